Background: an optimization exercise with open tools, aiming at small area, a short achievable clock period and few clock cycles per item. Do not read the settings as production practice.
RTL that was checked went through simulation tests only; none was proved equivalent to the original.
The runs stand in the order in which they began. Some may have run side by side, so a run need not build on the results above it, and the first need not be the original design.
Some runs may be left out. An edit can pass the tests and still lose a function that they never use.
For runs 3 to 6, only the layout was checked, not whether the RTL still works.

==> design/flow/design.v <==
module radix_4_mul (
  input logic clk,
  input logic rst,
  input logic mul_in_valid,
  input logic [1:0] mul_type,
  input logic [31:0] multiplier,
  input logic [31:0] multiplicand,
  input logic cpu_busy,
  output logic [31:0] mul_out,
  output logic mul_out_valid,
  output logic mul_busy
);
  enum bit [1:0] {MUL_WAIT_VALID, MUL_PRE_COMPUTE, MUL_COMPUTE, MUL_DONE} mul_state;
  logic [34:0] neg_1_multiplicand_w;
  logic [5:0]  cnt;
  logic [34:0] op_vector;
  logic [33:0] real_multiplier;
  logic [33:0] real_multiplicand;
  logic [67:0] neg_1_multiplicand;
  logic [67:0] pos_1_multiplicand;
  logic [67:0] product;
  logic [1:0] mul_type_r;
  assign mul_busy = (mul_state != MUL_WAIT_VALID);
  assign mul_out_valid = (mul_state == MUL_DONE);
  assign mul_out = !mul_type_r ? product[31:0] : product[63:32];
  always_ff @(posedge clk or posedge rst) begin
    if (rst) begin
      mul_type_r <= 2'd0;
    end
    else if (mul_state == MUL_WAIT_VALID && mul_in_valid) begin
      mul_type_r <= mul_type;
    end
  end
  always_ff @(posedge clk or posedge rst) begin
    if (rst) begin
      mul_state <= MUL_WAIT_VALID;
    end
    else begin
      case (mul_state)
        MUL_WAIT_VALID:  mul_state <= mul_in_valid ? MUL_PRE_COMPUTE : MUL_WAIT_VALID;
        MUL_PRE_COMPUTE: mul_state <= MUL_COMPUTE;
        MUL_COMPUTE:     mul_state <= (cnt == 5'd16) ? MUL_DONE : MUL_COMPUTE;
        MUL_DONE:        mul_state <= cpu_busy ? MUL_DONE : MUL_WAIT_VALID;
      endcase
    end
  end
  assign neg_1_multiplicand_w = ~{real_multiplicand[33], real_multiplicand} + 35'd1;
  always_ff @(posedge clk or posedge rst) begin
    if (rst) begin
      neg_1_multiplicand <= 68'd0;
      pos_1_multiplicand <= 68'd0;
      op_vector <= 35'd0;
      product <= 68'd0;
      cnt <= 6'd0;
    end
    else if (mul_state == MUL_PRE_COMPUTE) begin
      neg_1_multiplicand <= {{33{neg_1_multiplicand_w[34]}}, neg_1_multiplicand_w};
      pos_1_multiplicand <= {{34{real_multiplicand[33]}}, real_multiplicand};
      op_vector <= {real_multiplier, 1'b0};
      product <= 68'd0;
      cnt <= 6'd0;
    end
    else if (mul_state == MUL_COMPUTE) begin
      cnt <= cnt + 6'd1;
      op_vector <= op_vector >> 2;
      case (op_vector[2:0])
        3'b010, 3'b001: product <= product + ((pos_1_multiplicand) << (cnt << 1));
        3'b110, 3'b101: product <= product + ((neg_1_multiplicand) << (cnt << 1));
        3'b111, 3'b000: product <= product;
        3'b011:         product <= product + ((pos_1_multiplicand << 1) << (cnt << 1));
        3'b100:         product <= product + ((neg_1_multiplicand << 1) << (cnt << 1));
      endcase
    end
  end
  always_ff @(posedge clk or posedge rst) begin
    if (rst) begin
      real_multiplier <= 34'd0;
    end
    else if(mul_state == MUL_WAIT_VALID && mul_in_valid) begin
      if (mul_type[1]) begin
        real_multiplier <= {2'd0, multiplier};
      end
      else begin
        real_multiplier <= {{2{multiplier[31]}}, multiplier};
      end
    end
  end
  always_ff @(posedge clk or posedge rst) begin
    if (rst) begin
      real_multiplicand <= 34'd0;
    end
    else if (mul_state == MUL_WAIT_VALID && mul_in_valid) begin
      if (mul_type == 2'b11) begin
        real_multiplicand <= {2'd0, multiplicand};
      end
      else begin
        real_multiplicand <= {{2{multiplicand[31]}}, multiplicand};
      end
    end
  end
endmodule
module divider (
  input logic clk,
  input logic rst,
  input logic [31:0] divisor,
  input logic [31:0] dividend,
  input logic div_in_valid,
  input logic [1:0] div_type,
  input logic cpu_busy,
  output logic [31:0] div_out,
  output logic div_out_valid,
  output logic div_busy,
  output logic exception
);
  enum bit [2:0] {DIV_WAIT_VALID, DIV_DETECT_EXCEPTION, DIV_CONVERT_SIGN, DIV_COMPUTE, DIV_ADJUST, DIV_DONE} div_state;
  logic [31:0] divisor_r;
  logic [63:0] div_result;
  logic [4:0] cnt;
  logic divisor_sign;
  logic dividend_sign;
  logic [1:0] div_type_r;
  logic exception_w;
  logic exception_cond_1; 
  logic exception_cond_2;
  logic [31:0] alu_in_1;
  logic [31:0] alu_in_2;
  logic [31:0] alu_out;
  logic        rem_hi;
  logic [32:0] alu_out_33;
  logic [63:0] div_result_1;
  logic [63:0] div_result_2;
  assign div_out_valid = (div_state == DIV_DONE);
  assign div_busy = (div_state != DIV_WAIT_VALID);
  assign div_out = !div_type_r[1] ? div_result[31:0] : div_result[63:32];
  assign exception_cond_1 = (divisor_r == 32'd0);
  assign exception_cond_2 = (!div_type_r[0] && div_result[31:0] == 32'h80000000 && divisor_r == 32'hffffffff);
  assign exception_w = (exception_cond_1 || exception_cond_2);
  assign div_result_1 = div_result << 1;
  assign div_result_2 = {alu_out[30:0], div_result[31:0], 1'b1};
  always_ff @(posedge clk or posedge rst) begin
    if (rst) begin
      rem_hi <= 1'b0;
    end
    else if (div_state == DIV_CONVERT_SIGN) begin
      rem_hi <= 1'b0;
    end
    else if (div_state == DIV_COMPUTE) begin
      rem_hi <= alu_out_33[32] ? div_result[63] : alu_out[31];
    end
  end
  always_ff @(posedge clk or posedge rst) begin
    if (rst) begin
      div_type_r <= 2'd0;
    end
    else if (div_state == DIV_WAIT_VALID && div_in_valid) begin
      div_type_r <= div_type;
    end
  end
  always_ff @(posedge clk or posedge rst) begin 
    if (rst) begin
      div_state <= DIV_WAIT_VALID;
    end
    else begin
      case (div_state)
        DIV_WAIT_VALID:       div_state <= div_in_valid ? DIV_DETECT_EXCEPTION : DIV_WAIT_VALID;
        DIV_DETECT_EXCEPTION: div_state <= exception_w ? DIV_DONE : DIV_CONVERT_SIGN;
        DIV_CONVERT_SIGN:     div_state <= DIV_COMPUTE;
        DIV_COMPUTE:          div_state <= (cnt == 5'd31) ? DIV_ADJUST : DIV_COMPUTE;
        DIV_ADJUST:           div_state <= DIV_DONE;
        DIV_DONE:             div_state <= cpu_busy ? DIV_DONE : DIV_WAIT_VALID;
      endcase
    end
  end
  always_ff @(posedge clk or posedge rst) begin
    if (rst) begin
      divisor_r <= 32'd0;
      divisor_sign <= 1'b0;
    end
    else if (div_state == DIV_WAIT_VALID && div_in_valid) begin
      divisor_r <= divisor;
      divisor_sign <= 1'b0;
    end
    else if (div_state == DIV_CONVERT_SIGN && !div_type_r[0] && divisor_r[31]) begin
      divisor_r <= ~divisor_r + 32'd1;
      divisor_sign <= 1'b1;
    end
  end
  always_ff @(posedge clk or posedge rst) begin
    if (rst) begin
      dividend_sign <= 1'b0;
    end
    else if (div_state == DIV_WAIT_VALID && div_in_valid) begin
      dividend_sign <= 1'b0;
    end
    else if (div_state == DIV_CONVERT_SIGN && !div_type_r[0] && div_result[31]) begin
      dividend_sign <= 1'b1;
    end
  end
  always_ff @(posedge clk or posedge rst) begin
    if (rst) begin
      div_result <= 64'd0;
    end
    else if (div_state == DIV_WAIT_VALID && div_in_valid) begin
      div_result <= {32'd0, dividend};
    end
    else if (div_state == DIV_DETECT_EXCEPTION) begin
      if (exception_cond_1) begin
        div_result <= {div_result[31:0], 32'hffffffff};
      end
      else if (exception_cond_2) begin
        div_result <= {32'd0, div_result[31:0]};
      end
    end
    else if (div_state == DIV_CONVERT_SIGN) begin
      if (!div_type_r[0] && div_result[31]) begin
        div_result <= {31'd0, ~div_result[31:0] + 32'd1, 1'b0};
      end
      else begin
        div_result <= div_result << 1;
      end
    end
    else if (div_state == DIV_COMPUTE) begin
      if (alu_out_33[32]) begin
        div_result <= (cnt == 5'd31) ? {div_result[63:32], div_result_1[31:0]} : div_result_1;
      end
      else begin
        div_result <= (cnt == 5'd31) ? {alu_out, div_result_2[31:0]} : div_result_2;
      end
    end
    else if (div_state == DIV_ADJUST && !div_type_r[0]) begin
        case ({dividend_sign, divisor_sign})
          2'b01: div_result <= {div_result[63:32], ~div_result[31:0] + 32'd1};
          2'b10: div_result <= {~div_result[63:32] + 32'd1, ~div_result[31:0] + 32'd1};
          2'b11: div_result <= {~div_result[63:32] + 32'd1, div_result[31:0]};
        endcase
    end
  end
  always_ff @(posedge clk or posedge rst) begin
    if (rst) begin
      exception <= 1'b0;
    end
    else if (div_state == DIV_DETECT_EXCEPTION) begin
      exception <= exception_w;
    end
    else if (div_state == DIV_DONE && !cpu_busy) begin
      exception <= 1'b0;
    end
  end
  always_ff @(posedge clk or posedge rst) begin
    if (rst) begin
      cnt <= 5'd0;
    end
    else if (div_state == DIV_COMPUTE) begin
      cnt <= cnt + 5'd1;
    end
    else if (div_state == DIV_DONE && !cpu_busy) begin
      cnt <= 5'd0;
    end
  end
  assign alu_in_1 = div_result[63:32];
  assign alu_in_2 = divisor_r;
  assign alu_out_33 = {rem_hi, alu_in_1} - {1'b0, alu_in_2};
  assign alu_out = alu_out_33[31:0];
endmodule
module mdu_top(
  input logic clk,
  input logic rst,
  input logic mdu_in_valid,
  input logic [2:0] funct3,
  input logic [31:0] mdu_in_1,  
  input logic [31:0] mdu_in_2,  
  input logic cpu_busy,
  output logic [31:0] mdu_out,
  output logic mdu_out_valid,
  output logic mdu_busy,
  output logic exception
);
  logic funct3_2_r;
  logic mul_in_valid;
  logic [31:0] mul_out;
  logic mul_out_valid;
  logic mul_busy;
  logic div_in_valid;
  logic [31:0] div_out;
  logic div_out_valid;
  logic div_busy;
  assign mdu_busy = mul_busy || div_busy;
  assign mdu_out_valid = mul_out_valid || div_out_valid;
  assign mdu_out = funct3_2_r ? div_out : mul_out;
  assign mul_in_valid = mdu_in_valid && ~funct3[2];
  assign div_in_valid = mdu_in_valid && funct3[2];
  always_ff @(posedge clk or posedge rst) begin
    if (rst) begin
      funct3_2_r <= 1'b0;
    end
    else if (mdu_in_valid) begin
      funct3_2_r <= funct3[2];
    end
  end
  radix_4_mul radix_4_mul_0 (
    .clk(clk),
    .rst(rst),
    .multiplier(mdu_in_2),
    .multiplicand(mdu_in_1),
    .mul_in_valid(mul_in_valid),
    .mul_type(funct3[1:0]),
    .cpu_busy(cpu_busy),
    .mul_out(mul_out),
    .mul_out_valid(mul_out_valid),
    .mul_busy(mul_busy)
  );
  divider divider_0 (
    .clk(clk),
    .rst(rst),
    .divisor(mdu_in_2),
    .dividend(mdu_in_1),
    .div_in_valid(div_in_valid),
    .div_type(funct3[1:0]),
    .cpu_busy(cpu_busy),
    .div_out(div_out),
    .div_out_valid(div_out_valid),
    .div_busy(div_busy),
    .exception(exception)
  );
endmodule
==> design/flow/run.sh <==
#!/bin/bash
# synth_recipe.tcl (not shown) runs the flow's synth.tcl, then flattens the netlist and writes it again
# the make line also repeats each setting of config.mk as NAME=value (left out here)
make -C /OpenROAD-flow-scripts/flow DESIGN_CONFIG=/design/flow/config.mk WORK_HOME=/design/flow/orfs CLKGATE_MAP_FILE= SYNTH_SCRIPT=/design/flow/synth_recipe.tcl finish
==> design/flow/config.mk <==
export PLATFORM = sky130hd
export DESIGN_NAME = mdu_top
export DESIGN_NICKNAME = mdu_top
export VERILOG_FILES = /design/flow/design.v
export SDC_FILE = /design/flow/constraint.sdc
export NUM_CORES = 4
export LEC_CHECK = 0
export CAP_MARGIN = 20
export CORE_MARGIN = 2
export CORE_UTILIZATION = 40
export SLEW_MARGIN = 20
==> design/flow/constraint.sdc <==
create_clock -name core_clock -period 10.0 [get_ports {clk}]
set_input_delay 2.0000 -clock core_clock [delete_from_list [all_inputs] [get_ports {clk}]]
set_output_delay 2.0000 -clock core_clock [all_outputs]
set_load 0.01 [all_outputs]
==> impl_results.md, run 1 <==
* Outcome: finished clean
* Ys Warns at 3
* Vias in the first global route at 25547
* Critical R2R Capture: radix_4_mul_0.product[63]
* Post-route cell area at 32200 um2
* RSZ-0062 raised after global routing: no
* Initial core utilization at 0.405
* Worst setup endpoint: radix_4_mul_0.product[63]
* Share of flip-flops with an asynchronous set or reset at 1.00
* WL/cell at 23.4 um
* Final GP Congestion at 0.969
* Syn nets at 3712
* I/O Pins at 106
* Final Routed Wirelength at 104000 um
* Crit Path Max Fanout at 56
* Area share of the largest cell type after synthesis at 0.304
* Top cells by area, synth: dfrtp_1 30%, mux2_2 5.6%, mux2i_1 5.4%
* TritonCTS Sinks at 352
* Max Fclk at 155 MHz
* FF-to-FF setup slack at 3550 ps
* Startpoint Class: flop
* Max cap viols at 0
* Kind of critical path: reg -> reg
* DR pass1 iterations at 6
* GRT Util Overall at 0.272
* Slew @ Worst Pin at 1120 ps
* Setup TNS at 0 ps
* Final setup fails at 0
* NumNets Final at 3643
* DPL Wire Length at 76400 um
* Worst slew margin at 0.252
* Fillers at 7170
* Post-Synthesis Cells at 3525
* Core area at 71600 um2
* Slew Viols, Final at 0
* Clock-pin slew on the worst setup and hold paths at 60 ps
* Vias at 27261
* R2r startpoint: radix_4_mul_0.op_vector[1]
* Vias per cell at 6.14
* # hold bufs at CTS at 0
* Required time worst endpoint at 10530 ps
* Die W at 273 um
* Largest net degree at the start of global routing at 158
* H-tree depth at 2
* Hold Path Stages at 2
* EDFF count, synth at 0
* CTS resizes at 0
* CTS tree: done
* Post-DRT Antenna Nets at 0
* IO Port Bufs at 105
* Layout Area Growth over Synthesis at 10.9%
* Fin crit period at 6450 ps
* Maximum buffer depth of the clock tree at 3
* Register area share after synthesis at 0.304
* Post-CTS Setup Inserts at 0
* Setup crit end kind: flop
* Global-route wire length before repair at 159000 um
* Die Span Y at 273 um
* # DRC at 0
* Iter 0 DRT Violations at 2981
* Placed instance area at 30700 um2
* Critical Path AT at 6980 ps
* Worst reg2reg path depth at 18
* Cell taking the most area after synthesis: dfrtp_1
* Clock Skews at 43.0 ps
* Final period utilization at 0.645
* Share of layout cells above drive strength 1 at 0.0963
* CTS buffer count at 44
* Synth Register Bits at 352
* Netlist cell types at 88
* Main synth FF type: dfrtp_1
* Gr ovfl total at 0
* Die area at 74600 um2
* Final Hold Viols at 0
* Initial antenna violation count at 2
* CTS root buffer: clkbuf_16
* Row cnt at 98
* Avg Cell Area, Syn at 8.22 um2
* HP Class: reg -> reg
* Critical path origin: radix_4_mul_0.op_vector[1]
* Clock latency (worst-skew pair) at 620 ps
* Mapped Area at 29000 um2
## cell families after synthesis
kind of cell | count (synthesis) | share of synthesized area
multiplexers | 311 | 0.118
XOR/XNOR | 175 | 0.0535
adder cells (fa/ha/maj) | 116 | 0.0506
flip-flops | 352 | 0.304
AND/OR/NAND/NOR | 1065 | 0.175
AO/OA/AOI/OAI | 1134 | 0.249
buffers and inverters | 372 | 0.0499
## routing by layer
| metal | vias to the layer above | global-route usage | wire length (um) | part of all wire |
|---|---|---|---|---|
| li1 | 12887 | - | - | - |
| met2 | 948 | 0.445 | 48100 | 0.46 |
| met3 | 186 | 0.0378 | 6390 | 0.062 |
| met4 | 2 | 0.106 | 4100 | 0.040 |
| met5 | - | 0 | 12 | 0.00012 |
| met1 | 13238 | 0.364 | 45100 | 0.43 |
## layout by cell type (no fill, tap or decap), types with 14 or more instances in the layout
master,synthesis,final
xnor2_1,95,95
a31oi_1,35,35
o21a_1,14,14
nor2b_1,58,56
and3_1,49,49
a221oi_1,43,43
o22ai_1,35,35
inv_1,99,97
a22o_1,17,17
a21oi_1,298,298
nor2_1,276,273
a22oi_1,34,34
o21ai_0,294,294
nor4_1,26,26
and2_1,14,14
ha_1,114,111
nand3b_1,14,14
xor2_1,79,79
clkbuf_16,0,44
a211oi_1,77,77
o211ai_1,27,27
clkdlybuf4s50_1,0,105
mux2_2,144,144
buf_4,0,48
or2_2,16,16
nand2b_1,29,28
nand3_1,75,75
nand2_1,307,306
o31ai_1,29,29
o21ai_1,19,18
o41ai_1,14,14
nor3_1,99,98
or3_1,24,24
dfrtp_1,352,349
mux2i_1,157,157
nand4_1,39,39
o21bai_1,15,15
a21o_1,51,51
a221o_1,19,19
## critical path: stages (launching register included)
cell,delay (ps)
dfrtp_2,1000
xor2_4,400
a2111oi_0,880
nor2_1,160
mux4_2,560
mux2i_1,310
mux2i_1,160
and2_1,180
ha_1,440
nand4_1,260
nor4_1,490
nand2_1,120
a211oi_1,280
o21ai_0,240
a21oi_1,270
o211a_1,190
a211oi_2,40
or3_1,320
o21ai_2,60
## state kept, by name, summed over array words and instances, names as in the netlist
register	count
divider_0.divisor_r	32
radix_4_mul_0.mul_state	2
radix_4_mul_0.mul_type_r	2
divider_0.exception	1
radix_4_mul_0.product	64
radix_4_mul_0.pos_1_multiplicand	32
funct3_2_r	1
divider_0.divisor_sign	1
divider_0.div_type_r	2
divider_0.dividend_sign	1
radix_4_mul_0.real_multiplicand	33
divider_0.rem_hi	1
divider_0.cnt	5
radix_4_mul_0.real_multiplier	33
divider_0.div_state	3
divider_0.div_result	64
radix_4_mul_0.cnt	6
radix_4_mul_0.neg_1_multiplicand	35
radix_4_mul_0.op_vector	34
## metrics by stage
step / setup slack, ps / instances / hold slack [ps] / util
5_1_grt: 3000 / 4438 / 515 / 0.449
4_1_cts: 3800 / 4438 / 499 / 0.449
6_report: 3550 / 4439 / 493 / 0.449
3_3_place_gp: 3860 / 4360 / 476 / 0.428
3_5_place_dp: 3810 / 4360 / 484 / 0.428
2_1_floorplan: 3290 / 3525 / 451 / -
## synthesized netlist by cell type, types with 79 or more instances
master and count:
mux2i_1 157, xnor2_1 95, mux2_2 144, nor3_1 99, ha_1 114, clkbuf_1 208, inv_1 99, xor2_1 79
nand2_1 307, nor2_1 276, dfrtp_1 352, a21oi_1 298, o21ai_0 294
## worst min-delay path by stage
stage / from / to / slack, ps
CTS: radix_4_mul_0.real_multiplier[32] / radix_4_mul_0.real_multiplier[32] / 500
floorplan: radix_4_mul_0.real_multiplier[32] / radix_4_mul_0.real_multiplier[32] / 450
global route: radix_4_mul_0.real_multiplier[4] / radix_4_mul_0.real_multiplier[4] / 510
detailed placement: radix_4_mul_0.real_multiplier[32] / radix_4_mul_0.real_multiplier[32] / 480
finish: radix_4_mul_0.real_multiplier[32] / radix_4_mul_0.real_multiplier[32] / 490
global placement: radix_4_mul_0.real_multiplier[32] / radix_4_mul_0.real_multiplier[32] / 480
## area by class of cell
cell class	instances	area (um2)	area share
sequential	352	8810	0.274
inverter	102	387	0.0120
tap	950	1190	0.0370
clock buffer	59	1250	0.0388
clock inverter	19	239	0.00743
antenna	1	2.50	0.0000778
multi-input combinational	2801	18800	0.585
timing repair buffer	155	1450	0.0451
Testbench counts, summed over its fixed seeds: cycles 67,312, ops 2,400.
Power of run 1 is not shown: the default activity estimate is doubtful for this run.
==> run 2, diff against run 1 <==
==> design/flow/design.v (replaced) <==
module mdu_top(
  input  logic        clk,
  input  logic        rst,
  input  logic        mdu_in_valid,
  input  logic [2:0]  funct3,
  input  logic [31:0] mdu_in_1,
  input  logic [31:0] mdu_in_2,
  input  logic        cpu_busy,
  output logic [31:0] mdu_out,
  output logic        mdu_out_valid,
  output logic        mdu_busy,
  output logic        exception
);
  logic s_pend, s_mul, s_mcor, s_dneg, s_div, s_dfix;
  logic vld;
  logic busy;
  logic [32:0] a;       
  logic [32:0] h;       
  logic [31:0] l;       
  logic        bp;      
  logic        hz;      
  logic [5:0]  cnt;     
  logic [2:0]  op;
  logic        nneg;    
  logic        dneg;    
  logic        dzr;     
  logic        exc;
  logic        c_h, c_hs, c_l31, c_l, c_inv, c_b1, c_b2, c_binv, c_ci;
  assign mdu_out       = h[31:0];
  assign mdu_out_valid = vld;
  assign mdu_busy      = busy;
  assign exception     = exc;
  wire accept = mdu_in_valid & ~busy;
  wire div_signed = ~op[0];
  wire [32:0] he = h & {33{~hz}};
  logic [31:0] sm;                              
  always_comb begin
    sm = a[31:0];
    sm = sm | (sm >> 1);
    sm = sm | (sm >> 2);
    sm = sm | (sm >> 4);
    sm = sm | (sm >> 8);
    sm = sm | (sm >> 16);
  end
  wire [31:0] hi_mask = ~(sm >> 1);             
  wire ovf = dneg & (a[31:0] == 32'd0) & (l == 32'h80000000);
  wire [47:0] r16 = {he[31:0], l[31:16]};
  wire [35:0] r4  = {he[31:0], l[31:28]};
  wire skip16 = (cnt[5] | cnt[4]) & ~|(r16[47:32]) & ~|(r16[31:0] & hi_mask);
  wire skip4  = (|cnt[5:2]) & ~|(r4[35:32]) & ~|(r4[31:0] & hi_mask);
  wire [34:0] a35 = {{2{a[32]}}, a};
  logic [34:0] add_a, add_b, sum;
  logic        sum_lsb;
  always_comb begin
    add_a = ({35{c_h}}  & {{2{h[32]}}, h}) |
            ({35{c_hs}} & {1'b0, h[32:0], 1'b0}) |
            {34'd0, c_l31 & l[31]} |
            ({35{c_l}}  & {3'd0, l});
    add_a = add_a ^ {35{c_inv}};
    add_b = (({35{c_b1}} & a35) | ({35{c_b2}} & {a35[33:0], 1'b0})) ^ {35{c_binv}};
    {sum, sum_lsb} = {add_a, 1'b1} + {add_b, c_ci};
  end
  wire q = ~sum[34];
  wire last_mul = (cnt[4:0] == 5'd1);
  wire op_mulhu = (op[1:0] == 2'd3);
  wire div_first_special = hz & (dzr | nneg);
  wire div_last = skip16 ? (cnt == 6'd16) : skip4 ? (cnt == 6'd4) : (cnt == 6'd1);
  wire fix_inv = div_signed & (op[1] ? nneg : (nneg ^ dneg));
  function automatic logic [2:0] booth(input logic b2, input logic b1, input logic b0);
    booth[0] = b1 ^ b0;
    booth[1] = (b2 & ~b1 & ~b0) | (~b2 & b1 & b0);
    booth[2] = b2 & ~(b1 & b0);
  endfunction
  wire go = accept & ~(vld & cpu_busy);           
  wire resume = s_pend & ~cpu_busy;
  logic n_mul, n_mcor, n_dneg, n_div, n_dfix, n_pend;
  always_comb begin
    n_pend = (accept & vld & cpu_busy) | (s_pend & cpu_busy);
    n_mul  = (go & ~funct3[2]) | (resume & ~op[2]) | (s_mul & ~last_mul);
    n_mcor = s_mul & last_mul & op_mulhu & l[1];
    n_dneg = s_div & hz & ~dzr & nneg;
    n_div  = (go & funct3[2]) | (resume & op[2]) | s_dneg |
             (s_div & ~div_first_special & ~div_last);
    n_dfix = (s_div & hz & dzr) | (s_div & ~div_first_special & div_last);
  end
  logic [2:0] bn;
  always_comb begin
    if (!busy)       bn = booth(mdu_in_1[1], mdu_in_1[0], 1'b0);
    else if (s_pend) bn = booth(l[1], l[0], 1'b0);
    else             bn = booth(l[3], l[2], l[1]);
  end
  wire dneg_n = busy ? dneg : (mdu_in_2[31] & ~funct3[0]);
  always_ff @(posedge clk or posedge rst) begin
    if (rst) begin
      s_pend <= 1'b0; s_mul <= 1'b0; s_mcor <= 1'b0;
      s_dneg <= 1'b0; s_div <= 1'b0; s_dfix <= 1'b0;
      vld  <= 1'b0;
      busy <= 1'b0;
    end else begin
      s_pend <= n_pend; s_mul <= n_mul; s_mcor <= n_mcor;
      s_dneg <= n_dneg; s_div <= n_div; s_dfix <= n_dfix;
      busy <= n_pend | n_mul | n_mcor | n_dneg | n_div | n_dfix;
      if ((s_mul & ~n_mul & ~n_mcor) | s_mcor | s_dfix) vld <= 1'b1;
      else if (~cpu_busy & (~busy | s_pend))             vld <= 1'b0;
    end
  end
  always_ff @(posedge clk) begin
    c_h    <= (s_mul & n_mul) | n_mcor | (n_dfix & ~dzr & op[1]);
    c_hs   <= n_div & (s_div | s_dneg);
    c_l31  <= n_div;
    c_l    <= n_dneg | (n_dfix & (dzr ? op[1] : ~op[1]));
    c_inv  <= n_dneg | (n_dfix & (dzr ? ~op[1] : fix_inv));
    c_b1   <= (n_mul & bn[0]) | n_mcor | n_div;
    c_b2   <= n_mul & bn[1];
    c_binv <= (n_mul & bn[2]) | n_div;
    c_ci   <= (n_mul & bn[2]) | (n_div & ~dneg_n) | n_dneg | (n_dfix & ~dzr & fix_inv);
  end
  always_ff @(posedge clk) begin
    if (!busy) begin
      l    <= mdu_in_1;
      if (funct3[2])
        a  <= {1'b0, mdu_in_2 ^ {32{mdu_in_2[31] & ~funct3[0]}}};
      else
        a  <= {mdu_in_2[31] & ~funct3[1], mdu_in_2};
      op   <= funct3;
      nneg <= mdu_in_1[31] & ~funct3[0];
      dneg <= mdu_in_2[31] & ~funct3[0];
      dzr  <= (mdu_in_2 == 32'd0);
      bp   <= 1'b0;
      hz   <= 1'b1;
      cnt  <= funct3[2] ? 6'd32 : 6'd16;
    end
    if (s_mul) begin
      hz  <= 1'b0;
      exc <= 1'b0;
      bp  <= l[1];
      l   <= {sum[1:0], l[31:2]};
      cnt <= cnt - 6'd1;
      if (last_mul && op[1:0] == 2'b00) h <= {1'b0, sum[1:0], l[31:2]};
      else                              h <= sum[34:2];
    end
    if (s_mcor) h <= sum[32:0];
    if (s_dneg) begin
      l  <= sum[31:0];
      h  <= 33'd0;
      hz <= 1'b0;
    end
    if (s_div) begin
      if (hz) exc <= dzr | ovf;
      if (!div_first_special) begin
        hz <= 1'b0;
        if (skip16) begin
          h <= {1'b0, r16[31:0]};
          l <= {l[15:0], 16'd0};
          cnt <= cnt - 6'd16;
        end else if (skip4) begin
          h <= {1'b0, r4[31:0]};
          l <= {l[27:0], 4'd0};
          cnt <= cnt - 6'd4;
        end else begin
          h <= q ? {1'b0, sum[31:0]} : {he[31:0], l[31]};
          l <= {l[30:0], q};
          cnt <= cnt - 6'd1;
        end
      end
    end
    if (s_dfix) h <= sum[32:0];
  end
endmodule
==> run 2 against run 1 <==
  * Design area is 56% lower
  * Non-clock buffer count down 17
  * Sequential share of layout area shrank 5.8 points
  * Highest routed layer unchanged
  * Synthesized cell count down 53%
  * Still clean on timing, DRC and antenna
  * Critical endpoint is now h[27]
  * Die area fell by 56%
  * Final cell count shrank 54%
  * Area after synthesis decreased by 56%
  * Fmax is 35% higher
  * Core utilization up 0.32 points
  * Global-route usage rose by 4.7 points
  * Critical path depth down 5
  * Clock skew down 25 ps
==> impl_results.md, run 2 <==
* Outcome: finished clean
* Synth Area in XOR/XNOR at 0.0971 (+0.0435)
* Vias in the first global route at 12660 (-50%)
* # DRC at 0 (unchanged)
* NumNets Final at 1746 (-52%)
* Top post-synthesis cells by count: 176 x a21oi_1, 154 x nand2_1, 141 x nor2_1
* Most frequent cells in the layout: 176 x a21oi_1, 154 x nand2_1, 140 x nor2_1
* Top cells by area, synth: dfxtp_1 13%, edfxtp_1 10%, xnor2_1 8.8%
* Maximum buffer depth of the clock tree at 2 (-1)
* EDFF count, synth at 42 (+42)
* Critical Path AT at 5140 ps (-1840 ps)
* Max cap viols at 0 (unchanged)
* Die Span Y at 182 um (-34%)
* Required time worst endpoint at 10350 ps (-180 ps)
* Initial antenna violation count at 2 (unchanged)
* Largest family of logic cells by synthesized area: compound AO/OA/AOI/OAI gates
* Setup TNS at 0 ps (unchanged)
* Slew @ Worst Pin at 1100 ps (-20.9 ps)
* Netlist cell types at 82 (-6.8%)
* Most common cell after layout, fill and taps aside: a21oi_1
* Count leader, synth: a21oi_1
* Final Hold Viols at 0 (unchanged)
* Slew Viols, Final at 0 (unchanged)
* Clock Skews at 18.2 ps (-24.8 ps)
* Gr ovfl total at 0 (unchanged)
* DR pass1 iterations at 11 (+5)
* H-tree depth at 4 (+2)
* Setup crit end kind: flop
* Mapped Area at 12600 um2 (-56%)
* Final Routed Wirelength at 53100 um (-49%)
* # hold bufs at CTS at 0 (unchanged)
* Syn nets at 1782 (-52%)
* Synth Register Bits at 129 (-63%)
* Area share of the largest cell type after synthesis at 0.125 (-0.179)
* Compound-Gate Fraction of Synth Area at 0.296 (+0.0470)
* CTS tree: done
* Iter 0 DRT Violations at 2121 (-29%)
* CTS root buffer: clkbuf_16
* I/O Pins at 106 (unchanged)
* Post-DRT Antenna Nets at 0 (unchanged)
* Final GP Congestion at 0.994 (+2.5%)
* IO Port Bufs at 105 (unchanged)
* Vias at 13563 (-50%)
* Largest net degree at the start of global routing at 86 (-46%)
* Ys Warns at 1 (-2)
* GRT Util Overall at 0.319 (+0.0467)
* Initial core utilization at 0.403 (-0.00177)
* Register area share after synthesis at 0.241 (-0.0627)
* Post-synthesis mux area share at 0.0520 (-0.0657)
* Vias per cell at 6.62 (+7.8%)
* Startpoint Class: flop
* Clock latency (worst-skew pair) at 450 ps (-170 ps)
* Row cnt at 65 (-34%)
* Cell taking the most area after synthesis: dfxtp_1
* Layout Area Growth over Synthesis at 12.2%
* Share of flip-flops with an asynchronous set or reset at 0.0620 (-0.938)
* Top flop regs: a (33), h (33), l (32)
* Share of layout cells above drive strength 1 at 0.0578 (-0.0386)
* Post-CTS Setup Inserts at 0 (unchanged)
* HP Class: reg -> reg
* Adder-Cell Fraction of Synth Area at 0.0432 (-0.00736)
* Synth Area in Simple Gates at 0.188 (+0.0124)
* DPL Wire Length at 38200 um (-50%)
* Final period utilization at 0.480 (-0.166)
* Post-Synthesis Cells at 1668 (-53%)
* CTS buffer count at 17 (-61%)
* Avg Cell Area, Syn at 7.57 um2 (-8.0%)
* Die W at 182 um (-34%)
* Max Fclk at 209 MHz (+35%)
* Crit Path Max Fanout at 34 (-39%)
* Final setup fails at 0 (unchanged)
* WL/cell at 25.9 um (+11%)
* CTS resizes at 0 (unchanged)
* Core area at 31300 um2 (-56%)
* Die area at 33000 um2 (-56%)
* TritonCTS Sinks at 129 (-63%)
* Clock-pin slew on the worst setup and hold paths at 70 ps (about the same)
* Fin crit period at 4800 ps (-1660 ps)
* Global-route wire length before repair at 80200 um (-50%)
* Kind of critical path: reg -> reg
* Worst slew margin at 0.268 (+0.0157)
* Main synth FF type: dfxtp_1
* RSZ-0062 raised after global routing: no
-- run 2: cell types whose count changed after synthesis, moves of 71 or more --
cell,delta
o21ai_0,-217
clkbuf_1,-91
mux2i_1,-96
dfrtp_1,-344
nor3_1,-71
ha_1,-72
mux2_2,-140
nor2_1,-135
dfxtp_1,+79
nand2_1,-153
a21oi_1,-122
-- run 2: cell families after synthesis --
group / count (synthesis)
and+or+nand+nor: 499
DFF: 129
AOI/OAI and AO/OA: 559
buffers and inverters: 234
xor gates and xnor gates: 139
adders and majority gates: 43
muxes: 65
-- run 2: through the flow --
step	cells	utilization	hold WS, ps	setup slack, ps	area (um2)
finish	2048	0.452	523	5200	14200
detailed placement	2015	0.433	506	5020	13600
CTS	2047	0.452	527	4990	14200
global route	2047	0.452	557	4910	14200
floorplan	1668	-	492	6140	12600
global placement	2015	0.433	520	5180	13600
-- run 2: cell type report --
type / count / area (um2)
timing repair buffer: 138 / 1300
clock buffer: 19 / 433
multi-input combinational: 1305 / 8550
inverter: 41 / 154
tap: 402 / 503
clock inverter: 13 / 161
sequential: 129 / 3060
fill: 3170 / 17200
antenna: 1 / 2.50
-- run 2: per-layer routing --
metal | vias to the layer above | wire [um] | track usage
met3 | 175 | 5680 | 0.0718
met5 | - | 13 | 0
li1 | 6102 | - | -
met4 | 2 | 3070 | 0.174
met2 | 871 | 23100 | 0.489
met1 | 6413 | 21300 | 0.417
-- run 2: critical path, stage by stage (launching register included) --
cell	delay [ps]
dfxtp_2	1010
xnor2_1	210
ha_1	430
a21oi_1	500
nand2_1	110
a221oi_1	220
nand3_1	280
a41oi_2	320
xor2_2	150
buf_4	290
and2_1	540
a221o_1	230
o21ai_0	90
o311ai_1	270
-- run 2: worst paths after layout --
check,cells after the start,to,startpoint,slack (ps)
setup / recovery,13,h[27],c_binv,5200
hold / removal,2,exc,exc,520
setup reg to reg,13,h[27],c_binv,5200
hold reg to reg,2,exc,exc,520
max in group asynchronous,2,s_mul,rst,7930
min in group asynchronous,2,vld,rst,1810
Testbench counts for the RTL of run 2, summed over its fixed seeds: cycles 32,869, ops 2,400.
Power of run 2 is left out: the tool's default activity adds up to more than one toggle a clock period on the data nets, which glitch-free logic cannot reach.
==> run 3, diff against run 2 <==
--- a/design/flow/design.v
+++ b/design/flow/design.v
@@ -26,6 +26,7 @@
   logic        dzr;     
   logic        exc;
   logic        c_h, c_hs, c_l31, c_l, c_inv, c_b1, c_b2, c_binv, c_ci;
+  logic        c_d1, c_d2, c_dinv;    
   assign mdu_out       = h[31:0];
   assign mdu_out_valid = vld;
   assign mdu_busy      = busy;
@@ -48,20 +49,23 @@
   wire [35:0] r4  = {he[31:0], l[31:28]};
   wire skip16 = (cnt[5] | cnt[4]) & ~|(r16[47:32]) & ~|(r16[31:0] & hi_mask);
   wire skip4  = (|cnt[5:2]) & ~|(r4[35:32]) & ~|(r4[31:0] & hi_mask);
-  wire [34:0] a35 = {{2{a[32]}}, a};
-  logic [34:0] add_a, add_b, sum;
+  wire [36:0] a37 = {{4{a[32]}}, a};
+  logic [36:0] add_a, add_b, add_c, cs_s, cs_c, sum;
   logic        sum_lsb;
   always_comb begin
-    add_a = ({35{c_h}}  & {{2{h[32]}}, h}) |
-            ({35{c_hs}} & {1'b0, h[32:0], 1'b0}) |
-            {34'd0, c_l31 & l[31]} |
-            ({35{c_l}}  & {3'd0, l});
-    add_a = add_a ^ {35{c_inv}};
-    add_b = (({35{c_b1}} & a35) | ({35{c_b2}} & {a35[33:0], 1'b0})) ^ {35{c_binv}};
-    {sum, sum_lsb} = {add_a, 1'b1} + {add_b, c_ci};
+    add_a = ({37{c_h}}  & {{4{h[32]}}, h}) |
+            ({37{c_hs}} & {3'b0, h[32:0], 1'b0}) |
+            {36'd0, c_l31 & l[31]} |
+            ({37{c_l}}  & {5'd0, l});
+    add_a = add_a ^ {37{c_inv}};
+    add_b = (({37{c_b1}} & a37) | ({37{c_b2}} & {a37[35:0], 1'b0})) ^ {37{c_binv}};
+    add_c = (({37{c_d1}} & {a37[34:0], 2'b0}) | ({37{c_d2}} & {a37[33:0], 3'b0})) ^ {37{c_dinv}};
+    cs_s = add_a ^ add_b ^ add_c;
+    cs_c = {(add_a[35:0] & add_b[35:0]) | (add_a[35:0] & add_c[35:0]) | (add_b[35:0] & add_c[35:0]), c_ci};
+    {sum, sum_lsb} = {cs_s, 1'b1} + {cs_c, c_dinv};
   end
-  wire q = ~sum[34];
-  wire last_mul = (cnt[4:0] == 5'd1);
+  wire q = ~sum[36];
+  wire last_mul = (cnt[3:0] == 4'd1);
   wire op_mulhu = (op[1:0] == 2'd3);
   wire div_first_special = hz & (dzr | nneg);
   wire div_last = skip16 ? (cnt == 6'd16) : skip4 ? (cnt == 6'd4) : (cnt == 6'd1);
@@ -77,17 +81,24 @@
   always_comb begin
     n_pend = (accept & vld & cpu_busy) | (s_pend & cpu_busy);
     n_mul  = (go & ~funct3[2]) | (resume & ~op[2]) | (s_mul & ~last_mul);
-    n_mcor = s_mul & last_mul & op_mulhu & l[1];
+    n_mcor = s_mul & last_mul & op_mulhu & nneg;
     n_dneg = s_div & hz & ~dzr & nneg;
     n_div  = (go & funct3[2]) | (resume & op[2]) | s_dneg |
              (s_div & ~div_first_special & ~div_last);
     n_dfix = (s_div & hz & dzr) | (s_div & ~div_first_special & div_last);
   end
-  logic [2:0] bn;
+  logic [2:0] bn, bn2;
   always_comb begin
-    if (!busy)       bn = booth(mdu_in_1[1], mdu_in_1[0], 1'b0);
-    else if (s_pend) bn = booth(l[1], l[0], 1'b0);
-    else             bn = booth(l[3], l[2], l[1]);
+    if (!busy) begin
+      bn  = booth(mdu_in_1[1], mdu_in_1[0], 1'b0);
+      bn2 = booth(mdu_in_1[3], mdu_in_1[2], mdu_in_1[1]);
+    end else if (s_pend) begin
+      bn  = booth(l[1], l[0], 1'b0);
+      bn2 = booth(l[3], l[2], l[1]);
+    end else begin
+      bn  = booth(l[5], l[4], l[3]);
+      bn2 = booth(l[7], l[6], l[5]);
+    end
   end
   wire dneg_n = busy ? dneg : (mdu_in_2[31] & ~funct3[0]);
   always_ff @(posedge clk or posedge rst) begin
@@ -113,6 +124,9 @@
     c_b1   <= (n_mul & bn[0]) | n_mcor | n_div;
     c_b2   <= n_mul & bn[1];
     c_binv <= (n_mul & bn[2]) | n_div;
+    c_d1   <= n_mul & bn2[0];
+    c_d2   <= n_mul & bn2[1];
+    c_dinv <= n_mul & bn2[2];
     c_ci   <= (n_mul & bn[2]) | (n_div & ~dneg_n) | n_dneg | (n_dfix & ~dzr & fix_inv);
   end
   always_ff @(posedge clk) begin
@@ -123,21 +137,21 @@
       else
         a  <= {mdu_in_2[31] & ~funct3[1], mdu_in_2};
       op   <= funct3;
-      nneg <= mdu_in_1[31] & ~funct3[0];
+      nneg <= mdu_in_1[31] & (~funct3[0] | ~funct3[2]);
       dneg <= mdu_in_2[31] & ~funct3[0];
       dzr  <= (mdu_in_2 == 32'd0);
       bp   <= 1'b0;
       hz   <= 1'b1;
-      cnt  <= funct3[2] ? 6'd32 : 6'd16;
+      cnt  <= funct3[2] ? 6'd32 : 6'd8;
     end
     if (s_mul) begin
       hz  <= 1'b0;
       exc <= 1'b0;
-      bp  <= l[1];
-      l   <= {sum[1:0], l[31:2]};
+      bp  <= l[3];
+      l   <= {sum[3:0], l[31:4]};
       cnt <= cnt - 6'd1;
-      if (last_mul && op[1:0] == 2'b00) h <= {1'b0, sum[1:0], l[31:2]};
-      else                              h <= sum[34:2];
+      if (last_mul && op[1:0] == 2'b00) h <= {1'b0, sum[3:0], l[31:4]};
+      else                              h <= sum[36:4];
     end
     if (s_mcor) h <= sum[32:0];
     if (s_dneg) begin
==> run 3 against run 2 <==
  * Highest routed layer is now met4
  * Core utilization fell by 0.31 points
  * Non-clock buffer count rose by 10
  * Largest cell class unchanged
  * Design area rose by 16%
==> impl_results.md, run 3 <==
* # DRC at 0 (unchanged)
* Gr ovfl total at 0 (unchanged)
* Final GP Congestion at 1.04 (+4.3%)
* WL/cell at 27.9 um (+7.5%)
* Maximum buffer depth of the clock tree at 2 (unchanged)
* Largest net degree at the start of global routing at 69 (-20%)
* TritonCTS Sinks at 132 (+2.3%)
* Hold Worst Slack at 604 ps (+81.4 ps)
* Netlist cell types at 92 (+12%)
* Outcome: finished clean
* Critical Path AT at 6030 ps (+890 ps)
* Final setup fails at 0 (unchanged)
* Worst slew margin at 0.166 (-0.101)
* Clock latency (worst-skew pair) at 470 ps (+20 ps)
* Top cells by area, synth: dfxtp_1 11%, edfxtp_1 8.6%, xor2_1 6.1%
* Crit-path cells: xor2_1 -> fa_1 -> inv_1 -> ha_1 -> a21oi_1 -> o211ai_1 -> a41oi_1 -> o21ai_0 -> or4_1 -> nand3_2 -> or2_1 -> o21ai_2 -> a32o_1 -> or3_1
* Post-Synthesis Cells at 1892 (+13%)
* Share of flip-flops with an asynchronous set or reset at 0.0606 (-0.00141)
* H-tree depth at 4 (unchanged)
* Startpoint Class: flop
* Kind of critical path: reg -> reg
* CTS buffer count at 17 (unchanged)
* EDFF count, synth at 42 (unchanged)
* Cell taking the most area after synthesis: dfxtp_1
* Most common cell after layout, fill and taps aside: a21oi_1
* Slowest-stage cell, CP: dfxtp_2
* Die W at 196 um (+7.9%)
* Placed instance area at 15800 um2 (+16%)
* Final period utilization at 0.568 (+0.0880)
* Row cnt at 70 (+7.7%)
* Mapped Area at 14700 um2 (+17%)
* WL met1 at 26100 um (+23%)
* Ys Warns at 1 (unchanged)
* Syn nets at 2047 (+15%)
* Required time worst endpoint at 10350 ps (about the same)
* Die area at 38400 um2 (+16%)
* I/O Pins at 106 (unchanged)
* NumNets Final at 2011 (+15%)
* Fin crit period at 5680 ps (+880 ps)
* CP max stage delay at 1070 ps (+60 ps)
* Met2 wire length at 27800 um (+21%)
* Area share of the largest cell type after synthesis at 0.111 (-0.0139)
* Count leader, synth: a21oi_1
* Max cap viols at 0 (unchanged)
* Setup TNS at 0 ps (unchanged)
* Fillers at 3696 (+17%)
* Most frequent cells in the layout: 170 x a21oi_1, 158 x nor2_1, 139 x nand2_1
* Global-route wire length before repair at 96900 um (+21%)
* CTS tree: done
* Met3 WL at 6820 um (+20%)
* Slew @ Worst Pin at 1250 ps (+148 ps)
* RSZ-0062 raised after global routing: no
* HP Class: reg -> reg
* Slew Viols, Final at 0 (unchanged)
* Layout Area Growth over Synthesis at 11.1%
* Post-route cell area at 16400 um2 (+16%)
* CTS root buffer: clkbuf_16
* CTS resizes at 0 (unchanged)
* IO Port Bufs at 105 (unchanged)
* Initial antenna violation count at 1 (-1)
* Post-CTS Setup Inserts at 0 (unchanged)
* Share of layout cells above drive strength 1 at 0.0610 (+0.00324)
* Core area at 36400 um2 (+16%)
* Main synth FF type: dfxtp_1
* Post-DRT Antenna Nets at 0 (unchanged)
* DR pass1 iterations at 10 (-1)
* Clock-pin slew on the worst setup and hold paths at 70 ps (about the same)
* Setup crit end kind: flop
* Register area share after synthesis at 0.211 (-0.0305)
* Max Fclk at 176 MHz (-16%)
* Vias at 15591 (+15%)
* Synth Register Bits at 132 (+2.3%)
* Iter 0 DRT Violations at 2361 (+11%)
* # hold bufs at CTS at 0 (unchanged)
* Vias per cell at 6.66 (+0.61%)
* Final Routed Wirelength at 65300 um (+23%)
* GRT Util Overall at 0.338 (+0.0185)
* Crit Path Max Fanout at 34 (unchanged)
* DPL Wire Length at 47300 um (+24%)
* Initial core utilization at 0.404 (+0.00126)
* Final WS setup at 4320 ps (-880 ps)
* Top post-synthesis cells by count: 170 x a21oi_1, 159 x nor2_1, 139 x nand2_1
* Avg Cell Area, Syn at 7.79 um2 (+2.9%)
* Top flop regs: a (33), h (33), l (32)
* Die Span Y at 196 um (+7.9%)
* Place WS at 4060 ps (-955 ps)
* Top routing layer used: met4
* Clock Skews at 15.5 ps (-2.66 ps)
* Final Hold Viols at 0 (unchanged)
* Vias in the first global route at 14809 (+17%)
## run 3: metrics by stage
stage	cells	util
after global routing	2338	0.449
after CTS	2337	0.449
final	2340	0.449
after floorplan	1892	-
after global placement	2305	0.433
after detailed placement	2305	0.433
## run 3: per-layer routing
layer,vias up,global-route usage
met5,-,0
met2,973,0.509
met4,0,0.215
met1,7552,0.436
met3,262,0.0763
li1,6804,-
## run 3: kinds of logic after synthesis
logic type | count (synthesis) | share of synthesized area
AO/OA/AOI/OAI | 611 | 0.283
AND/OR/NAND/NOR | 506 | 0.169
buffers and inverters | 310 | 0.0925
XOR/XNOR | 173 | 0.103
flip-flops | 132 | 0.211
adder cells (fa/ha/maj) | 84 | 0.0897
multiplexers | 76 | 0.0520
## run 3: worst paths after layout
kind / startpoint / endpoint / slack (ps) / cells past startpoint
worst min-delay path: vld / vld / 600 / 2
worst min register to register: vld / vld / 600 / 2
min in group asynchronous: rst / vld / 1790 / 2
worst max-delay path: c_binv / h[22] / 4320 / 14
max in group asynchronous: rst / s_mul / 7920 / 2
worst max register to register: c_binv / h[22] / 4320 / 14
## run 3: final cells by class
| cell class | instances | area [um2] | area share |
|---|---|---|---|
| antenna | 3 | 7.51 | 0.000459 |
| clock buffer | 21 | 482 | 0.0294 |
| clock inverter | 11 | 111 | 0.00681 |
| inverter | 107 | 402 | 0.0245 |
| multi-input combinational | 1450 | 10300 | 0.629 |
| sequential | 132 | 3120 | 0.190 |
| tap | 468 | 586 | 0.0358 |
| timing repair buffer | 148 | 1370 | 0.0840 |
## run 3: critical path, delay by kind of cell, from the launching register on
kind / cells / cell delay, ps
buf+inv: 1 / 40
flops: 1 / 1070
fa+ha+maj: 2 / 930
xor+xnor: 1 / 200
simple gates: 4 / 1850
compound gates: 6 / 1410
Power of run 3 is left out for the same reason.
==> run 4, diff against run 3 <==
==> design/flow/flow/run.sh (new file) <==
#!/bin/bash
# Standard ORFS layout, with the resizer asked for extra setup margin so that
# it repairs timing below the 10 ns constraint. The SDC is left unchanged.
set -euo pipefail
MARGIN=$(cat flow/margin.txt)
bash standard.sh synth > synth.log 2>&1
bash standard.sh SETUP_SLACK_MARGIN=$MARGIN finish > layout.log 2>&1
==> design/flow/flow/margin.txt (new file) <==
6
==> design/flow/standard.sh (new file) <==
#!/bin/bash
# synth_recipe.tcl (not shown) runs the flow's synth.tcl, then flattens the netlist and writes it again
# the make line also repeats each setting of config.mk as NAME=value (left out here)
make -C /OpenROAD-flow-scripts/flow DESIGN_CONFIG=/design/flow/config.mk WORK_HOME=/design/flow/orfs CLKGATE_MAP_FILE= SYNTH_SCRIPT=/design/flow/synth_recipe.tcl "${@:-finish}"
removed: design/flow/run.sh
==> run 4 against run 3 <==
  * First-iteration DRC count is 2.3% lower
  * Clock skew is 2.2 ps higher
  * Final cell count is 3.4% higher
  * Critical path type unchanged
==> impl_results.md, run 4 <==
* Initial core utilization at 0.404 (unchanged)
* CTS buffer count at 17 (unchanged)
* Setup crit end kind: flop
* CTS root buffer: clkbuf_16
* Required time worst endpoint at 10350 ps (about the same)
* Clock Skews at 17.7 ps (+2.16 ps)
* Ys Warns at 1 (unchanged)
* Worst slew margin at 0.246 (+0.0801)
* H-tree depth at 4 (unchanged)
* CTS tree: done
* Max Fclk at 214 MHz (+22%)
* I/O Pins at 106 (unchanged)
* Synth Area in XOR/XNOR at 0.103 (unchanged)
* # hold bufs at CTS at 0 (unchanged)
* Row cnt at 70 (unchanged)
* Area share of the largest cell type after synthesis at 0.111 (unchanged)
* RSZ-0062 raised after global routing: yes
* Largest net degree at the start of global routing at 77 (+12%)
* Core area at 36400 um2 (unchanged)
* Placed instance area at 15800 um2 (+0.31%)
* DPL Wire Length at 46900 um (-0.93%)
* Initial antenna violation count at 1 (unchanged)
* Final GP Congestion at 0.993 (-4.2%)
* Max cap viols at 0 (unchanged)
* Vias in the first global route at 15455 (+4.4%)
* Iter 0 DRT Violations at 2306 (-2.3%)
* R2r startpoint: c_h
* Cell taking the most area after synthesis: dfxtp_1
* Final Routed Wirelength at 68400 um (+4.7%)
* Main synth FF type: dfxtp_1
* DR pass1 iterations at 11 (+1)
* NumNets Final at 2093 (+4.1%)
* Vias at 16003 (+2.6%)
* WL/cell at 28.2 um (+1.2%)
* Layout Area Growth over Synthesis at 26.1%
* Slew @ Worst Pin at 1130 ps (-120 ps)
* TritonCTS Sinks at 132 (unchanged)
* Die area at 38400 um2 (unchanged)
* Final Hold Viols at 0 (unchanged)
* Post-DRT Antenna Nets at 0 (unchanged)
* # DRC at 0 (unchanged)
* Adder-Cell Fraction of Synth Area at 0.0897 (unchanged)
* Die Span Y at 196 um (unchanged)
* Most common cell after layout, fill and taps aside: nor2_1
* Avg Cell Area, Syn at 7.79 um2 (unchanged)
* Vias per cell at 6.61 (-0.75%)
* Top flop regs: a (33), h (33), l (32)
* Mapped Area at 14700 um2 (unchanged)
* Setup TNS at 0 ps (unchanged)
* Outcome: finished clean
* Hold Path Stages at 2 (unchanged)
* Worst Min Path Start: vld
* GRT Util Overall at 0.351 (+0.0132)
* Post-synthesis mux area share at 0.0520 (unchanged)
* Critical path origin: c_h
* Post-route cell area at 18600 um2 (+13%)
* Synth Register Bits at 132 (unchanged)
* Syn nets at 2047 (unchanged)
* EDFF count, synth at 42 (unchanged)
* Top post-synthesis cells by count: 170 x a21oi_1, 159 x nor2_1, 139 x nand2_1
* Netlist cell types at 92 (unchanged)
* Count leader, synth: a21oi_1
* Slew Viols, Final at 0 (unchanged)
* Gr ovfl total at 0 (unchanged)
* Crit Path Max Fanout at 18 (-47%)
* Critical Path AT at 5020 ps (-1010 ps)
* Worst reg2reg path depth at 17 (+3)
* Synth Area in Simple Gates at 0.169 (unchanged)
* Most frequent cells in the layout: 154 x nor2_1, 137 x a21oi_1, 128 x nand2_1
* HP Class: reg -> reg
* Final period utilization at 0.467 (-0.101)
* Fin crit period at 4670 ps (-1010 ps)
* Startpoint Class: flop
* IO Port Bufs at 105 (unchanged)
* Clock-pin slew on the worst setup and hold paths at 70 ps (about the same)
* Die W at 196 um (unchanged)
* Final setup fails at 0 (unchanged)
* Compound-Gate Fraction of Synth Area at 0.283 (unchanged)
* Share of flip-flops with an asynchronous set or reset at 0.0606 (unchanged)
* Share of layout cells above drive strength 1 at 0.191 (+0.130)
* Maximum buffer depth of the clock tree at 2 (unchanged)
* Global-route wire length before repair at 101000 um (+4.1%)
* Register area share after synthesis at 0.211 (unchanged)
* Top cells by area, synth: dfxtp_1 11%, edfxtp_1 8.6%, xor2_1 6.1%
* Kind of critical path: reg -> reg
* Clock latency (worst-skew pair) at 460 ps (about the same)
* Post-Synthesis Cells at 1892 (unchanged)
* Largest family of logic cells by synthesized area: compound AO/OA/AOI/OAI gates
[run 4: cell families after synthesis]
| logic type | after synthesis |
|---|---|
| AO/OA/AOI/OAI | 611 |
| XOR/XNOR | 173 |
| adder cells (fa/ha/maj) | 84 |
| buffers and inverters | 310 |
| flip-flops | 132 |
| multiplexers | 76 |
| AND/OR/NAND/NOR | 506 |
[run 4: critical path, stage by stage (launching register included)]
cell and delay (ps):
dfxtp_4 370, buf_12 150, a222oi_1 660, xor2_1 160, fa_1 530, inv_2 50, ha_4 260, a21oi_4 170
o211ai_1 140, a21oi_2 170, buf_4 160, a21oi_4 70, or4_4 570, nand3_4 160, or2_4 190, o21ai_4 90
a32o_1 280, or3_1 350
[run 4: final timing paths]
check / end / slack (ps)
worst max-delay path: h[22] / 5330
max in group asynchronous: s_mul / 7930
min in group asynchronous: vld / 1790
worst min register to register: vld / 600
worst max register to register: h[22] / 5330
worst min-delay path: vld / 600
[run 4: area by class of cell]
type	instances	area, um2
clock inverters	10	95.1
fillers	3448	17900
flip-flops and latches	132	3130
multi-input cells	1451	11600
clock buffers	22	477
inverters	107	402
repair buffers	229	2230
well taps	468	586
diodes	1	2.50
[run 4: what timing repair did]
| item | CTS | global route |
|---|---|---|
| gates resized for setup | 197 | 93 |
| endpoints found under the hold margin | 0 | 0 |
| pin swaps | 66 | 77 |
| buffers inserted | 50 | 26 |
| gates cloned | 5 | 0 |
| setup endpoints to repair | 59 | 56 |
[run 4: stage by stage]
step	setup slack (ps)	utilization	cells	hold WS [ps]
after floorplan	5810	-	1892	468
after global placement	4400	0.434	2306	587
after detailed placement	4420	0.434	2306	585
after CTS	5520	0.491	2393	607
after global routing	5250	0.510	2419	673
final	5330	0.510	2420	603
[run 4: layer usage]
layer	GRT usage	up-vias	routed length, um
li1	-	6955	-
met1	0.454	7697	27000
met2	0.526	1060	29100
met3	0.0799	289	7290
met4	0.224	2	4960
met5	0.0115	-	55
Power of run 4 is left out for the same reason.
==> run 5, diff against run 4 <==
==> design/flow/design.v (replaced) <==
module mdu_top(
  input  logic        clk,
  input  logic        rst,
  input  logic        mdu_in_valid,
  input  logic [2:0]  funct3,
  input  logic [31:0] mdu_in_1,
  input  logic [31:0] mdu_in_2,
  input  logic        cpu_busy,
  output logic [31:0] mdu_out,
  output logic        mdu_out_valid,
  output logic        mdu_busy,
  output logic        exception
);
  logic s_pend, s_mul, s_mcor, s_norm, s_div, s_dfix;
  logic vld;
  logic busy;
  logic [33:0] a;       
  logic [32:0] h;       
  logic [31:0] l;       
  logic        bp;      
  logic [5:0]  cnt;     
  logic [2:0]  op;
  logic        nneg;    
  logic        dneg;    
  logic        dzr;     
  logic        exc;
  logic        c_h, c_l, c_inv, c_b1, c_b2, c_binv, c_ci;
  logic        c_d1, c_d2, c_dinv;    
  assign mdu_out       = h[31:0];
  assign mdu_out_valid = vld;
  assign mdu_busy      = busy;
  assign exception     = exc;
  wire accept = mdu_in_valid & ~busy;
  wire div_signed = ~op[0];
  wire [36:0] a37 = {{3{a[33]}}, a};
  logic [36:0] add_a, add_b, add_c, cs_s, cs_c, sum;
  logic        sum_lsb;
  always_comb begin
    add_a = ({37{c_h}} & {{4{h[32]}}, h}) |
            ({37{c_l}} & {5'd0, l});
    add_a = add_a ^ {37{c_inv}};
    add_b = (({37{c_b1}} & a37) | ({37{c_b2}} & {a37[35:0], 1'b0})) ^ {37{c_binv}};
    add_c = (({37{c_d1}} & {a37[34:0], 2'b0}) | ({37{c_d2}} & {a37[33:0], 3'b0})) ^ {37{c_dinv}};
    cs_s = add_a ^ add_b ^ add_c;
    cs_c = {(add_a[35:0] & add_b[35:0]) | (add_a[35:0] & add_c[35:0]) | (add_b[35:0] & add_c[35:0]), c_ci};
    {sum, sum_lsb} = {cs_s, 1'b1} + {cs_c, c_dinv};
  end
  function automatic logic [5:0] clz32(input logic [31:0] x);
    logic [15:0] z1; logic [15:0] c1;
    logic [7:0]  z2; logic [1:0] c2 [8];
    logic [3:0]  z3; logic [2:0] c3 [4];
    logic [1:0]  z4; logic [3:0] c4 [2];
    logic        z5; logic [4:0] c5;
    for (int i = 0; i < 16; i++) begin
      z1[i] = ~(x[2*i+1] | x[2*i]);
      c1[i] = ~x[2*i+1];
    end
    for (int i = 0; i < 8; i++) begin
      z2[i] = z1[2*i+1] & z1[2*i];
      c2[i] = z1[2*i+1] ? {1'b1, c1[2*i]} : {1'b0, c1[2*i+1]};
    end
    for (int i = 0; i < 4; i++) begin
      z3[i] = z2[2*i+1] & z2[2*i];
      c3[i] = z2[2*i+1] ? {1'b1, c2[2*i]} : {1'b0, c2[2*i+1]};
    end
    for (int i = 0; i < 2; i++) begin
      z4[i] = z3[2*i+1] & z3[2*i];
      c4[i] = z3[2*i+1] ? {1'b1, c3[2*i]} : {1'b0, c3[2*i+1]};
    end
    z5 = z4[1] & z4[0];
    c5 = z4[1] ? {1'b1, c4[0]} : {1'b0, c4[1]};
    clz32 = z5 ? 6'd32 : {1'b0, c5};
  endfunction
  wire [5:0] nclz = clz32(l ^ {32{nneg}});
  wire [5:0] dclz0 = clz32(a[31:0] ^ {32{dneg}});
  wire [5:0] dclz = dclz0[5] ? 6'd31 : dclz0;
  wire [6:0] kdiff = {1'b0, dclz} - {1'b0, nclz} + {6'd0, nneg};    
  wire [4:0] k = kdiff[4:0];
  wire [33:0] a_sh = a << k;
  wire ovf = dneg & (&a) & (l == 32'h80000000);
  wire q = ~sum[36];
  wire last_mul = (cnt[3:0] == 4'd1);
  wire last_div = (cnt == 6'd1);
  wire op_mulhu = (op[1:0] == 2'd3);
  wire fix_inv = div_signed & (op[1] ? nneg : (nneg ^ dneg));
  function automatic logic [2:0] booth(input logic b2, input logic b1, input logic b0);
    booth[0] = b1 ^ b0;
    booth[1] = (b2 & ~b1 & ~b0) | (~b2 & b1 & b0);
    booth[2] = b2 & ~(b1 & b0);
  endfunction
  wire go = accept & ~(vld & cpu_busy);           
  wire resume = s_pend & ~cpu_busy;
  wire norm_fix = dzr | kdiff[6];                 
  wire need_fix = dzr | fix_inv;                  
  logic n_mul, n_mcor, n_norm, n_div, n_dfix, n_pend;
  always_comb begin
    n_pend = (accept & vld & cpu_busy) | (s_pend & cpu_busy);
    n_mul  = (go & ~funct3[2]) | (resume & ~op[2]) | (s_mul & ~last_mul);
    n_mcor = s_mul & last_mul & op_mulhu & nneg;
    n_norm = (go & funct3[2]) | (resume & op[2]);
    n_div  = (s_norm & ~norm_fix) | (s_div & ~last_div);
    n_dfix = ((s_norm & norm_fix) | (s_div & last_div)) & need_fix;
  end
  logic [2:0] bn, bn2;
  always_comb begin
    if (!busy) begin
      bn  = booth(mdu_in_1[1], mdu_in_1[0], 1'b0);
      bn2 = booth(mdu_in_1[3], mdu_in_1[2], mdu_in_1[1]);
    end else if (s_pend) begin
      bn  = booth(l[1], l[0], 1'b0);
      bn2 = booth(l[3], l[2], l[1]);
    end else begin
      bn  = booth(l[5], l[4], l[3]);
      bn2 = booth(l[7], l[6], l[5]);
    end
  end
  wire nneg_n = busy ? nneg : (mdu_in_1[31] & ~funct3[0]);
  always_ff @(posedge clk or posedge rst) begin
    if (rst) begin
      s_pend <= 1'b0; s_mul <= 1'b0; s_mcor <= 1'b0;
      s_norm <= 1'b0; s_div <= 1'b0; s_dfix <= 1'b0;
      vld  <= 1'b0;
      busy <= 1'b0;
    end else begin
      s_pend <= n_pend; s_mul <= n_mul; s_mcor <= n_mcor;
      s_norm <= n_norm; s_div <= n_div; s_dfix <= n_dfix;
      busy <= n_pend | n_mul | n_mcor | n_norm | n_div | n_dfix;
      if ((s_mul & ~n_mul & ~n_mcor) | s_mcor | s_dfix |
          (((s_norm & norm_fix) | (s_div & last_div)) & ~need_fix)) vld <= 1'b1;
      else if (~cpu_busy & (~busy | s_pend))             vld <= 1'b0;
    end
  end
  always_ff @(posedge clk) begin
    c_h    <= (s_mul & n_mul) | n_mcor | n_div | (n_dfix & ~dzr & op[1]);
    c_l    <= n_norm | (n_dfix & (dzr ? op[1] : ~op[1]));
    c_inv  <= (n_norm & nneg_n) | (n_dfix & (dzr ? ~op[1] : fix_inv));
    c_b1   <= (n_mul & bn[0]) | n_mcor | n_div;
    c_b2   <= n_mul & bn[1];
    c_binv <= (n_mul & bn[2]) | (n_div & ~dneg);
    c_d1   <= n_mul & bn2[0];
    c_d2   <= n_mul & bn2[1];
    c_dinv <= n_mul & bn2[2];
    c_ci   <= (n_mul & bn[2]) | (n_div & ~dneg) | (n_norm & nneg_n) |
              (n_dfix & ~dzr & fix_inv);
  end
  always_ff @(posedge clk) begin
    if (!busy) begin
      l    <= mdu_in_1;
      a    <= {{2{mdu_in_2[31] & (funct3[2] ? ~funct3[0] : ~funct3[1])}}, mdu_in_2};
      op   <= funct3;
      nneg <= mdu_in_1[31] & (~funct3[0] | ~funct3[2]);
      dneg <= mdu_in_2[31] & ~funct3[0];
      dzr  <= (mdu_in_2 == 32'd0);
      bp   <= 1'b0;
      cnt  <= 6'd8;
    end
    if (s_mul) begin
      exc <= 1'b0;
      bp  <= l[3];
      l   <= {sum[3:0], l[31:4]};
      cnt <= cnt - 6'd1;
      if (last_mul && op[1:0] == 2'b00) h <= {1'b0, sum[3:0], l[31:4]};
      else                              h <= sum[36:4];
    end
    if (s_mcor) h <= sum[32:0];
    if (s_norm) begin
      exc <= dzr | ovf;
      h   <= {1'b0, sum[31:0]} & {33{~(kdiff[6] & ~op[1] & ~need_fix)}};
      if (!dzr) l <= 32'd0;
      a   <= a_sh;
      cnt <= {1'b0, k} + 6'd1;
    end
    if (s_div) begin
      if (last_div && !op[1] && !need_fix) h <= {1'b0, l[30:0], q};
      else if (q) h <= sum[32:0];
      l   <= {l[30:0], q};
      a   <= {a[33], a[33:1]};
      cnt <= cnt - 6'd1;
    end
    if (s_dfix) h <= sum[32:0];
  end
endmodule
==> design/flow/run.sh (new file) <==
#!/bin/bash
# synth_recipe.tcl (not shown) runs the flow's synth.tcl, then flattens the netlist and writes it again
# the make line also repeats each setting of config.mk as NAME=value (left out here)
make -C /OpenROAD-flow-scripts/flow DESIGN_CONFIG=/design/flow/config.mk WORK_HOME=/design/flow/orfs CLKGATE_MAP_FILE= SYNTH_SCRIPT=/design/flow/synth_recipe.tcl finish
removed: design/flow/flow/run.sh
removed: design/flow/flow/margin.txt
removed: design/flow/standard.sh
==> run 5 against run 4 <==
  * Setup slack worse by 1300 ps
  * Sequential cell count down 2
  * Hold slack worse by 88 ps
  * Final cell count up 5.7%
  * Area after synthesis up 7.8%
  * Fmax down 22%
  * Wire length down 10%
  * Count of clock-buffer cells in the layout down 5
  * Largest cell class unchanged
  * Design area down 6.3%
  * First-iteration DRC count down 14%
==> impl_results.md, run 5 <==
* Outcome: finished clean
* Post-Synthesis Cells at 2109 (+11%)
* WL/cell at 24.0 um (-15%)
* Most common cell after layout, fill and taps aside: nand2_1
* Cell taking the most area after synthesis: dfxtp_1
* Gr ovfl total at 0 (unchanged)
* Area share of the largest cell type after synthesis at 0.0945 (-0.0169)
* GRT Util Overall at 0.295 (-0.0560)
* Netlist cell types at 95 (+3.3%)
* # hold bufs at CTS at 0 (unchanged)
* Slew @ Worst Pin at 1210 ps (+79.9 ps)
* Vias per cell at 6.35 (-4.0%)
* Clock latency (worst-skew pair) at 460 ps (about the same)
* DPL Wire Length at 46000 um (-1.9%)
* Global-route wire length before repair at 94000 um (-6.8%)
* Ys Warns at 7 (+6)
* Max cap viols at 0 (unchanged)
* Final period utilization at 0.600 (+0.133)
* Die W at 203 um (+3.8%)
* CTS tree: done
* Placed instance area at 16800 um2 (+6.2%)
* Crit Path Max Fanout at 43 (+25)
* EDFF count, synth at 47 (+12%)
* NumNets Final at 2192 (+4.7%)
* Kind of critical path: reg -> reg
* Vias in the first global route at 15274 (-1.2%)
* HP Class: reg -> reg
* IO Port Bufs at 105 (unchanged)
* Largest net degree at the start of global routing at 98 (+27%)
* Top flop regs: a (34), h (33), l (32)
* TritonCTS Sinks at 130 (-1.5%)
* Initial core utilization at 0.408 (+0.00382)
* Count leader, synth: nand2_1
* Syn nets at 2273 (+11%)
* R2r startpoint: l[13]
* Biggest register: a
* Iter 0 DRT Violations at 1983 (-14%)
* Setup TNS at 0 ps (unchanged)
* Setup crit end kind: flop
* Worst reg2reg path depth at 19 (+2)
* Slew Viols, Final at 0 (unchanged)
* ANT cells at 0 (-1)
* Register area share after synthesis at 0.196 (-0.0147)
* Post-route cell area at 17400 um2 (-6.3%)
* Critical Path AT at 6160 ps (+1140 ps)
* Maximum buffer depth of the clock tree at 2 (unchanged)
* Top post-synthesis cells by count: 239 x nand2_1, 190 x nor2_1, 163 x clkbuf_1
* I/O Pins at 106 (unchanged)
* CTS resizes at 0 (-100%)
* Critical R2R Capture: a[31]
* RSZ-0062 raised after global routing: no
* Clock Skews at 14.1 ps (-3.59 ps)
* Final Hold Viols at 0 (unchanged)
* Most frequent cells in the layout: 238 x nand2_1, 190 x nor2_1, 151 x a21oi_1
* H-tree depth at 4 (unchanged)
* Post-DRT Antenna Nets at 0 (unchanged)
* Main synth FF type: dfxtp_1
* Clock-pin slew on the worst setup and hold paths at 70 ps (about the same)
* Die Span Y at 203 um (+3.8%)
* CTS root buffer: clkbuf_16
* Row cnt at 72 (+2.9%)
* Layout Area Growth over Synthesis at 9.52%
* Max Fclk at 167 MHz (-22%)
* Required time worst endpoint at 10160 ps (-190 ps)
* Vias at 16246 (+1.5%)
* DR pass1 iterations at 6 (-5)
* Startpoint Class: flop
* Post-CTS Setup Inserts at 0 (-100%)
* # DRC at 0 (unchanged)
* Final setup fails at 0 (unchanged)
* Die area at 41300 um2 (+7.7%)
* Share of flip-flops with an asynchronous set or reset at 0.0615 (+0.000932)
* Top cells by area, synth: dfxtp_1 9.5%, edfxtp_1 8.9%, xor2_1 6.3%
* Synth Register Bits at 130 (-1.5%)
* CTS buffer count at 17 (unchanged)
* Final GP Congestion at 0.967 (-2.7%)
* Fin crit period at 6000 ps (+1330 ps)
* Critical path origin: l[13]
* Mapped Area at 15900 um2 (+7.8%)
* Final Routed Wirelength at 61300 um (-10%)
* Initial antenna violation count at 0 (-1)
* Worst setup endpoint: a[31]
* Core area at 38900 um2 (+6.8%)
* Max reg flops at 34
* Avg Cell Area, Syn at 7.53 um2 (-3.3%)
* FF-to-FF setup slack at 4000 ps (-1330 ps)
* Worst slew margin at 0.190 (-0.0565)
* Share of layout cells above drive strength 1 at 0.0715 (-0.119)
[run 5: cell count changes after synthesis, moves of 29 or more]
cell      change
nand2_1     +100
a22oi_1      +53
a222oi_1     -34
clkbuf_1     +29
xnor2_1      -34
o21ai_0      +39
nor2_1       +31
[run 5: cell type report]
type,instances,area [um2]
fillers,3957,21500
multi-input cells,1628,11300
flip-flops and latches,130,3130
repair buffers,132,1250
well taps,518,648
inverters,119,447
clock buffers,17,425
clock inverters,15,165
[run 5: worst min-delay path by stage]
stage	start	endpoint	slack (ps)	depth (start not counted)
floorplan	h[14]	h[14]	500	2
finish	dneg	c_binv	520	1
global route	dneg	c_binv	540	1
CTS	dneg	c_binv	520	1
global placement	dneg	c_binv	500	1
detailed placement	dneg	c_binv	510	1
[run 5: critical path: stages (launching register included)]
cell	delay (ps)
dfxtp_1	500
or4_1	740
o22ai_1	390
nand2_1	160
nor2_1	190
nor2_1	60
inv_1	170
o31ai_1	160
ha_1	310
inv_1	60
ha_4	160
fa_2	1290
mux2i_1	340
a21oi_1	120
mux2_2	340
mux2_2	310
nand2_1	80
o31ai_1	60
a21oi_1	150
o21ai_0	100
[run 5: through the flow]
| stage | instances | utilization | hold WS [ps] | setup slack, ps |
|---|---|---|---|---|
| after floorplan | 2109 | - | 502 | 5140 |
| after global placement | 2526 | 0.431 | 504 | 4040 |
| after detailed placement | 2526 | 0.431 | 510 | 4070 |
| after CTS | 2558 | 0.446 | 520 | 4040 |
| after global routing | 2559 | 0.447 | 539 | 3690 |
| final | 2559 | 0.447 | 515 | 4000 |
[run 5: routing by layer]
| metal | vias to the layer above | global-route usage | wire length, um | part of all wire |
|---|---|---|---|---|
| met5 | - | 0 | 0 | 0 |
| met4 | 0 | 0.126 | 2600 | 0.042 |
| li1 | 7383 | - | - | - |
| met1 | 7744 | 0.414 | 26500 | 0.43 |
| met3 | 162 | 0.0551 | 5820 | 0.095 |
| met2 | 957 | 0.442 | 26400 | 0.43 |
[run 5: kinds of logic (layout without fill, tap and decap cells)]
kind of cell    count (synthesis)  in the layout  share of synthesized area
flops                         130            130                      0.196
simple gates                  634            634                      0.179
xor+xnor                      153            153                     0.0853
fa+ha+maj                      93             93                     0.0908
mux                            90             90                     0.0714
compound gates                658            658                      0.283
buf+inv                       351            283                     0.0941
Power of run 5 is left out for the same reason.
==> run 6, diff against run 5 <==
==> design/flow/flow/run.sh (new file) <==
#!/bin/bash
# Standard ORFS layout, with the resizer asked for extra setup margin so that
# it repairs timing below the 10 ns constraint. The SDC is left unchanged.
set -euo pipefail
MARGIN=$(cat flow/margin.txt)
bash standard.sh synth > synth.log 2>&1
bash standard.sh SETUP_SLACK_MARGIN=$MARGIN finish > layout.log 2>&1
==> design/flow/flow/margin.txt (new file) <==
6
==> design/flow/standard.sh (new file) <==
#!/bin/bash
# synth_recipe.tcl (not shown) runs the flow's synth.tcl, then flattens the netlist and writes it again
# the make line also repeats each setting of config.mk as NAME=value (left out here)
make -C /OpenROAD-flow-scripts/flow DESIGN_CONFIG=/design/flow/config.mk WORK_HOME=/design/flow/orfs CLKGATE_MAP_FILE= SYNTH_SCRIPT=/design/flow/synth_recipe.tcl "${@:-finish}"
removed: design/flow/run.sh
==> run 6 against run 5 <==
  * Sequential share of layout area fell by 2.1 points
  * Synthesized cell count did not move
  * Wire length rose by 13%
  * Design area rose by 15%
  * Largest cell class unchanged
==> impl_results.md, run 6 <==
* Outcome: finished clean
* WL/cell at 25.6 um (+6.9%)
* Vias at 17392 (+7.1%)
* DR pass1 iterations at 8 (+2)
* Max reg flops at 34 (unchanged)
* TritonCTS Sinks at 130 (unchanged)
* Setup TNS at 0 ps (unchanged)
* Placed instance area at 16900 um2 (+0.82%)
* Required time worst endpoint at 10190 ps (+30 ps)
* Count leader, synth: nand2_1
* Kind of critical path: reg -> reg
* H-tree depth at 4 (unchanged)
* CTS tree: done
* Area share of the largest cell type after synthesis at 0.0945 (unchanged)
* Register area share after synthesis at 0.196 (unchanged)
* Post-Synthesis Cells at 2109 (unchanged)
* Ys Warns at 7 (unchanged)
* Maximum buffer depth of the clock tree at 2 (unchanged)
* Cell taking the most area after synthesis: dfxtp_1
* Final Hold Viols at 0 (unchanged)
* Slew Viols, Final at 0 (unchanged)
* Avg Cell Area, Syn at 7.53 um2 (unchanged)
* Clock Skews at 13.2 ps (-0.850 ps)
* Largest net degree at the start of global routing at 75 (-23%)
* CTS buffer count at 17 (unchanged)
* Final period utilization at 0.510 (-0.0898)
* DPL Wire Length at 47400 um (+3.0%)
* Layout Area Growth over Synthesis at 25.6%
* Post-route cell area at 20000 um2 (+15%)
* Final setup fails at 0 (unchanged)
* GRT Util Overall at 0.326 (+0.0307)
* Gr ovfl total at 0 (unchanged)
* Initial antenna violation count at 0 (unchanged)
* Fin crit period at 5100 ps (-898 ps)
* CTS root buffer: clkbuf_16
* EDFF count, synth at 47 (unchanged)
* Most frequent cells in the layout: 223 x nand2_1, 178 x nor2_1, 128 x a21oi_1
* Netlist cell types at 95 (unchanged)
* Slew @ Worst Pin at 1020 ps (-183 ps)
* Top post-synthesis cells by count: 239 x nand2_1, 190 x nor2_1, 163 x clkbuf_1
* Synth Register Bits at 130 (unchanged)
* RSZ-0062 raised after global routing: yes
* # hold bufs at CTS at 0 (unchanged)
* Post-DRT Antenna Nets at 0 (unchanged)
* Startpoint Class: flop
* Setup crit end kind: flop
* Final GP Congestion at 0.957 (-1.1%)
* Cell mode on critical path: buf_4
* Global-route wire length before repair at 103000 um (+9.3%)
* Mapped Area at 15900 um2 (unchanged)
* Top cells by area, synth: dfxtp_1 9.5%, edfxtp_1 8.9%, xor2_1 6.3%
* Buf+Inv Stages, Crit Path at 7 (+5)
* Vias in the first global route at 16296 (+6.7%)
* ANT cells at 0 (unchanged)
* Worst slew margin at 0.313 (+0.123)
* Row cnt at 72 (unchanged)
* Most common cell after layout, fill and taps aside: nand2_1
* HP Class: reg -> reg
* NumNets Final at 2326 (+6.1%)
* Die W at 203 um (unchanged)
* Crit-path cells: or4_4 -> o22ai_2 -> nand2b_1 -> buf_4 -> buf_4 -> buf_6 -> o211ai_1 -> o21ai_1 -> ha_1 -> inv_2 -> ha_4 -> fa_4 -> buf_12 -> buf_12 -> buf_4 -> mux4_2 -> nand2_1 -> nand2_1 -> nor2_1 -> nor3_1 -> a21oi_1 -> o21ai_0
* Clock-pin slew on the worst setup and hold paths at 70 ps (about the same)
* Slowest-stage cell, CP: fa_4
* Share of layout cells above drive strength 1 at 0.219 (+0.148)
* Critical Path AT at 5290 ps (-870 ps)
* Max cap viols at 0 (unchanged)
* Initial core utilization at 0.408 (unchanged)
* Biggest register: a
* Share of flip-flops with an asynchronous set or reset at 0.0615 (unchanged)
* Main synth FF type: dfxtp_1
* Max Fclk at 196 MHz (+18%)
* Final Routed Wirelength at 69000 um (+13%)
* Iter 0 DRT Violations at 2322 (+17%)
* IO Port Bufs at 105 (unchanged)
* # DRC at 0 (unchanged)
* Crit Path Max Fanout at 7 (-84%)
* Top flop regs: a (34), h (33), l (32)
* Clock latency (worst-skew pair) at 470 ps (about the same)
* CP max stage delay at 870 ps (-420 ps)
* I/O Pins at 106 (unchanged)
* Core area at 38900 um2 (unchanged)
* Vias per cell at 6.46 (+1.7%)
* Die area at 41300 um2 (unchanged)
* Syn nets at 2273 (unchanged)
* Cell family with most CP delay: adder cells
* Die Span Y at 203 um (unchanged)
[run 6: final timing paths]
path / slack (ps) / startpoint / cells after the start / to
min in group asynchronous: 1810 / rst / 2 / busy
max reg2reg: 4900 / a[11] / 22 / a[23]
max in group asynchronous: 7910 / rst / 2 / s_mul
min reg2reg: 560 / l[8] / 2 / l[9]
min: 560 / l[8] / 2 / l[9]
max: 4900 / a[11] / 22 / a[23]
[run 6: cell type report]
cell class / instances / area [um2]
well taps: 518 / 648
flip-flops and latches: 130 / 3170
clock inverters: 15 / 184
clock buffers: 17 / 425
fillers: 3737 / 19000
multi-input cells: 1631 / 12400
inverters: 119 / 449
repair buffers: 263 / 2640
[run 6: worst register-to-register path, cell delays in order, from the launching register on]
cell      delay, ps
edfxtp_1        500
or4_4           550
o22ai_2         120
nand2b_1        120
buf_4           140
buf_4           120
buf_6           110
o211ai_1        150
o21ai_1         100
ha_1            310
inv_2            40
ha_4            150
fa_4            870
buf_12          140
buf_12          120
buf_4           110
mux4_2          310
nand2_1         100
nand2_1          70
nor2_1          160
nor3_1          100
a21oi_1         280
o21ai_0         140
[run 6: per-layer routing]
metal  vias up  part of all wire  global-route usage
met4         0             0.054               0.154
met1      8426              0.42               0.451
met3       209              0.10              0.0606
li1       7674                 -                   -
met5         -                 0                   0
met2      1083              0.43               0.488
[run 6: through the flow]
step	hold WS, ps	cells	util	worst slack [ps]
2_1_floorplan	502	2109	-	5730
4_1_cts	557	2632	0.481	5030
6_report	564	2693	0.513	4900
5_1_grt	593	2693	0.513	4730
3_5_place_dp	575	2526	0.435	4010
3_3_place_gp	568	2526	0.435	3990
[run 6: cell families after synthesis]
group                      after synthesis  synth area share
AOI/OAI and AO/OA                      658             0.283
buffers and inverters                  351            0.0941
xor gates and xnor gates               153            0.0853
DFF                                    130             0.196
and+or+nand+nor                        634             0.179
muxes                                   90            0.0714
adders and majority gates               93            0.0908
[run 6: repair_timing]
item                       4_1_cts  5_1_grt
resized for setup              135      156
setup endpoints to repair       86       85
cloned                           8        0
pin swaps                       53       65
buffers inserted                66       60
Power of run 6 is left out for the same reason.
==> run 7, diff against run 6 <==
--- a/design/flow/design.v
+++ b/design/flow/design.v
@@ -24,6 +24,8 @@
   logic        dneg;    
   logic        dzr;     
   logic        exc;
+  logic [5:0]  nclz;    
+  logic [5:0]  dclz;    
   logic        c_h, c_l, c_inv, c_b1, c_b2, c_binv, c_ci;
   logic        c_d1, c_d2, c_dinv;    
   assign mdu_out       = h[31:0];
@@ -71,9 +73,7 @@
     c5 = z4[1] ? {1'b1, c4[0]} : {1'b0, c4[1]};
     clz32 = z5 ? 6'd32 : {1'b0, c5};
   endfunction
-  wire [5:0] nclz = clz32(l ^ {32{nneg}});
-  wire [5:0] dclz0 = clz32(a[31:0] ^ {32{dneg}});
-  wire [5:0] dclz = dclz0[5] ? 6'd31 : dclz0;
+  wire [5:0] dclz_in = clz32(mdu_in_2 ^ {32{mdu_in_2[31] & ~funct3[0]}});
   wire [6:0] kdiff = {1'b0, dclz} - {1'b0, nclz} + {6'd0, nneg};    
   wire [4:0] k = kdiff[4:0];
   wire [33:0] a_sh = a << k;
@@ -151,6 +151,8 @@
       nneg <= mdu_in_1[31] & (~funct3[0] | ~funct3[2]);
       dneg <= mdu_in_2[31] & ~funct3[0];
       dzr  <= (mdu_in_2 == 32'd0);
+      nclz <= clz32(mdu_in_1 ^ {32{mdu_in_1[31] & ~funct3[0]}});
+      dclz <= dclz_in[5] ? 6'd31 : dclz_in;
       bp   <= 1'b0;
       cnt  <= 6'd8;
     end
==> design/flow/run.sh (new file) <==
#!/bin/bash
# synth_recipe.tcl (not shown) runs the flow's synth.tcl, then flattens the netlist and writes it again
# the make line also repeats each setting of config.mk as NAME=value (left out here)
make -C /OpenROAD-flow-scripts/flow DESIGN_CONFIG=/design/flow/config.mk WORK_HOME=/design/flow/orfs CLKGATE_MAP_FILE= SYNTH_SCRIPT=/design/flow/synth_recipe.tcl finish
--- a/design/flow/config.mk
+++ b/design/flow/config.mk
@@ -5,7 +5,7 @@
 export SDC_FILE = /design/flow/constraint.sdc
 export NUM_CORES = 4
 export LEC_CHECK = 0
-export CAP_MARGIN = 20
+export CAP_MARGIN = 50
 export CORE_MARGIN = 2
 export CORE_UTILIZATION = 40
-export SLEW_MARGIN = 20
+export SLEW_MARGIN = 80
removed: design/flow/flow/run.sh
removed: design/flow/flow/margin.txt
removed: design/flow/standard.sh
==> run 7 against run 6 <==
  * Core utilization decreased by 0.20 points
  * Sequential share of layout area grew 1.3 points
  * Register-to-register slack worse by 1200 ps
  * Clock skew about the same
  * Setup slack lost 1200 ps
  * Fmax is 19% lower
  * Synthesized cell count shrank 0.85%
  * Non-clock buffer count increased by 35
  * Wire length fell by 6.4%
  * Critical path depth is 2 higher
==> impl_results.md, run 7 <==
* Layout Area Growth over Synthesis at 25.8%
* CTS buffer count at 17 (unchanged)
* Register area share after synthesis at 0.213 (+0.0169)
* Max Fclk at 160 MHz (-19%)
* FF-to-FF setup slack at 3730 ps (-1160 ps)
* Cell taking the most area after synthesis: edfxtp_1
* Max reg flops at 34 (unchanged)
* Biggest register: a
* H-tree depth at 4 (unchanged)
* IO Port Bufs at 105 (unchanged)
* I/O Pins at 106 (unchanged)
* Gr ovfl total at 0 (unchanged)
* NumNets Final at 2361 (+1.5%)
* Core area at 39800 um2 (+2.3%)
* Initial antenna violation count at 1 (+1)
* Setup crit end kind: flop
* Startpoint Class: flop
* Required time worst endpoint at 10410 ps (+220 ps)
* Top flop regs: a (34), h (33), l (32)
* Top post-synthesis cells by count: 225 x nand2_1, 152 x a21oi_1, 139 x nor2_1, 139 x o21ai_0, 130 x a22oi_1
* Worst slew margin at 0.774 (+0.461)
* Most common cell after layout, fill and taps aside: nand2_1
* HP Class: reg -> reg
* Most frequent cells in the layout: 221 x nand2_1, 130 x nor2_1, 130 x a21oi_1
* ANT cells at 0 (unchanged)
* CTS resizes at 0 (-100%)
* R2r startpoint: a[11]
* DR pass1 iterations at 7 (-1)
* EDFF count, synth at 58 (+23%)
* Final Hold Viols at 0 (unchanged)
* Setup TNS at 0 ps (unchanged)
* CTS tree: done
* # hold bufs at CTS at 0 (unchanged)
* Fin crit period at 6270 ps (+1160 ps)
* Slew @ Worst Pin at 339 ps (-685 ps)
* WL/cell at 23.6 um (-7.8%)
* DPL Wire Length at 49900 um (+5.3%)
* Post-DRT Antenna Nets at 0 (unchanged)
* Crit Path Max Fanout at 7 (unchanged)
* Area share of the largest cell type after synthesis at 0.108 (+0.0132)
* Netlist cell types at 88 (-7.4%)
* Die Span Y at 205 um (+0.88%)
* Initial core utilization at 0.406 (-0.00206)
* Largest net degree at the start of global routing at 39 (-48%)
* Final setup fails at 0 (unchanged)
* GRT Util Overall at 0.304 (-0.0218)
* Kind of critical path: reg -> reg
* TritonCTS Sinks at 141 (+8.5%)
* Row cnt at 73 (+1.4%)
* Final period utilization at 0.627 (+0.116)
* Post-CTS Setup Inserts at 0 (-100%)
* Vias at 17277 (-0.66%)
* Synth Register Bits at 141 (+8.5%)
* Slew Viols, Final at 0 (unchanged)
* Worst setup endpoint: h[16]
* Final GP Congestion at 0.952 (-0.51%)
* RSZ-0062 raised after global routing: no
* Final Routed Wirelength at 64600 um (-6.4%)
* Clock Skews at 13.4 ps (+0.175 ps)
* Clock-pin slew on the worst setup and hold paths at 70 ps (about the same)
* Outcome: finished clean
* Syn nets at 2255 (-0.79%)
* Top cells by area, synth: edfxtp_1 11%, dfxtp_1 9.3%, xor2_1 6.2%
* Critical R2R Capture: h[16]
* Max cap viols at 0 (unchanged)
* Die W at 205 um (+0.88%)
* # DRC at 0 (unchanged)
* Count leader, synth: nand2_1
* Ys Warns at 7 (unchanged)
* Global-route wire length before repair at 97500 um (-5.1%)
* Post-Synthesis Cells at 2091 (-0.85%)
* Worst reg2reg path depth at 24 (+9.1%)
* Die area at 42000 um2 (+1.8%)
* Vias in the first global route at 15989 (-1.9%)
* Share of flip-flops with an asynchronous set or reset at 0.0567 (-0.00480)
* Iter 0 DRT Violations at 1991 (-14%)
* Critical Path AT at 6680 ps (+1390 ps)
* Maximum buffer depth of the clock tree at 2 (unchanged)
* Mapped Area at 16200 um2 (+1.8%)
* Share of layout cells above drive strength 1 at 0.216 (-0.00347)
* Clock latency (worst-skew pair) at 460 ps (about the same)
* CTS root buffer: clkbuf_16
* Main synth FF type: dfxtp_1
* Avg Cell Area, Syn at 7.73 um2 (+2.7%)
* Vias per cell at 6.32 (-2.2%)
* Critical path origin: a[11]
-- run 7: worst min path at each step --
stage	from	end	slack [ps]	cells after the start
after floorplan	l[19]	h[20]	500	2
after global placement	vld	vld	580	2
after detailed placement	l[22]	l[23]	530	2
after CTS	l[22]	l[23]	540	2
after global routing	l[14]	l[15]	580	2
final	l[22]	l[23]	550	2
-- run 7: cell families (layout without fill, tap and decap cells) --
kind of cell               after synthesis  count (layout)  share of synthesized area
and+or+nand+nor                        611             611                      0.178
DFF                                    141             141                      0.213
buffers and inverters                  338             457                     0.0927
adders and majority gates               93              93                     0.0891
muxes                                  107             107                     0.0798
AOI/OAI and AO/OA                      651             651                      0.266
xor gates and xnor gates               150             150                     0.0812
-- run 7: area by class of cell --
type / instances / area (um2)
Inverter: 127 / 479
Clock inverter: 14 / 121
Sequential cell: 141 / 3500
Fill cell: 3848 / 19500
Clock buffer: 18 / 450
Tap cell: 525 / 657
Timing Repair Buffer: 298 / 2620
Multi-Input combinational cell: 1612 / 12500
-- run 7: worst max-delay path, cell delays in order, from the launching register on --
cell and delay (ps):
edfxtp_1 450, clkdlybuf4s18_2 310, clkdlybuf4s18_2 290, a22oi_1 230, xor2_1 140, fa_1 560
inv_1 50, ha_2 440, a21oi_2 110, o211ai_1 170, clkdlybuf4s25_1 330, a22oi_1 90
clkdlybuf4s25_1 320, clkdlybuf4s25_1 290, a211o_1 330, a2111oi_4 380, buf_1 190, clkdlybuf4s50_1 540
o31ai_4 70, clkbuf_2 160, buf_1 160, buf_1 140, buf_2 170, a211oi_1 170
a221o_1 130
-- run 7: metal layers --
metal  part of all wire  up-vias  track usage
li1                   -     7781            -
met1               0.40     8291        0.406
met2               0.46     1033        0.494
met3              0.092      170       0.0466
met4              0.042        2        0.116
met5            0.00014        -            0
-- run 7: stage by stage --
| step | utilization | hold slack [ps] | setup WS [ps] | std cells | area (um2) |
|---|---|---|---|---|---|
| after floorplan | - | 501 | 5570 | 2091 | 16200 |
| after global placement | 0.430 | 579 | 4620 | 2538 | 17100 |
| after detailed placement | 0.488 | 532 | 4070 | 2693 | 19400 |
| after CTS | 0.502 | 542 | 4030 | 2725 | 20000 |
| after global routing | 0.511 | 577 | 3470 | 2735 | 20300 |
| final | 0.511 | 550 | 3730 | 2735 | 20300 |
Testbench counts for the RTL of run 7, summed over its fixed seeds: cycles 18,533, ops 2,400.
Power of run 7 is left out for the same reason.
==> run 8, diff against run 7 <==
--- a/design/flow/config.mk
+++ b/design/flow/config.mk
@@ -5,7 +5,7 @@
 export SDC_FILE = /design/flow/constraint.sdc
 export NUM_CORES = 4
 export LEC_CHECK = 0
-export CAP_MARGIN = 50
+export CAP_MARGIN = 20
 export CORE_MARGIN = 2
 export CORE_UTILIZATION = 40
-export SLEW_MARGIN = 80
+export SLEW_MARGIN = 20
==> run 8 against run 7 <==
  * Non-clock buffer count fell by 165
  * Synthesized cell count did not move
  * Setup slack improved by 710 ps
  * Critical endpoint is now h[12]
==> impl_results.md, run 8 <==
* Outcome: finished clean
* # DRC at 0 (unchanged)
* CTS resizes at 0 (unchanged)
* GRT Util Overall at 0.298 (-0.00575)
* Max Fclk at 180 MHz (+13%)
* Fin crit period at 5560 ps (-708 ps)
* Worst slew margin at 0.256 (-0.518)
* Top cells by area, synth: edfxtp_1 11%, dfxtp_1 9.3%, xor2_1 6.2%
* Startpoint Class: flop
* HP Class: reg -> reg
* Die Span Y at 205 um (unchanged)
* Initial antenna violation count at 0 (-1)
* Vias per cell at 6.40 (+1.4%)
* TritonCTS Sinks at 141 (unchanged)
* Largest net degree at the start of global routing at 66 (+69%)
* Cell taking the most area after synthesis: edfxtp_1
* Max reg flops at 34 (unchanged)
* Post-Synthesis Cells at 2091 (unchanged)
* EDFF count, synth at 58 (unchanged)
* Vias in the first global route at 15367 (-3.9%)
* Setup crit end kind: flop
* Fillers at 4143 (+7.7%)
* WL/cell at 24.4 um (+3.5%)
* Avg Cell Area, Syn at 7.73 um2 (unchanged)
* CTS buffer count at 17 (unchanged)
* Global-route wire length before repair at 95200 um (-2.4%)
* Gr ovfl total at 0 (unchanged)
* DPL Wire Length at 46500 um (-6.9%)
* Max cap viols at 0 (unchanged)
* Final Routed Wirelength at 62800 um (-2.7%)
* Most common cell after layout, fill and taps aside: nand2_1
* Final setup fails at 0 (unchanged)
* Core area at 39800 um2 (unchanged)
* Die W at 205 um (unchanged)
* Layout Area Growth over Synthesis at 9.19%
* Final period utilization at 0.556 (-0.0708)
* Setup TNS at 0 ps (unchanged)
* Post-DRT Antenna Nets at 0 (unchanged)
* Slew Viols, Final at 0 (unchanged)
* Die area at 42000 um2 (unchanged)
* H-tree depth at 4 (unchanged)
* Syn nets at 2255 (unchanged)
* NumNets Final at 2196 (-7.0%)
* Row cnt at 73 (unchanged)
* Maximum buffer depth of the clock tree at 2 (unchanged)
* Kind of critical path: reg -> reg
* Most frequent cells in the layout: 224 x nand2_1, 152 x a21oi_1, 139 x nor2_1
* Iter 0 DRT Violations at 2002 (+0.55%)
* Final GP Congestion at 0.952 (unchanged)
* Ys Warns at 7 (unchanged)
* Post-CTS Setup Inserts at 0 (unchanged)
* Biggest register: a
* Mapped Area at 16200 um2 (unchanged)
* Register area share after synthesis at 0.213 (unchanged)
* Share of layout cells above drive strength 1 at 0.0606 (-0.155)
* Main synth FF type: dfxtp_1
* IO Port Bufs at 105 (unchanged)
* Clock latency (worst-skew pair) at 460 ps (about the same)
* Required time worst endpoint at 10380 ps (-30 ps)
* Synth Register Bits at 141 (unchanged)
* RSZ-0062 raised after global routing: no
* Clock-pin slew on the worst setup and hold paths at 70 ps (about the same)
* Initial core utilization at 0.406 (unchanged)
* Share of flip-flops with an asynchronous set or reset at 0.0567 (unchanged)
* CTS root buffer: clkbuf_16
* Crit Path Max Fanout at 33 (+26)
* Vias at 16462 (-4.7%)
* Top post-synthesis cells by count: 225 x nand2_1, 152 x a21oi_1, 139 x nor2_1, 139 x o21ai_0, 130 x a22oi_1
* CTS tree: done
* Final Hold Viols at 0 (unchanged)
* Critical Path AT at 5950 ps (-730 ps)
* I/O Pins at 106 (unchanged)
* # hold bufs at CTS at 0 (unchanged)
* Area share of the largest cell type after synthesis at 0.108 (unchanged)
* Top flop regs: a (34), h (33), l (32)
* Count leader, synth: nand2_1
* Netlist cell types at 88 (unchanged)
* Clock Skews at 13.7 ps (+0.317 ps)
* DR pass1 iterations at 6 (-1)
* Slew @ Worst Pin at 1120 ps (+777 ps)
## run 8: path summary, 6_finish.rpt
path	startpoint	endpoint	slack (ps)	depth (start not counted)
setup / recovery	c_h	h[12]	4440	15
hold / removal	l[22]	l[23]	610	2
setup reg to reg	c_h	h[12]	4440	15
hold reg to reg	l[22]	l[23]	610	2
max in group asynchronous	rst	s_mul	7950	2
min in group asynchronous	rst	busy	1780	2
## run 8: layer usage
| metal | wire length [um] | share of wire | track usage |
|---|---|---|---|
| met5 | 0 | 0 | 0 |
| met4 | 3000 | 0.048 | 0.146 |
| met3 | 5360 | 0.085 | 0.0437 |
| met2 | 28400 | 0.45 | 0.467 |
| met1 | 26100 | 0.41 | 0.401 |
## run 8: kinds of logic after synthesis
| family | count (synthesis) | share of synthesized area |
|---|---|---|
| flip-flops | 141 | 0.213 |
| XOR/XNOR | 150 | 0.0812 |
| adder cells (fa/ha/maj) | 93 | 0.0891 |
| AND/OR/NAND/NOR | 611 | 0.178 |
| buffers and inverters | 338 | 0.0927 |
| multiplexers | 107 | 0.0798 |
| AO/OA/AOI/OAI | 651 | 0.266 |
## run 8: critical path, stage by stage (launching register included)
cell and delay [ps]:
dfxtp_1 300, buf_4 250, a22oi_1 520, xor2_1 150, fa_1 500, inv_1 40, ha_1 410, nand2_1 180
nor4_1 390, a22oi_1 190, a211o_1 370, a2111oi_4 470, o31a_1 920, nand2_2 330, a211o_1 320, o211ai_1 90
## run 8: layout make-up
class / instances / area, um2 / area share
Multi-Input combinational cell: 1612 / 11300 / 0.638
Clock inverter: 14 / 110 / 0.00624
Sequential cell: 141 / 3450 / 0.196
Tap cell: 525 / 657 / 0.0372
Timing Repair Buffer: 133 / 1260 / 0.0714
Clock buffer: 18 / 429 / 0.0243
Inverter: 127 / 477 / 0.0270
Antenna cell: 1 / 2.50 / 0.000142
## run 8: stage by stage
stage	setup slack, ps	cells	utilization	cell area (um2)	hold WS [ps]
floorplan	5570	2091	-	16200	501
global route	4250	2570	0.443	17700	642
CTS	4550	2570	0.443	17700	597
detailed placement	4580	2538	0.430	17100	591
global placement	4620	2538	0.430	17100	579
finish	4440	2571	0.443	17700	608
Power of run 8 is left out for the same reason.
==> run 9, diff against run 8 <==
--- a/design/flow/config.mk
+++ b/design/flow/config.mk
@@ -5,6 +5,7 @@
 export SDC_FILE = /design/flow/constraint.sdc
 export NUM_CORES = 4
 export LEC_CHECK = 0
+export ABC_AREA = 1
 export CAP_MARGIN = 20
 export CORE_MARGIN = 2
 export CORE_UTILIZATION = 40
==> run 9 against run 8 <==
  * Core utilization increased by 0.44 points
  * Count of clock-buffer cells in the layout is 6 higher
  * Critical path depth increased by 5
  * Die area increased by 5.4%
  * Area after synthesis grew 5.5%
  * Fmax grew 6.5%
  * Register-to-register slack improved by 340 ps
  * Sequential share of layout area down 1.3 points
==> impl_results.md, run 9 <==
* Worst Min Path Start: l[14]
* Final period utilization at 0.522 (-0.0341)
* ANT cells at 0 (-1)
* Vias per cell at 5.81 (-9.3%)
* Share of layout cells above drive strength 1 at 0.0472 (-0.0135)
* DR pass1 iterations at 6 (unchanged)
* H-tree depth at 4 (unchanged)
* Final setup fails at 0 (unchanged)
* Row cnt at 75 (+2.7%)
* Hold Worst Slack at 549 ps (-58.9 ps)
* DPL Wire Length at 53300 um (+15%)
* Slew @ Worst Pin at 1070 ps (-42.1 ps)
* Die area at 44300 um2 (+5.4%)
* Critical R2R Capture: h[7]
* FF-to-FF setup slack at 4780 ps (+340 ps)
* CTS resizes at 0 (unchanged)
* Iter 0 DRT Violations at 2103 (+5.0%)
* IO Port Bufs at 105 (unchanged)
* Crit Path Max Fanout at 32 (-3.0%)
* Gr ovfl total at 0 (unchanged)
* # hold bufs at CTS at 0 (unchanged)
* Slew Viols, Final at 0 (unchanged)
* Most common cell after layout, fill and taps aside: nand2_1
* Share of flip-flops with an asynchronous set or reset at 0.0567 (unchanged)
* Place WS at 4910 ps (+326 ps)
* Kind of critical path: reg -> reg
* CTS root buffer: clkbuf_16
* Vias in the first global route at 17607 (+15%)
* Netlist cell types at 65 (-26%)
* Clock latency (worst-skew pair) at 470 ps (about the same)
* Initial core utilization at 0.406 (about the same)
* NumNets Final at 2864 (+30%)
* Max Fclk at 192 MHz (+6.5%)
* Initial antenna violation count at 1 (+1)
* Required time worst endpoint at 10410 ps (+30 ps)
* Final GP Congestion at 0.994 (+4.4%)
* EDFF count, synth at 58 (unchanged)
* Cell taking the most area after synthesis: nand2_1
* Critical Path AT at 5630 ps (-320 ps)
* Layout Area Growth over Synthesis at 10.3%
* Mapped Area at 17100 um2 (+5.5%)
* Vias at 18891 (+15%)
* Worst slew margin at 0.283 (+0.0273)
* Top cells by area, synth: nand2_1 14%, edfxtp_1 10%, dfxtp_1 8.8%
* Max cap viols at 0 (unchanged)
* HP Class: reg -> reg
* Maximum buffer depth of the clock tree at 2 (unchanged)
* Fin crit period at 5220 ps (-341 ps)
* Post-DRT Antenna Nets at 0 (unchanged)
* Outcome: finished clean
* CTS tree: done
* Register area share after synthesis at 0.202 (-0.0112)
* Setup TNS at 0 ps (unchanged)
* Ys Warns at 7 (unchanged)
* Top post-synthesis cells by count: 652 x nand2_1, 372 x inv_1, 233 x o21ai_0
* Largest net degree at the start of global routing at 69 (+4.5%)
* TritonCTS Sinks at 141 (unchanged)
* RSZ-0062 raised after global routing: no
* FF/Latch Area at 3440 um2 (-0.25%)
* Synth Register Bits at 141 (unchanged)
* Area share of the largest cell type after synthesis at 0.143 (+0.0357)
* Post-Synthesis Cells at 2712 (+30%)
* Count leader, synth: nand2_1
* Startpoint Class: flop
* R2r startpoint: c_l
* Die W at 211 um (+2.7%)
* Final Hold Viols at 0 (unchanged)
* Avg Cell Area, Syn at 6.29 um2 (-19%)
* Footprint of the multi-input gates at 11300 um2 (+0.62%)
* Setup crit end kind: flop
* Hold Path Sink: l[10]
* Clock-pin slew on the worst setup and hold paths at 70 ps (about the same)
* Final Routed Wirelength at 68200 um (+8.6%)
* Max reg flops at 34 (unchanged)
* WL/cell at 21.0 um (-14%)
* Worst reg2reg path depth at 20 (+5)
* Most frequent cells in the layout: 652 x nand2_1, 370 x inv_1, 232 x o21ai_0
* CTS buffer count at 17 (unchanged)
* Global-route wire length before repair at 103000 um (+8.0%)
* Clock Skews at 17.5 ps (+3.76 ps)
* GRT Util Overall at 0.302 (+0.00423)
* Fillers at 4431 (+7.0%)
* I/O Pins at 106 (unchanged)
* Hold Path Stages at 2 (unchanged)
* Main synth FF type: dfxtp_1
* Top flop regs: a (34), h (33), l (32)
* Final WS setup at 4780 ps (+341 ps)
* Syn nets at 2876 (+28%)
* Die Span Y at 211 um (+2.7%)
* Core area at 42000 um2 (+5.6%)
* # DRC at 0 (unchanged)
* Biggest register: a
* Post-CTS Setup Inserts at 0 (unchanged)
-- run 9: changes by cell type after synthesis, moves of 30 or more --
cell     delta
o21ai_0    +94
nand2_1   +427
nor2_1     +47
inv_1     +247
a22oi_1    -91
o22ai_1    +97
nand3_1    +92
xnor2_1    -30
mux2i_1    -65
-- run 9: cells by family (layout without fill, tap and decap cells) --
logic type / Yosys count / count (layout) / share of synthesized area
adders and majority gates: 93 / 93 / 0.0845
DFF: 141 / 141 / 0.202
muxes: 20 / 20 / 0.0117
buffers and inverters: 564 / 565 / 0.135
AOI/OAI and AO/OA: 662 / 662 / 0.226
xor gates and xnor gates: 130 / 130 / 0.0676
and+or+nand+nor: 1102 / 1102 / 0.274
-- run 9: worst max-delay path by stage --
stage	start	depth (start not counted)	end	slack, ps
after floorplan	mdu_in_2[31]	12	dclz[0]	6410
after global placement	funct3[0]	9	nclz[3]	4940
after detailed placement	funct3[0]	9	nclz[3]	4910
after CTS	c_l	20	h[7]	4930
after global routing	c_b1	22	h[10]	4350
final	c_l	20	h[7]	4780
-- run 9: cell type report --
class,instances,share of cell area
clock buffer,24,0.0279
clock inverter,8,0.00525
inverter,406,0.0811
multi-input combinational,2007,0.602
sequential,141,0.183
tap,539,0.0358
timing repair buffer,127,0.0646
-- run 9: metal layers --
metal  track usage  share of wire  vias to the layer above  wire length, um
met4         0.124          0.039                        2             2630
li1              -              -                     8946                -
met5             0        0.00019                        -               13
met1         0.410           0.43                     8816            29200
met2         0.464           0.44                      978            29700
met3        0.0672          0.097                      149             6610
-- run 9: per-stage QoR --
step | util | std cells | area [um2]
6_report | 0.448 | 3252 | 18800
5_1_grt | 0.448 | 3252 | 18800
4_1_cts | 0.448 | 3252 | 18800
3_5_place_dp | 0.433 | 3220 | 18200
3_3_place_gp | 0.433 | 3220 | 18200
2_1_floorplan | - | 2712 | 17100
-- run 9: worst max-delay path: stages, from the launching register on --
cell and delay [ps]:
dfxtp_1 300, inv_1 760, o21ai_0 460, xor2_1 260, fa_1 530, inv_1 40
ha_1 440, nand2_1 140, nor2_1 240, nand2_1 110, a21oi_1 140, nor2_1 80
nand2_1 70, nand2_1 70, nand3_2 300, nand3_2 430, inv_2 480, nand2_1 90
nand2_1 80, nor2_1 40, nor2_1 90
Power of run 9 is left out for the same reason.
==> run 10, diff against run 9 <==
==> design/flow/flow/run.sh (new file) <==
#!/bin/bash
# Standard ORFS layout with two changes to how it is made (the SDC is unchanged):
# - the port buffers that ORFS inserts at placement are plain buffers (buf_2)
#   instead of the delay cells buffer_ports picks by default;
# - the resizer is asked for extra setup margin (flow/margin.txt, in ns) so it
#   also repairs timing below the 10 ns constraint.
set -euo pipefail
MARGIN=$(cat flow/margin.txt)
bash standard.sh synth > synth.log 2>&1
bash standard.sh "BUFFER_PORTS_ARGS=-buffer_cell sky130_fd_sc_hd__buf_2" \
  "SETUP_SLACK_MARGIN=$MARGIN" finish > layout.log 2>&1
==> design/flow/flow/margin.txt (new file) <==
5.5
==> design/flow/standard.sh (new file) <==
#!/bin/bash
# synth_recipe.tcl (not shown) runs the flow's synth.tcl, then flattens the netlist and writes it again
# the make line also repeats each setting of config.mk as NAME=value (left out here)
make -C /OpenROAD-flow-scripts/flow DESIGN_CONFIG=/design/flow/config.mk WORK_HOME=/design/flow/orfs CLKGATE_MAP_FILE= SYNTH_SCRIPT=/design/flow/synth_recipe.tcl "${@:-finish}"
--- a/design/flow/config.mk
+++ b/design/flow/config.mk
@@ -5,8 +5,7 @@
 export SDC_FILE = /design/flow/constraint.sdc
 export NUM_CORES = 4
 export LEC_CHECK = 0
-export ABC_AREA = 1
-export CAP_MARGIN = 20
+export CAP_MARGIN = 40
 export CORE_MARGIN = 2
 export CORE_UTILIZATION = 40
 export SLEW_MARGIN = 20
removed: design/flow/run.sh
==> run 10 against run 9 <==
  * Wire length decreased by 8.6%
  * Register-to-register slack improved by 760 ps
  * Synthesized cell count decreased by 23%
  * Final cell count decreased by 19%
  * Critical path type unchanged
  * Critical endpoint is now h[25]
  * Highest routed layer is now met4
==> impl_results.md, run 10 <==
* CP max stage delay at 660 ps (-100 ps)
* Row cnt at 73 (-2.7%)
* Most common cell after layout, fill and taps aside: nand2_1
* I/O Pins at 106 (unchanged)
* Fillers at 4045 (-8.7%)
* DR pass1 iterations at 7 (+1)
* Largest family of logic cells by synthesized area: compound AO/OA/AOI/OAI gates
* Cell family with most CP delay: compound AO/OA/AOI/OAI gates
* Slew Viols, Final at 0 (unchanged)
* Count leader, synth: nand2_1
* WL/cell at 23.7 um (+13%)
* Synth Area in Simple Gates at 0.178 (-0.0963)
* Most frequent cells in the layout: 223 x nand2_1, 146 x a21oi_1, 138 x nor2_1
* Vias per cell at 6.33 (+8.9%)
* Cell mode on critical path: o21ai_0
* Largest net degree at the start of global routing at 66 (-4.3%)
* Final Hold Viols at 0 (unchanged)
* Register area share after synthesis at 0.213 (+0.0112)
* Critical Path AT at 4790 ps (-840 ps)
* Share of flip-flops with an asynchronous set or reset at 0.0567 (unchanged)
* Initial antenna violation count at 0 (-1)
* Buf+Inv Stages, Crit Path at 2 (-1)
* Startpoint Class: flop
* Setup crit end kind: flop
* RSZ-0062 raised after global routing: yes
* Ys Warns at 7 (unchanged)
* Syn nets at 2255 (-22%)
* NumNets Final at 2254 (-21%)
* H-tree depth at 4 (unchanged)
* Initial core utilization at 0.406 (about the same)
* Final GP Congestion at 0.987 (-0.73%)
* Mapped Area at 16200 um2 (-5.2%)
* Die area at 42000 um2 (-5.1%)
* Avg Cell Area, Syn at 7.73 um2 (+23%)
* Outcome: finished clean
* Synth Area in XOR/XNOR at 0.0812 (+0.0136)
* GRT Util Overall at 0.292 (-0.0100)
* Adder-Cell Fraction of Synth Area at 0.0891 (+0.00467)
* Final Routed Wirelength at 62300 um (-8.6%)
* Top flop regs: a (34), h (33), l (32)
* Post-DRT Antenna Nets at 0 (unchanged)
* Synth Register Bits at 141 (unchanged)
* # DRC at 0 (unchanged)
* Fin crit period at 4460 ps (-758 ps)
* Clock-pin slew on the worst setup and hold paths at 60 ps (about the same)
* CTS root buffer: clkbuf_16
* Worst slew margin at 0.383 (+0.0999)
* Maximum buffer depth of the clock tree at 2 (unchanged)
* DPL Wire Length at 45500 um (-15%)
* Cell taking the most area after synthesis: edfxtp_1
* Slowest-stage cell, CP: dfxtp_1
* Max reg flops at 34 (unchanged)
* Top cells by area, synth: edfxtp_1 11%, dfxtp_1 9.3%, xor2_1 6.2%
* Gr ovfl total at 0 (unchanged)
* Global-route wire length before repair at 93500 um (-9.0%)
* EDFF count, synth at 58 (unchanged)
* Iter 0 DRT Violations at 2141 (+1.8%)
* Required time worst endpoint at 10330 ps (-80 ps)
* Share of layout cells above drive strength 1 at 0.168 (+0.121)
* Netlist cell types at 88 (+35%)
* Core area at 39800 um2 (-5.3%)
* Layout Area Growth over Synthesis at 12.2%
* ANT cells at 0 (unchanged)
* Area share of the largest cell type after synthesis at 0.108 (-0.0357)
* Max Fclk at 224 MHz (+17%)
* Biggest register: a
* Kind of critical path: reg -> reg
* Compound-Gate Fraction of Synth Area at 0.266 (+0.0406)
* CTS tree: done
* Top post-synthesis cells by count: 225 x nand2_1, 152 x a21oi_1, 139 x nor2_1, 139 x o21ai_0, 130 x a22oi_1
* IO Port Bufs at 105 (unchanged)
* Crit Path Max Fanout at 7 (-78%)
* Die W at 205 um (-2.6%)
* Final period utilization at 0.446 (-0.0758)
* # hold bufs at CTS at 0 (unchanged)
* Post-Synthesis Cells at 2091 (-23%)
* Vias in the first global route at 15416 (-12%)
* Slew @ Worst Pin at 911 ps (-163 ps)
* TritonCTS Sinks at 141 (unchanged)
* Clock Skews at 18.0 ps (+0.474 ps)
* Setup TNS at 0 ps (unchanged)
* HP Class: reg -> reg
* CTS buffer count at 17 (unchanged)
* Main synth FF type: dfxtp_1
* Crit-path cells: a22oi_1 -> xor2_1 -> fa_1 -> inv_1 -> ha_1 -> a21oi_1 -> o21ai_0 -> a221oi_1 -> o31ai_4 -> a311oi_2 -> buf_4 -> o21ai_0 -> xnor2_2 -> o221a_2 -> o221ai_1
* Final setup fails at 0 (unchanged)
* Clock latency (worst-skew pair) at 460 ps (about the same)
* FF/Latch Area at 3460 um2 (+0.58%)
* Footprint of the multi-input gates at 11600 um2 (+2.5%)
* Max cap viols at 0 (unchanged)
* Vias at 16625 (-12%)
* Post-synthesis mux area share at 0.0798 (+0.0680)
* Die Span Y at 205 um (-2.6%)
-- run 10: worst paths after layout --
| check | cells past startpoint | startpoint | slack [ps] | end |
|---|---|---|---|---|
| max reg2reg | 15 | l[10] | 5540 | h[25] |
| max | 15 | l[10] | 5540 | h[25] |
| min reg2reg | 2 | l[26] | 600 | l[27] |
| min in group asynchronous | 2 | rst | 1480 | s_mul |
| min | 2 | l[26] | 600 | l[27] |
| max in group asynchronous | 2 | rst | 8250 | s_mul |
-- run 10: area by class of cell --
type,count,share of cell area
clock buffers,20,0.0252
repair buffers,191,0.0731
multi-input cells,1612,0.641
well taps,525,0.0362
inverters,127,0.0263
flip-flops and latches,141,0.191
clock inverters,12,0.00745
-- run 10: routing by layer --
layer,up-vias,share of wire,global-route usage
met2,973,0.45,0.458
met4,0,0.048,0.136
met3,167,0.10,0.0606
li1,7569,-,-
met1,7916,0.40,0.385
met5,-,0,0
-- run 10: what timing repair did --
action	CTS	global route
setup buffers	23	27
resized for setup	32	73
setup endpoints to repair	33	33
pin swaps	3	10
hold endpoints to repair	0	0
cloned	0	1
-- run 10: stage by stage --
step	hold slack [ps]	cells	utilization	area [um2]	worst slack, ps
floorplan	501	2091	-	16200	5570
global placement	581	2539	0.417	16600	4930
detailed placement	590	2543	0.418	16700	4820
CTS	603	2598	0.441	17600	5480
global route	626	2628	0.456	18100	5410
finish	596	2628	0.456	18100	5540
-- run 10: tightest hold or removal path: stages (launching register included) --
cell and delay [ps]:
dfxtp_2 400, nand2_1 90, o21ai_0 70
-- run 10: kinds of logic after synthesis --
family,Yosys count
buffers and inverters,338
adder cells (fa/ha/maj),93
AND/OR/NAND/NOR,611
multiplexers,107
XOR/XNOR,150
AO/OA/AOI/OAI,651
flip-flops,141
Power of run 10 is left out for the same reason.
==> run 11, diff against run 10 <==
--- a/design/flow/config.mk
+++ b/design/flow/config.mk
@@ -5,6 +5,7 @@
 export SDC_FILE = /design/flow/constraint.sdc
 export NUM_CORES = 4
 export LEC_CHECK = 0
+export ABC_AREA = 1
 export CAP_MARGIN = 40
 export CORE_MARGIN = 2
 export CORE_UTILIZATION = 40
==> run 11 against run 10 <==
  * Register-to-register slack improved by 160 ps
  * Synthesized cell count grew 30%
  * First-iteration DRC count increased by 16%
  * Highest routed layer is now met5
==> impl_results.md, run 11 <==
* Largest family of logic cells by synthesized area: simple AND/OR/NAND/NOR gates
* Startpoint Class: flop
* IO Port Bufs at 105 (unchanged)
* Avg Cell Area, Syn at 6.29 um2 (-19%)
* FF/Latch Area at 3450 um2 (-0.47%)
* Slowest-stage cell, CP: fa_1
* DR pass1 iterations at 6 (-1)
* Critical path origin: c_l
* Count leader, synth: nand2_1
* Area share of the largest cell type after synthesis at 0.143 (+0.0357)
* RSZ-0062 raised after global routing: no
* H-tree depth at 4 (unchanged)
* Post-synthesis mux area share at 0.0117 (-0.0680)
* DPL Wire Length at 54500 um (+20%)
* Outcome: finished clean
* Max Fclk at 232 MHz (+3.7%)
* Initial core utilization at 0.406 (about the same)
* Met2 wire length at 31000 um (+11%)
* # DRC at 0 (unchanged)
* CTS tree: done
* Register area share after synthesis at 0.202 (-0.0112)
* Syn nets at 2876 (+28%)
* Slew @ Worst Pin at 921 ps (+10.3 ps)
* I/O Pins at 106 (unchanged)
* Die Span Y at 211 um (+2.7%)
* Cell family with most CP delay: simple AND/OR/NAND/NOR gates
* Share of layout cells above drive strength 1 at 0.0931 (-0.0748)
* Netlist cell types at 65 (-26%)
* ANT cells at 0 (unchanged)
* Cell taking the most area after synthesis: nand2_1
* Synth Register Bits at 141 (unchanged)
* Top post-synthesis cells by count: 652 x nand2_1, 372 x inv_1, 233 x o21ai_0
* CP max stage delay at 500 ps (-160 ps)
* Setup TNS at 0 ps (unchanged)
* CP Depth at 20 (+5)
* Clock Skews at 18.1 ps (+0.150 ps)
* Gr ovfl total at 0 (unchanged)
* Top routing layer used: met5
* Top cells by area, synth: nand2_1 14%, edfxtp_1 10%, dfxtp_1 8.8%
* CTS buffer count at 17 (unchanged)
* NumNets Final at 2880 (+28%)
* Core area at 42000 um2 (+5.6%)
* WL met1 at 29600 um (+18%)
* Max cap viols at 0 (unchanged)
* Final GP Congestion at 1.01 (+2.7%)
* Critical R2R Capture: h[12]
* Buf+Inv Stages, Crit Path at 3 (+1)
* Initial antenna violation count at 1 (+1)
* Main synth FF type: dfxtp_1
* Worst reg2reg path depth at 20 (+5)
* Crit-path cells: clkinvlp_4 -> buf_6 -> o21ai_0 -> xor2_1 -> fa_1 -> inv_1 -> ha_1 -> a21oi_1 -> o21ai_1 -> nand2_1 -> a21oi_1 -> nor2_1 -> nand2_1 -> nand2_1 -> nand2_1 -> nor2_4 -> nand2_2 -> nand2_4 -> nand2_1 -> a21oi_1
* Required time worst endpoint at 10420 ps (+90 ps)
* Max reg flops at 34 (unchanged)
* Worst setup endpoint: h[12]
* Vias at 18722 (+13%)
* Adder-Cell Fraction of Synth Area at 0.0845 (-0.00467)
* Hold Worst Slack at 548 ps (-47.8 ps)
* Synth Area in XOR/XNOR at 0.0676 (-0.0136)
* Hold Path Stages at 2 (unchanged)
* Most common cell after layout, fill and taps aside: nand2_1
* Cell mode on critical path: nand2_1
* FF-to-FF setup slack at 5700 ps (+160 ps)
* Most frequent cells in the layout: 652 x nand2_1, 369 x inv_1, 224 x o21ai_0
* Share of flip-flops with an asynchronous set or reset at 0.0567 (unchanged)
* Vias in the first global route at 17486 (+13%)
* Fin crit period at 4300 ps (-160 ps)
* EDFF count, synth at 58 (unchanged)
* Clock-pin slew on the worst setup and hold paths at 70 ps (about the same)
* CTS root buffer: clkbuf_16
* Top flop regs: a (34), h (33), l (32)
* Mapped Area at 17100 um2 (+5.5%)
* R2r startpoint: c_l
* Die area at 44300 um2 (+5.4%)
* Ys Warns at 7 (unchanged)
* Compound-Gate Fraction of Synth Area at 0.226 (-0.0406)
* Post-DRT Antenna Nets at 0 (unchanged)
* Biggest register: a
* Maximum buffer depth of the clock tree at 2 (unchanged)
* Post-Synthesis Cells at 2712 (+30%)
* Crit Path Max Fanout at 15 (+8)
* Synth Area in Simple Gates at 0.274 (+0.0963)
* Critical Path AT at 4720 ps (-70 ps)
* Layout Area Growth over Synthesis at 8.77%
* Row cnt at 75 (+2.7%)
* Iter 0 DRT Violations at 2479 (+16%)
* Slew Viols, Final at 0 (unchanged)
* Final Hold Viols at 0 (unchanged)
* Clock latency (worst-skew pair) at 490 ps (+30 ps)
* # hold bufs at CTS at 0 (unchanged)
* Kind of critical path: reg -> reg
* Fillers at 4538 (+12%)
* Setup crit end kind: flop
* Footprint of the multi-input gates at 11400 um2 (-2.1%)
* Vias per cell at 5.73 (-9.4%)
* Final Routed Wirelength at 69000 um (+11%)
* Largest net degree at the start of global routing at 69 (+4.5%)
* Final setup fails at 0 (unchanged)
* Final period utilization at 0.430 (-0.0160)
* TritonCTS Sinks at 141 (unchanged)
* HP Class: reg -> reg
* Die W at 211 um (+2.7%)
* Worst slew margin at 0.380 (-0.00295)
* Final core utilization at 0.442 (-0.0141)
* Met3 WL at 6070 um (-2.8%)
* Global-route wire length before repair at 105000 um (+12%)
* GRT Util Overall at 0.311 (+0.0187)
* WL/cell at 21.1 um (-11%)
[run 11: worst reg2reg max path, stage by stage (launching register included)]
cell        delay (ps)
dfxtp_2            410
clkinvlp_4         180
buf_6              190
o21ai_0            470
xor2_1             160
fa_1               500
inv_1               40
ha_1               370
a21oi_1            210
o21ai_1            100
nand2_1             90
a21oi_1             60
nor2_1             180
nand2_1             80
nand2_1            120
nand2_1            150
nor2_4             280
nand2_2            150
nand2_4            250
nand2_1             80
a21oi_1            150
[run 11: timing repair]
item	4_1_cts	5_1_grt
setup buffers	5	0
gates cloned	1	0
setup endpoints to repair	24	32
pin swaps	1	0
resized for setup	10	12
[run 11: per-layer routing]
| layer | up-vias | global-route usage |
|---|---|---|
| met5 | - | 0 |
| met4 | 2 | 0.117 |
| met3 | 119 | 0.0517 |
| met2 | 961 | 0.493 |
| met1 | 8659 | 0.424 |
| li1 | 8981 | - |
[run 11: worst min path at each step]
stage | slack [ps] | end | from
after global placement | 530 | l[7] | l[11]
final | 550 | l[19] | l[23]
after CTS | 550 | l[19] | l[23]
after global routing | 570 | l[20] | l[24]
after detailed placement | 530 | l[16] | l[20]
after floorplan | 500 | l[16] | l[20]
[run 11: cell families after synthesis]
family | Yosys count
buffers and inverters | 564
muxes | 20
AOI/OAI and AO/OA | 662
DFF | 141
xor gates and xnor gates | 130
adders and majority gates | 93
and+or+nand+nor | 1102
[run 11: area by class of cell]
cell class / instances / share of cell area
inverters: 406 / 0.0827
flip-flops and latches: 141 / 0.186
multi-input cells: 2007 / 0.613
repair buffers: 142 / 0.0478
clock buffers: 21 / 0.0254
clock inverters: 11 / 0.00876
well taps: 539 / 0.0363
repair inverters: 1 / 0.000404
[run 11: per-stage QoR]
stage	cell area [um2]	setup slack (ps)	cells
6_report	18600	5700	3268
5_1_grt	18600	5520	3268
4_1_cts	18500	5680	3266
3_5_place_dp	17800	5250	3228
3_3_place_gp	17700	5060	3219
2_1_floorplan	17100	6410	2712
Power of run 11 is left out for the same reason.
==> run 12, diff against run 11 <==
==> design/flow/flow/margin.txt (replaced) <==
6
==> run 12 against run 11 <==
  * Die area unchanged
  * Largest cell class unchanged
  * Critical path type is now in -> reg
  * Design area increased by 3.6%
  * Global-route usage increased by 0.11 points
  * Synthesized cell count unchanged
  * Area after synthesis unchanged
  * Still clean
==> impl_results.md, run 12 <==
* WL/cell at 21.3 um (+0.63%)
* Vias per cell at 5.77 (+0.79%)
* Area share of the largest cell type after synthesis at 0.143 (unchanged)
* Vias at 19037 (+1.7%)
* Cell taking the most area after synthesis: nand2_1
* Netlist cell types at 65 (unchanged)
* FF-to-FF setup slack at 6170 ps (+470 ps)
* Die Span Y at 211 um (unchanged)
* Vias in the first global route at 17516 (+0.17%)
* Largest net degree at the start of global routing at 69 (unchanged)
* Hold Path Stages at 2 (unchanged)
* Slew @ Worst Pin at 939 ps (+17.7 ps)
* Global-route wire length before repair at 105000 um (+0.30%)
* Outcome: finished clean
* Max Fclk at 258 MHz (+11%)
* Die area at 44300 um2 (unchanged)
* Hold Path Sink: l[20]
* Setup crit end kind: flop
* CTS root buffer: clkbuf_16
* Maximum buffer depth of the clock tree at 2 (unchanged)
* Max cap viols at 0 (unchanged)
* Fillers at 4514 (-0.53%)
* Die W at 211 um (unchanged)
* Top post-synthesis cells by count: 652 x nand2_1, 372 x inv_1, 233 x o21ai_0
* Startpoint Class: primary input
* Share of flip-flops with an asynchronous set or reset at 0.0567 (unchanged)
* Gr ovfl total at 0 (unchanged)
* Critical R2R Capture: h[27]
* DR pass1 iterations at 6 (unchanged)
* Crit Path Max Fanout at 27 (+12)
* Compound-Gate Fraction of Synth Area at 0.226 (unchanged)
* Max reg flops at 34 (unchanged)
* R2r startpoint: a[30]
* Worst Min Path Start: l[24]
* Worst slew margin at 0.368 (-0.0119)
* # DRC at 0 (unchanged)
* ANT cells at 0 (unchanged)
* Final period utilization at 0.387 (-0.0432)
* CTS tree: done
* Main synth FF type: dfxtp_1
* Clock latency (worst-skew pair) at 480 ps (about the same)
* Post-DRT Antenna Nets at 0 (unchanged)
* GRT Util Overall at 0.312 (+0.00106)
* Core area at 42000 um2 (unchanged)
* EDFF count, synth at 58 (unchanged)
* Top flop regs: a (34), h (33), l (32)
* Largest family of logic cells by synthesized area: simple AND/OR/NAND/NOR gates
* Final Hold Viols at 0 (unchanged)
* Post-synthesis mux area share at 0.0117 (unchanged)
* Clock Skews at 17.8 ps (-0.304 ps)
* NumNets Final at 2909 (+1.0%)
* Register area share after synthesis at 0.202 (unchanged)
* Post-Synthesis Cells at 2712 (unchanged)
* Synth Register Bits at 141 (unchanged)
* Critical Path AT at 4070 ps (-650 ps)
* Initial core utilization at 0.406 (unchanged)
* Initial antenna violation count at 0 (-1)
* Final GP Congestion at 1.01 (unchanged)
* Biggest register: a
* CTS buffer count at 17 (unchanged)
* Fin crit period at 3870 ps (-432 ps)
* Kind of critical path: in -> reg
* Synth Area in XOR/XNOR at 0.0676 (unchanged)
* Layout Area Growth over Synthesis at 12.6%
* Final setup fails at 0 (unchanged)
* IO Port Bufs at 105 (unchanged)
* Slew Viols, Final at 0 (unchanged)
* Most frequent cells in the layout: 644 x nand2_1, 346 x inv_1, 205 x o21ai_0
* RSZ-0062 raised after global routing: yes
* Ys Warns at 7 (unchanged)
* Row cnt at 75 (unchanged)
* HP Class: reg -> reg
* Mapped Area at 17100 um2 (unchanged)
* Adder-Cell Fraction of Synth Area at 0.0845 (unchanged)
* H-tree depth at 4 (unchanged)
* Setup TNS at 0 ps (unchanged)
* Top cells by area, synth: nand2_1 14%, edfxtp_1 10%, dfxtp_1 8.8%
* Worst reg2reg path depth at 19 (-5.0%)
* Clock-pin slew on the worst setup and hold paths at 70 ps (about the same)
* Syn nets at 2876 (unchanged)
* Share of layout cells above drive strength 1 at 0.134 (+0.0407)
* Iter 0 DRT Violations at 2696 (+8.8%)
* I/O Pins at 106 (unchanged)
* Hold Worst Slack at 549 ps (+1.33 ps)
* TritonCTS Sinks at 141 (unchanged)
* Synth Area in Simple Gates at 0.274 (unchanged)
* Avg Cell Area, Syn at 6.29 um2 (unchanged)
* Final Routed Wirelength at 70100 um (+1.5%)
* DPL Wire Length at 54500 um (unchanged)
* Most common cell after layout, fill and taps aside: nand2_1
* Count leader, synth: nand2_1
* Required time worst endpoint at 10200 ps (-220 ps)
## run 12: cell counts after synthesis
No cell type changed its count.
## run 12: how the worst max path moves through the flow
stage	endpoint	start	depth (start not counted)
2_1_floorplan	dclz[0]	mdu_in_2[31]	12
3_5_place_dp	h[9]	c_l	20
4_1_cts	h[24]	c_l	22
6_report	nclz[0]	funct3[0]	10
3_3_place_gp	h[9]	c_l	20
5_1_grt	h[30]	c_l	22
## run 12: critical path: stages
cell and delay, ps:
buf_2 280, nor2_4 110, inv_4 240, nand3_1 120
o21ai_1 170, nand2_1 180, nor3_2 260, nand2_2 180
nor4_4 390, a31oi_1 130
## run 12: routing by layer
metal | routed length [um] | global-route usage
met1 | 29600 | 0.429
met2 | 31500 | 0.495
met3 | 6370 | 0.0484
met4 | 2580 | 0.113
met5 | 0 | 0
## run 12: cell families after synthesis
group | Yosys count
AO/OA/AOI/OAI | 662
AND/OR/NAND/NOR | 1102
XOR/XNOR | 130
buffers and inverters | 564
flip-flops | 141
multiplexers | 20
adder cells (fa/ha/maj) | 93
## run 12: repair_timing
item | 4_1_cts | 5_1_grt
resized for setup | 37 | 125
cloned | 2 | 2
pin swaps | 4 | 8
hold buffers | 0 | 0
setup buffers | 9 | 23
endpoints found under the setup margin | 40 | 55
## run 12: through the flow
stage | cell area, um2 | setup slack, ps | cells | utilization
after floorplan | 17100 | 6410 | 2712 | -
after global placement | 17700 | 5060 | 3219 | 0.420
after detailed placement | 17800 | 5250 | 3228 | 0.423
after CTS | 18600 | 6010 | 3271 | 0.443
after global routing | 19200 | 5920 | 3297 | 0.457
final | 19200 | 6130 | 3297 | 0.457
## run 12: area by class of cell
type	instances	area, um2	share of cell area
clock buffer	21	472	0.0245
clock inverter	11	163	0.00846
inverter	406	1570	0.0817
multi-input combinational	2009	11800	0.611
sequential	141	3460	0.180
tap	539	674	0.0351
timing repair buffer	168	1120	0.0583
timing repair inverter	2	15.0	0.000781
Power of run 12 is left out for the same reason.
==> run 13, diff against run 12 <==
==> design/flow/flow/margin.txt (replaced) <==
6.5
==> run 13 against run 12 <==
  * Hold slack gained 1.9 ps
  * First-iteration DRC count shrank 9.0%
  * Design area grew 9.5%
==> impl_results.md, run 13 <==
* CTS root buffer: clkbuf_16
* Share of flip-flops with an asynchronous set or reset at 0.0567 (unchanged)
* Post-Synthesis Cells at 2712 (unchanged)
* Top cells by area, synth: nand2_1 14%, edfxtp_1 10%, dfxtp_1 8.8%
* Outcome: finished clean
* Netlist cell types at 65 (unchanged)
* Critical Path AT at 4020 ps (-50 ps)
* Die Span Y at 211 um (unchanged)
* Worst Min Path Start: l[24]
* Avg Cell Area, Syn at 6.29 um2 (unchanged)
* Gr ovfl total at 0 (unchanged)
* Synth Area in XOR/XNOR at 0.0676 (unchanged)
* Max Fclk at 276 MHz (+6.7%)
* Final setup fails at 0 (unchanged)
* Startpoint Class: flop
* HP Class: reg -> reg
* Compound-Gate Fraction of Synth Area at 0.226 (unchanged)
* H-tree depth at 4 (unchanged)
* # hold bufs at CTS at 0 (unchanged)
* WL/cell at 22.0 um (+3.4%)
* Most common cell after layout, fill and taps aside: nand2_1
* Maximum buffer depth of the clock tree at 2 (unchanged)
* Largest net degree at the start of global routing at 69 (unchanged)
* Die area at 44300 um2 (unchanged)
* TritonCTS Sinks at 141 (unchanged)
* Global-route wire length before repair at 111000 um (+6.2%)
* Vias at 19676 (+3.4%)
* Share of layout cells above drive strength 1 at 0.219 (+0.0855)
* Count leader, synth: nand2_1
* Initial antenna violation count at 2 (+2)
* IO Port Bufs at 105 (unchanged)
* Vias in the first global route at 18712 (+6.8%)
* Largest family of logic cells by synthesized area: simple AND/OR/NAND/NOR gates
* Core area at 42000 um2 (unchanged)
* Setup TNS at 0 ps (unchanged)
* Layout Area Growth over Synthesis at 23.3%
* CTS buffer count at 17 (unchanged)
* Area share of the largest cell type after synthesis at 0.143 (unchanged)
* Fillers at 4325 (-4.2%)
* Most frequent cells in the layout: 597 x nand2_1, 324 x inv_1, 178 x o21ai_0
* Top flop regs: a (34), h (33), l (32)
* Synth Register Bits at 141 (unchanged)
* Cell taking the most area after synthesis: nand2_1
* Max cap viols at 0 (unchanged)
* RSZ-0062 raised after global routing: yes
* Vias per cell at 5.84 (+1.2%)
* Clock-pin slew on the worst setup and hold paths at 60 ps (about the same)
* DPL Wire Length at 55600 um (+2.0%)
* Synth Area in Simple Gates at 0.274 (unchanged)
* # DRC at 0 (unchanged)
* Biggest register: a
* Ys Warns at 7 (unchanged)
* GRT Util Overall at 0.331 (+0.0187)
* Register area share after synthesis at 0.202 (unchanged)
* Initial core utilization at 0.406 (unchanged)
* Final Routed Wirelength at 74000 um (+5.6%)
* Max reg flops at 34 (unchanged)
* Clock latency (worst-skew pair) at 470 ps (about the same)
* Mapped Area at 17100 um2 (unchanged)
* Final Hold Viols at 0 (unchanged)
* Slew Viols, Final at 0 (unchanged)
* Critical path origin: c_l
* Clock Skews at 9.32 ps (-8.48 ps)
* Setup crit end kind: flop
* EDFF count, synth at 58 (unchanged)
* Final period utilization at 0.363 (-0.0242)
* CTS tree: done
* R2r startpoint: c_l
* Crit Path Max Fanout at 9 (-67%)
* Row cnt at 75 (unchanged)
* Slew @ Worst Pin at 939 ps (+0.391 ps)
* Kind of critical path: reg -> reg
* Die W at 211 um (unchanged)
* NumNets Final at 2978 (+2.4%)
* Final GP Congestion at 1.01 (-0.35%)
* I/O Pins at 106 (unchanged)
* Post-DRT Antenna Nets at 0 (unchanged)
* Post-synthesis mux area share at 0.0117 (unchanged)
* Adder-Cell Fraction of Synth Area at 0.0845 (unchanged)
* Main synth FF type: dfxtp_1
* DR pass1 iterations at 8 (+2)
* Fin crit period at 3630 ps (-242 ps)
* Iter 0 DRT Violations at 2454 (-9.0%)
* Syn nets at 2876 (unchanged)
* Required time worst endpoint at 10390 ps (+190 ps)
* Top post-synthesis cells by count: 652 x nand2_1, 372 x inv_1, 233 x o21ai_0
* Worst slew margin at 0.373 (+0.00482)
[run 13: stage by stage]
| stage | setup slack, ps | instances | hold slack (ps) | cell area, um2 | utilization |
|---|---|---|---|---|---|
| final | 6370 | 3367 | 551 | 21000 | 0.501 |
| after floorplan | 6440 | 2712 | 503 | 17100 | - |
| after detailed placement | 5410 | 3226 | 528 | 17900 | 0.425 |
| after global routing | 6180 | 3366 | 577 | 21000 | 0.500 |
| after global placement | 5050 | 3218 | 523 | 17700 | 0.421 |
| after CTS | 6410 | 3335 | 543 | 20400 | 0.484 |
[run 13: critical path: stages, from the launching register on]
cell and delay [ps]:
dfxtp_2 340, clkinvlp_4 90, buf_12 160, buf_12 160, buf_8 130, o22ai_4 190
xor2_1 120, fa_1 500, inv_2 50, ha_4 300, nand2_4 70, nor2_4 130
nand2_2 90, a21oi_2 150, nor2_4 70, nand2_1 70, nand2_2 80, nand3_4 140
nand3_4 190, buf_6 230, nor2_2 90, nor2_2 50, a21oi_2 140
[run 13: path summary, 6_finish.rpt]
path | endpoint | slack [ps] | depth (start not counted)
worst max-delay path | h[14] | 6370 | 22
worst min-delay path | l[20] | 550 | 2
worst max register to register | h[14] | 6370 | 22
worst min register to register | l[20] | 550 | 2
max in group asynchronous | s_mul | 8250 | 2
min in group asynchronous | s_norm | 1480 | 2
[run 13: final cells by class]
| class | count | area, um2 | share of cell area |
|---|---|---|---|
| multi-input combinational | 2010 | 12800 | 0.608 |
| tap | 539 | 674 | 0.0320 |
| timing repair inverter | 2 | 17.5 | 0.000832 |
| antenna | 1 | 2.50 | 0.000119 |
| clock buffer | 26 | 514 | 0.0244 |
| inverter | 406 | 1600 | 0.0760 |
| clock inverter | 6 | 35.0 | 0.00166 |
| timing repair buffer | 236 | 1940 | 0.0920 |
| sequential | 141 | 3460 | 0.164 |
[run 13: cell families after synthesis]
| logic type | after synthesis |
|---|---|
| compound gates | 662 |
| xor+xnor | 130 |
| fa+ha+maj | 93 |
| buf+inv | 564 |
| flops | 141 |
| mux | 20 |
| simple gates | 1102 |
[run 13: timing repair]
item,CTS,global route
setup endpoints to repair,74,66
gates cloned,7,3
gates resized for setup,338,116
hold endpoints to repair,0,0
pin swaps,44,35
setup buffers,70,28
[run 13: metal layers]
metal / global-route usage / routed length (um) / vias to the layer above
met5: 0 / 0 / -
met4: 0.198 / 4480 / 0
met3: 0.0626 / 7170 / 190
met2: 0.500 / 32000 / 1109
met1: 0.438 / 30400 / 9196
li1: - / - / 9181
Power of run 13 is left out for the same reason.
==> run 14, diff against run 13 <==
==> design/flow/flow/margin.txt (replaced) <==
6
--- a/design/flow/config.mk
+++ b/design/flow/config.mk
@@ -9,4 +9,5 @@
 export CAP_MARGIN = 40
 export CORE_MARGIN = 2
 export CORE_UTILIZATION = 40
+export CTS_BUF_LIST = sky130_fd_sc_hd__clkbuf_4 sky130_fd_sc_hd__clkbuf_8
 export SLEW_MARGIN = 20
==> run 14 against run 13 <==
  * Sequential cell count unchanged
  * Final cell count decreased by 2.1%
  * Synthesized cell count unchanged
  * Core utilization decreased by 4.9 points
  * Non-clock buffer count decreased by 68
  * Area after synthesis unchanged
  * Setup slack got worse by 260 ps
  * Critical path type unchanged
  * Clock skew increased by 8.9 ps
  * Fmax decreased by 6.6%
==> impl_results.md, run 14 <==
* Outcome: finished clean
* Clock Skews at 18.2 ps (+8.86 ps)
* Register area share after synthesis at 0.202 (unchanged)
* DPL Wire Length at 54500 um (-2.0%)
* Synth Area in Simple Gates at 0.274 (unchanged)
* Initial antenna violation count at 0 (-2)
* Final setup fails at 0 (unchanged)
* Final period utilization at 0.388 (+0.0257)
* WL/cell at 21.2 um (-3.6%)
* HP Class: reg -> reg
* Top flop regs: a (34), h (33), l (32)
* Ys Warns at 7 (unchanged)
* Max cap viols at 0 (unchanged)
* CTS tree: done
* Gr ovfl total at 0 (unchanged)
* Post-Synthesis Cells at 2712 (unchanged)
* Avg Cell Area, Syn at 6.29 um2 (unchanged)
* Final Hold Viols at 0 (unchanged)
* Adder-Cell Fraction of Synth Area at 0.0845 (unchanged)
* Largest net degree at the start of global routing at 69 (unchanged)
* EDFF count, synth at 58 (unchanged)
* Slew @ Worst Pin at 843 ps (-95.9 ps)
* Setup TNS at 0 ps (unchanged)
* Critical Path AT at 4330 ps (+310 ps)
* Netlist cell types at 65 (unchanged)
* Synth Register Bits at 141 (unchanged)
* CP max stage delay at 500 ps (about the same)
* Post-Place Cells at 3228 (+0.062%)
* H-tree depth at 4 (unchanged)
* ANT cells at 0 (-1)
* Fillers at 4533 (+4.8%)
* Die Span Y at 211 um (unchanged)
* Slew Viols, Final at 0 (unchanged)
* Post-synthesis mux area share at 0.0117 (unchanged)
* Cell mode on critical path: inv_1
* Area share of the largest cell type after synthesis at 0.143 (unchanged)
* Syn nets at 2876 (unchanged)
* Vias in the first global route at 17500 (-6.5%)
* Final Routed Wirelength at 69900 um (-5.6%)
* Maximum buffer depth of the clock tree at 2 (unchanged)
* Global-route wire length before repair at 105000 um (-6.0%)
* Most common cell after layout, fill and taps aside: nand2_1
* Setup crit end kind: flop
* CTS root buffer: clkbuf_8
* Die area at 44300 um2 (unchanged)
* Clock latency (worst-skew pair) at 540 ps (+70 ps)
* IO Port Bufs at 105 (unchanged)
* Largest family of logic cells by synthesized area: simple AND/OR/NAND/NOR gates
* Mapped Area at 17100 um2 (unchanged)
* Final GP Congestion at 1.01 (+0.35%)
* Row cnt at 75 (unchanged)
* TritonCTS Sinks at 141 (unchanged)
* Vias at 19063 (-3.1%)
* Share of layout cells above drive strength 1 at 0.128 (-0.0913)
* GRT Util Overall at 0.310 (-0.0203)
* Max Fclk at 257 MHz (-6.6%)
* Core area at 42000 um2 (unchanged)
* RSZ-0062 raised after global routing: yes
* Share of flip-flops with an asynchronous set or reset at 0.0567 (unchanged)
* Crit-path cells: clkinvlp_4 -> buf_8 -> o21ai_1 -> xor2_1 -> fa_1 -> inv_1 -> ha_1 -> nand2_1 -> nor2_1 -> inv_1 -> nor3_1 -> nand2_2 -> nand3_1 -> nand2_2 -> inv_1 -> nor2_1 -> a21oi_1 -> nand3_1 -> nand2_1 -> inv_1
* Main synth FF type: dfxtp_1
* Finished Layout Cells at 3297 (-2.1%)
* Die W at 211 um (unchanged)
* Kind of critical path: reg -> reg
* I/O Pins at 106 (unchanged)
* Fin crit period at 3880 ps (+257 ps)
* Slowest-stage cell, CP: fa_1
* Count leader, synth: nand2_1
* DR pass1 iterations at 6 (-2)
* Max reg flops at 34 (unchanged)
* Top post-synthesis cells by count: 652 x nand2_1, 372 x inv_1, 233 x o21ai_0
* Iter 0 DRT Violations at 2630 (+7.2%)
* Initial core utilization at 0.406 (unchanged)
* Vias per cell at 5.78 (-1.1%)
* Crit Path Max Fanout at 13 (+4)
* Most frequent cells in the layout: 647 x nand2_1, 355 x inv_1, 208 x o21ai_0
* Compound-Gate Fraction of Synth Area at 0.226 (unchanged)
* Worst slew margin at 0.433 (+0.0594)
* Startpoint Class: flop
* Top cells by area, synth: nand2_1 14%, edfxtp_1 10%, dfxtp_1 8.8%
* Post-DRT Antenna Nets at 0 (unchanged)
* Synth Area in XOR/XNOR at 0.0676 (unchanged)
* CTS buffer count at 17 (unchanged)
* Clock-pin slew on the worst setup and hold paths at 90 ps (+30 ps)
* Required time worst endpoint at 10450 ps (+60 ps)
* Layout Area Growth over Synthesis at 11.2%
* Biggest register: a
* Cell taking the most area after synthesis: nand2_1
* NumNets Final at 2909 (-2.3%)
* # DRC at 0 (unchanged)
run 14: path summary, 6_finish.rpt:
kind	slack, ps	to	from	depth (start not counted)
worst max register to register	6120	h[30]	c_l	20
min in group asynchronous	1410	busy	rst	2
worst max-delay path	6120	h[30]	c_l	20
worst min-delay path	550	l[16]	l[20]	2
max in group asynchronous	8320	s_mul	rst	2
worst min register to register	550	l[16]	l[20]	2
run 14: logic make-up (layout without fill, tap and decap cells):
family	after synthesis	count (layout)
flip-flops	141	141
AO/OA/AOI/OAI	662	662
multiplexers	20	20
buffers and inverters	564	607
AND/OR/NAND/NOR	1102	1105
XOR/XNOR	130	130
adder cells (fa/ha/maj)	93	93
run 14: what timing repair did:
item,CTS,global route
gates cloned,2,2
pin swaps,4,10
buffers inserted,6,26
hold buffers,0,0
gates resized for setup,37,97
endpoints found under the setup margin,38,56
run 14: routing by layer:
layer | routed length (um) | vias up | GRT usage
met5 | 0 | - | 0
met4 | 2870 | 0 | 0.120
met3 | 6230 | 148 | 0.0445
met2 | 31200 | 1028 | 0.492
met1 | 29600 | 8859 | 0.426
li1 | - | 9028 | -
run 14: critical path: cells and delay by family, from the launching register on:
kind	cells	cell delay, ps
compound gates	2	490
xor+xnor	1	130
fa+ha+maj	2	840
buf+inv	6	680
flops	1	400
simple gates	9	1260
run 14: per-stage QoR:
stage               setup slack, ps  cell area, um2  hold WS, ps   util
finish                         6120           19000          553  0.451
global placement               5060           17700          529  0.420
CTS                            6010           18400          550  0.438
detailed placement             5250           17800          529  0.423
global route                   5850           19000          574  0.451
floorplan                      6410           17100          503      -
run 14: layout make-up:
cell class	instances	area, um2	share of cell area
clock buffers	20	263	0.0138
clock inverters	12	193	0.0102
inverters	406	1560	0.0824
flip-flops and latches	141	3460	0.182
multi-input cells	2010	11700	0.617
repair inverters	1	7.51	0.000396
well taps	539	674	0.0355
repair buffers	168	1100	0.0581
Power of run 14 is left out for the same reason.
==> run 15, diff against run 14 <==
--- a/design/flow/config.mk
+++ b/design/flow/config.mk
@@ -10,4 +10,5 @@
 export CORE_MARGIN = 2
 export CORE_UTILIZATION = 40
 export CTS_BUF_LIST = sky130_fd_sc_hd__clkbuf_4 sky130_fd_sc_hd__clkbuf_8
+export PLACE_DENSITY = 0.7
 export SLEW_MARGIN = 20
==> run 15 against run 14 <==
  * Critical path depth down 7
  * Highest routed layer is now met5
  * Largest cell class unchanged
  * Count of clock-buffer cells in the layout shrank 2
  * Clock skew is 4.9 ps higher
  * Sequential share of layout area up 0.24 points
  * Critical path type unchanged
==> impl_results.md, run 15 <==
* Footprint of the multi-input gates at 11600 um2 (-1.2%)
* Gr ovfl total at 0 (unchanged)
* Die area at 44300 um2 (unchanged)
* Most common cell after layout, fill and taps aside: nand2_1
* Slew Viols, Final at 0 (unchanged)
* Synth Area in XOR/XNOR at 0.0676 (unchanged)
* Top cells by area, synth: nand2_1 14%, edfxtp_1 10%, dfxtp_1 8.8%
* Post-DRT Antenna Nets at 0 (unchanged)
* Count leader, synth: nand2_1
* Fin crit period at 3870 ps (-12.0 ps)
* CTS tree: done
* Crit Path Max Fanout at 30 (+17)
* Row cnt at 75 (unchanged)
* Biggest register: a
* R2r startpoint: nclz[0]
* Register area share after synthesis at 0.202 (unchanged)
* RSZ-0062 raised after global routing: yes
* Setup crit end kind: flop
* Cell taking the most area after synthesis: nand2_1
* Compound-Gate Fraction of Synth Area at 0.226 (unchanged)
* GRT Util Overall at 0.307 (-0.00292)
* H-tree depth at 4 (unchanged)
* Iter 0 DRT Violations at 2468 (-6.2%)
* TritonCTS Sinks at 141 (unchanged)
* Outcome: finished clean
* Clock Skews at 23.1 ps (+4.94 ps)
* Top flop regs: a (34), h (33), l (32)
* Syn nets at 2876 (unchanged)
* Synth Register Bits at 141 (unchanged)
* Clock-pin slew on the worst setup and hold paths at 80 ps (about the same)
* Max Fclk at 258 MHz (+0.31%)
* Vias per cell at 5.93 (+2.6%)
* CTS buffer count at 17 (unchanged)
* Ys Warns at 7 (unchanged)
* Share of flip-flops with an asynchronous set or reset at 0.0567 (unchanged)
* Most frequent cells in the layout: 647 x nand2_1, 332 x inv_1, 220 x o21ai_0
* Final Hold Viols at 0 (unchanged)
* Largest net degree at the start of global routing at 69 (unchanged)
* DPL Wire Length at 54600 um (+0.14%)
* Main synth FF type: dfxtp_1
* Layout Area Growth over Synthesis at 10.3%
* Synth Area in Simple Gates at 0.274 (unchanged)
* Worst slew margin at 0.415 (-0.0171)
* Clock latency (worst-skew pair) at 520 ps (-20 ps)
* # hold bufs at CTS at 0 (unchanged)
* Startpoint Class: flop
* Final Routed Wirelength at 71100 um (+1.7%)
* Die Span Y at 211 um (unchanged)
* Initial antenna violation count at 1 (+1)
* Max cap viols at 0 (unchanged)
* Hold Path Stages at 2 (unchanged)
* Top post-synthesis cells by count: 652 x nand2_1, 372 x inv_1, 233 x o21ai_0
* Initial core utilization at 0.406 (unchanged)
* Worst Min Path Start: l[24]
* Max reg flops at 34 (unchanged)
* Mapped Area at 17100 um2 (unchanged)
* FF-to-FF setup slack at 6130 ps (about the same)
* Avg Cell Area, Syn at 6.29 um2 (unchanged)
* Slew @ Worst Pin at 876 ps (+32.5 ps)
* NumNets Final at 2905 (-0.14%)
* HP Class: reg -> reg
* EDFF count, synth at 58 (unchanged)
* WL/cell at 21.6 um (+1.7%)
* Post-synthesis mux area share at 0.0117 (unchanged)
* Largest family of logic cells by synthesized area: simple AND/OR/NAND/NOR gates
* Share of layout cells above drive strength 1 at 0.132 (+0.00418)
* Setup TNS at 0 ps (unchanged)
* Die W at 211 um (unchanged)
* Fillers at 4479 (-1.2%)
* # DRC at 0 (unchanged)
* FF/Latch Area at 3470 um2 (+0.51%)
* Post-Synthesis Cells at 2712 (unchanged)
* Critical R2R Capture: a[28]
* DR pass1 iterations at 7 (+1)
* Critical Path AT at 4090 ps (-240 ps)
* Worst reg2reg path depth at 13 (-35%)
* Area share of the largest cell type after synthesis at 0.143 (unchanged)
* Vias in the first global route at 17795 (+1.7%)
* Kind of critical path: reg -> reg
* CTS root buffer: clkbuf_8
* Netlist cell types at 65 (unchanged)
* Core area at 42000 um2 (unchanged)
* Adder-Cell Fraction of Synth Area at 0.0845 (unchanged)
* Final period utilization at 0.387 (-0.00120)
* I/O Pins at 106 (unchanged)
* Global-route wire length before repair at 104000 um (-0.58%)
* Required time worst endpoint at 10220 ps (-230 ps)
* Maximum buffer depth of the clock tree at 2 (unchanged)
* Vias at 19538 (+2.5%)
* IO Port Bufs at 105 (unchanged)
* Hold Path Sink: l[20]
* Final setup fails at 0 (unchanged)
* Final GP Congestion at 1.02 (+0.95%)
run 15: changes by cell type in the layout (fill, tap and decap cells not counted), moves of 5 or more:
cell     delta
o21ai_2     -8
ha_2        -7
dfxtp_2     +5
o21ai_0    +12
dfxtp_1     -8
buf_8       -6
inv_1      -23
inv_2      +17
buf_4       -7
ha_1        +8
run 15: what timing repair did:
item,CTS,global route
pin swaps,1,8
setup endpoints to repair,36,48
gates cloned,1,9
setup buffers,0,26
resized for setup,22,114
run 15: worst max-delay path by stage:
stage                            start  endpoint  slack (ps)
after global placement            c_b2      h[9]        5170
after global routing               c_l     h[23]        5910
after floorplan           mdu_in_2[31]   dclz[0]        6410
final                          nclz[0]     a[28]        6130
after detailed placement          c_b1     h[10]        5020
after CTS                          c_h     h[10]        6000
run 15: kinds of logic after synthesis:
group                    count (synthesis)
AO/OA/AOI/OAI                          662
XOR/XNOR                               130
adder cells (fa/ha/maj)                 93
buffers and inverters                  564
flip-flops                             141
multiplexers                            20
AND/OR/NAND/NOR                       1102
run 15: metrics by stage:
step,hold slack [ps],utilization,instances,cell area (um2),worst slack [ps]
after floorplan,503,-,2712,17100,6410
after global placement,515,0.420,3219,17700,5170
after detailed placement,524,0.423,3224,17800,5020
after CTS,543,0.434,3257,18200,6000
after global routing,569,0.448,3293,18800,5910
final,548,0.448,3294,18800,6130
run 15: routing by layer:
metal / GRT usage / wire (um) / share of wire
met1: 0.407 / 28900 / 0.41
met2: 0.478 / 31000 / 0.44
met3: 0.0670 / 7840 / 0.11
met4: 0.142 / 3280 / 0.046
met5: 0 / 27 / 0.00038
run 15: cell type report:
type                    instances  area share
flip-flops and latches        141       0.185
clock buffers                  18      0.0128
diodes                          1    0.000133
well taps                     539      0.0358
multi-input cells            2011       0.615
repair inverters                4     0.00146
repair buffers                160      0.0580
inverters                     406      0.0848
clock inverters                14     0.00764
run 15: critical path: stages (launching register included):
cell and delay [ps]:
edfxtp_1 430, ha_1 300, inv_1 40, ha_1 210
fa_1 560, buf_6 250, clkinvlp_4 210, buf_16 190
or2_2 290, o21ai_0 100, o21ai_0 170, or2_2 300
o21ai_0 310, o221ai_1 200
Power of run 15 is left out for the same reason.
==> run 16, diff against run 15 <==
--- a/design/flow/config.mk
+++ b/design/flow/config.mk
@@ -10,5 +10,5 @@
 export CORE_MARGIN = 2
 export CORE_UTILIZATION = 40
 export CTS_BUF_LIST = sky130_fd_sc_hd__clkbuf_4 sky130_fd_sc_hd__clkbuf_8
-export PLACE_DENSITY = 0.7
+export PLACE_DENSITY = 0.8
 export SLEW_MARGIN = 20
==> run 16 against run 15 <==
  * Wire length shrank 8.9%
  * Sequential cell count unchanged
  * Fmax decreased by 1.0%
  * Synthesized cell count unchanged
  * Sequential share of layout area shrank 0.13 points
  * Highest routed layer is now met4
==> impl_results.md, run 16 <==
* Outcome: finished clean
* Buf+Inv Stages, Crit Path at 5 (+1)
* TritonCTS Sinks at 141 (unchanged)
* CTS buffer count at 17 (unchanged)
* Critical R2R Capture: h[16]
* Share of layout cells above drive strength 1 at 0.121 (-0.0115)
* Max reg flops at 34 (unchanged)
* I/O Pins at 106 (unchanged)
* CP Depth at 21 (+8)
* Biggest register: a
* Kind of critical path: reg -> reg
* Vias in the first global route at 17037 (-4.3%)
* # hold bufs at CTS at 0 (unchanged)
* Footprint of the multi-input gates at 11600 um2 (+0.44%)
* CTS root buffer: clkbuf_8
* Post-DRT Antenna Nets at 0 (unchanged)
* Worst slew margin at 0.336 (-0.0794)
* Cell taking the most area after synthesis: nand2_1
* Ys Warns at 7 (unchanged)
* WL/cell at 19.7 um (-8.6%)
* Maximum buffer depth of the clock tree at 2 (unchanged)
* Final Hold Viols at 0 (unchanged)
* Post-Place Cells at 3223 (-0.031%)
* DPL Wire Length at 48900 um (-10%)
* Count leader, synth: nand2_1
* Final Routed Wirelength at 64700 um (-8.9%)
* Die area at 44300 um2 (unchanged)
* GRT Util Overall at 0.281 (-0.0267)
* Slew @ Worst Pin at 993 ps (+117 ps)
* Hold Path Sink: l[18]
* Netlist cell types at 65 (unchanged)
* Register area share after synthesis at 0.202 (unchanged)
* RSZ-0062 raised after global routing: yes
* Required time worst endpoint at 10370 ps (+150 ps)
* Die W at 211 um (unchanged)
* Final period utilization at 0.391 (+0.00404)
* Global-route wire length before repair at 97000 um (-6.7%)
* Layout Area Growth over Synthesis at 10.5%
* Slew Viols, Final at 0 (unchanged)
* Largest net degree at the start of global routing at 70 (+1.4%)
* Main synth FF type: dfxtp_1
* Post-Synthesis Cells at 2712 (unchanged)
* Max Fclk at 256 MHz (-1.0%)
* Finished Layout Cells at 3284 (-0.30%)
* Mapped Area at 17100 um2 (unchanged)
* Final core utilization at 0.448 (+0.000685)
* Clock latency (worst-skew pair) at 500 ps (-20 ps)
* Clock-pin slew on the worst setup and hold paths at 90 ps (about the same)
* FF-to-FF setup slack at 6090 ps (-40 ps)
* Top cells by area, synth: nand2_1 14%, edfxtp_1 10%, dfxtp_1 8.8%
* Most frequent cells in the layout: 641 x nand2_1, 361 x inv_1, 207 x o21ai_0
* CTS tree: done
* Clock Skews at 15.4 ps (-7.76 ps)
* R2r startpoint: c_l
* Vias at 19404 (-0.69%)
* Row cnt at 75 (unchanged)
* Share of flip-flops with an asynchronous set or reset at 0.0567 (unchanged)
* EDFF count, synth at 58 (unchanged)
* Crit-path cells: clkinvlp_4 -> buf_12 -> buf_6 -> o22ai_4 -> xor2_2 -> fa_1 -> inv_1 -> ha_1 -> a21oi_1 -> o21ai_1 -> nand2_1 -> nand3_1 -> nor2_2 -> nand2_1 -> nand2_1 -> nand3_4 -> nand3_4 -> nand2_8 -> clkbuf_4 -> nand2_1 -> nand3_1
* Crit Path Max Fanout at 8 (-73%)
* Max cap viols at 0 (unchanged)
* Cell mode on critical path: nand2_1
* NumNets Final at 2895 (-0.34%)
* # DRC at 0 (unchanged)
* Critical Path AT at 4290 ps (+200 ps)
* Avg Cell Area, Syn at 6.29 um2 (unchanged)
* Area share of the largest cell type after synthesis at 0.143 (unchanged)
* Gr ovfl total at 0 (unchanged)
* CP max stage delay at 490 ps (-70 ps)
* HP Class: reg -> reg
* H-tree depth at 4 (unchanged)
* Setup TNS at 0 ps (unchanged)
* IO Port Bufs at 105 (unchanged)
* Hold Path Stages at 2 (unchanged)
* Worst reg2reg path depth at 21 (+8)
* Top post-synthesis cells by count: 652 x nand2_1, 372 x inv_1, 233 x o21ai_0
* Initial core utilization at 0.406 (unchanged)
* Fillers at 4201 (-6.2%)
* Syn nets at 2876 (unchanged)
* Core area at 42000 um2 (unchanged)
* Startpoint Class: flop
* Iter 0 DRT Violations at 3117 (+26%)
* Final setup fails at 0 (unchanged)
* Worst Min Path Start: l[22]
* Setup crit end kind: flop
* Initial antenna violation count at 2 (+1)
* Die Span Y at 211 um (unchanged)
* FF/Latch Area at 3450 um2 (-0.58%)
* Vias per cell at 5.91 (-0.38%)
* Slowest-stage cell, CP: fa_1
* Top flop regs: a (34), h (33), l (32)
* Synth Register Bits at 141 (unchanged)
* Most common cell after layout, fill and taps aside: nand2_1
* Cell family with most CP delay: simple AND/OR/NAND/NOR gates
* Final GP Congestion at 1.06 (+3.7%)
* Fin crit period at 3910 ps (+40.4 ps)
* DR pass1 iterations at 9 (+2)
## run 16: cell count changes in the layout (fill, tap and decap cells not counted), sizes merged
| cell | delta |
|---|---|
| nand2 | -1 |
| buf | -4 |
| clkdlybuf4s15 | -1 |
| nand3 | -1 |
| nor2 | -1 |
| inv | +2 |
| clkbuf | +2 |
| clkinv | -2 |
| clkinvlp | -4 |
## run 16: cell families (layout without fill, tap and decap cells)
group           count (synthesis)  after routing  share of synthesized area
simple gates                 1102           1103                      0.274
other cells                     0              1                          0
fa+ha+maj                      93             93                     0.0845
xor+xnor                      130            130                     0.0676
compound gates                662            662                      0.226
flops                         141            141                      0.202
buf+inv                       564            595                      0.135
mux                            20             20                     0.0117
## run 16: how the worst max path moves through the flow
stage / slack [ps] / end / start
2_1_floorplan: 6410 / dclz[0] / mdu_in_2[31]
3_3_place_gp: 5310 / h[7] / c_l
3_5_place_dp: 5250 / h[25] / c_d2
4_1_cts: 6020 / h[12] / c_b2
5_1_grt: 5960 / h[16] / c_l
6_report: 6090 / h[16] / c_l
## run 16: repair_timing
action	CTS	global route
setup endpoints to repair	36	44
buffers inserted	4	19
gates resized for setup	22	100
cloned	1	4
pin swaps	2	8
endpoints found under the hold margin	0	0
## run 16: through the flow
stage | area [um2] | worst slack (ps) | hold WS [ps]
detailed placement | 17800 | 5250 | 531
global route | 18900 | 5960 | 564
global placement | 17600 | 5310 | 519
finish | 18900 | 6090 | 569
CTS | 18300 | 6020 | 552
floorplan | 17100 | 6410 | 503
## run 16: layer usage
layer,track usage,vias up,routed length [um]
met3,0.0553,239,8080
met2,0.425,1360,27800
met5,0,-,0
met4,0.141,0,3610
met1,0.381,8813,25200
li1,-,8992,-
## run 16: worst min-delay path, stage by stage (launching register included)
cell	delay [ps]
dfxtp_1	350
a22oi_1	90
o22ai_1	90
## run 16: area by class of cell
class / instances / area share
flip-flops and latches: 141 / 0.183
diodes: 1 / 0.000133
repair inverters: 1 / 0.000265
repair buffers: 156 / 0.0599
inverters: 406 / 0.0832
clock inverters: 13 / 0.00743
well taps: 539 / 0.0358
clock buffers: 19 / 0.0135
multi-input cells: 2008 / 0.617
Power of run 16 is left out for the same reason.
==> run 17, diff against run 16 <==
==> design/flow/flow/margin.txt (replaced) <==
6.25
--- a/design/flow/config.mk
+++ b/design/flow/config.mk
@@ -10,5 +10,5 @@
 export CORE_MARGIN = 2
 export CORE_UTILIZATION = 40
 export CTS_BUF_LIST = sky130_fd_sc_hd__clkbuf_4 sky130_fd_sc_hd__clkbuf_8
-export PLACE_DENSITY = 0.8
+export PLACE_DENSITY = 0.7
 export SLEW_MARGIN = 20
==> run 17 against run 16 <==
  * Critical path depth is 2 lower
  * Sequential cell count stayed put
  * Wire length is 14% higher
  * Via count is 3.0% higher
  * Critical endpoint is now h[27]
==> impl_results.md, run 17 <==
* Outcome: finished clean
* DR pass1 iterations at 6 (-3)
* Setup crit end kind: flop
* # DRC at 0 (unchanged)
* Vias in the first global route at 18072 (+6.1%)
* Buf+Inv Stages, Crit Path at 4 (-1)
* Clock-pin slew on the worst setup and hold paths at 90 ps (about the same)
* Setup TNS at 0 ps (unchanged)
* Area share of the largest cell type after synthesis at 0.143 (unchanged)
* Cell family with most CP delay: simple AND/OR/NAND/NOR gates
* Most common cell after layout, fill and taps aside: nand2_1
* Clock Skews at 21.1 ps (+5.75 ps)
* WL/cell at 21.9 um (+11%)
* Netlist cell types at 65 (unchanged)
* Critical Path AT at 4150 ps (-140 ps)
* GRT Util Overall at 0.315 (+0.0344)
* Most frequent cells in the layout: 599 x nand2_1, 314 x inv_1, 196 x o21ai_0
* Slew Viols, Final at 0 (unchanged)
* Avg Cell Area, Syn at 6.29 um2 (unchanged)
* Post-Synthesis Cells at 2712 (unchanged)
* Startpoint Class: flop
* HP Class: reg -> reg
* Top flop regs: a (34), h (33), l (32)
* CTS tree: done
* Final period utilization at 0.370 (-0.0215)
* Share of layout cells above drive strength 1 at 0.215 (+0.0946)
* Ys Warns at 7 (unchanged)
* Cell mode on critical path: nand3_4
* H-tree depth at 4 (unchanged)
* Top post-synthesis cells by count: 652 x nand2_1, 372 x inv_1, 233 x o21ai_0
* Syn nets at 2876 (unchanged)
* Fin crit period at 3700 ps (-215 ps)
* Row cnt at 75 (unchanged)
* Synth Register Bits at 141 (unchanged)
* Final setup fails at 0 (unchanged)
* Gr ovfl total at 0 (unchanged)
* Initial core utilization at 0.406 (unchanged)
* Largest net degree at the start of global routing at 69 (-1.4%)
* Slowest-stage cell, CP: fa_1
* Core area at 42000 um2 (unchanged)
* Global-route wire length before repair at 106000 um (+9.6%)
* IO Port Bufs at 105 (unchanged)
* Required time worst endpoint at 10450 ps (+80 ps)
* Share of flip-flops with an asynchronous set or reset at 0.0567 (unchanged)
* Clock latency (worst-skew pair) at 520 ps (+20 ps)
* Max Fclk at 270 MHz (+5.8%)
* Worst slew margin at 0.393 (+0.0573)
* Count leader, synth: nand2_1
* Max reg flops at 34 (unchanged)
* Cell taking the most area after synthesis: nand2_1
* Final Routed Wirelength at 73500 um (+14%)
* Vias per cell at 5.94 (+0.59%)
* Layout Area Growth over Synthesis at 20.6%
* Register area share after synthesis at 0.202 (unchanged)
* Max cap viols at 0 (unchanged)
* CTS root buffer: clkbuf_8
* Mapped Area at 17100 um2 (unchanged)
* Initial antenna violation count at 2 (unchanged)
* Vias at 19983 (+3.0%)
* Main synth FF type: dfxtp_1
* TritonCTS Sinks at 141 (unchanged)
* Die Span Y at 211 um (unchanged)
* RSZ-0062 raised after global routing: yes
* Biggest register: a
* Final GP Congestion at 1.02 (-3.6%)
* Top cells by area, synth: nand2_1 14%, edfxtp_1 10%, dfxtp_1 8.8%
* Final Hold Viols at 0 (unchanged)
* Kind of critical path: reg -> reg
* Die W at 211 um (unchanged)
* Crit-path cells: buf_12 -> clkinvlp_4 -> o22ai_4 -> xor2_2 -> fa_1 -> inv_2 -> ha_4 -> a21oi_4 -> o21ai_2 -> nand2_1 -> nand3_2 -> nor2_4 -> nand3_4 -> nand3_4 -> nand3_4 -> buf_6 -> nor2_2 -> nand2_1 -> a21oi_1
* Maximum buffer depth of the clock tree at 2 (unchanged)
* I/O Pins at 106 (unchanged)
* DPL Wire Length at 54600 um (+12%)
* Slew @ Worst Pin at 909 ps (-84.2 ps)
* Crit Path Max Fanout at 8 (unchanged)
* CP max stage delay at 530 ps (+40 ps)
* EDFF count, synth at 58 (unchanged)
* CTS buffer count at 17 (unchanged)
* Post-DRT Antenna Nets at 0 (unchanged)
* NumNets Final at 2971 (+2.6%)
* Die area at 44300 um2 (unchanged)
* Iter 0 DRT Violations at 2359 (-24%)
## run 17: layer usage
metal  vias up  track usage  share of wire
met2      1202        0.487           0.44
met5         -            0              0
li1       9166            -              -
met4         0        0.145          0.049
met3       210       0.0690           0.11
met1      9405        0.420           0.40
## run 17: cells by family (layout without fill, tap and decap cells)
family,count (synthesis),in the layout,synth area share
and+or+nand+nor,1102,1106,0.274
AOI/OAI and AO/OA,662,662,0.226
buffers and inverters,564,668,0.135
DFF,141,141,0.202
xor gates and xnor gates,130,130,0.0676
adders and majority gates,93,93,0.0845
muxes,20,20,0.0117
other,0,3,0
## run 17: area by class of cell
type / count / area (um2)
Inverter: 406 / 1660
Clock buffer: 18 / 241
Tap cell: 539 / 674
Clock inverter: 14 / 144
Timing Repair inverter: 4 / 42.5
Fill cell: 4349 / 21500
Antenna cell: 3 / 7.51
Sequential cell: 141 / 3480
Multi-Input combinational cell: 2011 / 12600
Timing Repair Buffer: 226 / 1690
## run 17: tightest hold or removal path: cells and delay by family (launching register included)
kind               cells  cell delay [ps]
DFF                    1              340
AOI/OAI and AO/OA      2              170
## run 17: metrics by stage
| stage | hold slack [ps] | util | instances | instance area (um2) | setup WS (ps) |
|---|---|---|---|---|---|
| 4_1_cts | 543 | 0.445 | 3284 | 18700 | 6250 |
| 6_report | 549 | 0.490 | 3362 | 20600 | 6300 |
| 5_1_grt | 569 | 0.490 | 3359 | 20600 | 6150 |
| 3_5_place_dp | 524 | 0.423 | 3224 | 17800 | 5020 |
| 2_1_floorplan | 503 | - | 2712 | 17100 | 6410 |
| 3_3_place_gp | 515 | 0.420 | 3219 | 17700 | 5170 |
## run 17: what timing repair did
item | in CTS | in global routing
cloned | 8 | 5
pin swaps | 7 | 30
hold buffers | 0 | 0
resized for setup | 115 | 308
buffers inserted | 20 | 69
endpoints found under the setup margin | 51 | 59
## run 17: path summary, 6_finish.rpt
check | from | end | slack (ps) | cells after the start
setup / recovery | c_h | h[27] | 6300 | 19
hold / removal | l[22] | l[18] | 550 | 2
setup reg to reg | c_h | h[27] | 6300 | 19
hold reg to reg | l[22] | l[18] | 550 | 2
max in group asynchronous | rst | s_mul | 8300 | 2
min in group asynchronous | rst | vld | 1420 | 2
Power of run 17 is left out for the same reason.
==> run 18, diff against run 17 <==
==> design/flow/flow/margin.txt (replaced) <==
6
--- a/design/flow/config.mk
+++ b/design/flow/config.mk
@@ -12,3 +12,4 @@
 export CTS_BUF_LIST = sky130_fd_sc_hd__clkbuf_4 sky130_fd_sc_hd__clkbuf_8
 export PLACE_DENSITY = 0.7
 export SLEW_MARGIN = 20
+export TNS_END_PERCENT = 10
==> run 18 against run 17 <==
  * Still clean
  * Wire length is 3.3% lower
  * Area after synthesis stayed put
  * Count of clock-buffer cells in the layout stayed put
  * Fmax is 6.9% lower
  * First-iteration DRC count is 2.3% higher
  * Sequential cell count stayed put
  * Hold slack worse by 6.7 ps
  * Sequential share of layout area is 1.6 points higher
  * Register-to-register slack worse by 280 ps
  * Die area stayed put
  * Via count is 2.9% lower
  * Setup slack worse by 280 ps
  * Highest routed layer is now met5
==> impl_results.md, run 18 <==
* Iter 0 DRT Violations at 2413 (+2.3%)
* DPL Wire Length at 54600 um (unchanged)
* Top post-synthesis cells by count: 652 x nand2_1, 372 x inv_1, 233 x o21ai_0
* Fin crit period at 3970 ps (+276 ps)
* Share of flip-flops with an asynchronous set or reset at 0.0567 (unchanged)
* Routing usage on met3 at 0.0670 (-0.00194)
* Slew @ Worst Pin at 890 ps (-19.1 ps)
* Vias per cell at 5.90 (-0.80%)
* CTS buffer count at 17 (unchanged)
* Final GP Congestion at 1.02 (unchanged)
* Critical Path AT at 4200 ps (+50 ps)
* NumNets Final at 2900 (-2.4%)
* Max Fclk at 252 MHz (-6.9%)
* Clock latency (worst-skew pair) at 520 ps (about the same)
* Final setup fails at 0 (unchanged)
* Top cells by area, synth: nand2_1 14%, edfxtp_1 10%, dfxtp_1 8.8%
* WL/cell at 21.6 um (-1.3%)
* Place WS at 5020 ps (unchanged)
* Hold Worst Slack at 543 ps (-6.71 ps)
* H-tree depth at 4 (unchanged)
* Initial core utilization at 0.406 (unchanged)
* Mapped Area at 17100 um2 (unchanged)
* Maximum buffer depth of the clock tree at 2 (unchanged)
* Die W at 211 um (unchanged)
* Avg Cell Area, Syn at 6.29 um2 (unchanged)
* # hold bufs at CTS at 0 (unchanged)
* Most frequent cells in the layout: 650 x nand2_1, 340 x inv_1, 221 x o21ai_0
* Area share of the largest cell type after synthesis at 0.143 (unchanged)
* Max cap viols at 0 (unchanged)
* Vias in the first global route at 17782 (-1.6%)
* Netlist cell types at 65 (unchanged)
* EDFF count, synth at 58 (unchanged)
* Initial antenna violation count at 1 (-1)
* Register area share after synthesis at 0.202 (unchanged)
* Post-Synthesis Cells at 2712 (unchanged)
* Startpoint Class: flop
* RSZ-0062 raised after global routing: yes
* Final period utilization at 0.397 (+0.0276)
* Final Hold Viols at 0 (unchanged)
* Layer with the highest usage: met2
* GRT Util Overall at 0.307 (-0.00768)
* Die area at 44300 um2 (unchanged)
* Row cnt at 75 (unchanged)
* FF-to-FF setup slack at 6030 ps (-280 ps)
* TritonCTS Sinks at 141 (unchanged)
* CTS tree: done
* Setup crit end kind: flop
* Core area at 42000 um2 (unchanged)
* Kind of critical path: reg -> reg
* Grt met1 use at 0.407 (-0.0127)
* Slew Viols, Final at 0 (unchanged)
* Final Routed Wirelength at 71100 um (-3.3%)
* Share of layout cells above drive strength 1 at 0.122 (-0.0930)
* Setup TNS at 0 ps (unchanged)
* Top flop regs: a (34), h (33), l (32)
* Vias at 19404 (-2.9%)
* Layout Area Growth over Synthesis at 9.69%
* HP Class: reg -> reg
* Syn nets at 2876 (unchanged)
* Die Span Y at 211 um (unchanged)
* Ys Warns at 7 (unchanged)
* Worst slew margin at 0.406 (+0.0128)
* Gr ovfl total at 0 (unchanged)
* DR pass1 iterations at 7 (+1)
* Largest net degree at the start of global routing at 69 (unchanged)
* Clock Skews at 18.5 ps (-2.59 ps)
* Biggest register: a
* Count leader, synth: nand2_1
* Outcome: finished clean
* IO Port Bufs at 105 (unchanged)
* Met2 Usage GRT at 0.478 (-0.00899)
* Final core utilization at 0.445 (-0.0445)
* Final WS setup at 6030 ps (-276 ps)
* # DRC at 0 (unchanged)
* Global-route wire length before repair at 104000 um (-2.2%)
* Crit Path Max Fanout at 30 (+22)
* Max reg flops at 34 (unchanged)
* CTS root buffer: clkbuf_8
* Most common cell after layout, fill and taps aside: nand2_1
* Clock-pin slew on the worst setup and hold paths at 80 ps (about the same)
* Cell taking the most area after synthesis: nand2_1
* Post-DRT Antenna Nets at 0 (unchanged)
* Main synth FF type: dfxtp_1
* Synth Register Bits at 141 (unchanged)
* I/O Pins at 106 (unchanged)
* Required time worst endpoint at 10220 ps (-230 ps)
[run 18: cell families after synthesis]
logic type,Yosys count,share of synthesized area
AO/OA/AOI/OAI,662,0.226
XOR/XNOR,130,0.0676
adder cells (fa/ha/maj),93,0.0845
buffers and inverters,564,0.135
flip-flops,141,0.202
multiplexers,20,0.0117
AND/OR/NAND/NOR,1102,0.274
[run 18: path summary, 6_finish.rpt]
kind                          from     to  depth (start not counted)
min reg2reg                  l[24]  l[20]                          2
max                        nclz[0]  a[28]                         13
min in group asynchronous      rst  s_div                          2
min                          l[24]  l[20]                          2
max reg2reg                nclz[0]  a[28]                         13
max in group asynchronous      rst  s_mul                          2
[run 18: per-layer routing]
| layer | vias to the layer above | share of wire |
|---|---|---|
| li1 | 9026 | - |
| met1 | 9091 | 0.41 |
| met2 | 1113 | 0.44 |
| met3 | 172 | 0.11 |
| met4 | 2 | 0.042 |
| met5 | - | 0.00018 |
[run 18: worst max-delay path, stage by stage, from the launching register on]
cell	delay, ps
edfxtp_1	430
ha_1	300
inv_1	40
ha_1	210
fa_1	540
buf_4	320
clkinvlp_4	240
buf_16	200
or2_2	290
o21ai_0	100
o21ai_0	170
or2_2	310
o21ai_0	320
o221ai_1	200
[run 18: cell type report]
type / count / area, um2
Fill cell: 4477 / 23300
Multi-Input combinational cell: 2011 / 11500
Sequential cell: 141 / 3470
Inverter: 406 / 1590
Timing Repair Buffer: 155 / 1050
Tap cell: 539 / 674
Clock buffer: 18 / 241
Clock inverter: 14 / 144
Timing Repair inverter: 4 / 27.5
Antenna cell: 3 / 7.51
[run 18: what timing repair did]
| item | in CTS | in global routing |
|---|---|---|
| pin swaps | 1 | 7 |
| gates resized for setup | 20 | 90 |
| buffers inserted | 0 | 21 |
| endpoints found under the setup margin | 36 | 48 |
| cloned | 1 | 9 |
[run 18: per-stage QoR]
step | std cells | cell area [um2]
2_1_floorplan | 2712 | 17100
3_3_place_gp | 3219 | 17700
3_5_place_dp | 3224 | 17800
4_1_cts | 3257 | 18200
5_1_grt | 3288 | 18700
6_report | 3291 | 18700
Power of run 18 is left out for the same reason.
==> run 19, diff against run 18 <==
==> design/flow/flow/margin.txt (replaced) <==
5.8
--- a/design/flow/config.mk
+++ b/design/flow/config.mk
@@ -12,4 +12,3 @@
 export CTS_BUF_LIST = sky130_fd_sc_hd__clkbuf_4 sky130_fd_sc_hd__clkbuf_8
 export PLACE_DENSITY = 0.7
 export SLEW_MARGIN = 20
-export TNS_END_PERCENT = 10
==> run 19 against run 18 <==
  * Design area down 1.8%
  * Critical path depth unchanged
  * First-iteration DRC count decreased by 0.70%
  * Area after synthesis did not move
  * Register-to-register slack lost 90 ps
  * Hold slack improved by 1.6 ps
  * Sequential share of layout area is 0.23 points higher
==> impl_results.md, run 19 <==
* Syn nets at 2876 (unchanged)
* DR pass1 iterations at 8 (+1)
* Main synth FF type: dfxtp_1
* Kind of critical path: reg -> reg
* Worst Min Path Start: l[24]
* Count leader, synth: nand2_1
* Worst slew margin at 0.401 (-0.00506)
* Fin crit period at 4060 ps (+87.4 ps)
* Slew @ Worst Pin at 898 ps (+7.59 ps)
* Post-Synthesis Cells at 2712 (unchanged)
* Initial antenna violation count at 2 (+1)
* Worst reg2reg path depth at 13 (unchanged)
* Cell taking the most area after synthesis: nand2_1
* Register area share after synthesis at 0.202 (unchanged)
* Required time worst endpoint at 10220 ps (about the same)
* Outcome: finished clean
* Final setup fails at 0 (unchanged)
* Biggest register: a
* Clock-pin slew on the worst setup and hold paths at 80 ps (about the same)
* CTS buffer count at 17 (unchanged)
* Max reg flops at 34 (unchanged)
* Largest net degree at the start of global routing at 69 (unchanged)
* Share of flip-flops with an asynchronous set or reset at 0.0567 (unchanged)
* Slew Viols, Final at 0 (unchanged)
* Hold Path Sink: l[20]
* Final Routed Wirelength at 69600 um (-2.1%)
* WL/cell at 21.3 um (-1.4%)
* Share of layout cells above drive strength 1 at 0.0983 (-0.0239)
* Clock latency (worst-skew pair) at 520 ps (about the same)
* Setup crit end kind: flop
* Clock Skews at 22.9 ps (+4.33 ps)
* Final period utilization at 0.406 (+0.00874)
* Row cnt at 75 (unchanged)
* IO Port Bufs at 105 (unchanged)
* H-tree depth at 4 (unchanged)
* GRT Util Overall at 0.307 (-0.000735)
* Critical R2R Capture: a[28]
* Vias per cell at 5.89 (about the same)
* # DRC at 0 (unchanged)
* Startpoint Class: flop
* CTS tree: done
* Avg Cell Area, Syn at 6.29 um2 (unchanged)
* Hold Path Stages at 2 (unchanged)
* RSZ-0062 raised after global routing: no
* # hold bufs at CTS at 0 (unchanged)
* Crit Path Max Fanout at 30 (unchanged)
* Final Hold Viols at 0 (unchanged)
* Most common cell after layout, fill and taps aside: nand2_1
* CTS root buffer: clkbuf_8
* FF-to-FF setup slack at 5940 ps (-90 ps)
* Core area at 42000 um2 (unchanged)
* I/O Pins at 106 (unchanged)
* Die area at 44300 um2 (unchanged)
* Layout Area Growth over Synthesis at 7.73%
* EDFF count, synth at 58 (unchanged)
* Maximum buffer depth of the clock tree at 2 (unchanged)
* Gr ovfl total at 0 (unchanged)
* Initial core utilization at 0.406 (unchanged)
* Top post-synthesis cells by count: 652 x nand2_1, 372 x inv_1, 233 x o21ai_0
* Synth Register Bits at 141 (unchanged)
* Post-DRT Antenna Nets at 0 (unchanged)
* Max Fclk at 246 MHz (-2.2%)
* Final GP Congestion at 1.02 (unchanged)
* HP Class: reg -> reg
* DPL Wire Length at 54600 um (unchanged)
* R2r startpoint: nclz[0]
* Area share of the largest cell type after synthesis at 0.143 (unchanged)
* Iter 0 DRT Violations at 2396 (-0.70%)
* Top flop regs: a (34), h (33), l (32)
* Setup TNS at 0 ps (unchanged)
* Critical Path AT at 4280 ps (+80 ps)
* Top cells by area, synth: nand2_1 14%, edfxtp_1 10%, dfxtp_1 8.8%
* Global-route wire length before repair at 104000 um (-0.31%)
* TritonCTS Sinks at 141 (unchanged)
* Ys Warns at 7 (unchanged)
* Most frequent cells in the layout: 652 x nand2_1, 366 x inv_1, 225 x o21ai_0
* Vias in the first global route at 17719 (-0.35%)
* Netlist cell types at 65 (unchanged)
* Max cap viols at 0 (unchanged)
* Mapped Area at 17100 um2 (unchanged)
* Die Span Y at 211 um (unchanged)
* Die W at 211 um (unchanged)
* Vias at 19264 (-0.72%)
* NumNets Final at 2878 (-0.76%)
run 19: cell families (layout without fill, tap and decap cells):
family / after synthesis / count (layout) / synth area share
other cells: 0 / 3 / 0
buf+inv: 564 / 577 / 0.135
fa+ha+maj: 93 / 93 / 0.0845
compound gates: 662 / 662 / 0.226
simple gates: 1102 / 1104 / 0.274
mux: 20 / 20 / 0.0117
xor+xnor: 130 / 130 / 0.0676
flops: 141 / 141 / 0.202
run 19: worst max path at each step:
stage / start / to / slack [ps]
final: nclz[0] / a[28] / 5940
after global routing: a[18] / h[12] / 5740
after CTS: c_h / h[12] / 5810
after detailed placement: c_b1 / h[10] / 5020
after global placement: c_b2 / h[9] / 5170
after floorplan: mdu_in_2[31] / dclz[0] / 6410
run 19: routing by layer:
metal / track usage / part of all wire / vias to the layer above
met5: 0 / 0.00066 / -
met4: 0.138 / 0.042 / 6
met3: 0.0644 / 0.11 / 164
met2: 0.478 / 0.44 / 1099
met1: 0.408 / 0.41 / 9025
li1: - / - / 8970
run 19: critical path, cell delays in order (launching register included):
cell	delay (ps)
edfxtp_1	430
ha_1	300
inv_1	40
ha_1	210
fa_1	540
buf_4	310
inv_1	290
buf_16	240
or2_2	290
o21ai_0	100
o21ai_0	170
or2_2	310
o21ai_0	320
o221ai_1	210
run 19: cell type report:
cell class	count	area [um2]
Multi-Input combinational cell	2009	11400
Clock buffer	18	241
Clock inverter	14	144
Timing Repair inverter	1	6.26
Inverter	406	1550
Sequential cell	141	3450
Fill cell	4511	23700
Antenna cell	3	7.51
Tap cell	539	674
Timing Repair Buffer	138	866
run 19: repair_timing:
action | CTS | global route
pin swaps | 0 | 5
cloned | 0 | 3
buffers inserted | 0 | 6
endpoints found under the setup margin | 34 | 35
resized for setup | 11 | 38
run 19: per-stage QoR:
step	instances	cell area, um2	utilization	hold slack (ps)	setup slack [ps]
6_report	3269	18400	0.437	544	5940
5_1_grt	3266	18400	0.437	568	5740
4_1_cts	3256	18200	0.433	543	5810
3_5_place_dp	3224	17800	0.423	524	5020
3_3_place_gp	3219	17700	0.420	515	5170
2_1_floorplan	2712	17100	-	503	6410
Power of run 19 is left out for the same reason.
==> run 20, diff against run 19 <==
--- a/design/flow/design.v
+++ b/design/flow/design.v
@@ -26,6 +26,7 @@
   logic        exc;
   logic [5:0]  nclz;    
   logic [5:0]  dclz;    
+  logic        npow;    
   logic        c_h, c_l, c_inv, c_b1, c_b2, c_binv, c_ci;
   logic        c_d1, c_d2, c_dinv;    
   assign mdu_out       = h[31:0];
@@ -74,7 +75,7 @@
     clz32 = z5 ? 6'd32 : {1'b0, c5};
   endfunction
   wire [5:0] dclz_in = clz32(mdu_in_2 ^ {32{mdu_in_2[31] & ~funct3[0]}});
-  wire [6:0] kdiff = {1'b0, dclz} - {1'b0, nclz} + {6'd0, nneg};    
+  wire [6:0] kdiff = {1'b0, dclz} - {1'b0, nclz} + {6'd0, npow};    
   wire [4:0] k = kdiff[4:0];
   wire [33:0] a_sh = a << k;
   wire ovf = dneg & (&a) & (l == 32'h80000000);
@@ -152,6 +153,7 @@
       dneg <= mdu_in_2[31] & ~funct3[0];
       dzr  <= (mdu_in_2 == 32'd0);
       nclz <= clz32(mdu_in_1 ^ {32{mdu_in_1[31] & ~funct3[0]}});
+      npow <= mdu_in_1[31] & ~funct3[0] & ~|(~mdu_in_1[31:1] & mdu_in_1[30:0]);
       dclz <= dclz_in[5] ? 6'd31 : dclz_in;
       bp   <= 1'b0;
       cnt  <= 6'd8;
==> design/flow/flow/margin.txt (replaced) <==
6
==> run 20 against run 19 <==
  * Largest cell class unchanged
  * Sequential share of layout area fell by 0.50 points
  * Final cell count grew 3.2%
  * Clock skew is 6.9 ps higher
  * First-iteration DRC count increased by 19%
  * Still clean
  * Critical path depth rose by 8
  * Highest routed layer is now met4
  * Critical endpoint is now h[9]
  * Hold slack improved by 19 ps
  * Fmax grew 6.4%
  * Sequential cell count grew 1
  * Critical path type unchanged
  * Area after synthesis grew 1.8%
==> impl_results.md, run 20 <==
* Core area at 43000 um2 (+2.2%)
* Max Fclk at 262 MHz (+6.4%)
* Count leader, synth: nand2_1
* Avg Cell Area, Syn at 6.28 um2 (-0.12%)
* Post-DRT Antenna Nets at 0 (unchanged)
* Hold Worst Slack at 563 ps (+19.0 ps)
* WL/cell at 19.4 um (-8.7%)
* Worst slew margin at 0.485 (+0.0843)
* Most common cell after layout, fill and taps aside: nand2_1
* IO Port Bufs at 105 (unchanged)
* Final setup fails at 0 (unchanged)
* Most frequent cells in the layout: 696 x nand2_1, 384 x inv_1, 183 x nor2_1
* Crit-path cells: clkinvlp_4 -> buf_12 -> buf_16 -> o21ai_2 -> xor2_1 -> fa_1 -> inv_1 -> ha_1 -> nand2_1 -> inv_1 -> nand2_1 -> nand2_1 -> nand3b_1 -> xor2_1 -> nand2_1 -> nand3b_1 -> nand2_1 -> inv_1 -> nand2_1 -> nor2_1 -> nor2_1
* Register area share after synthesis at 0.200 (-0.00176)
* Startpoint Class: flop
* Initial core utilization at 0.404 (-0.00190)
* Clock latency (worst-skew pair) at 510 ps (about the same)
* Initial antenna violation count at 0 (-2)
* Top cells by area, synth: nand2_1 15%, edfxtp_1 10%, dfxtp_1 8.6%
* Crit Path Max Fanout at 13 (-57%)
* Maximum buffer depth of the clock tree at 2 (unchanged)
* Max reg flops at 34 (unchanged)
* Synth Area in XOR/XNOR at 0.0641 (-0.00355)
* Finished Layout Cells at 3372 (+3.2%)
* Final period utilization at 0.382 (-0.0244)
* Share of layout cells above drive strength 1 at 0.114 (+0.0158)
* Fillers at 4634 (+2.7%)
* Grt met1 use at 0.391 (-0.0166)
* Outcome: finished clean
* Slew Viols, Final at 0 (unchanged)
* Clock-pin slew on the worst setup and hold paths at 90 ps (about the same)
* Final Hold Viols at 0 (unchanged)
* Clock Skews at 29.8 ps (+6.90 ps)
* H-tree depth at 4 (unchanged)
* Setup crit end kind: flop
* Global-route wire length before repair at 99300 um (-4.2%)
* Iter 0 DRT Violations at 2841 (+19%)
* Mapped Area at 17400 um2 (+1.8%)
* Layout Area Growth over Synthesis at 9.59%
* Main synth FF type: dfxtp_1
* DPL Wire Length at 51500 um (-5.8%)
* Adder-Cell Fraction of Synth Area at 0.0830 (-0.00146)
* EDFF count, synth at 59 (+1.7%)
* ANT cells at 0 (-3)
* Compound-Gate Fraction of Synth Area at 0.218 (-0.00757)
* # hold bufs at CTS at 0 (unchanged)
* Met2 Usage GRT at 0.441 (-0.0369)
* Gr ovfl total at 0 (unchanged)
* FF-to-FF setup slack at 6180 ps (+240 ps)
* I/O Pins at 106 (unchanged)
* Post-synthesis mux area share at 0.0121 (+0.000374)
* Post-Place Cells at 3325 (+3.1%)
* Slew @ Worst Pin at 771 ps (-126 ps)
* DR pass1 iterations at 8 (unchanged)
* Max cap viols at 0 (unchanged)
* Post-route cell area at 19000 um2 (+3.5%)
* Die W at 212 um (+0.86%)
* Largest family of logic cells by synthesized area: simple AND/OR/NAND/NOR gates
* Area share of the largest cell type after synthesis at 0.151 (+0.00725)
* Cell taking the most area after synthesis: nand2_1
* CTS root buffer: clkbuf_8
* Syn nets at 2927 (+1.8%)
* GRT Util Overall at 0.286 (-0.0205)
* Critical Path AT at 4270 ps (about the same)
* Placed instance area at 18100 um2 (+2.1%)
* Largest net degree at the start of global routing at 63 (-8.7%)
* Ys Warns at 7 (unchanged)
* Top flop regs: a (34), h (33), l (32)
* HP Class: reg -> reg
* Setup TNS at 0 ps (unchanged)
* Cell mode on critical path: nand2_1
* Cell family with most CP delay: simple AND/OR/NAND/NOR gates
* CTS buffer count at 17 (unchanged)
* Routing usage on met3 at 0.0467 (-0.0177)
* RSZ-0062 raised after global routing: yes
* Row cnt at 76 (+1.3%)
* Die area at 45100 um2 (+1.7%)
* Synth Area in Simple Gates at 0.288 (+0.0141)
* Final GP Congestion at 1.00 (-1.9%)
* Top post-synthesis cells by count: 697 x nand2_1, 391 x inv_1, 190 x o21ai_0
* CP max stage delay at 490 ps (-50 ps)
* Fin crit period at 3820 ps (-244 ps)
* Vias per cell at 5.72 (-2.9%)
* CTS tree: done
* Required time worst endpoint at 10450 ps (+230 ps)
* Die Span Y at 212 um (+0.86%)
* Vias at 19291 (+0.14%)
* Biggest register: a
* Netlist cell types at 68 (+4.6%)
* Kind of critical path: reg -> reg
* NumNets Final at 2938 (+2.1%)
* Slowest-stage cell, CP: fa_1
* # DRC at 0 (unchanged)
* Vias in the first global route at 17408 (-1.8%)
* TritonCTS Sinks at 142 (+0.71%)
* Synth Register Bits at 142 (+0.71%)
* Post-Synthesis Cells at 2763 (+1.9%)
* Buf+Inv Stages, Crit Path at 6 (+2)
* Share of flip-flops with an asynchronous set or reset at 0.0563 (-0.000400)
* Final Routed Wirelength at 65500 um (-5.9%)
* Layer with the highest usage: met2
[run 20: area by class of cell]
class                           count  area, um2  area share
Sequential cell                   142       3480       0.183
Timing Repair Buffer              149        986      0.0518
Clock inverter                     12       97.6     0.00513
Multi-Input combinational cell   2053      11900       0.626
Clock buffer                       20        256      0.0135
Tap cell                          585        732      0.0385
Inverter                          411       1560      0.0822
[run 20: metal layers]
layer  part of all wire  routed length (um)
met5                  0                   0
met1               0.42               27500
met3              0.095                6250
met4              0.047                3100
met2               0.44               28700
[run 20: through the flow]
stage	setup slack, ps	util
after floorplan	6420	-
after global placement	5380	0.419
after detailed placement	5510	0.422
after CTS	6040	0.433
after global routing	5930	0.443
final	6180	0.443
[run 20: final timing paths]
check                           startpoint    end  cells past startpoint
worst min-delay path                 l[11]   l[7]                      2
min in group asynchronous              rst  s_mul                      2
worst max-delay path                   c_l   h[9]                     21
max in group asynchronous              rst  s_div                      2
worst max register to register         c_l   h[9]                     21
worst min register to register       l[11]   l[7]                      2
[run 20: cells by family after synthesis]
| logic type | count (synthesis) |
|---|---|
| buffers and inverters | 569 |
| adder cells (fa/ha/maj) | 93 |
| AO/OA/AOI/OAI | 640 |
| AND/OR/NAND/NOR | 1171 |
| flip-flops | 142 |
| multiplexers | 21 |
| XOR/XNOR | 127 |
[run 20: worst register-to-register path, delay by kind of cell, from the launching register on]
| family | cells | cell delay (ps) |
|---|---|---|
| DFF | 1 | 360 |
| AOI/OAI and AO/OA | 1 | 290 |
| adders and majority gates | 2 | 820 |
| buffers and inverters | 6 | 560 |
| and+or+nand+nor | 10 | 1170 |
| xor gates and xnor gates | 2 | 590 |
[run 20: what timing repair did]
action | CTS | global route
resized for setup | 47 | 67
gates cloned | 0 | 2
pin swaps | 0 | 7
setup endpoints to repair | 33 | 45
setup buffers | 4 | 8
Testbench counts for the RTL of run 20, summed over its fixed seeds: cycles 18,323, ops 2,400.
Power of run 20 is left out for the same reason.

what the ideal ports hide:
In the flow no input, the clock included, has a driving cell. The finished layouts below were timed again as built, in two steps. Step 1: set_driving_cell puts a clkbuf_16 on clk and a buf_2 on each other input, an assumption about the parent block. Step 2 moves the port delays by t, midway between the first and last clock arrival at a register: inputs arrive t later, outputs are due t later. That takes back most of the time a late clock gives input paths. Three values: ideal ports, drivers, drivers and shift; two values: the first two.
| run | t (ns) | setup WS [ns] | worst hold slack (ns) | worst setup path at the end | latest minus earliest clock arrival (ns) |
|---|---|---|---|---|---|
| run 1 | 0.661 | 3.547 / 3.547 / 3.547 | 0.493 / 0.493 / 0.493 | register to register | 0.043 / 0.043 |
| run 2 | 0.492 | 5.204 / 5.204 / 5.204 | 0.523 / 0.523 / 0.523 | register to register | 0.018 / 0.018 |
| run 3 | 0.518 | 4.324 / 4.324 / 4.324 | 0.604 / 0.604 / 0.604 | register to register | 0.016 / 0.015 |
| run 4 | 0.506 | 5.329 / 5.329 / 5.329 | 0.603 / 0.603 / 0.603 | register to register | 0.018 / 0.017 |
| run 5 | 0.517 | 3.999 / 3.999 / 3.999 | 0.515 / 0.515 / 0.515 | register to register | 0.014 / 0.014 |
| run 6 | 0.516 | 4.896 / 4.896 / 4.896 | 0.564 / 0.564 / 0.564 | register to register | 0.014 / 0.013 |
| run 7 | 0.508 | 3.732 / 3.732 / 3.732 | 0.550 / 0.550 / 0.550 | register to register | 0.014 / 0.013 |
| run 8 | 0.508 | 4.439 / 4.439 / 4.439 | 0.608 / 0.608 / 0.608 | register to register | 0.014 / 0.013 |
| run 9 | 0.511 | 4.780 / 4.780 / 4.780 | 0.549 / 0.549 / 0.549 | register to register | 0.018 / 0.018 |
| run 10 | 0.505 | 5.538 / 5.538 / 5.197 | 0.596 / 0.596 / 0.596 | input to register | 0.018 / 0.018 |
| run 11 | 0.531 | 5.698 / 5.698 / 5.343 | 0.548 / 0.548 / 0.548 | input to register | 0.018 / 0.018 |
| run 12 | 0.526 | 6.130 / 6.161 / 5.635 | 0.549 / 0.549 / 0.549 | input to register | 0.018 / 0.018 |
| run 13 | 0.514 | 6.372 / 6.372 / 5.976 | 0.551 / 0.551 / 0.551 | input to register | 0.010 / 0.009 |
| run 14 | 0.581 | 6.115 / 6.115 / 5.584 | 0.553 / 0.553 / 0.553 | input to register | 0.019 / 0.019 |
| run 15 | 0.556 | 6.127 / 6.127 / 5.635 | 0.548 / 0.548 / 0.548 | input to register | 0.023 / 0.024 |
| run 16 | 0.536 | 6.087 / 6.087 / 5.680 | 0.569 / 0.569 / 0.569 | input to register | 0.016 / 0.015 |
| run 17 | 0.566 | 6.302 / 6.302 / 5.824 | 0.549 / 0.549 / 0.549 | input to register | 0.021 / 0.021 |
| run 18 | 0.568 | 6.026 / 6.026 / 5.495 | 0.543 / 0.543 / 0.543 | input to register | 0.019 / 0.019 |
| run 19 | 0.559 | 5.939 / 5.939 / 5.493 | 0.544 / 0.544 / 0.544 | input to register | 0.023 / 0.023 |
| run 20 | 0.544 | 6.182 / 6.182 / 5.682 | 0.563 / 0.563 / 0.563 | input to register | 0.030 / 0.030 |
After both steps every run listed still meets setup and hold.
